Background: an optimization exercise with open tools, aiming at small area and a short achievable clock period. Do not read the settings as production practice.
RTL that was checked went through simulation tests only; none was proved equivalent to the original.
Order is by start time. A run may have started before the one above it ended, and the first run may already hold edits.
Some runs may be left out. An edit can pass the tests and still lose a function that they never use.
Only the layout flow was run in runs 2 to 8; the RTL was not checked for function there.
Power figures rest on the tool's default switching activity, not on a simulated workload.

**flow/design.v**
```verilog
module comparator#(parameter WIDTH = 8)
(
	input [WIDTH-1:0]A, 
	input	[WIDTH-1:0]B,
	output reg [WIDTH-1:0]L,
	output reg [WIDTH-1:0] H
);
always@(*)
	begin
		if(A < B)
			begin 
				L <= A; 
				H <= B;
			end
		else 
			begin 
				L <= B; 
				H <= A; 
			end
	end
endmodule  
module cableUnit#(parameter WIDTH = 8)
(
	input [WIDTH-1:0]in,
	output [WIDTH-1:0]out
);
assign out = in ;
endmodule
module m_interface#(parameter WIDTH = 1,parameter n = 4)
(
	input [2*n*WIDTH-1:0]in,
	output [n*WIDTH-1:0]outOdd,
	output [n*WIDTH-1:0]outEven
);
wire [(n/2)*WIDTH-1:0] tempAodd; 
wire [(n/2)*WIDTH-1:0] tempAeven; 
wire [(n/2)*WIDTH-1:0] tempBodd; 
wire [(n/2)*WIDTH-1:0] tempBeven; 
assign outOdd = {tempBodd,tempAodd}; 
assign outEven = {tempBeven,tempAeven}; 
genvar i;
generate
	for(i = 0; i < n-1; i = i + 2) 
		begin :oddValues
			if(i == 0) 
				begin 
					cableUnit#(.WIDTH(WIDTH)) unita(in[WIDTH-1:0],tempAodd[WIDTH-1:0]);
					cableUnit#(.WIDTH(WIDTH)) unitb(in[(n+1)*WIDTH-1:n*WIDTH],tempBodd[WIDTH-1:0]);	
				end 
			else 
				begin 
					cableUnit#(.WIDTH(WIDTH)) unita1(in[(i+1)*WIDTH-1:i*WIDTH],tempAodd[((i/2)+1)*WIDTH-1:(i/2)*WIDTH]); 
					cableUnit#(.WIDTH(WIDTH)) unitb2(in[(i+1+n)*WIDTH-1:(i+n)*WIDTH],tempBodd[((i/2)+1)*WIDTH-1:(i/2)*WIDTH]); 
				end
		end
endgenerate
genvar j;
generate
	for(j = 1; j < n; j = j + 2) 
		begin :evenValues
			cableUnit#(.WIDTH(WIDTH)) unita1(in[(j+1)*WIDTH-1:j*WIDTH],tempAeven[(((j-1)/2)+1)*WIDTH-1:((j-1)/2)*WIDTH]); 
			cableUnit#(.WIDTH(WIDTH)) unitb2(in[(j+1+n)*WIDTH-1:(j+n)*WIDTH],tempBeven[(((j-1)/2)+1)*WIDTH-1:((j-1)/2)*WIDTH]); 		
		end
endgenerate
endmodule
module m_2to4#(parameter WIDTH = 4)
(
	input [4*WIDTH-1:0]inba,
	output [4*WIDTH-1:0]c,
	output [WIDTH-1:0]a1_t,
	output [WIDTH-1:0]b1_t,
	output [WIDTH-1:0]a2_t,
	output [WIDTH-1:0]b2_t
);
localparam n = 2; 
wire [n*WIDTH-1:0] tempbaOdd;
wire [n*WIDTH-1:0] tempbaEven;
wire [n*WIDTH-1:0] tempCodd; 
wire [n*WIDTH-1:0] tempCeven;
assign c[WIDTH-1:0] = tempCodd[WIDTH-1:0]; 
assign c[(2*n)*WIDTH-1:(2*n-1)*WIDTH] = tempCeven[n*WIDTH-1:(n-1)*WIDTH]; 
assign a1_t = tempbaOdd[WIDTH-1:0];
assign b1_t = tempbaOdd[2*WIDTH-1:WIDTH];
assign a2_t = tempbaEven[WIDTH-1:0];
assign b2_t = tempbaEven[2*WIDTH-1:WIDTH];
m_interface#(.WIDTH(WIDTH),.n(n)) inInterface
(
	.in(inba),
	.outOdd(tempbaOdd),
	.outEven(tempbaEven)
);
generate 
	genvar i; 
		for(i = 0; i < n; i = i + 1)
			begin:oddEvenMerge 
				if(i == 0)
					begin 
					comparator#(.WIDTH(WIDTH)) comparator_0
					(
						.A(tempbaOdd[WIDTH-1:0]),
						.B(tempbaOdd[2*WIDTH-1:WIDTH]),
						.L(tempCodd[WIDTH-1:0]),
						.H(tempCodd[n*WIDTH-1:(n-1)*WIDTH])
					);				
					end
				else
					begin 
						comparator#(.WIDTH(WIDTH)) comparator_1
					(
						.A(tempbaEven[WIDTH-1:0]),
						.B(tempbaEven[2*WIDTH-1:WIDTH]),
						.L(tempCeven[WIDTH-1:0]),
						.H(tempCeven[n*WIDTH-1:(n-1)*WIDTH])
					);							
					end
			end
	endgenerate
generate 
	genvar j; 
		for(j = 0; j < n-1; j = j + 1)
			begin:finalComparators 
				comparator#(.WIDTH(WIDTH)) comparator_2
					(
						.A(tempCodd[n*WIDTH-1:(n-1)*WIDTH]),
						.B(tempCeven[WIDTH-1:0]),
						.L(c[2*WIDTH-1:WIDTH]),
						.H(c[3*WIDTH-1:2*WIDTH])
					);						
			end
	endgenerate	
endmodule
module m_4to8#(parameter WIDTH = 3)
(
	input [(2*4*WIDTH)-1:0]inba,
	output [(2*4*WIDTH)-1:0]c
);
localparam n = 4; 
wire [2*(n/2)*WIDTH-1:0] tempbaOdd; 
wire [2*(n/2)*WIDTH-1:0] tempbaEven; 
wire [n*WIDTH-1:0] tempCodd; 
wire [n*WIDTH-1:0] tempCeven;
assign c[WIDTH-1:0] = tempCodd[WIDTH-1:0];  
assign c[(2*n*WIDTH)-1:(2*n-1)*WIDTH] = tempCeven[n*WIDTH-1:(n-1)*WIDTH]; 
m_interface#(.WIDTH(WIDTH),.n(n)) inInterface
(
	.in(inba),
	.outOdd(tempbaOdd),
	.outEven(tempbaEven)
);
generate 
	genvar i; 
		for(i = 0; i < 2; i = i + 1)
			begin:oddEvenMerge 
				if(i == 0)
					begin 
					m_2to4#(.WIDTH(WIDTH)) m_2to4_0
					(
						.inba(tempbaOdd),
						.c(tempCodd)
					);				
					end
				else
					begin 
						m_2to4#(.WIDTH(WIDTH)) m_2to4_1
					(
						.inba(tempbaEven),
						.c(tempCeven)
					);						
					end
			end
	endgenerate
generate 
	genvar j; 
		for(j = 1; j < n; j = j + 1)
			begin:finalComparators 
				comparator#(.WIDTH(WIDTH)) comparator_0
					(
						.A(tempCodd[(j+1)*WIDTH-1:j*WIDTH]),
						.B(tempCeven[(j*WIDTH)-1:(j-1)*WIDTH]),
						.L(c[(2*j*WIDTH)-1:(2*j-1)*WIDTH]),
						.H(c[((2*j+1)*WIDTH)-1:(2*j)*WIDTH])
					);						
			end
	endgenerate
wire [1*WIDTH-1:0*WIDTH]c1 = c[1*WIDTH-1:0*WIDTH];
wire [1*WIDTH-1:0*WIDTH]c2 = c[2*WIDTH-1:1*WIDTH];
wire [1*WIDTH-1:0*WIDTH]c3 = c[3*WIDTH-1:2*WIDTH];
wire [1*WIDTH-1:0*WIDTH]c4 = c[4*WIDTH-1:3*WIDTH];
wire [1*WIDTH-1:0*WIDTH]c5 = c[5*WIDTH-1:4*WIDTH];
wire [1*WIDTH-1:0*WIDTH]c6 = c[6*WIDTH-1:5*WIDTH];
wire [1*WIDTH-1:0*WIDTH]c7 = c[7*WIDTH-1:6*WIDTH];
wire [1*WIDTH-1:0*WIDTH]c8 = c[8*WIDTH-1:7*WIDTH];	
endmodule
module regLoad#(parameter WIDTH = 3,parameter n = 2)
(
	input clk,
	input rst,
	input [1:0]load,
	input [2*n*WIDTH-1:0]inba,
	output[2*n*WIDTH-1:0]y
);
reg [n*WIDTH-1:0]tempa,tempb; 
assign y = {tempb,tempa};
always@(posedge clk,negedge rst)
	begin 
		if(!rst)
			begin 
				tempa <= 0; 
				tempb <= 0; 
			end
		else if(load[0])
			begin 
				tempa <= inba[n*WIDTH-1:0];
			end
		else if(load[1])
			begin 
				tempb <= inba[2*n*WIDTH-1:n*WIDTH];
			end
		else 
			begin
				tempa <= tempa; 
				tempb <= tempb; 
			end
	end
endmodule
module m_4to8_r#(parameter WIDTH = 3)
(
	input clk,
	input rst,
	input [1:0]load,
	input [(2*4*WIDTH)-1:0]inba,
	output [(2*4*WIDTH)-1:0]c
);
localparam n = 4; 
wire [(2*n*WIDTH)-1:0]tempba;
wire [2*(n/2)*WIDTH-1:0] tempbaOdd; 
wire [2*(n/2)*WIDTH-1:0] tempbaEven; 
wire [n*WIDTH-1:0] tempCodd; 
wire [n*WIDTH-1:0] tempCeven;
assign c[WIDTH-1:0] = tempCodd[WIDTH-1:0];  
assign c[(2*n*WIDTH)-1:(2*n-1)*WIDTH] = tempCeven[n*WIDTH-1:(n-1)*WIDTH]; 
regLoad#(.WIDTH(WIDTH),.n(n)) register
(
	.clk(clk),
	.rst(rst),
	.load(load),
	.inba(inba),
	.y(tempba)
);
m_interface#(.WIDTH(WIDTH),.n(n)) inInterface
(
	.in(tempba),
	.outOdd(tempbaOdd),
	.outEven(tempbaEven)
);
generate 
	genvar i; 
		for(i = 0; i < 2; i = i + 1)
			begin:oddEvenMerge 
				if(i == 0)
					begin 
					m_2to4#(.WIDTH(WIDTH)) m_2to4_0
					(
						.inba(tempbaOdd),
						.c(tempCodd)
					);				
					end
				else
					begin 
						m_2to4#(.WIDTH(WIDTH)) m_2to4_1
					(
						.inba(tempbaEven),
						.c(tempCeven)
					);						
					end
			end
	endgenerate
generate 
	genvar j; 
		for(j = 1; j < n; j = j + 1)
			begin:finalComparators 
				comparator#(.WIDTH(WIDTH)) comparator_0
					(
						.A(tempCodd[(j+1)*WIDTH-1:j*WIDTH]),
						.B(tempCeven[(j*WIDTH)-1:(j-1)*WIDTH]),
						.L(c[(2*j*WIDTH)-1:(2*j-1)*WIDTH]),
						.H(c[((2*j+1)*WIDTH)-1:(2*j)*WIDTH])
					);						
			end
	endgenerate
wire [1*WIDTH-1:0*WIDTH]c1 = c[1*WIDTH-1:0*WIDTH];
wire [1*WIDTH-1:0*WIDTH]c2 = c[2*WIDTH-1:1*WIDTH];
wire [1*WIDTH-1:0*WIDTH]c3 = c[3*WIDTH-1:2*WIDTH];
wire [1*WIDTH-1:0*WIDTH]c4 = c[4*WIDTH-1:3*WIDTH];
wire [1*WIDTH-1:0*WIDTH]c5 = c[5*WIDTH-1:4*WIDTH];
wire [1*WIDTH-1:0*WIDTH]c6 = c[6*WIDTH-1:5*WIDTH];
wire [1*WIDTH-1:0*WIDTH]c7 = c[7*WIDTH-1:6*WIDTH];
wire [1*WIDTH-1:0*WIDTH]c8 = c[8*WIDTH-1:7*WIDTH];	
endmodule
module m_8to16_r#(parameter WIDTH = 3,parameter n = 8)
(
	input clk,
	input rst,
	input [1:0]load,
	input [(2*n*WIDTH)-1:0]inba,
	output [(2*n*WIDTH)-1:0]c
);
wire [(2*n*WIDTH)-1:0]tempba;
wire [2*(n/2)*WIDTH-1:0] tempbaOdd; 
wire [2*(n/2)*WIDTH-1:0] tempbaEven; 
wire [n*WIDTH-1:0] tempCodd; 
wire [n*WIDTH-1:0] tempCeven;
assign c[WIDTH-1:0] = tempCodd[WIDTH-1:0];  
assign c[(2*n*WIDTH)-1:(2*n-1)*WIDTH] = tempCeven[n*WIDTH-1:(n-1)*WIDTH]; 
regLoad#(.WIDTH(WIDTH),.n(n)) register
(
	.clk(clk),
	.rst(rst),
	.load(load),
	.inba(inba),
	.y(tempba)
);
m_interface#(.WIDTH(WIDTH),.n(n)) inInterface
(
	.in(tempba),
	.outOdd(tempbaOdd),
	.outEven(tempbaEven)
);
generate 
	genvar i; 
		for(i = 0; i < 2; i = i + 1)
			begin:oddEvenMerge 
				if(i == 0)
					begin 
					m_4to8#(.WIDTH(WIDTH)) m_2to4_0
					(
						.inba(tempbaOdd),
						.c(tempCodd)
					);				
					end
				else
					begin 
						m_4to8#(.WIDTH(WIDTH)) m_2to4_1
					(
						.inba(tempbaEven),
						.c(tempCeven)
					);						
					end
			end
	endgenerate
generate 
	genvar j; 
		for(j = 1; j < n; j = j + 1)
			begin:finalComparators 
				comparator#(.WIDTH(WIDTH)) comparator_0
					(
						.A(tempCodd[(j+1)*WIDTH-1:j*WIDTH]),
						.B(tempCeven[(j*WIDTH)-1:(j-1)*WIDTH]),
						.L(c[(2*j*WIDTH)-1:(2*j-1)*WIDTH]),
						.H(c[((2*j+1)*WIDTH)-1:(2*j)*WIDTH])
					);						
			end
	endgenerate
wire [1*WIDTH-1:0*WIDTH]c1 = c[1*WIDTH-1:0*WIDTH];
wire [1*WIDTH-1:0*WIDTH]c2 = c[2*WIDTH-1:1*WIDTH];
wire [1*WIDTH-1:0*WIDTH]c3 = c[3*WIDTH-1:2*WIDTH];
wire [1*WIDTH-1:0*WIDTH]c4 = c[4*WIDTH-1:3*WIDTH];
wire [1*WIDTH-1:0*WIDTH]c5 = c[5*WIDTH-1:4*WIDTH];
wire [1*WIDTH-1:0*WIDTH]c6 = c[6*WIDTH-1:5*WIDTH];
wire [1*WIDTH-1:0*WIDTH]c7 = c[7*WIDTH-1:6*WIDTH];
wire [1*WIDTH-1:0*WIDTH]c8 = c[8*WIDTH-1:7*WIDTH];	
wire [1*WIDTH-1:0*WIDTH]c9 = c[9*WIDTH-1:8*WIDTH];
wire [1*WIDTH-1:0*WIDTH]c10 = c[10*WIDTH-1:9*WIDTH];
wire [1*WIDTH-1:0*WIDTH]c11 = c[11*WIDTH-1:10*WIDTH];
wire [1*WIDTH-1:0*WIDTH]c12 = c[12*WIDTH-1:11*WIDTH];
wire [1*WIDTH-1:0*WIDTH]c13 = c[13*WIDTH-1:12*WIDTH];
wire [1*WIDTH-1:0*WIDTH]c14 = c[14*WIDTH-1:13*WIDTH];
wire [1*WIDTH-1:0*WIDTH]c15 = c[15*WIDTH-1:14*WIDTH];
wire [1*WIDTH-1:0*WIDTH]c16 = c[16*WIDTH-1:15*WIDTH];
wire [1*WIDTH-1:0*WIDTH]a1 = tempbaOdd[1*WIDTH-1:0*WIDTH];
wire [1*WIDTH-1:0*WIDTH]a3 = tempbaOdd[2*WIDTH-1:1*WIDTH];
wire [1*WIDTH-1:0*WIDTH]a5 = tempbaOdd[3*WIDTH-1:2*WIDTH];
wire [1*WIDTH-1:0*WIDTH]a7 = tempbaOdd[4*WIDTH-1:3*WIDTH];
wire [1*WIDTH-1:0*WIDTH]a2 = tempbaEven[1*WIDTH-1:0*WIDTH];
wire [1*WIDTH-1:0*WIDTH]a4 = tempbaEven[2*WIDTH-1:1*WIDTH];
wire [1*WIDTH-1:0*WIDTH]a6 = tempbaEven[3*WIDTH-1:2*WIDTH];
wire [1*WIDTH-1:0*WIDTH]a8 = tempbaEven[4*WIDTH-1:3*WIDTH];
wire [1*WIDTH-1:0*WIDTH]b1 = inba[9*WIDTH-1:8*WIDTH];
wire [1*WIDTH-1:0*WIDTH]b2 = inba[10*WIDTH-1:9*WIDTH];
wire [1*WIDTH-1:0*WIDTH]b3 = inba[11*WIDTH-1:10*WIDTH];
wire [1*WIDTH-1:0*WIDTH]b4 = inba[12*WIDTH-1:11*WIDTH];
endmodule
module sortingNetwork4#
(
parameter WIDTH = 16)
(
	input [WIDTH-1:0]d1, 
	input [WIDTH-1:0]d2,
	input [WIDTH-1:0]d3,
	input [WIDTH-1:0]d4,
	output [4*WIDTH-1:0]d
);
wire [WIDTH-1:0]y1,y2,y3,y4; 
wire [WIDTH-1:0] tempMinComp0;
wire [WIDTH-1:0] tempMinComp1;
wire [WIDTH-1:0] tempMinComp2;
wire [WIDTH-1:0] tempMinComp3;
wire [WIDTH-1:0] tempMaxComp0;
wire [WIDTH-1:0] tempMaxComp1;
wire [WIDTH-1:0] tempMaxComp2;
wire [WIDTH-1:0] tempMaxComp3;
assign d = {y4,y3,y2,y1};
comparator#(.WIDTH(WIDTH)) comparator0
(
	.A(d1),
	.B(d2),
	.L(tempMinComp0),
	.H(tempMaxComp0)
);
comparator#(.WIDTH(WIDTH)) comparator1
(
	.A(d3),
	.B(d4),
	.L(tempMinComp1),
	.H(tempMaxComp1)
);
comparator#(.WIDTH(WIDTH)) comparator2
(
	.A(tempMinComp0),
	.B(tempMaxComp1),
	.L(tempMinComp2),
	.H(tempMaxComp2)
);
comparator#(.WIDTH(WIDTH)) comparator3
(
	.A(tempMaxComp0),
	.B(tempMinComp1),
	.L(tempMinComp3),
	.H(tempMaxComp3)
);
comparator#(.WIDTH(WIDTH)) comparator4
(
	.A(tempMinComp2),
	.B(tempMinComp3),
	.L(y1),
	.H(y2)
);
comparator#(.WIDTH(WIDTH)) comparator5
(
	.A(tempMaxComp3),
	.B(tempMaxComp2),
	.L(y3),
	.H(y4)
);
endmodule
module ctrlUnit_sorter
(
	input clk,
	input rst,
	input [1:0]M,
	input start,
	output reg done,
	output reg [1:0]loadQPSK,
	output reg [1:0]loadQAM16,
	output reg loadOutQPSK,
	output loadOutQAM16
);
parameter M_QPSK = 2'b00;
parameter M_QAM16 = 2'b01;
reg [1:0]countGroups;
reg fullQAM16;
assign loadOutQAM16 = fullQAM16;
always@(*)
	begin
		loadQPSK = 2'b00;
		loadOutQPSK = 1'b0;
		if(start)
			begin
				if(M[0])
					loadQPSK = countGroups[0] ? 2'b10:2'b01;
				else
					loadOutQPSK = 1'b1;
			end
	end
always@(posedge clk, negedge rst)
	begin
		if(!rst)
			begin
				countGroups <= 0;
				loadQAM16 <= 0;
				fullQAM16 <= 0;
				done <= 0;
			end
		else
			begin
				if(start && M[0])
					countGroups <= countGroups + 1;
				if(start && M[0] && countGroups[0])
					loadQAM16 <= countGroups[1] ? 2'b10:2'b01;
				else
					loadQAM16 <= 2'b00;
				fullQAM16 <= loadQAM16[1];
				done <= fullQAM16 | loadOutQPSK;
			end
	end
endmodule
module sorter#
(
	parameter WIDTH = 16
)
(
	input clk,
	input rst,
	input [WIDTH-1:0] d1,
	input [WIDTH-1:0] d2,
	input [WIDTH-1:0] d3,
	input [WIDTH-1:0] d4,
	input start,
	input [1:0]M,
	output done,
	output reg [4*WIDTH-1:0]y
);
wire [4*WIDTH-1:0]tempyQPSK;
wire [8*WIDTH-1:0]tempinba8to16;
wire [16*WIDTH-1:0]tempc_QAM16;
wire [1:0]loadQPSK;
wire [1:0]loadQAM16;
wire loadOutQPSK;
wire loadOutQAM16;
sortingNetwork4#(.WIDTH(WIDTH)) sortingNetwork
(
	.d1(d1),
	.d2(d2),
	.d3(d3),
	.d4(d4),
	.d(tempyQPSK)
);
m_4to8_r#(.WIDTH(WIDTH)) _4to8
(
	 .clk(clk),
	 .rst(rst),
	 .load(loadQPSK),
	 .inba({tempyQPSK,tempyQPSK}),
	 .c(tempinba8to16)
);
m_8to16_r#(.WIDTH(WIDTH)) _8to16
(
	 .clk(clk),
	 .rst(rst),
	 .load(loadQAM16),
	 .inba({tempinba8to16,tempinba8to16}),
	 .c(tempc_QAM16)
);
always@(posedge clk, negedge rst)
	begin
		if(!rst)
			y <= 0;
		else if(loadOutQAM16)
			y <= tempc_QAM16[4*WIDTH-1:0];
		else if(loadOutQPSK)
			y <= tempyQPSK;
	end
ctrlUnit_sorter controlUnit
(
	.clk(clk),
	.rst(rst),
	.start(start),
	.M(M),
	.done(done),
	.loadQPSK(loadQPSK),
	.loadQAM16(loadQAM16),
	.loadOutQPSK(loadOutQPSK),
	.loadOutQAM16(loadOutQAM16)
);
endmodule
```
**flow/constraint.sdc**
```tcl
create_clock -name core_clock -period 10.0 [get_ports {clk}]
set_input_delay 2.0000 -clock core_clock [delete_from_list [all_inputs] [get_ports {clk}]]
set_output_delay 2.0000 -clock core_clock [all_outputs]
set_load 0.01 [all_outputs]
```
**flow/config.mk**
```make
export PLATFORM = sky130hd
export DESIGN_NAME = sorter
export DESIGN_NICKNAME = sorter
export VERILOG_FILES = /design/flow/design.v
export SDC_FILE = /design/flow/constraint.sdc
export NUM_CORES = 4
export LEC_CHECK = 0
export CAP_MARGIN = 20
export CORE_MARGIN = 2
export CORE_UTILIZATION = 40
export SLEW_MARGIN = 20
```
**flow/run.sh**
```bash
#!/bin/bash
# synth_recipe.tcl (not shown) runs the flow's synth.tcl, then flattens the netlist and writes it again
# the make line also repeats each setting of config.mk as NAME=value (left out here)
make -C /OpenROAD-flow-scripts/flow DESIGN_CONFIG=/design/flow/config.mk WORK_HOME=/design/flow/orfs CLKGATE_MAP_FILE= SYNTH_SCRIPT=/design/flow/synth_recipe.tcl finish
```
==> results of run 1 <==
## area by class of cell
class,count,area [µm²],area share (%)
multi-input cells,2849,20600,55.0
flip-flops and latches,390,9760,26.0
repair buffers,330,2890,7.69
inverters,373,1400,3.73
well taps,1060,1330,3.53
clock buffers,63,1250,3.34
clock inverters,15,255,0.680
## sequential cells by signal (all words and copies together) (netlist names)
name / flops
_4to8.register.tempa: 64
_8to16.register.tempb: 96
controlUnit.loadQAM16: 2
_4to8.register.tempb: 64
controlUnit.fullQAM16: 1
controlUnit.countGroups: 2
y: 64
_8to16.register.tempa: 96
controlUnit.done: 1
## kinds of logic (layout without fill, tap and decap cells)
logic type,after synthesis,in the layout,synth area share [%]
buffers and inverters,559,781,6.65
and+or+nand+nor,894,894,12.2
muxes,422,422,13.5
adders and majority gates,402,402,15.6
DFF,390,390,30.2
AOI/OAI and AO/OA,1128,1130,21.7
xor gates and xnor gates,1,1,0.0271
## layout by cell type (no fill, tap or decap), types with 48 or more instances in the layout
master and count:
o21ai_0 359, dfrtp_1 388, inv_1 372, buf_4 192, a21o_1 99, mux2i_1 305
mux2_2 106, nand2_1 366, nand4_1 70, ha_1 402, a21oi_1 306, nor2_1 275
a22oi_1 48, o211ai_1 51, clkdlybuf4s50_1 131
## timing repair
| action | 4_1_cts | 5_1_grt |
|---|---|---|
| setup endpoints to repair | 0 | 48 |
| buffers inserted | 0 | 4 |
| gates resized for setup | 0 | 12 |
## worst max-delay path by stage
| stage | depth (start not counted) | slack, ns | end |
|---|---|---|---|
| after floorplan | 43 | 1.34 | y[33]$_DFFE_PN0P_ |
| after global placement | 41 | 0.37 | y[39]$_DFFE_PN0P_ |
| after detailed placement | 41 | 0.18 | y[41]$_DFFE_PN0P_ |
| after CTS | 41 | 0.11 | y[16]$_DFFE_PN0P_ |
| after global routing | 40 | 0.05 | y[50]$_DFFE_PN0P_ |
| final | 41 | 0.75 | y[39]$_DFFE_PN0P_ |
## worst reg2reg max path: cells and delay by family, from the launching register on
| family | cells | cell delay, ns |
|---|---|---|
| buf+inv | 6 | 1.00 |
| mux | 2 | 0.89 |
| compound gates | 23 | 4.61 |
| flops | 1 | 0.42 |
| simple gates | 6 | 0.99 |
| fa+ha+maj | 4 | 1.20 |
## per-layer routing
| metal | GRT usage [%] | vias up | wire, µm |
|---|---|---|---|
| met5 | 0 | - | 0 |
| met4 | 11.5 | 0 | 5770 |
| met3 | 2.62 | 203 | 6010 |
| met2 | 45.5 | 857 | 53100 |
| met1 | 37.2 | 13900 | 51000 |
| li1 | - | 14000 | - |
## through the flow
stage / std cells / instance area [µm²] / hold WS (ns)
final: 5080 / 37500 / 0.464
after global placement: 4996 / 35900 / 0.462
after CTS: 5074 / 37400 / 0.470
after global routing: 5080 / 37500 / 0.494
after detailed placement: 4996 / 35900 / 0.460
after floorplan: 3796 / 32300 / 0.367
==> impl_metrics.csv, run 1 <==
group,metric,value,unit
floorplan,core-area,80200,µm²
synthesis,ys_async_sr_fraction,100,%
cts,cts_hold_buf,0,
critical_path,path_class,"reg2reg",
synthesis,synthFlopType,"dfrtp_1",
global_routing,grt_pass1_wl,172,mm
sta,setup_tns,0,ns
critical_path,worstPathRequired,10.48,ns
synthesis,synth_top_area_share,30.2,%
global_routing,grtUsageTotal,27.7,%
synthesis,synth-edff-count,0,
global_routing,grt_max_degree,153,
synthesis,synthCells,3796,
finish,drive_gt1_share,11.2,%
sta,timing.fmax,0.108,GHz
finish,fill_cells,7905,
detailed_routing,wl,116,mm
sta,max_slew_margin,22.8,%
synthesis,synth_nets,4267,
synthesis,syn_area_per_cell,8.50,µm²
cts,htreeDepth,2,
finish,fin_util,46.8,%
critical_path,critPathLaunchType,"flop",
detailed_routing,drt-pass1-iter-count,6,
placed_design,io_buffers,132,
critical_path,reg2reg_to,"y[39]$_DFFE_PN0P_",
detailed_routing,vias,29000,
critical_path,r2r_slack,0.75,ns
cts,clk_path_buf_depth,3,
detailed_routing,wl_per_cell,22.8,µm
detailed_routing,ant_nets,0,
sta,hold_viol_final,0,
flow_run,drv_cap,0,
floorplan,chipHeight,288,µm
synthesis,ys_seq_area_share,30.2,%
placed_design,place_hpwl,92.6,mm
critical_path,reg2reg_depth,41,
sta,worstMarginPinSlew,1.13,ns
synthesis,netlist_area,32300,µm²
critical_path,rr_startpoint,"_8to16.register.tempa[10]$_DFFE_PN0P_",
placed_design,place_ws,0.182,ns
hold_path,holdPathEnd,"controlUnit.loadQAM16[0]$_DFF_PN0_",
global_routing,grt_pass1_vias,27400,
detailed_routing,avgViaCountPerCell,5.71,
placed_design,gp_congestion,1.01,
critical_path,slowest_stage,"mux2i_1",
sta,rsz0062_at_grt,"false",
cts,clkTransAtPathRegs,0.07,ns
finish,area_delta_synth_final,16.3,%
synthesis,yosysMostFrequentCell,"ha_1",
critical_path,cp_top_family,"compound AO/OA/AOI/OAI gates",
floorplan,rows,104,
sta,setup_violations,0,
cts,numClockSinks,390,
global_routing,antenna_found_initial,3,
hold_path,worstHoldStart,"controlUnit.countGroups[1]$_DFFE_PN0P_",
outcome,outcome,"complete, no violations",
floorplan,initial_core_util,40.3,%
cts,numCtsBuffers,45,
cts,insertion_delay,0.63,ns
critical_path,critical-path-max-stage-delay,0.53,ns
hold_path,whs_path_depth,1,
sta,layout_min_cycle_time,9.25,ns
synthesis,synth.distinct_cells,83,
critical_path,crit_buf_inv,6,
finish,num_antenna_cells,0,
synthesis,synth-seq-cells,390,
synthesis,ys_warn_count,5,
critical_path,cp_max_fo,56,
critical_path,critical_path.startpoint,"_8to16.register.tempa[10]$_DFFE_PN0P_",
sta,layout_worst_path_cycle_share,92.5,%
floorplan,io_pins,134,
critical_path,critPathCaptureType,"flop",
detailed_routing,drc_errors,0,
detailed_routing,drt_iter0_markers,2352,
floorplan,die_area,83000,µm²
synthesis,post_synth_most_frequent_cells,"ha_1, dfrtp_1, inv_1",
sta,layout_setup_ws,0.748,ns
synthesis,synth_area_leaders,"dfrtp_1, ha_1, mux2i_1, o21ai_0, a21oi_1",
cts,tritoncts,"done",
finish,fin_nets,4460,
sta,drv_slew,0,
hold_path,hold_class,"reg2reg",
critical_path,cp_data_arrival_time,9.73,ns
floorplan,die_x,288,µm
sta,skew,0.0660,ns
cts,root_buffer,"clkbuf_16",
global_routing,overflow,0,
synthesis,synth_top_cell_by_area,"dfrtp_1",
Power of run 1 is not shown: default switching activity piles up to over one toggle a cycle in this logic, so the estimate is an artifact.
==> run 2, diff against run 1 <==
==> flow/design.v (replaced) <==
module sorter#
(
	parameter WIDTH = 16
)
(
	input clk,
	input rst,
	input [WIDTH-1:0] d1,
	input [WIDTH-1:0] d2,
	input [WIDTH-1:0] d3,
	input [WIDTH-1:0] d4,
	input start,
	input [1:0]M,
	output reg done,
	output [4*WIDTH-1:0]y
);
reg [1:0] cnt;       
reg v_r;             
reg first_r;         
reg last_r;          
wire first = ~M[0] | (cnt == 2'd0);
wire last  = ~M[0] | (cnt == 2'd3);
always@(posedge clk, negedge rst)
	begin
		if(!rst)
			begin
				cnt <= 0;
				v_r <= 0;
				first_r <= 0;
				last_r <= 0;
				done <= 0;
			end
		else
			begin
				if(start && M[0])
					cnt <= cnt + 1'b1;
				v_r <= start;
				first_r <= start & first;
				last_r <= start & last;
				done <= last_r;
			end
	end
reg [WIDTH-1:0] g [0:3];
always@(posedge clk)
	begin
		g[0] <= d1;
		g[1] <= d2;
		g[2] <= d3;
		g[3] <= d4;
	end
reg [WIDTH-1:0] s [0:3];
assign y = {s[3], s[2], s[1], s[0]};
reg c [0:3][0:3];
reg b [0:3][0:3];
reg [2:0] ns;         
reg [2:0] ng;         
reg [WIDTH-1:0] nxt [0:3];
integer i, j, k, p;
always@(*)
	begin
		for(j = 0; j < 4; j = j + 1)
			for(k = 0; k < 4; k = k + 1)
				c[j][k] = ~v_r | (~first_r & (s[k] <= g[j]));
		for(i = 0; i < 4; i = i + 1)
			for(j = 0; j < 4; j = j + 1)
				b[i][j] = (i < j) ? (g[i] <= g[j]) : 1'b0;
		for(p = 0; p < 4; p = p + 1)
			nxt[p] = 0;
		for(j = 0; j < 4; j = j + 1)
			begin
				ns = c[j][0] + c[j][1] + c[j][2] + c[j][3];
				ng = 0;
				for(i = 0; i < 4; i = i + 1)
					if(i < j)
						ng = ng + b[i][j];
					else if(i > j)
						ng = ng + !b[j][i];
				for(p = 0; p < 4; p = p + 1)
					if(ns + ng == p)
						nxt[p] = nxt[p] | g[j];
			end
		for(k = 0; k < 4; k = k + 1)
			begin
				ng = !c[0][k] + !c[1][k] + !c[2][k] + !c[3][k];
				for(p = k; p < 4; p = p + 1)
					if(ng == p - k)
						nxt[p] = nxt[p] | s[k];
			end
	end
always@(posedge clk)
	begin
		s[0] <= nxt[0];
		s[1] <= nxt[1];
		s[2] <= nxt[2];
		s[3] <= nxt[3];
	end
endmodule
==> run 2 against run 1 <==
Net effect:
- hold slack worse by 0.097 ns
- via count down 53%
- clock-buffer cell count down 45
- cell area down 57%
==> impl_metrics.csv, run 2 <==
group,metric,value,unit
cts,tritoncts,"done",
global_routing,overflow,0,
cts,root_buffer,"clkbuf_16",
critical_path,crit_buf_inv,3,
hold_path,holdPathEnd,"done$_DFF_PN0_",
cts,cts_resized,0,
global_routing,grt_max_degree,36,
floorplan,initial_core_util,40.5,%
finish,drive_gt1_share,4.78,%
critical_path,cp_top_family,"adder cells",
cts,clkTransAtPathRegs,0.06,ns
synthesis,synth_top_cell_by_area,"ha_1",
synthesis,yosysMostFrequentCell,"ha_1",
cts,numCtsBuffers,17,
detailed_routing,drt_iter0_markers,1621,
sta,rsz0062_at_grt,"false",
critical_path,path_class,"reg2reg",
critical_path,reg2reg_to,"s[0][2]$_DFF_P_",
synthesis,synth_area_leaders,"ha_1, dfxtp_1, a22oi_1, a21oi_1, nand3_1",
synthesis,synthCells,1509,
synthesis,synthFlopType,"dfxtp_1",
power_and_ir_drop,power_density,288,nW/µm²
floorplan,chipHeight,188,µm
sta,setup_violations,0,
floorplan,rows,67,
power_and_ir_drop,leakagePower,7.36,nW
synthesis,netlist_area,13600,µm²
finish,finalNonFillerCells,2102,
placed_design,gp_congestion,0.972,
critical_path,cp_max_fo,16,
finish,fin_util,48.1,%
synthesis,synth-seq-cells,134,
sta,hold_viol_final,0,
detailed_routing,avgViaCountPerCell,6.52,
global_routing,grtUsageTotal,30.0,%
sta,max_slew_margin,29.5,%
detailed_routing,wl,53.6,mm
detailed_routing,wl_per_cell,25.5,µm
placed_design,placed_cells,2072,
finish,final_common_cell,"ha_1",
detailed_routing,drt-pass1-iter-count,9,
sta,skew,0.0193,ns
finish,layout_common_cells,"ha_1, a22oi_1, clkdlybuf4s50_1, a21oi_1, dfxtp_1",
critical_path,r2r_slack,3.72,ns
finish,fin_nets,2094,
global_routing,antenna_found_initial,0,
critical_path,cp_cell_sequence,"inv_1 > ha_1 > a21o_1 > a21oi_1 > a21oi_1 > a2111oi_0 > a31oi_1 > fa_1 > inv_1 > fa_1 > inv_1 > fa_1 > fa_1 > and3_1 > a22oi_1 > nand2_1",
synthesis,synth-edff-count,0,
cts,post_cts_buffers,0,
critical_path,worstPathRequired,10.39,ns
critical_path,critical-path-max-stage-delay,0.90,ns
finish,area_delta_synth_final,18.5,%
floorplan,io_pins,134,
critical_path,cpMostUsedCell,"fa_1",
cts,clk_path_buf_depth,2,
synthesis,syn_area_per_cell,8.99,µm²
finish,largestRegisters,"g: 64 flops, s: 64 flops, cnt: 2 flops",
synthesis,ys_seq_area_share,20.0,%
detailed_routing,drc_errors,0,
synthesis,synth_top_area_share,33.4,%
cts,htreeDepth,4,
sta,drv_slew,0,
outcome,outcome,"complete, no violations",
sta,setup_tns,0,ns
critical_path,reg2reg_depth,16,
floorplan,core-area,33400,µm²
sta,worstMarginPinSlew,1.03,ns
finish,fill_cells,3198,
synthesis,synth.distinct_cells,58,
synthesis,post_synth_most_frequent_cells,"ha_1, a22oi_1, a21oi_1",
synthesis,ys_async_sr_fraction,4.48,%
critical_path,slowest_stage,"a2111oi_0",
placed_design,place_area,15500,µm²
flow_run,drv_cap,0,
detailed_routing,vias,13700,
global_routing,grt_pass1_vias,13300,
hold_path,hold_class,"reg2reg",
critical_path,critPathCaptureType,"flop",
global_routing,grt_pass1_wl,79.7,mm
hold_path,whs_path_depth,0,
critical_path,critPathLaunchType,"flop",
sta,timing.fmax,0.159,GHz
detailed_routing,ant_nets,0,
finish,finalInstanceArea,16100,µm²
critical_path,cp_data_arrival_time,6.67,ns
floorplan,die_area,35400,µm²
cts,numClockSinks,134,
critical_path,crit_cells,16,
power_and_ir_drop,vdd_drop_max,0.208,mV
cts,cts_hold_buf,0,
floorplan,die_x,188,µm
synthesis,ys_warn_count,6,
hold_path,worstHoldStart,"last_r$_DFF_PN0_",
finish,num_antenna_cells,0,
placed_design,place_hpwl,42.8,mm
placed_design,io_buffers,132,
synthesis,synth_nets,1960,
critical_path,rr_startpoint,"g[0][10]$_DFF_P_",
sta,layout_worst_path_cycle_share,62.8,%
cts,insertion_delay,0.46,ns
sta,layout_min_cycle_time,6.28,ns
run 2: cell types whose count changed in the layout (fill, tap and decap cells not counted), moves of 88 or more:
cell	delta
inv_1	-272
o21ai_0	-338
buf_4	-169
nand3_1	+88
nor2_1	-241
mux2_2	-105
nand2_1	-282
dfxtp_1	+128
mux2i_1	-305
a21oi_1	-177
dfrtp_1	-382
run 2: where the power goes:
part           internal, mW  switching (mW)
clock                 0.389           0.255
combinational          1.25            1.63
sequential            0.698           0.408
run 2: how the worst max path moves through the flow:
stage                startpoint  slack, ns          endpoint
4_1_cts        g[0][10]$_DFF_P_       3.91   s[0][2]$_DFF_P_
3_3_place_gp   g[1][10]$_DFF_P_       3.92  s[3][13]$_DFF_P_
2_1_floorplan  g[0][10]$_DFF_P_       5.31   s[0][2]$_DFF_P_
6_report       g[0][10]$_DFF_P_       3.72   s[0][2]$_DFF_P_
3_5_place_dp   g[0][10]$_DFF_P_       3.93   s[0][2]$_DFF_P_
5_1_grt        g[0][10]$_DFF_P_       3.64   s[0][3]$_DFF_P_
run 2: metrics by stage:
stage | setup WS (ns) | total power, mW | hold slack (ns)
after global routing | 3.64 | 4.97 | 0.374
after detailed placement | 3.93 | 3.91 | 0.345
after global placement | 3.92 | 3.80 | 0.341
final | 3.72 | 4.63 | 0.367
after CTS | 3.91 | 4.56 | 0.372
after floorplan | 5.31 | 2.76 | 0.331
run 2: worst reg2reg max path: stages, from the launching register on:
cell and delay, ns:
dfxtp_1 0.64, inv_1 0.22, ha_1 0.37, a21o_1 0.19
a21oi_1 0.14, a21oi_1 0.09, a2111oi_0 0.90, a31oi_1 0.34
fa_1 0.56, inv_1 0.06, fa_1 0.54, inv_1 0.06
fa_1 0.47, fa_1 0.62, and3_1 0.73, a22oi_1 0.20
nand2_1 0.11
run 2: final cells by class:
class	instances	area [µm²]	share of cell area, %
timing repair buffer	155	1490	9.29
inverter	100	375	2.33
multi-input combinational	1235	10300	64.4
sequential	134	2710	16.9
clock inverter	12	156	0.973
clock buffer	18	429	2.67
tap	448	561	3.49
run 2: kinds of logic after synthesis:
kind of cell,count (synthesis),synth area share [%]
AO/OA/AOI/OAI,474,24.7
multiplexers,1,0.0830
flip-flops,134,20.0
AND/OR/NAND/NOR,377,14.8
XOR/XNOR,1,0.0646
buffers and inverters,140,3.98
adder cells (fa/ha/maj),382,36.4
run 2: routing by layer:
layer / global-route usage (%) / part of all wire (%) / wire, µm
met4: 15.1 / 4.8 / 2570
met1: 39.9 / 43 / 22800
met3: 6.34 / 9.3 / 4980
met5: 0 / 0 / 0
met2: 45.6 / 43 / 23200
==> run 3, diff against run 2 <==
--- a/flow/design.v
+++ b/flow/design.v
@@ -51,40 +51,77 @@
 reg [WIDTH-1:0] s [0:3];
 assign y = {s[3], s[2], s[1], s[0]};
 reg c [0:3][0:3];
-reg b [0:3][0:3];
-reg [2:0] ns;         
-reg [2:0] ng;         
+reg bf [0:3][0:3];
+reg ps [0:3][0:4];    
+reg qg [0:3][0:3];    
+reg zs [0:3][0:3];    
+reg [1:0] n1;
+reg [2:0] n2;
+reg sel;
 reg [WIDTH-1:0] nxt [0:3];
-integer i, j, k, p;
+integer i, j, k, m, p;
+function le;
+	input [WIDTH-1:0] a;
+	input [WIDTH-1:0] b;
+	reg [WIDTH-1:0] gg, pp;
+	integer w, x;
+	begin
+		gg = b & ~a;
+		pp = b | ~a;
+		for(w = WIDTH; w > 1; w = w / 2)
+			for(x = 0; x < w / 2; x = x + 1)
+				begin
+					gg[x] = gg[2*x+1] | (pp[2*x+1] & gg[2*x]);
+					pp[x] = pp[2*x+1] & pp[2*x];
+				end
+		le = gg[0] | pp[0];
+	end
+endfunction
 always@(*)
 	begin
 		for(j = 0; j < 4; j = j + 1)
 			for(k = 0; k < 4; k = k + 1)
-				c[j][k] = ~v_r | (~first_r & (s[k] <= g[j]));
+				c[j][k] = ~v_r | (~first_r & le(s[k], g[j]));
 		for(i = 0; i < 4; i = i + 1)
 			for(j = 0; j < 4; j = j + 1)
-				b[i][j] = (i < j) ? (g[i] <= g[j]) : 1'b0;
-		for(p = 0; p < 4; p = p + 1)
-			nxt[p] = 0;
+				if(i < j)
+					bf[i][j] = le(g[i], g[j]);
+				else if(i > j)
+					bf[i][j] = ~le(g[j], g[i]);
+				else
+					bf[i][j] = 1'b0;
 		for(j = 0; j < 4; j = j + 1)
 			begin
-				ns = c[j][0] + c[j][1] + c[j][2] + c[j][3];
-				ng = 0;
+				ps[j][0] = ~c[j][0];
+				for(m = 1; m < 4; m = m + 1)
+					ps[j][m] = c[j][m-1] & ~c[j][m];
+				ps[j][4] = c[j][3];
+				n1 = 0;
+				n2 = 0;
 				for(i = 0; i < 4; i = i + 1)
-					if(i < j)
-						ng = ng + b[i][j];
-					else if(i > j)
-						ng = ng + !b[j][i];
-				for(p = 0; p < 4; p = p + 1)
-					if(ns + ng == p)
-						nxt[p] = nxt[p] | g[j];
+					if(i != j)
+						n2 = n2 + bf[i][j];
+				for(m = 0; m < 4; m = m + 1)
+					qg[j][m] = (n2 == m);
 			end
 		for(k = 0; k < 4; k = k + 1)
 			begin
-				ng = !c[0][k] + !c[1][k] + !c[2][k] + !c[3][k];
-				for(p = k; p < 4; p = p + 1)
-					if(ng == p - k)
-						nxt[p] = nxt[p] | s[k];
+				n2 = !c[0][k] + !c[1][k] + !c[2][k] + !c[3][k];
+				for(m = 0; m < 4; m = m + 1)
+					zs[k][m] = (n2 == m);
+			end
+		for(p = 0; p < 4; p = p + 1)
+			begin
+				nxt[p] = 0;
+				for(j = 0; j < 4; j = j + 1)
+					begin
+						sel = 1'b0;
+						for(m = 0; m <= p; m = m + 1)
+							sel = sel | (ps[j][m] & qg[j][p-m]);
+						nxt[p] = nxt[p] | ({WIDTH{sel}} & g[j]);
+					end
+				for(k = 0; k <= p; k = k + 1)
+					nxt[p] = nxt[p] | ({WIDTH{zs[k][p-k]}} & s[k]);
 			end
 	end
 always@(posedge clk)
--- a/flow/config.mk
+++ b/flow/config.mk
@@ -7,5 +7,5 @@
 export LEC_CHECK = 0
 export CAP_MARGIN = 20
 export CORE_MARGIN = 2
-export CORE_UTILIZATION = 40
+export CORE_UTILIZATION = 30
 export SLEW_MARGIN = 20
==> run 3 against run 2 <==
Net effect:
- still clean
- via count up 7.7%
- die area up 20%
- hold slack worse by 0.012 ns
- routed wire length up 28%
- non-clock buffer count up 4
- clock-buffer cell count up 2
- critical path type unchanged
==> impl_metrics.csv, run 3 <==
group,metric,value,unit
power_and_ir_drop,p_clk_share,14.7,%
outcome,outcome,"complete, no violations",
sta,skew,0.0188,ns
global_routing,antenna_found_initial,3,
placed_design,gp_congestion,1.02,
sta,max_slew_margin,20.4,%
cts,numCtsBuffers,17,
global_routing,overflow,0,
sta,setup_tns,0,ns
power_and_ir_drop,vdd_drop_max,0.156,mV
placed_design,io_buffers,132,
detailed_routing,drt-pass1-iter-count,8,
detailed_routing,vias,14700,
synthesis,synth-seq-cells,134,
synthesis,syn_area_per_cell,7.48,µm²
power_and_ir_drop,p_sw,2.48,mW
synthesis,post_synth_most_frequent_cells,"nand2_1, dfxtp_1, clkbuf_1",
sta,setup_violations,0,
cts,clk_path_buf_depth,2,
finish,layout_common_cells,"nand2_1, clkdlybuf4s50_1, dfxtp_1, inv_1, o21ai_0",
detailed_routing,wl,68.4,mm
detailed_routing,ant_nets,0,
critical_path,critPathLaunchType,"flop",
synthesis,yosysMostFrequentCell,"nand2_1",
synthesis,synth_top_area_share,20.9,%
synthesis,synth_area_leaders,"dfxtp_1, nand2_1, maj3_1, a22oi_1, a222oi_1",
flow_run,drv_cap,0,
detailed_routing,avgViaCountPerCell,6.73,
floorplan,die_area,42500,µm²
sta,whs,0.355,ns
power_and_ir_drop,p_int,2.30,mW
synthesis,synth-edff-count,0,
power_and_ir_drop,leakagePower,5.33,nW
placed_design,place_hpwl,47.4,mm
sta,layout_worst_path_cycle_share,63.9,%
power_and_ir_drop,comb_power_share,60.9,%
cts,root_buffer,"clkbuf_16",
critical_path,cp_max_fo,12,
cts,tritoncts,"done",
synthesis,synth_nets,1726,
cts,post_cts_buffers,0,
cts,cts_hold_buf,0,
sta,rsz0062_at_grt,"false",
hold_path,hold_class,"reg2reg",
floorplan,die_x,206,µm
floorplan,chipHeight,206,µm
sta,worstMarginPinSlew,1.19,ns
power_and_ir_drop,power_density,330,nW/µm²
finish,area_delta_synth_final,18.0,%
critical_path,cp_data_arrival_time,6.79,ns
synthesis,synthCells,1639,
detailed_routing,wl_per_cell,31.2,µm
global_routing,grtUsageTotal,31.7,%
synthesis,netlist_area,12300,µm²
sta,layout_min_cycle_time,6.39,ns
critical_path,path_class,"reg2reg",
cts,htreeDepth,4,
finish,drive_gt1_share,8.75,%
finish,fin_nets,1733,
floorplan,core-area,40600,µm²
global_routing,grt_pass1_vias,14000,
finish,fill_cells,4319,
synthesis,synthFlopType,"dfxtp_1",
cts,insertion_delay,0.48,ns
detailed_routing,drc_errors,0,
critical_path,critPathCaptureType,"flop",
finish,final_common_cell,"nand2_1",
global_routing,grt_max_degree,59,
synthesis,ys_seq_area_share,22.1,%
synthesis,ys_async_sr_fraction,4.48,%
detailed_routing,drt_iter0_markers,2125,
cts,numClockSinks,134,
cts,clkTransAtPathRegs,0.07,ns
finish,largestRegisters,"g: 64 flops, s: 64 flops, cnt: 2 flops",
power_and_ir_drop,p_seq_share,24.4,%
sta,hold_viol_final,0,
cts,cts_resized,0,
sta,drv_slew,0,
synthesis,synth.distinct_cells,92,
floorplan,io_pins,134,
synthesis,ys_warn_count,9,
synthesis,synth_top_cell_by_area,"dfxtp_1",
floorplan,rows,74,
floorplan,initial_core_util,30.2,%
global_routing,grt_pass1_wl,96.9,mm
power_and_ir_drop,switching_share,51.9,%
sta,timing.fmax,0.156,GHz
critical_path,worstPathRequired,10.39,ns
## run 3: changes by cell type in the layout (fill, tap and decap cells not counted), sizes merged, moves of 20 or more
cell	before	now
a21oi	129	83
nand2	84	173
a221o	3	38
nand2b	2	40
o221ai	1	21
nand3	110	68
ha	362	10
nand4	71	23
nor2b	16	39
o22ai	0	37
o21ai	24	93
a22oi	135	71
maj3	0	80
nor2	34	79
## run 3: final cells by class
cell class / count / area, µm² / area share [%]
tap: 532 / 666 / 4.60
antenna: 1 / 2.50 / 0.0173
inverter: 116 / 435 / 3.01
clock inverter: 11 / 173 / 1.19
sequential: 134 / 2710 / 18.7
clock buffer: 20 / 457 / 3.15
multi-input combinational: 1218 / 8460 / 58.4
timing repair buffer: 159 / 1570 / 10.8
## run 3: cells by family (layout without fill, tap and decap cells)
family,after synthesis,after routing,share of synthesized area [%]
buffers and inverters,287,306,10.1
other,0,1,0
adders and majority gates,98,98,9.03
DFF,134,134,22.1
AOI/OAI and AO/OA,610,610,38.2
muxes,2,2,0.173
and+or+nand+nor,507,507,20.4
xor gates and xnor gates,1,1,0.0714
## run 3: critical path, cell delays in order, from the launching register on
cell and delay [ns]:
dfxtp_1 0.72, inv_2 0.26, a222oi_1 0.43, nand2_1 0.30, a2111oi_1 1.01, o22ai_1 0.39, maj3_2 0.40, maj3_2 0.35
o21ai_0 0.25, fa_1 0.45, inv_1 0.07, ha_1 0.14, ha_1 0.26, nor3_4 0.63, buf_8 0.25, a22oi_1 0.08
nand2_1 0.09, a221oi_1 0.05, o211ai_1 0.14
## run 3: path summary, 6_finish.rpt
| kind | from | to | slack, ns | cells after the start |
|---|---|---|---|---|
| min in group asynchronous | rst | last_r$_DFF_PN0_ | 1.77 | 1 |
| hold / removal | last_r$_DFF_PN0_ | done$_DFF_PN0_ | 0.36 | 0 |
| max in group asynchronous | rst | v_r$_DFF_PN0_ | 8.00 | 1 |
| setup reg to reg | g[2][9]$_DFF_P_ | s[3][4]$_DFF_P_ | 3.61 | 18 |
| setup / recovery | g[2][9]$_DFF_P_ | s[3][4]$_DFF_P_ | 3.61 | 18 |
| hold reg to reg | last_r$_DFF_PN0_ | done$_DFF_PN0_ | 0.36 | 0 |
## run 3: metal layers
layer  vias up  share of wire [%]  GRT usage, %
met5         -                  0             0
met4         0                6.2          18.9
met3       242                 11          8.10
met2      1088                 44          48.4
met1      7163                 39          40.0
li1       6254                  -             -
## run 3: power groups by stage
stage	logic, mW	registers, mW	clock network (mW)
global route	3.05	1.18	0.733
global placement	2.69	1.15	0
finish	2.91	1.17	0.704
detailed placement	2.75	1.15	0
floorplan	1.81	0.850	0
CTS	2.76	1.14	0.712
## run 3: through the flow
step	std cells	util (%)	power, mW	setup slack [ns]	instance area [µm²]
final	2191	35.7	4.78	3.61	14500
after CTS	2186	35.5	4.61	3.61	14400
after global placement	2153	33.9	3.84	3.68	13700
after floorplan	1639	-	2.66	5.57	12300
after global routing	2190	35.7	4.96	3.41	14500
after detailed placement	2155	34.0	3.89	3.65	13800
==> run 4, diff against run 3 <==
--- a/flow/config.mk
+++ b/flow/config.mk
@@ -8,4 +8,5 @@
 export CAP_MARGIN = 20
 export CORE_MARGIN = 2
 export CORE_UTILIZATION = 30
+export SETUP_SLACK_MARGIN = 5
 export SLEW_MARGIN = 20
==> run 4 against run 3 <==
Net effect:
- register-to-register slack better by 1.4 ns
- setup slack better by 1.4 ns
- synthesized cell count unchanged
- global-route usage up 0.15 points
- power up 3.7%
- sequential power about the same
- cell area up 5.2%
- fmax up 28%
- critical path depth up 1
- clock skew up 0.0012 ns
- sequential share of layout area down 0.30 points
- critical path type unchanged
==> impl_metrics.csv, run 4 <==
group,metric,value,unit
synthesis,synthSimpleGateAreaFrac,20.4,%
cts,clk_path_buf_depth,2,
outcome,outcome,"complete, no violations",
finish,area_delta_synth_final,24.2,%
global_routing,grt_max_degree,59,
floorplan,die_x,206,µm
sta,worstMarginPinSlew,0.906,ns
placed_design,io_buffers,132,
cts,htreeDepth,4,
cts,insertion_delay,0.48,ns
synthesis,syn_area_per_cell,7.48,µm²
power_and_ir_drop,power_density,326,nW/µm²
detailed_routing,ant_nets,0,
critical_path,critPathCaptureType,"flop",
sta,skew,0.0200,ns
finish,fill_cells,4283,
synthesis,synth.distinct_cells,92,
synthesis,synth_nets,1726,
cts,root_buffer,"clkbuf_16",
finish,fin_nets,1762,
sta,rsz0062_at_grt,"true",
synthesis,ys_warn_count,9,
cts,clkTransAtPathRegs,0.06,ns
detailed_routing,avgViaCountPerCell,6.68,
synthesis,synthFlopType,"dfxtp_1",
cts,cts_hold_buf,0,
detailed_routing,drc_errors,0,
sta,max_slew_margin,39.6,%
detailed_routing,drt-pass1-iter-count,8,
detailed_routing,wl_per_cell,30.9,µm
synthesis,synthCells,1639,
floorplan,initial_core_util,30.2,%
synthesis,synth-xor-area-share,0.0714,%
finish,largestRegisters,"g: 64 flops, s: 64 flops, cnt: 2 flops",
global_routing,grt_pass1_vias,14100,
synthesis,synth_top_area_share,20.9,%
sta,setup_tns,0,ns
critical_path,worstPathRequired,10.34,ns
synthesis,yosysMostFrequentCell,"nand2_1",
floorplan,io_pins,134,
floorplan,chipHeight,206,µm
critical_path,path_class,"reg2reg",
floorplan,core-area,40600,µm²
critical_path,slowest_stage,"fa_2",
floorplan,rows,74,
synthesis,synth_compound_area_share,38.2,%
synthesis,synth_top_cell_by_area,"dfxtp_1",
synthesis,post_synth_most_frequent_cells,"nand2_1, dfxtp_1, clkbuf_1",
finish,layout_common_cells,"nand2_1, clkdlybuf4s50_1, inv_1, o21ai_0, a21oi_1",
finish,final_common_cell,"nand2_1",
detailed_routing,wl,68.7,mm
sta,layout_worst_path_cycle_share,50.0,%
cts,numCtsBuffers,17,
critical_path,cp_max_fo,16,
flow_run,drv_cap,0,
placed_design,place_hpwl,47.4,mm
cts,tritoncts,"done",
power_and_ir_drop,switching_share,51.1,%
critical_path,cp_data_arrival_time,5.34,ns
power_and_ir_drop,comb_power_share,62.1,%
sta,setup_violations,0,
sta,timing.fmax,0.200,GHz
critical_path,critPathLaunchType,"flop",
critical_path,critical-path-max-stage-delay,0.57,ns
synthesis,ys_seq_area_share,22.1,%
synthesis,synthAdderAreaFrac,9.03,%
placed_design,place_ws,3.65,ns
power_and_ir_drop,vdd_drop_max,0.226,mV
synthesis,synth_area_leaders,"dfxtp_1, nand2_1, maj3_1, a22oi_1, a222oi_1",
power_and_ir_drop,leakagePower,5.55,nW
power_and_ir_drop,p_clk_share,14.2,%
synthesis,netlist_area,12300,µm²
global_routing,overflow,0,
power_and_ir_drop,p_seq_share,23.7,%
sta,layout_setup_ws,5.00,ns
sta,drv_slew,0,
global_routing,antenna_found_initial,3,
synthesis,synth-seq-cells,134,
sta,layout_min_cycle_time,5.00,ns
critical_path,crit_buf_inv,3,
detailed_routing,vias,14800,
power_and_ir_drop,p_sw,2.53,mW
power_and_ir_drop,p_int,2.43,mW
detailed_routing,drt_iter0_markers,2177,
critical_path,cp_top_family,"compound AO/OA/AOI/OAI gates",
hold_path,hold_class,"reg2reg",
global_routing,grt_pass1_wl,97.5,mm
placed_design,gp_congestion,1.02,
global_routing,grtUsageTotal,31.8,%
sta,hold_viol_final,0,
critical_path,cp_cell_sequence,"nor2_2 > a21oi_1 > o41ai_2 > o21ai_0 > a221o_1 > a222oi_1 > buf_4 > o21ai_0 > a22oi_1 > o221ai_1 > o211ai_1 > fa_2 > inv_1 > a2111oi_0 > a32oi_1 > o211ai_2 > buf_12 > a221oi_1 > o211ai_1",
synthesis,synth-edff-count,0,
cts,numClockSinks,134,
sta,whs,0.355,ns
synthesis,synth_top_family_by_area,"compound AO/OA/AOI/OAI gates",
synthesis,synthMuxAreaShare,0.173,%
synthesis,ys_async_sr_fraction,4.48,%
finish,drive_gt1_share,16.1,%
floorplan,die_area,42500,µm²
==> run 4: changes by cell type in the layout (fill, tap and decap cells not counted), sizes merged <==
cell | before | now
buf | 27 | 56
clkinvlp | 2 | 9
inv | 111 | 105
clkinv | 10 | 9
==> run 4: final timing paths <==
check	start	end	slack, ns	depth (start not counted)
worst max-delay path	g[3][0]$_DFF_P_	s[3][2]$_DFF_P_	5.00	19
worst min-delay path	last_r$_DFF_PN0_	done$_DFF_PN0_	0.35	0
worst max register to register	g[3][0]$_DFF_P_	s[3][2]$_DFF_P_	5.00	19
worst min register to register	last_r$_DFF_PN0_	done$_DFF_PN0_	0.35	0
max in group asynchronous	rst	v_r$_DFF_PN0_	8.01	1
min in group asynchronous	rst	last_r$_DFF_PN0_	1.76	1
==> run 4: stage by stage <==
step | instance area, µm² | utilization, % | cells | power [mW]
final | 15200 | 37.6 | 2220 | 4.96
after global routing | 15200 | 37.6 | 2219 | 5.14
after CTS | 14900 | 36.8 | 2208 | 4.78
after detailed placement | 13800 | 34.0 | 2155 | 3.89
after global placement | 13700 | 33.9 | 2153 | 3.84
after floorplan | 12300 | - | 1639 | 2.66
==> run 4: layout make-up <==
cell class,instances,area [µm²],share of cell area (%)
Clock inverter,11,173,1.13
Sequential cell,134,2810,18.4
Inverter,116,470,3.09
Clock buffer,20,457,3.00
Timing Repair Buffer,188,1950,12.8
Tap cell,532,666,4.37
Antenna cell,1,2.50,0.0164
Multi-Input combinational cell,1218,8710,57.2
==> run 4: timing repair <==
action / 4_1_cts / 5_1_grt
buffers inserted: 22 / 11
cloned: 0 / 0
pin swaps: 14 / 9
gates resized for setup: 66 / 73
endpoints found under the setup margin: 64 / 64
==> run 4: layer usage <==
| metal | share of wire (%) | vias to the layer above | GRT usage [%] |
|---|---|---|---|
| met4 | 7.0 | 2 | 19.3 |
| met2 | 43 | 1069 | 48.8 |
| met1 | 39 | 7174 | 40.1 |
| met5 | 0.023 | - | 0 |
| li1 | - | 6320 | - |
| met3 | 11 | 269 | 7.95 |
==> run 4: cell families after synthesis <==
logic type                 after synthesis
DFF                                    134
xor gates and xnor gates                 1
and+or+nand+nor                        507
AOI/OAI and AO/OA                      610
muxes                                    2
adders and majority gates               98
buffers and inverters                  287
==> run 4: power groups by stage <==
stage | registers, mW | logic [mW] | clock network [mW]
after floorplan | 0.850 | 1.81 | 0
after global placement | 1.15 | 2.69 | 0
after detailed placement | 1.15 | 2.75 | 0
after CTS | 1.14 | 2.93 | 0.712
after global routing | 1.18 | 3.23 | 0.733
final | 1.17 | 3.08 | 0.703
==> run 5, diff against run 4 <==
==> flow/design.v (replaced) <==
module sorter#
(
	parameter WIDTH = 16
)
(
	input clk,
	input rst,
	input [WIDTH-1:0] d1,
	input [WIDTH-1:0] d2,
	input [WIDTH-1:0] d3,
	input [WIDTH-1:0] d4,
	input start,
	input [1:0]M,
	output reg done,
	output [4*WIDTH-1:0]y
);
function le;
	input [WIDTH-1:0] a;
	input [WIDTH-1:0] b;
	reg [WIDTH-1:0] gg, pp;
	integer w, x;
	begin
		gg = b & ~a;
		pp = b | ~a;
		for(w = WIDTH; w > 1; w = w / 2)
			for(x = 0; x < w / 2; x = x + 1)
				begin
					gg[x] = gg[2*x+1] | (pp[2*x+1] & gg[2*x]);
					pp[x] = pp[2*x+1] & pp[2*x];
				end
		le = gg[0] | pp[0];
	end
endfunction
reg [1:0] cnt;       
reg v_r;             
reg first_r;         
reg last_r;          
wire first = ~M[0] | (cnt == 2'd0);
wire last  = ~M[0] | (cnt == 2'd3);
always@(posedge clk, negedge rst)
	begin
		if(!rst)
			begin
				cnt <= 0;
				v_r <= 0;
				first_r <= 0;
				last_r <= 0;
				done <= 0;
			end
		else
			begin
				if(start && M[0])
					cnt <= cnt + 1'b1;
				v_r <= start;
				first_r <= start & first;
				last_r <= start & last;
				done <= last_r;
			end
	end
wire [WIDTH-1:0] d [0:3];
assign d[0] = d1;
assign d[1] = d2;
assign d[2] = d3;
assign d[3] = d4;
reg bf [0:3][0:3];    
reg [1:0] r [0:3];    
reg [WIDTH-1:0] hn [0:3];
integer i, j, k, p;
always@(*)
	begin
		for(i = 0; i < 4; i = i + 1)
			for(j = 0; j < 4; j = j + 1)
				if(i < j)
					bf[i][j] = le(d[i], d[j]);
				else if(i > j)
					bf[i][j] = ~le(d[j], d[i]);
				else
					bf[i][j] = 1'b0;
		for(j = 0; j < 4; j = j + 1)
			begin
				r[j] = 0;
				for(i = 0; i < 4; i = i + 1)
					if(i != j)
						r[j] = r[j] + bf[i][j];
			end
		for(p = 0; p < 4; p = p + 1)
			begin
				hn[p] = 0;
				for(j = 0; j < 4; j = j + 1)
					hn[p] = hn[p] | ({WIDTH{r[j] == p}} & d[j]);
			end
	end
reg [WIDTH-1:0] h [0:3];
always@(posedge clk)
	begin
		h[0] <= hn[0];
		h[1] <= hn[1];
		h[2] <= hn[2];
		h[3] <= hn[3];
	end
reg [WIDTH-1:0] s [0:3];
assign y = {s[3], s[2], s[1], s[0]};
reg c [0:3][0:3];
reg sel;
reg [WIDTH-1:0] nxt [0:3];
always@(*)
	begin
		for(k = 0; k < 4; k = k + 1)
			for(j = 0; j < 4; j = j + 1)
				c[k][j] = (k + j <= 3) ? (~v_r | (~first_r & le(s[k], h[j]))) : 1'b0;
		for(p = 0; p < 4; p = p + 1)
			begin
				nxt[p] = 0;
				for(k = 0; k <= p; k = k + 1)
					begin
						sel = c[k][p-k];
						if(p - k >= 1)
							sel = sel & ~c[k][p-k-1];
						nxt[p] = nxt[p] | ({WIDTH{sel}} & s[k]);
					end
				for(j = 0; j <= p; j = j + 1)
					begin
						sel = ~c[p-j][j];
						if(p - j >= 1)
							sel = sel & c[p-j-1][j];
						nxt[p] = nxt[p] | ({WIDTH{sel}} & h[j]);
					end
			end
	end
always@(posedge clk)
	begin
		s[0] <= nxt[0];
		s[1] <= nxt[1];
		s[2] <= nxt[2];
		s[3] <= nxt[3];
	end
endmodule
==> run 5 against run 4 <==
Net effect:
- cell area down 8.0%
- synthesized cell count down 12%
- hold slack better by 0.0013 ns
- setup slack worse by 0.17 ns
- clock skew down 0.0035 ns
- global-route usage down 7.4 points
- critical path type is now in2reg
- register-to-register slack better by 0.68 ns
- fmax down 3.3%
- sequential power up 26%
- largest power group unchanged
- clock power down 11%
==> impl_metrics.csv, run 5 <==
group,metric,value,unit
hold_path,whs_path_depth,0,
floorplan,die_area,39100,µm²
finish,final_common_cell,"nand2_1",
cts,cts_hold_buf,0,
floorplan,io_pins,134,
synthesis,synthCells,1439,
synthesis,synth_nets,1514,
flow_run,drv_cap,0,
critical_path,reg2reg_depth,9,
outcome,outcome,"complete, no violations",
placed_design,place_hpwl,36.6,mm
cts,root_buffer,"clkbuf_16",
detailed_routing,avgViaCountPerCell,6.48,
placed_design,placed_cells,1926,
synthesis,syn_area_per_cell,7.82,µm²
finish,layout_common_cells,"nand2_1, inv_1, dfxtp_1, clkdlybuf4s50_1, a22oi_2",
detailed_routing,wl_met1,21.4,mm
detailed_routing,drc_errors,0,
floorplan,chipHeight,198,µm
placed_design,place_ws,3.14,ns
cts,tritoncts,"done",
finish,area_delta_synth_final,24.6,%
critical_path,rr_startpoint,"h[1][13]$_DFF_P_",
floorplan,rows,70,
synthesis,synth_top_cell_by_area,"dfxtp_1",
synthesis,ys_async_sr_fraction,4.48,%
critical_path,cp_max_fo,8,
power_and_ir_drop,power_density,372,nW/µm²
global_routing,antenna_found_initial,0,
cts,numCtsBuffers,17,
placed_design,gp_congestion,0.973,
synthesis,synth-seq-cells,134,
sta,rsz0062_at_grt,"true",
synthesis,synth_top_area_share,19.9,%
sta,skew,0.0164,ns
synthesis,synthFlopType,"dfxtp_1",
hold_path,worstHoldStart,"last_r$_DFF_PN0_",
detailed_routing,vias,12800,
synthesis,netlist_area,11200,µm²
cts,insertion_delay,0.43,ns
power_and_ir_drop,vdd_drop_max,0.149,mV
sta,worstMarginPinSlew,1.11,ns
synthesis,post_synth_most_frequent_cells,"nand2_1, a22oi_1, inv_1",
detailed_routing,wl_met2,21.6,mm
detailed_routing,top_layer,"met4",
finish,finalNonFillerCells,1979,
critical_path,critPathCaptureType,"flop",
global_routing,grtUsageTotal,24.5,%
cts,clkTransAtPathRegs,0.07,ns
critical_path,path_class,"in2reg",
finish,fin_nets,1572,
synthesis,synth_area_leaders,"dfxtp_1, a22oi_1, a221o_1, nand2_1, maj3_1",
critical_path,cp_data_arrival_time,5.49,ns
global_routing,grt_pass1_vias,12300,
floorplan,initial_core_util,30.6,%
global_routing,overflow,0,
synthesis,ys_warn_count,8,
placed_design,io_buffers,132,
synthesis,synth-edff-count,16,
finish,multi_input_area,7790,µm²
sta,layout_worst_path_cycle_share,51.7,%
hold_path,hold_class,"reg2reg",
finish,seq_area,2870,µm²
global_routing,grt_pass1_wl,73.8,mm
cts,numClockSinks,134,
detailed_routing,drt_iter0_markers,1687,
synthesis,yosysMostFrequentCell,"nand2_1",
floorplan,die_x,198,µm
critical_path,critPathLaunchType,"input pin",
sta,drv_slew,0,
critical_path,worstPathRequired,10.32,ns
critical_path,reg2reg_to,"s[3][3]$_DFF_P_",
sta,hold_viol_final,0,
detailed_routing,wl,49.5,mm
detailed_routing,drt-pass1-iter-count,6,
critical_path,r2r_slack,5.68,ns
cts,htreeDepth,4,
finish,fill_cells,3705,
finish,drive_gt1_share,16.4,%
detailed_routing,ant_nets,0,
sta,setup_violations,0,
cts,clk_path_buf_depth,2,
global_routing,grt_max_degree,39,
power_and_ir_drop,leakagePower,5.24,nW
sta,layout_setup_ws,4.83,ns
floorplan,core-area,36800,µm²
synthesis,synth.distinct_cells,90,
synthesis,ys_seq_area_share,25.5,%
sta,setup_tns,0,ns
sta,layout_min_cycle_time,5.17,ns
hold_path,holdPathEnd,"done$_DFF_PN0_",
power_and_ir_drop,power,5.21,mW
sta,max_slew_margin,23.9,%
sta,timing.fmax,0.193,GHz
detailed_routing,wl_per_cell,25.0,µm
detailed_routing,route.met3.wl,4.48,mm
-- run 5: changes by cell type after synthesis, moves of 22 or more --
cell      delta
a221o_1     +25
buf_2       -22
nand2_1     -37
a22oi_1     +64
o21ai_0     -35
a21oi_1     -27
nor2_1      -30
nand3_1     -38
a222oi_1    -27
inv_1       +40
-- run 5: worst max-delay path, cell delays in order --
cell and delay (ns):
buf_8 0.09, nor2b_4 0.11, maj3_2 0.29, maj3_2 0.29
maj3_2 0.30, maj3_2 0.30, maj3_2 0.30, maj3_2 0.31
nand2_2 0.11, a311oi_4 0.11, fa_2 0.54, buf_6 0.15
buf_4 0.13, and2_4 0.19, a22oi_1 0.20, nand2_1 0.07
-- run 5: repair_timing --
| action | 4_1_cts | 5_1_grt |
|---|---|---|
| pin swaps | 19 | 45 |
| resized for setup | 118 | 80 |
| setup endpoints to repair | 64 | 64 |
| gates cloned | 3 | 4 |
| setup buffers | 11 | 1 |
| hold endpoints to repair | 0 | 0 |
-- run 5: cell type report --
class                   instances  area share (%)
diodes                          1          0.0178
repair buffers                169            12.0
multi-input cells            1038            55.6
well taps                     468            4.18
flip-flops and latches        134            20.5
clock buffers                  17            3.03
inverters                     137            3.67
clock inverters                15            1.06
-- run 5: per-stage QoR --
stage	cell area, µm²	utilization [%]	hold slack (ns)
floorplan	11600	-	0.331
detailed placement	12900	35.0	0.339
global placement	12900	35.0	0.339
global route	14000	38.1	0.360
finish	14000	38.1	0.356
CTS	13800	37.4	0.361
-- run 5: worst max-delay path by stage --
stage,start,end,slack (ns),cells after the start
after CTS,d3[0],h[0][10]$_DFF_P_,4.91,15
after global routing,d3[1],h[0][2]$_DFF_P_,4.76,15
after global placement,d2[10],h[2][8]$_DFF_P_,3.18,14
final,d3[0],h[0][2]$_DFF_P_,4.83,16
after floorplan,d3[1],h[2][12]$_DFF_P_,4.68,15
after detailed placement,d2[10],h[1][1]$_DFF_P_,3.14,13
-- run 5: report_power, final --
part           internal, mW  switching [mW]
clock                 0.332           0.295
combinational          1.31            1.80
sequential            0.835           0.645
-- run 5: kinds of logic (layout without fill, tap and decap cells) --
logic type	after synthesis	count (layout)	share of synthesized area (%)
xor gates and xnor gates	1	1	0.0779
other	0	1	0
muxes	2	2	0.200
DFF	134	134	25.5
and+or+nand+nor	383	386	16.8
buffers and inverters	270	338	10.1
adders and majority gates	70	70	6.79
AOI/OAI and AO/OA	579	579	40.5
-- run 5: per-layer routing --
layer / global-route usage [%] / up-vias
li1: - / 5681
met1: 33.7 / 6182
met2: 37.7 / 819
met3: 4.37 / 143
met4: 9.77 / 0
met5: 0 / -
==> run 6, diff against run 5 <==
==> flow/flow/run.sh (new file) <==
#!/bin/bash
# Standard ORFS layout, with two changes: port buffers use the small
# buf_1 cell (repair resizes them where timing needs it), and timing repair
# aims for extra setup slack.
set -euo pipefail
MARGIN=$(cat flow/margin.txt)
bash standard.sh \
	"BUFFER_PORTS_ARGS=-buffer_cell sky130_fd_sc_hd__buf_1" \
	"SETUP_SLACK_MARGIN=$MARGIN" \
	finish > standard.log 2>&1
==> flow/flow/margin.txt (new file) <==
6
==> flow/standard.sh (new file) <==
#!/bin/bash
# synth_recipe.tcl (not shown) runs the flow's synth.tcl, then flattens the netlist and writes it again
# the make line also repeats each setting of config.mk as NAME=value (left out here)
make -C /OpenROAD-flow-scripts/flow DESIGN_CONFIG=/design/flow/config.mk WORK_HOME=/design/flow/orfs CLKGATE_MAP_FILE= SYNTH_SCRIPT=/design/flow/synth_recipe.tcl "${@:-finish}"
--- a/flow/config.mk
+++ b/flow/config.mk
@@ -8,5 +8,4 @@
 export CAP_MARGIN = 20
 export CORE_MARGIN = 2
 export CORE_UTILIZATION = 30
-export SETUP_SLACK_MARGIN = 5
 export SLEW_MARGIN = 20
removed: flow/run.sh
==> run 6 against run 5 <==
Net effect:
- highest routed layer is now met5
- combinational power shrank 5%
- clock power rose by 2%
- clock-buffer cell count unchanged
- cell area fell by 4.5%
- global-route usage increased by 0.35 points
- sequential share of layout area increased by 0.96 points
- cell count increased by 0.15%
- synthesized cell count unchanged
- still clean on timing, DRC and antenna
- power down 2.3%
==> impl_metrics.csv, run 6 <==
group,metric,value,unit
outcome,outcome,"complete, no violations",
hold_path,hold_class,"reg2reg",
synthesis,synth.distinct_cells,90,
power_and_ir_drop,power,5.09,mW
critical_path,r2r_slack,6.11,ns
global_routing,grt_pass1_vias,12300,
critical_path,critical_path.startpoint,"d3[0]",
hold_path,whs_path_depth,0,
critical_path,cpMostUsedCell,"maj3_2",
sta,layout_min_cycle_time,5.18,ns
detailed_routing,drt-pass1-iter-count,6,
finish,area_delta_synth_final,19.1,%
synthesis,synthCells,1439,
critical_path,worstPathRequired,10.36,ns
sta,skew,0.00898,ns
cts,clkTransAtPathRegs,0.07,ns
detailed_routing,wl_per_cell,25.2,µm
synthesis,synth-seq-cells,134,
floorplan,io_pins,134,
cts,insertion_delay,0.42,ns
detailed_routing,vias,12900,
critical_path,reg2reg_depth,8,
synthesis,synth_nets,1514,
floorplan,die_x,198,µm
sta,timing.fmax,0.193,GHz
sta,max_slew_margin,32.8,%
synthesis,ys_warn_count,8,
global_routing,overflow,0,
synthesis,netlist_area,11200,µm²
placed_design,io_buffers,132,
finish,final_common_cell,"nand2_1",
critical_path,path_class,"in2reg",
floorplan,core-area,36800,µm²
global_routing,grt_pass1_wl,74.9,mm
hold_path,holdPathEnd,"done$_DFF_PN0_",
placed_design,place_ws,3.56,ns
synthesis,ys_async_sr_fraction,4.48,%
finish,num_antenna_cells,0,
finish,drive_gt1_share,16.1,%
synthesis,syn_area_per_cell,7.82,µm²
critical_path,cp_max_fo,5,
sta,setup_tns,0,ns
sta,hold_viol_final,0,
sta,worstMarginPinSlew,1.00,ns
detailed_routing,drc_errors,0,
cts,numClockSinks,134,
hold_path,worstHoldStart,"last_r$_DFF_PN0_",
critical_path,rr_startpoint,"h[0][9]$_DFF_P_",
sta,setup_violations,0,
detailed_routing,drt_iter0_markers,1754,
detailed_routing,wl,50.0,mm
cts,tritoncts,"done",
synthesis,synth_area_leaders,"dfxtp_1, a22oi_1, a221o_1, nand2_1, maj3_1",
synthesis,synthFlopType,"dfxtp_1",
synthesis,synth_top_area_share,19.9,%
critical_path,critPathCaptureType,"flop",
finish,fin_nets,1576,
power_and_ir_drop,power_density,380,nW/µm²
synthesis,post_synth_most_frequent_cells,"nand2_1, a22oi_1, inv_1",
finish,finalInstanceArea,13400,µm²
placed_design,gp_congestion,0.968,
placed_design,place_hpwl,36.6,mm
critical_path,reg2reg_to,"s[2][12]$_DFF_P_",
synthesis,synth-edff-count,16,
cts,numCtsBuffers,17,
sta,layout_worst_path_cycle_share,51.8,%
critical_path,cp_data_arrival_time,5.54,ns
critical_path,critical-path-max-stage-delay,0.50,ns
detailed_routing,avgViaCountPerCell,6.49,
global_routing,antenna_found_initial,1,
detailed_routing,ant_nets,0,
global_routing,grt_max_degree,39,
synthesis,ys_seq_area_share,25.5,%
sta,layout_setup_ws,4.82,ns
sta,rsz0062_at_grt,"true",
synthesis,yosysMostFrequentCell,"nand2_1",
sta,drv_slew,0,
global_routing,grtUsageTotal,24.8,%
power_and_ir_drop,vdd_drop_max,0.156,mV
cts,root_buffer,"clkbuf_16",
cts,clk_path_buf_depth,2,
finish,layout_common_cells,"nand2_1, inv_1, buf_1, dfxtp_1, a22oi_1",
power_and_ir_drop,leakagePower,4.91,nW
floorplan,chipHeight,198,µm
synthesis,synth_top_cell_by_area,"dfxtp_1",
floorplan,die_area,39100,µm²
critical_path,slowest_stage,"fa_2",
flow_run,drv_cap,0,
critical_path,cp_cell_sequence,"buf_8 > nor2b_4 > maj3_2 > maj3_2 > maj3_2 > maj3_2 > maj3_2 > maj3_2 > nand2_4 > a311o_1 > fa_2 > buf_6 > nor2b_4 > buf_12 > buf_8 > a22oi_2 > nand2_1",
floorplan,rows,70,
cts,htreeDepth,4,
floorplan,initial_core_util,30.6,%
placed_design,place_area,12000,µm²
critical_path,critPathLaunchType,"input pin",
run 6: how the worst max path moves through the flow:
stage,endpoint,slack [ns],cells past startpoint
after CTS,h[1][3]$_DFF_P_,4.85,17
after floorplan,h[2][12]$_DFF_P_,4.68,15
after global routing,h[1][14]$_DFF_P_,4.76,17
final,h[1][14]$_DFF_P_,4.82,17
after global placement,h[3][14]$_DFF_P_,3.51,13
after detailed placement,h[1][3]$_DFF_P_,3.56,13
run 6: critical path, delay by kind of cell:
family	cells	cell delay [ns]
AO/OA/AOI/OAI	2	0.25
adder cells (fa/ha/maj)	7	2.27
AND/OR/NAND/NOR	4	0.51
buffers and inverters	4	0.51
run 6: cells by family (layout without fill, tap and decap cells):
| kind of cell | count (synthesis) | in the layout | synth area share, % |
|---|---|---|---|
| fa+ha+maj | 70 | 70 | 6.79 |
| mux | 2 | 2 | 0.200 |
| flops | 134 | 134 | 25.5 |
| xor+xnor | 1 | 1 | 0.0779 |
| buf+inv | 270 | 342 | 10.1 |
| compound gates | 579 | 579 | 40.5 |
| simple gates | 383 | 386 | 16.8 |
run 6: per-stage QoR:
stage               utilization (%)  hold slack [ns]  std cells
floorplan                         -            0.331       1439
global placement               32.7            0.339       1923
detailed placement             32.7            0.343       1923
CTS                            35.8            0.355       1977
global route                   36.4            0.358       1982
finish                         36.4            0.355       1982
run 6: timing repair:
item / 4_1_cts / 5_1_grt
gates cloned: 6 / 1
buffers inserted: 16 / 4
pin swaps: 47 / 37
setup endpoints to repair: 64 / 81
hold buffers: 0 / 0
gates resized for setup: 80 / 50
run 6: final cells by class:
class	instances	area, µm²
clock inverter	15	160
multi-input combinational	1038	7810
fill	3835	23400
inverter	137	514
clock buffer	17	425
tap	468	586
timing repair buffer	173	1020
sequential	134	2870
run 6: report_power, final:
part / total, mW / switching (mW) / internal, mW
clock network: 0.638 / 0.284 / 0.354
registers: 1.48 / 0.646 / 0.835
logic: 2.97 / 1.81 / 1.17
total: 5.09 / 2.74 / 2.35
run 6: metal layers:
layer / track usage, % / wire length, µm / up-vias / share of wire (%)
met5: 0 / 18 / - / 0.036
met4: 8.94 / 1590 / 2 / 3.2
met3: 4.18 / 4770 / 132 / 9.6
met2: 39.0 / 22100 / 835 / 44
met1: 34.1 / 21500 / 6218 / 43
li1: - / - / 5685 / -
==> run 7, diff against run 6 <==
--- a/flow/design.v
+++ b/flow/design.v
@@ -1,3 +1,24 @@
+module comparator#(parameter WIDTH = 16)
+(
+	input [WIDTH-1:0] a,
+	input [WIDTH-1:0] b,
+	output o
+);
+reg [WIDTH-1:0] gg, pp;
+integer w, x;
+always@(*)
+	begin
+		gg = b & ~a;
+		pp = b | ~a;
+		for(w = WIDTH; w > 1; w = w / 2)
+			for(x = 0; x < w / 2; x = x + 1)
+				begin
+					gg[x] = gg[2*x+1] | (pp[2*x+1] & gg[2*x]);
+					pp[x] = pp[2*x+1] & pp[2*x];
+				end
+	end
+assign o = gg[0] | pp[0];
+endmodule
 module sorter#
 (
 	parameter WIDTH = 16
@@ -14,23 +35,6 @@
 	output reg done,
 	output [4*WIDTH-1:0]y
 );
-function le;
-	input [WIDTH-1:0] a;
-	input [WIDTH-1:0] b;
-	reg [WIDTH-1:0] gg, pp;
-	integer w, x;
-	begin
-		gg = b & ~a;
-		pp = b | ~a;
-		for(w = WIDTH; w > 1; w = w / 2)
-			for(x = 0; x < w / 2; x = x + 1)
-				begin
-					gg[x] = gg[2*x+1] | (pp[2*x+1] & gg[2*x]);
-					pp[x] = pp[2*x+1] & pp[2*x];
-				end
-		le = gg[0] | pp[0];
-	end
-endfunction
 reg [1:0] cnt;       
 reg v_r;             
 reg first_r;         
@@ -62,8 +66,18 @@
 assign d[1] = d2;
 assign d[2] = d3;
 assign d[3] = d4;
+wire le_d [0:3][0:3];
+genvar gi, gj;
+generate
+	for(gi = 0; gi < 4; gi = gi + 1)
+		for(gj = gi + 1; gj < 4; gj = gj + 1)
+			begin: cmp_d
+				comparator#(.WIDTH(WIDTH)) u(.a(d[gi]), .b(d[gj]), .o(le_d[gi][gj]));
+			end
+endgenerate
 reg bf [0:3][0:3];    
-reg [1:0] r [0:3];    
+reg oh [0:3][0:3];    
+reg x0, x1, x2;
 reg [WIDTH-1:0] hn [0:3];
 integer i, j, k, p;
 always@(*)
@@ -71,23 +85,26 @@
 		for(i = 0; i < 4; i = i + 1)
 			for(j = 0; j < 4; j = j + 1)
 				if(i < j)
-					bf[i][j] = le(d[i], d[j]);
+					bf[i][j] = le_d[i][j];
 				else if(i > j)
-					bf[i][j] = ~le(d[j], d[i]);
+					bf[i][j] = ~le_d[j][i];
 				else
 					bf[i][j] = 1'b0;
 		for(j = 0; j < 4; j = j + 1)
 			begin
-				r[j] = 0;
-				for(i = 0; i < 4; i = i + 1)
-					if(i != j)
-						r[j] = r[j] + bf[i][j];
+				x0 = bf[(j+1)%4][j];
+				x1 = bf[(j+2)%4][j];
+				x2 = bf[(j+3)%4][j];
+				oh[j][0] = ~x0 & ~x1 & ~x2;
+				oh[j][1] = (x0 & ~x1 & ~x2) | (~x0 & x1 & ~x2) | (~x0 & ~x1 & x2);
+				oh[j][2] = (~x0 & x1 & x2) | (x0 & ~x1 & x2) | (x0 & x1 & ~x2);
+				oh[j][3] = x0 & x1 & x2;
 			end
 		for(p = 0; p < 4; p = p + 1)
 			begin
 				hn[p] = 0;
 				for(j = 0; j < 4; j = j + 1)
-					hn[p] = hn[p] | ({WIDTH{r[j] == p}} & d[j]);
+					hn[p] = hn[p] | ({WIDTH{oh[j][p]}} & d[j]);
 			end
 	end
 reg [WIDTH-1:0] h [0:3];
@@ -101,13 +118,21 @@
 reg [WIDTH-1:0] s [0:3];
 assign y = {s[3], s[2], s[1], s[0]};
 reg c [0:3][0:3];
+wire le_sh [0:3][0:3];
+generate
+	for(gi = 0; gi < 4; gi = gi + 1)
+		for(gj = 0; gi + gj < 4; gj = gj + 1)
+			begin: cmp_sh
+				comparator#(.WIDTH(WIDTH)) u(.a(s[gi]), .b(h[gj]), .o(le_sh[gi][gj]));
+			end
+endgenerate
 reg sel;
 reg [WIDTH-1:0] nxt [0:3];
 always@(*)
 	begin
 		for(k = 0; k < 4; k = k + 1)
 			for(j = 0; j < 4; j = j + 1)
-				c[k][j] = (k + j <= 3) ? (~v_r | (~first_r & le(s[k], h[j]))) : 1'b0;
+				c[k][j] = (k + j <= 3) ? (~v_r | (~first_r & le_sh[k][j])) : 1'b0;
 		for(p = 0; p < 4; p = p + 1)
 			begin
 				nxt[p] = 0;
--- a/flow/config.mk
+++ b/flow/config.mk
@@ -9,3 +9,5 @@
 export CORE_MARGIN = 2
 export CORE_UTILIZATION = 30
 export SLEW_MARGIN = 20
+export SYNTH_HIERARCHICAL = 1
+export SYNTH_MINIMUM_KEEP_SIZE = 0
==> run 7 against run 6 <==
Net effect:
- sequential cell count did not move
- sequential power fell by 19%
- critical path depth fell by 5
- critical path type unchanged
==> impl_metrics.csv, run 7 <==
group,metric,value,unit
cts,cts_hold_buf,0,
finish,num_antenna_cells,0,
critical_path,cp_data_arrival_time,4.32,ns
power_and_ir_drop,vdd_drop_max,0.104,mV
synthesis,synth-xor-area-share,0.519,%
cts,numCtsBuffers,17,
synthesis,synth-edff-count,16,
placed_design,place_hpwl,30.8,mm
synthesis,synthFlopType,"dfxtp_1",
sta,timing.fmax,0.248,GHz
critical_path,crit_buf_inv,3,
synthesis,synth_top_family_by_area,"compound AO/OA/AOI/OAI gates",
critical_path,rr_startpoint,"h[0][6]$_DFF_P_",
finish,area_delta_synth_final,16.6,%
critical_path,critPathCaptureType,"flop",
cts,htreeDepth,4,
power_and_ir_drop,p_seq_share,35.6,%
synthesis,netlist_area,11300,µm²
outcome,outcome,"complete, no violations",
synthesis,ys_seq_area_share,25.3,%
detailed_routing,wl_per_cell,19.7,µm
synthesis,synth_top_cell_by_area,"dfxtp_1",
hold_path,whs_path_depth,0,
critical_path,slowest_stage,"maj3_2",
power_and_ir_drop,p_int,1.79,mW
sta,layout_worst_path_cycle_share,40.3,%
critical_path,critical-path-max-stage-delay,0.30,ns
synthesis,ys_warn_count,22,
critical_path,cp_max_fo,16,
floorplan,chipHeight,198,µm
sta,rsz0062_at_grt,"true",
floorplan,die_area,39400,µm²
critical_path,critPathLaunchType,"input pin",
flow_run,drv_cap,0,
detailed_routing,drc_errors,0,
detailed_routing,drt_iter0_markers,1597,
global_routing,grt_max_degree,33,
cts,tritoncts,"done",
detailed_routing,ant_nets,0,
synthesis,yosysMostFrequentCell,"inv_1",
synthesis,synth.distinct_cells,52,
finish,fin_nets,1588,
finish,finalNonFillerCells,2041,
critical_path,worstPathRequired,10.30,ns
hold_path,worstHoldStart,"last_r$_DFF_PN0_",
detailed_routing,avgViaCountPerCell,5.76,
sta,drv_slew,0,
power_and_ir_drop,switching_share,46.8,%
global_routing,overflow,0,
placed_design,gp_congestion,0.887,
synthesis,ys_async_sr_fraction,4.48,%
sta,layout_min_cycle_time,4.03,ns
global_routing,grtUsageTotal,20.0,%
critical_path,reg2reg_depth,9,
synthesis,synth_area_leaders,"dfxtp_1, a222oi_1, inv_1, nand2b_1, a22oi_1",
critical_path,cp_cell_sequence,"buf_2 > nand2b_4 > maj3_2 > nand3_1 > a31oi_2 > o211ai_1 > buf_4 > xor2_4 > mux2i_4 > buf_12 > a22o_1 > a221o_1",
power_and_ir_drop,comb_power_share,46.9,%
critical_path,path_class,"in2reg",
placed_design,placed_cells,1979,
hold_path,hold_class,"reg2reg",
synthesis,syn_area_per_cell,8.15,µm²
floorplan,die_x,198,µm
synthesis,synthSimpleGateAreaFrac,25.2,%
sta,setup_tns,0,ns
placed_design,io_buffers,132,
floorplan,initial_core_util,30.3,%
global_routing,grt_pass1_vias,11200,
cts,clk_path_buf_depth,2,
finish,layout_common_cells,"inv_1, nand2b_1, dfxtp_1, a222oi_1, a22oi_1",
floorplan,core-area,37400,µm²
cts,clkTransAtPathRegs,0.06,ns
finish,final_common_cell,"inv_1",
sta,max_slew_margin,23.5,%
detailed_routing,vias,11800,
synthesis,synthCells,1391,
sta,worstMarginPinSlew,1.14,ns
global_routing,antenna_found_initial,0,
floorplan,io_pins,134,
hold_path,holdPathEnd,"done$_DFF_PN0_",
sta,skew,0.0122,ns
cts,root_buffer,"clkbuf_16",
synthesis,synth_top_area_share,19.8,%
finish,drive_gt1_share,14.5,%
sta,setup_violations,0,
synthesis,synthAdderAreaFrac,7.64,%
cts,numClockSinks,134,
detailed_routing,drt-pass1-iter-count,7,
synthesis,synth_nets,1462,
synthesis,synth-seq-cells,134,
synthesis,synth_compound_area_share,31.6,%
global_routing,grt_pass1_wl,62.7,mm
sta,hold_viol_final,0,
detailed_routing,wl,40.2,mm
critical_path,reg2reg_to,"s[2][2]$_DFF_P_",
power_and_ir_drop,leakagePower,5.35,nW
floorplan,rows,71,
power_and_ir_drop,p_clk_share,17.5,%
critical_path,cp_top_family,"compound AO/OA/AOI/OAI gates",
cts,insertion_delay,0.42,ns
power_and_ir_drop,p_sw,1.58,mW
synthesis,post_synth_most_frequent_cells,"inv_1, nand2b_1, dfxtp_1",
critical_path,r2r_slack,6.82,ns
power_and_ir_drop,power_density,255,nW/µm²
synthesis,synthMuxAreaShare,0.221,%
==> run 7: routing by layer <==
metal	part of all wire, %	routed length (µm)	track usage (%)	vias to the layer above
met5	0	0	0	-
met4	2.0	811	5.29	0
met3	7.3	2930	1.92	52
met2	46	18300	31.8	533
met1	45	18100	28.7	5662
li1	-	-	-	5505
==> run 7: worst reg2reg max path, cell delays in order (launching register included) <==
cell and delay [ns]:
dfxtp_1 0.80, nand2b_1 0.23, nand3_1 0.09, a21oi_1 0.12, a31oi_1 0.15, o211ai_1 0.34, inv_1 0.16, nor3_2 0.87
a222oi_1 0.23, nand2_1 0.14
==> run 7: final cells by class <==
type | count | area [µm²]
fillers | 3996 | 24200
multi-input cells | 998 | 7550
flip-flops and latches | 134 | 2870
repair buffers | 165 | 848
inverters | 201 | 754
well taps | 511 | 639
clock buffers | 17 | 425
clock inverters | 15 | 131
==> run 7: what timing repair did <==
| item | in CTS | in global routing |
|---|---|---|
| setup endpoints to repair | 64 | 64 |
| buffers inserted | 27 | 3 |
| cloned | 0 | 0 |
| pin swaps | 13 | 5 |
| endpoints found under the hold margin | 0 | 0 |
| resized for setup | 53 | 38 |
==> run 7: kinds of logic after synthesis <==
logic type      Yosys count
compound gates          445
buf+inv                 259
xor+xnor                  5
mux                       2
fa+ha+maj                82
flops                   134
simple gates            464
==> run 7: stage by stage <==
| step | instance area (µm²) | total power [mW] | hold slack, ns | util (%) | setup slack (ns) |
|---|---|---|---|---|---|
| 5_1_grt | 13200 | 3.59 | 0.371 | 35.4 | 5.91 |
| 4_1_cts | 13100 | 3.34 | 0.365 | 35.1 | 5.95 |
| 6_report | 13200 | 3.37 | 0.362 | 35.4 | 5.97 |
| 3_5_place_dp | 12200 | 2.71 | 0.341 | 32.6 | 4.60 |
| 3_3_place_gp | 12200 | 2.66 | 0.343 | 32.5 | 4.68 |
| 2_1_floorplan | 11300 | 2.17 | 0.331 | - | 6.11 |
==> run 7: power by group through the flow <==
stage / sequential, mW / combinational [mW] / clock, mW
floorplan: 1.07 / 1.10 / 0
global placement: 1.18 / 1.48 / 0
detailed placement: 1.19 / 1.52 / 0
CTS: 1.18 / 1.56 / 0.595
global route: 1.24 / 1.73 / 0.624
finish: 1.20 / 1.58 / 0.590
==> run 7: how the worst max path moves through the flow <==
stage	start	to	slack, ns	cells after the start
after floorplan	d3[0]	h[2][10]$_DFF_P_	6.11	11
after global placement	d4[6]	h[0][4]$_DFF_P_	4.68	9
after detailed placement	d4[6]	h[1][6]$_DFF_P_	4.60	10
after CTS	d1[7]	h[1][8]$_DFF_P_	5.95	11
after global routing	d4[2]	h[2][8]$_DFF_P_	5.91	11
final	d2[6]	h[2][13]$_DFF_P_	5.97	12
==> run 8, diff against run 7 <==
--- a/flow/design.v
+++ b/flow/design.v
@@ -1,24 +1,3 @@
-module comparator#(parameter WIDTH = 16)
-(
-	input [WIDTH-1:0] a,
-	input [WIDTH-1:0] b,
-	output o
-);
-reg [WIDTH-1:0] gg, pp;
-integer w, x;
-always@(*)
-	begin
-		gg = b & ~a;
-		pp = b | ~a;
-		for(w = WIDTH; w > 1; w = w / 2)
-			for(x = 0; x < w / 2; x = x + 1)
-				begin
-					gg[x] = gg[2*x+1] | (pp[2*x+1] & gg[2*x]);
-					pp[x] = pp[2*x+1] & pp[2*x];
-				end
-	end
-assign o = gg[0] | pp[0];
-endmodule
 module sorter#
 (
 	parameter WIDTH = 16
@@ -35,6 +14,23 @@
 	output reg done,
 	output [4*WIDTH-1:0]y
 );
+function le;
+	input [WIDTH-1:0] a;
+	input [WIDTH-1:0] b;
+	reg [WIDTH-1:0] gg, pp;
+	integer w, x;
+	begin
+		gg = b & ~a;
+		pp = b | ~a;
+		for(w = WIDTH; w > 1; w = w / 2)
+			for(x = 0; x < w / 2; x = x + 1)
+				begin
+					gg[x] = gg[2*x+1] | (pp[2*x+1] & gg[2*x]);
+					pp[x] = pp[2*x+1] & pp[2*x];
+				end
+		le = gg[0] | pp[0];
+	end
+endfunction
 reg [1:0] cnt;       
 reg v_r;             
 reg first_r;         
@@ -66,15 +62,6 @@
 assign d[1] = d2;
 assign d[2] = d3;
 assign d[3] = d4;
-wire le_d [0:3][0:3];
-genvar gi, gj;
-generate
-	for(gi = 0; gi < 4; gi = gi + 1)
-		for(gj = gi + 1; gj < 4; gj = gj + 1)
-			begin: cmp_d
-				comparator#(.WIDTH(WIDTH)) u(.a(d[gi]), .b(d[gj]), .o(le_d[gi][gj]));
-			end
-endgenerate
 reg bf [0:3][0:3];    
 reg oh [0:3][0:3];    
 reg x0, x1, x2;
@@ -85,9 +72,9 @@
 		for(i = 0; i < 4; i = i + 1)
 			for(j = 0; j < 4; j = j + 1)
 				if(i < j)
-					bf[i][j] = le_d[i][j];
+					bf[i][j] = le(d[i], d[j]);
 				else if(i > j)
-					bf[i][j] = ~le_d[j][i];
+					bf[i][j] = ~le(d[j], d[i]);
 				else
 					bf[i][j] = 1'b0;
 		for(j = 0; j < 4; j = j + 1)
@@ -118,21 +105,13 @@
 reg [WIDTH-1:0] s [0:3];
 assign y = {s[3], s[2], s[1], s[0]};
 reg c [0:3][0:3];
-wire le_sh [0:3][0:3];
-generate
-	for(gi = 0; gi < 4; gi = gi + 1)
-		for(gj = 0; gi + gj < 4; gj = gj + 1)
-			begin: cmp_sh
-				comparator#(.WIDTH(WIDTH)) u(.a(s[gi]), .b(h[gj]), .o(le_sh[gi][gj]));
-			end
-endgenerate
 reg sel;
 reg [WIDTH-1:0] nxt [0:3];
 always@(*)
 	begin
 		for(k = 0; k < 4; k = k + 1)
 			for(j = 0; j < 4; j = j + 1)
-				c[k][j] = (k + j <= 3) ? (~v_r | (~first_r & le_sh[k][j])) : 1'b0;
+				c[k][j] = (k + j <= 3) ? (~v_r | (~first_r & le(s[k], h[j]))) : 1'b0;
 		for(p = 0; p < 4; p = p + 1)
 			begin
 				nxt[p] = 0;
--- a/flow/config.mk
+++ b/flow/config.mk
@@ -9,5 +9,3 @@
 export CORE_MARGIN = 2
 export CORE_UTILIZATION = 30
 export SLEW_MARGIN = 20
-export SYNTH_HIERARCHICAL = 1
-export SYNTH_MINIMUM_KEEP_SIZE = 0
==> run 8 against run 7 <==
Net effect:
- synthesized cell count shrank 4.8%
- combinational power is 22% higher
- core utilization rose by 1.9 points
- clock-buffer cell count unchanged
- setup slack worse by 0.052 ns
- cell area is 2.2% lower
- cell count decreased by 8.3%
- first-iteration DRC count grew 57%
- still clean on timing, DRC and antenna
==> impl_metrics.csv, run 8 <==
group,metric,value,unit
global_routing,grt_pass1_vias,11500,
synthesis,ys_seq_area_share,27.0,%
outcome,outcome,"complete, no violations",
sta,setup_tns,0,ns
power_and_ir_drop,p_clk_share,17.6,%
floorplan,initial_core_util,30.6,%
detailed_routing,avgViaCountPerCell,6.59,
sta,drv_slew,0,
critical_path,reg2reg_depth,9,
cts,numClockSinks,134,
synthesis,netlist_area,10600,µm²
floorplan,rows,68,
cts,insertion_delay,0.42,ns
finish,area_delta_synth_final,21.8,%
global_routing,grt_max_degree,18,
power_and_ir_drop,switching_share,48.7,%
global_routing,grtUsageTotal,25.3,%
synthesis,synth_area_leaders,"dfxtp_1, a222oi_1, maj3_1, inv_1, edfxtp_1",
critical_path,path_class,"in2reg",
synthesis,ys_async_sr_fraction,4.48,%
power_and_ir_drop,p_seq_share,31.6,%
cts,root_buffer,"clkbuf_16",
sta,timing.fmax,0.245,GHz
finish,fill_cells,3619,
detailed_routing,drt_iter0_markers,2504,
power_and_ir_drop,comb_power_share,50.7,%
floorplan,die_x,192,µm
synthesis,synth_top_cell_by_area,"dfxtp_1",
synthesis,synth-seq-cells,134,
cts,htreeDepth,4,
power_and_ir_drop,leakagePower,4.99,nW
finish,finalInstanceArea,12900,µm²
synthesis,synth_nets,1395,
floorplan,core-area,34700,µm²
flow_run,drv_cap,0,
global_routing,grt_pass1_wl,71.0,mm
floorplan,die_area,36900,µm²
sta,skew,0.0186,ns
placed_design,gp_congestion,0.947,
synthesis,synthCells,1324,
sta,rsz0062_at_grt,"true",
cts,tritoncts,"done",
synthesis,post_synth_most_frequent_cells,"inv_1, dfxtp_1, nand2_1",
sta,hold_viol_final,0,
cts,clk_path_buf_depth,2,
global_routing,antenna_found_initial,0,
detailed_routing,wl,48.5,mm
placed_design,place_hpwl,34.5,mm
power_and_ir_drop,power,3.79,mW
detailed_routing,wl_met2,20.9,mm
cts,numCtsBuffers,17,
cts,clkTransAtPathRegs,0.06,ns
floorplan,chipHeight,192,µm
critical_path,cp_data_arrival_time,4.37,ns
synthesis,synth-edff-count,16,
placed_design,io_buffers,132,
floorplan,io_pins,134,
sta,setup_violations,0,
detailed_routing,ant_nets,0,
sta,worstMarginPinSlew,1.24,ns
critical_path,critPathCaptureType,"flop",
detailed_routing,top_layer,"met4",
sta,max_slew_margin,17.3,%
hold_path,hold_class,"reg2reg",
critical_path,slowest_stage,"xnor2_4",
synthesis,synthFlopType,"dfxtp_1",
finish,final_common_cell,"inv_1",
hold_path,whs_path_depth,0,
finish,layout_common_cells,"inv_1, dfxtp_1, nand2_1, a222oi_1, buf_1",
detailed_routing,wl_per_cell,25.9,µm
critical_path,critical-path-max-stage-delay,0.30,ns
detailed_routing,drc_errors,0,
synthesis,synth_top_area_share,21.1,%
critical_path,cp_cell_sequence,"buf_1 > inv_2 > a22oi_1 > nand3_2 > o211ai_1 > a21oi_4 > buf_12 > buf_12 > xnor2_4 > a21oi_4 > a22o_1 > a221o_1",
power_and_ir_drop,p_int,1.94,mW
power_and_ir_drop,power_density,293,nW/µm²
detailed_routing,wl_met1,19.5,mm
detailed_routing,drt-pass1-iter-count,10,
synthesis,ys_warn_count,8,
critical_path,cp_max_fo,8,
synthesis,synth.distinct_cells,86,
sta,layout_min_cycle_time,4.08,ns
placed_design,place_area,11400,µm²
power_and_ir_drop,vdd_drop_max,0.180,mV
finish,num_antenna_cells,0,
global_routing,overflow,0,
critical_path,worstPathRequired,10.30,ns
detailed_routing,vias,12300,
synthesis,syn_area_per_cell,8.02,µm²
critical_path,critPathLaunchType,"input pin",
finish,drive_gt1_share,18.5,%
finish,fin_nets,1476,
power_and_ir_drop,p_sw,1.84,mW
detailed_routing,route.met3.wl,5.89,mm
sta,layout_worst_path_cycle_share,40.8,%
synthesis,yosysMostFrequentCell,"inv_1",
-- run 8: final timing paths --
kind	start	end	slack, ns
min in group asynchronous	rst	done$_DFF_PN0_	1.45
hold reg to reg	last_r$_DFF_PN0_	done$_DFF_PN0_	0.35
setup / recovery	d4[8]	h[2][4]$_DFF_P_	5.92
max in group asynchronous	rst	cnt[1]$_DFFE_PN0P_	8.32
setup reg to reg	s[1][14]$_DFF_P_	s[2][4]$_DFF_P_	6.08
hold / removal	last_r$_DFF_PN0_	done$_DFF_PN0_	0.35
-- run 8: layer usage --
layer / track usage [%] / vias up
met5: 0 / -
met4: 10.9 / 0
met3: 5.06 / 165
met2: 37.9 / 982
met1: 34.9 / 5856
li1: - / 5330
-- run 8: area by class of cell --
class / instances / area, µm² / area share (%)
Clock inverter: 14 / 188 / 1.45
Tap cell: 455 / 569 / 4.40
Sequential cell: 134 / 2870 / 22.2
Multi-Input combinational cell: 921 / 7090 / 54.8
Clock buffer: 17 / 425 / 3.29
Inverter: 150 / 576 / 4.45
Timing Repair Buffer: 181 / 1210 / 9.37
-- run 8: repair_timing --
action,4_1_cts,5_1_grt
setup buffers,27,10
gates cloned,2,3
pin swaps,27,33
hold buffers,0,0
gates resized for setup,106,70
endpoints found under the setup margin,64,74
-- run 8: critical path, delay by kind of cell --
| kind | cells | cell delay, ns |
|---|---|---|
| compound gates | 6 | 1.31 |
| xor+xnor | 1 | 0.30 |
| buf+inv | 4 | 0.67 |
| simple gates | 1 | 0.09 |
-- run 8: metrics by stage --
stage                     hold slack, ns  std cells  util, %  setup WS [ns]
after floorplan                    0.331       1324        -           5.79
after global placement             0.337       1799     32.7           4.69
after detailed placement           0.337       1799     32.7           4.77
after CTS                          0.351       1859     36.3           5.93
after global routing               0.365       1872     37.3           5.83
final                              0.349       1872     37.3           5.92
-- run 8: logic make-up (layout without fill, tap and decap cells) --
logic type | after synthesis | after routing | synth area share (%)
compound gates | 521 | 522 | 39.5
simple gates | 321 | 322 | 15.2
buf+inv | 271 | 362 | 10.6
flops | 134 | 134 | 27.0
fa+ha+maj | 66 | 66 | 6.37
mux | 6 | 6 | 0.789
xor+xnor | 5 | 5 | 0.483
-- run 8: power by group through the flow --
| stage | Clock [mW] | Combinational, mW | Sequential [mW] |
|---|---|---|---|
| floorplan | 0 | 1.26 | 1.00 |
| global placement | 0 | 1.73 | 1.18 |
| detailed placement | 0 | 1.74 | 1.18 |
| CTS | 0.674 | 1.83 | 1.17 |
| global route | 0.696 | 2.04 | 1.22 |
| finish | 0.668 | 1.92 | 1.20 |
==> run 9, diff against run 8 <==
--- a/flow/design.v
+++ b/flow/design.v
@@ -1,3 +1,24 @@
+module comparator#(parameter WIDTH = 16)
+(
+	input [WIDTH-1:0] a,
+	input [WIDTH-1:0] b,
+	output o
+);
+reg [WIDTH-1:0] gg, pp;
+integer w, x;
+always@(*)
+	begin
+		gg = b & ~a;
+		pp = b | ~a;
+		for(w = WIDTH; w > 1; w = w / 2)
+			for(x = 0; x < w / 2; x = x + 1)
+				begin
+					gg[x] = gg[2*x+1] | (pp[2*x+1] & gg[2*x]);
+					pp[x] = pp[2*x+1] & pp[2*x];
+				end
+	end
+assign o = gg[0] | pp[0];
+endmodule
 module sorter#
 (
 	parameter WIDTH = 16
@@ -14,23 +35,6 @@
 	output reg done,
 	output [4*WIDTH-1:0]y
 );
-function le;
-	input [WIDTH-1:0] a;
-	input [WIDTH-1:0] b;
-	reg [WIDTH-1:0] gg, pp;
-	integer w, x;
-	begin
-		gg = b & ~a;
-		pp = b | ~a;
-		for(w = WIDTH; w > 1; w = w / 2)
-			for(x = 0; x < w / 2; x = x + 1)
-				begin
-					gg[x] = gg[2*x+1] | (pp[2*x+1] & gg[2*x]);
-					pp[x] = pp[2*x+1] & pp[2*x];
-				end
-		le = gg[0] | pp[0];
-	end
-endfunction
 reg [1:0] cnt;       
 reg v_r;             
 reg first_r;         
@@ -62,19 +66,27 @@
 assign d[1] = d2;
 assign d[2] = d3;
 assign d[3] = d4;
+wire le_d [0:3][0:3];
+genvar gi, gj;
+generate
+	for(gi = 0; gi < 4; gi = gi + 1)
+		for(gj = gi + 1; gj < 4; gj = gj + 1)
+			begin: cmp_d
+				comparator#(.WIDTH(WIDTH)) u(.a(d[gi]), .b(d[gj]), .o(le_d[gi][gj]));
+			end
+endgenerate
 reg bf [0:3][0:3];    
 reg oh [0:3][0:3];    
 reg x0, x1, x2;
-reg [WIDTH-1:0] hn [0:3];
 integer i, j, k, p;
 always@(*)
 	begin
 		for(i = 0; i < 4; i = i + 1)
 			for(j = 0; j < 4; j = j + 1)
 				if(i < j)
-					bf[i][j] = le(d[i], d[j]);
+					bf[i][j] = le_d[i][j];
 				else if(i > j)
-					bf[i][j] = ~le(d[j], d[i]);
+					bf[i][j] = ~le_d[j][i];
 				else
 					bf[i][j] = 1'b0;
 		for(j = 0; j < 4; j = j + 1)
@@ -87,31 +99,46 @@
 				oh[j][2] = (~x0 & x1 & x2) | (x0 & ~x1 & x2) | (x0 & x1 & ~x2);
 				oh[j][3] = x0 & x1 & x2;
 			end
-		for(p = 0; p < 4; p = p + 1)
+	end
+reg [WIDTH-1:0] g [0:3];
+reg oh_r [0:3][0:3];
+always@(posedge clk)
+	begin
+		for(j = 0; j < 4; j = j + 1)
 			begin
-				hn[p] = 0;
-				for(j = 0; j < 4; j = j + 1)
-					hn[p] = hn[p] | ({WIDTH{oh[j][p]}} & d[j]);
+				g[j] <= d[j];
+				for(p = 0; p < 4; p = p + 1)
+					oh_r[j][p] <= oh[j][p];
 			end
 	end
 reg [WIDTH-1:0] h [0:3];
-always@(posedge clk)
+always@(*)
 	begin
-		h[0] <= hn[0];
-		h[1] <= hn[1];
-		h[2] <= hn[2];
-		h[3] <= hn[3];
+		for(p = 0; p < 4; p = p + 1)
+			begin
+				h[p] = 0;
+				for(j = 0; j < 4; j = j + 1)
+					h[p] = h[p] | ({WIDTH{oh_r[j][p]}} & g[j]);
+			end
 	end
 reg [WIDTH-1:0] s [0:3];
 assign y = {s[3], s[2], s[1], s[0]};
 reg c [0:3][0:3];
+wire le_sh [0:3][0:3];
+generate
+	for(gi = 0; gi < 4; gi = gi + 1)
+		for(gj = 0; gi + gj < 4; gj = gj + 1)
+			begin: cmp_sh
+				comparator#(.WIDTH(WIDTH)) u(.a(s[gi]), .b(h[gj]), .o(le_sh[gi][gj]));
+			end
+endgenerate
 reg sel;
 reg [WIDTH-1:0] nxt [0:3];
 always@(*)
 	begin
 		for(k = 0; k < 4; k = k + 1)
 			for(j = 0; j < 4; j = j + 1)
-				c[k][j] = (k + j <= 3) ? (~v_r | (~first_r & le(s[k], h[j]))) : 1'b0;
+				c[k][j] = (k + j <= 3) ? (~v_r | (~first_r & le_sh[k][j])) : 1'b0;
 		for(p = 0; p < 4; p = p + 1)
 			begin
 				nxt[p] = 0;
==> flow/flow/margin.txt (replaced) <==
6.5
--- a/flow/config.mk
+++ b/flow/config.mk
@@ -9,3 +9,5 @@
 export CORE_MARGIN = 2
 export CORE_UTILIZATION = 30
 export SLEW_MARGIN = 20
+export SYNTH_HIERARCHICAL = 1
+export SYNTH_MINIMUM_KEEP_SIZE = 0
==> run 9 against run 8 <==
Net effect:
- clock power up 2%
- sequential cell count up 16
- clock-buffer cell count up 1
- first-iteration DRC count down 36%
- hold slack worse by 0.0040 ns
- register-to-register slack better by 0.52 ns
- cell area about the same
- power down 8.4%
- synthesized area up 5.3%
- combinational power down 15%
- largest power group unchanged
- highest routed layer unchanged
==> impl_metrics.csv, run 9 <==
group,metric,value,unit
cts,numCtsBuffers,17,
synthesis,synth-edff-count,16,
power_and_ir_drop,p_int,1.87,mW
detailed_routing,drt-pass1-iter-count,9,
critical_path,cp_top_family,"compound AO/OA/AOI/OAI gates",
placed_design,place_area,12000,µm²
sta,rsz0062_at_grt,"true",
hold_path,worstHoldStart,"last_r$_DFF_PN0_",
synthesis,synth_nets,1444,
power_and_ir_drop,comb_power_share,47.4,%
synthesis,syn_area_per_cell,8.15,µm²
finish,finalNonFillerCells,1981,
finish,final_common_cell,"a22oi_1",
global_routing,grt_pass1_wl,64.3,mm
detailed_routing,ant_nets,0,
cts,clkTransAtPathRegs,0.07,ns
synthesis,synth_area_leaders,"dfxtp_1, a22oi_1, inv_1, nand2b_1, a222oi_1",
cts,cts_hold_buf,0,
synthesis,post_synth_most_frequent_cells,"a22oi_1, inv_1, dfxtp_1",
global_routing,overflow,0,
floorplan,rows,70,
floorplan,initial_core_util,30.5,%
placed_design,place_hpwl,30.9,mm
finish,layout_common_cells,"a22oi_1, inv_1, buf_1, dfxtp_1, nand2b_1",
synthesis,synth.distinct_cells,47,
detailed_routing,wl,41.5,mm
finish,fin_nets,1571,
floorplan,chipHeight,197,µm
critical_path,critPathCaptureType,"flop",
cts,tritoncts,"done",
critical_path,critical-path-max-stage-delay,0.52,ns
critical_path,cp_max_fo,7,
sta,layout_min_cycle_time,3.42,ns
sta,skew,0.0115,ns
sta,timing.fmax,0.293,GHz
finish,drive_gt1_share,11.2,%
synthesis,synthFlopType,"dfxtp_1",
global_routing,grt_pass1_vias,11100,
sta,hold_viol_final,0,
detailed_routing,wl_per_cell,20.9,µm
finish,fin_util,35.2,%
synthesis,synth_top_area_share,22.9,%
cts,htreeDepth,4,
synthesis,yosysMostFrequentCell,"a22oi_1",
cts,insertion_delay,0.43,ns
finish,finalInstanceArea,12900,µm²
floorplan,die_area,38800,µm²
sta,setup_violations,0,
synthesis,ys_async_sr_fraction,4.00,%
critical_path,slowest_stage,"o211ai_1",
critical_path,cpMostUsedCell,"nand3_1",
global_routing,grtUsageTotal,21.1,%
finish,num_antenna_cells,0,
global_routing,antenna_found_initial,0,
critical_path,crit_buf_inv,1,
floorplan,core-area,36700,µm²
power_and_ir_drop,vdd_drop_max,0.100,mV
cts,numClockSinks,150,
flow_run,drv_cap,0,
power_and_ir_drop,leakagePower,5.31,nW
outcome,outcome,"complete, no violations",
power_and_ir_drop,p_sw,1.60,mW
sta,setup_tns,0,ns
finish,area_delta_synth_final,15.6,%
power_and_ir_drop,p_clk_share,19.6,%
synthesis,synth_top_cell_by_area,"dfxtp_1",
placed_design,placed_cells,1922,
sta,drv_slew,0,
placed_design,gp_congestion,0.910,
sta,max_slew_margin,47.6,%
critical_path,cp_data_arrival_time,3.73,ns
synthesis,netlist_area,11200,µm²
hold_path,hold_class,"reg2reg",
floorplan,io_pins,134,
critical_path,critPathLaunchType,"input pin",
cts,clk_path_buf_depth,2,
sta,layout_worst_path_cycle_share,34.2,%
placed_design,io_buffers,132,
power_and_ir_drop,p_seq_share,33.1,%
critical_path,critical_path.startpoint,"d3[6]",
critical_path,cp_cell_sequence,"clkbuf_2 > nand2b_4 > maj3_2 > nand3_1 > a31oi_1 > o211ai_1 > nand2b_1 > nand3_1 > o21ai_0",
floorplan,die_x,197,µm
cts,root_buffer,"clkbuf_16",
synthesis,synthCells,1373,
critical_path,worstPathRequired,10.31,ns
detailed_routing,drt_iter0_markers,1605,
sta,worstMarginPinSlew,0.785,ns
critical_path,path_class,"in2reg",
detailed_routing,avgViaCountPerCell,5.92,
power_and_ir_drop,switching_share,46.1,%
power_and_ir_drop,power_density,268,nW/µm²
detailed_routing,drc_errors,0,
detailed_routing,vias,11700,
sta,whs,0.344,ns
synthesis,ys_warn_count,24,
synthesis,ys_seq_area_share,28.5,%
critical_path,rr_startpoint,"oh_r[5]$_DFF_P_",
synthesis,synth-seq-cells,150,
global_routing,grt_max_degree,17,
## run 9: power by group through the flow
stage / sequential [mW] / clock (mW) / combinational [mW]
final: 1.15 / 0.679 / 1.64
after global placement: 1.14 / 0 / 1.52
after global routing: 1.17 / 0.713 / 1.80
after floorplan: 1.02 / 0 / 1.13
after CTS: 1.13 / 0.686 / 1.60
after detailed placement: 1.14 / 0 / 1.55
## run 9: worst register-to-register path, cell delays in order (launching register included)
cell       delay, ns
dfxtp_2         0.46
a22oi_1         0.22
nand2_1         0.44
nand2b_1        0.36
o2111ai_1       0.12
nand3_1         0.10
a31oi_1         0.31
o211ai_1        0.33
nor3b_4         0.28
buf_12          0.19
a222oi_1        0.36
nand3_1         0.12
## run 9: what timing repair did
item,in CTS,in global routing
gates resized for setup,17,13
pin swaps,6,6
buffers inserted,21,6
endpoints found under the setup margin,60,56
## run 9: final cells by class
| cell class | instances | area [µm²] |
|---|---|---|
| fillers | 3777 | 23800 |
| multi-input cells | 962 | 6930 |
| flip-flops and latches | 150 | 3210 |
| repair buffers | 165 | 831 |
| inverters | 204 | 766 |
| well taps | 468 | 586 |
| clock buffers | 18 | 450 |
| clock inverters | 14 | 160 |
## run 9: layer usage
metal | vias up | wire length [µm] | track usage (%)
li1 | 5353 | - | -
met1 | 5642 | 18300 | 30.5
met2 | 682 | 18200 | 32.3
met3 | 51 | 4240 | 3.43
met4 | 0 | 734 | 5.90
met5 | - | 0 | 0
## run 9: final timing paths
path	slack (ns)	end	cells past startpoint
hold / removal	0.34	done$_DFF_PN0_	0
setup / recovery	6.58	oh_r[10]$_DFF_P_	9
setup reg to reg	6.60	s[2][13]$_DFF_P_	11
hold reg to reg	0.34	done$_DFF_PN0_	0
max in group asynchronous	8.34	last_r$_DFF_PN0_	1
min in group asynchronous	1.42	done$_DFF_PN0_	1
## run 9: cells by family after synthesis
logic type / synth area share [%]
buf+inv: 9.72
fa+ha+maj: 7.74
flops: 28.5
compound gates: 30.0
mux: 0.101
xor+xnor: 0.313
simple gates: 23.6
## run 9: through the flow
| stage | total power, mW | setup WS, ns |
|---|---|---|
| finish | 3.47 | 6.58 |
| global route | 3.69 | 6.47 |
| CTS | 3.42 | 6.53 |
| detailed placement | 2.69 | 5.87 |
| global placement | 2.66 | 5.89 |
| floorplan | 2.15 | 6.63 |
==> run 10, diff against run 9 <==
--- a/flow/design.v
+++ b/flow/design.v
@@ -1,6 +1,6 @@
 module comparator#(parameter WIDTH = 16)
 (
-	input [WIDTH-1:0] a,
+	input [WIDTH-1:0] na,
 	input [WIDTH-1:0] b,
 	output o
 );
@@ -8,8 +8,29 @@
 integer w, x;
 always@(*)
 	begin
-		gg = b & ~a;
-		pp = b | ~a;
+		gg = b & na;
+		pp = b | na;
+		for(w = WIDTH; w > 1; w = w / 2)
+			for(x = 0; x < w / 2; x = x + 1)
+				begin
+					gg[x] = gg[2*x+1] | (pp[2*x+1] & gg[2*x]);
+					pp[x] = pp[2*x+1] & pp[2*x];
+				end
+	end
+assign o = gg[0] | pp[0];
+endmodule
+module comparator_nb#(parameter WIDTH = 16)
+(
+	input [WIDTH-1:0] a,
+	input [WIDTH-1:0] nb,
+	output o
+);
+reg [WIDTH-1:0] gg, pp;
+integer w, x;
+always@(*)
+	begin
+		gg = ~(nb | a);
+		pp = ~(nb & a);
 		for(w = WIDTH; w > 1; w = w / 2)
 			for(x = 0; x < w / 2; x = x + 1)
 				begin
@@ -72,7 +93,7 @@
 	for(gi = 0; gi < 4; gi = gi + 1)
 		for(gj = gi + 1; gj < 4; gj = gj + 1)
 			begin: cmp_d
-				comparator#(.WIDTH(WIDTH)) u(.a(d[gi]), .b(d[gj]), .o(le_d[gi][gj]));
+				comparator#(.WIDTH(WIDTH)) u(.na(~d[gi]), .b(d[gj]), .o(le_d[gi][gj]));
 			end
 endgenerate
 reg bf [0:3][0:3];    
@@ -129,7 +150,7 @@
 	for(gi = 0; gi < 4; gi = gi + 1)
 		for(gj = 0; gi + gj < 4; gj = gj + 1)
 			begin: cmp_sh
-				comparator#(.WIDTH(WIDTH)) u(.a(s[gi]), .b(h[gj]), .o(le_sh[gi][gj]));
+				comparator_nb#(.WIDTH(WIDTH)) u(.a(s[gi]), .nb(~h[gj]), .o(le_sh[gi][gj]));
 			end
 endgenerate
 reg sel;
--- a/flow/config.mk
+++ b/flow/config.mk
@@ -6,6 +6,7 @@
 export NUM_CORES = 4
 export LEC_CHECK = 0
 export CAP_MARGIN = 20
+export CELL_PAD_IN_SITES_DETAIL_PLACEMENT = 1
 export CORE_MARGIN = 2
 export CORE_UTILIZATION = 30
 export SLEW_MARGIN = 20
==> run 10 against run 9 <==
Net effect:
- still clean
- cell area shrank 3.3%
- critical path depth is the same
- non-clock buffer count rose by 29
- synthesized area down 9.3%
- first-iteration DRC count decreased by 3.2%
- fmax fell by 2.4%
- clock skew increased by 0.0026 ns
- power rose by 2.6%
- clock power shrank 8.0%
- combinational power is 4% higher
- sequential share of layout area is 1.1 points higher
- sequential power grew 7%
- critical endpoint is now oh_r[7]$_DFF_P_
- largest cell class unchanged
==> impl_metrics.csv, run 10 <==
group,metric,value,unit
outcome,outcome,"complete, no violations",
synthesis,synth-xor-area-share,0.345,%
placed_design,gp_congestion,0.913,
synthesis,synthSimpleGateAreaFrac,10.4,%
detailed_routing,drc_errors,0,
detailed_routing,drt-pass1-iter-count,13,
critical_path,path_class,"in2reg",
global_routing,overflow,0,
synthesis,synth_area_leaders,"dfxtp_1, a22o_1, a22oi_1, o21ai_0, a222oi_1",
sta,worstMarginPinSlew,0.856,ns
synthesis,ys_warn_count,25,
detailed_routing,vias,12100,
placed_design,place_area,11200,µm²
cts,numClockSinks,150,
power_and_ir_drop,vdd_drop_max,0.113,mV
cts,root_buffer,"clkbuf_16",
synthesis,synth.distinct_cells,54,
placed_design,place_hpwl,31.7,mm
critical_path,slowest_stage,"or3_4",
global_routing,grtUsageMet1,32.4,%
synthesis,synth-seq-cells,150,
finish,fin_nets,1429,
detailed_routing,drt_iter0_markers,1554,
finish,final_common_cell,"dfxtp_1",
detailed_routing,ant_nets,0,
sta,skew,0.0142,ns
synthesis,yosysMostFrequentCell,"dfxtp_1",
finish,area_delta_synth_final,23.3,%
sta,layout_min_cycle_time,3.50,ns
sta,rsz0062_at_grt,"true",
cts,htreeDepth,4,
synthesis,ys_async_sr_fraction,4.00,%
hold_path,worstHoldStart,"last_r$_DFF_PN0_",
floorplan,io_pins,134,
synthesis,synthMuxAreaShare,0.111,%
detailed_routing,wl,44.4,mm
floorplan,die_x,188,µm
floorplan,rows,67,
synthesis,syn_area_per_cell,8.41,µm²
critical_path,cp_data_arrival_time,3.81,ns
cts,clkTransAtPathRegs,0.07,ns
cts,cts_hold_buf,0,
global_routing,grt_pass1_vias,11800,
detailed_routing,wl_per_cell,24.4,µm
power_and_ir_drop,leakagePower,4.78,nW
critical_path,critPathLaunchType,"input pin",
flow_run,drv_cap,0,
critical_path,critPathCaptureType,"flop",
global_routing,grt_pass1_wl,67.1,mm
power_and_ir_drop,power_density,285,nW/µm²
sta,max_slew_margin,43.0,%
synthesis,synthCells,1207,
floorplan,initial_core_util,30.3,%
critical_path,cp_top_family,"simple AND/OR/NAND/NOR gates",
global_routing,met3_usage,3.63,%
synthesis,synthAdderAreaFrac,0.912,%
floorplan,die_area,35300,µm²
synthesis,synth_top_area_share,25.3,%
cts,insertion_delay,0.44,ns
cts,tritoncts,"done",
sta,setup_tns,0,ns
critical_path,rr_startpoint,"oh_r[14]$_DFF_P_",
global_routing,grtUsageTotal,23.7,%
synthesis,synth-edff-count,16,
critical_path,critical-path-max-stage-delay,0.45,ns
global_routing,top_usage_layer,"met2",
finish,finalInstanceArea,12500,µm²
cts,numCtsBuffers,17,
synthesis,synth_top_family_by_area,"compound AO/OA/AOI/OAI gates",
synthesis,synthFlopType,"dfxtp_1",
sta,layout_worst_path_cycle_share,35.0,%
floorplan,core-area,33400,µm²
detailed_routing,avgViaCountPerCell,6.65,
finish,drive_gt1_share,17.6,%
global_routing,grtUsageMet2,38.3,%
synthesis,synth_nets,1278,
critical_path,critical_path.startpoint,"d2[5]",
placed_design,io_buffers,132,
sta,drv_slew,0,
synthesis,post_synth_most_frequent_cells,"dfxtp_1, o21ai_0, inv_1",
critical_path,cp_max_fo,5,
critical_path,cp_cell_sequence,"buf_2 > inv_8 > or2_1 > maj3_2 > a21oi_2 > nor4_2 > or3_4 > buf_4 > nor3b_1",
global_routing,grt_max_degree,17,
cts,clk_path_buf_depth,2,
critical_path,crit_buf_inv,3,
critical_path,worstPathRequired,10.31,ns
sta,hold_viol_final,0,
synthesis,ys_seq_area_share,31.5,%
finish,num_antenna_cells,0,
synthesis,synth_compound_area_share,50.5,%
synthesis,netlist_area,10100,µm²
sta,setup_violations,0,
finish,layout_common_cells,"dfxtp_1, o21ai_0, buf_1, a22oi_1, o22ai_1",
global_routing,antenna_found_initial,0,
floorplan,chipHeight,188,µm
synthesis,synth_top_cell_by_area,"dfxtp_1",
sta,timing.fmax,0.286,GHz
hold_path,hold_class,"reg2reg",
-- run 10: power by group --
| part | internal [mW] | switching (mW) | leakage (nW) |
|---|---|---|---|
| Combinational | 0.726 | 0.980 | 3.18 |
| Clock | 0.329 | 0.296 | 0.276 |
| Sequential | 0.780 | 0.447 | 1.32 |
| Total | 1.83 | 1.72 | 4.78 |
-- run 10: logic make-up after synthesis --
kind of cell / after synthesis
mux: 1
flops: 150
buf+inv: 150
simple gates: 209
fa+ha+maj: 8
compound gates: 685
xor+xnor: 4
-- run 10: layout make-up --
type                       count  area (µm²)
multi-input combinational    908        6750
clock buffer                  17         425
fill                        3971       20900
sequential                   150        3240
inverter                      87         348
tap                          448         561
clock inverter                15         131
timing repair buffer         194        1050
-- run 10: worst paths after layout --
path,endpoint,slack (ns),depth (start not counted)
min reg2reg,done$_DFF_PN0_,0.35,0
max in group asynchronous,cnt[1]$_DFFE_PN0P_,8.35,1
min,done$_DFF_PN0_,0.35,0
min in group asynchronous,done$_DFF_PN0_,1.43,1
max reg2reg,s[3][15]$_DFF_P_,6.55,12
max,oh_r[7]$_DFF_P_,6.50,9
-- run 10: worst register-to-register path, stage by stage (launching register included) --
cell and delay [ns]:
dfxtp_2 0.47, a22o_1 0.27, a221oi_4 0.25, buf_4 0.20
o21ai_0 0.08, a211o_1 0.33, a32oi_1 0.29, nand3_1 0.14
nor4bb_2 0.20, buf_4 0.22, a22oi_1 0.23, o21ai_0 0.13
or4_1 0.51
-- run 10: layer usage --
metal	wire (µm)	up-vias
li1	-	5336
met3	3890	87
met5	0	-
met2	20500	697
met1	19000	5971
met4	1090	0
-- run 10: metrics by stage --
step | utilization (%) | setup WS (ns) | cells | hold slack [ns] | power, mW
2_1_floorplan | - | 6.44 | 1207 | 0.331 | 2.11
3_3_place_gp | 33.3 | 5.89 | 1748 | 0.339 | 2.65
3_5_place_dp | 33.4 | 5.86 | 1750 | 0.338 | 2.72
4_1_cts | 35.8 | 6.42 | 1789 | 0.353 | 3.41
5_1_grt | 37.4 | 6.41 | 1819 | 0.381 | 3.75
6_report | 37.4 | 6.50 | 1819 | 0.355 | 3.56
-- run 10: repair_timing --
item | CTS | global route
hold endpoints to repair | 0 | 0
endpoints found under the setup margin | 76 | 78
pin swaps | 1 | 20
buffers inserted | 7 | 29
gates resized for setup | 48 | 79
cloned | 0 | 1
==> run 11, diff against run 10 <==
--- a/flow/config.mk
+++ b/flow/config.mk
@@ -6,7 +6,6 @@
 export NUM_CORES = 4
 export LEC_CHECK = 0
 export CAP_MARGIN = 20
-export CELL_PAD_IN_SITES_DETAIL_PLACEMENT = 1
 export CORE_MARGIN = 2
 export CORE_UTILIZATION = 30
 export SLEW_MARGIN = 20
==> run 11 against run 10 <==
Net effect:
- clock-buffer cell count up 4
- sequential cell count unchanged
- power is 1.3% lower
- cell area decreased by 1.3%
- highest routed layer unchanged
- clock skew is 0.0014 ns lower
- largest power group unchanged
==> impl_metrics.csv, run 11 <==
group,metric,value,unit
cts,cts_hold_buf,0,
finish,final_common_cell,"dfxtp_1",
global_routing,grt_pass1_wl,61.9,mm
cts,numCtsBuffers,17,
floorplan,io_pins,134,
global_routing,overflow,0,
detailed_routing,avgViaCountPerCell,6.53,
global_routing,top_usage_layer,"met2",
sta,drv_slew,0,
synthesis,post_synth_most_frequent_cells,"dfxtp_1, o21ai_0, inv_1",
critical_path,critPathCaptureType,"flop",
synthesis,netlist_area,10100,µm²
synthesis,syn_area_per_cell,8.41,µm²
placed_design,place_area,11200,µm²
sta,skew,0.0128,ns
cts,insertion_delay,0.43,ns
sta,hold_viol_final,0,
critical_path,cp_max_fo,7,
sta,max_slew_margin,30.1,%
global_routing,met3_usage,2.84,%
cts,clk_path_buf_depth,2,
synthesis,ys_warn_count,25,
synthesis,synthCells,1207,
synthesis,synth-xor-area-share,0.345,%
critical_path,worstPathRequired,10.32,ns
critical_path,critPathLaunchType,"input pin",
flow_run,drv_cap,0,
critical_path,cp_data_arrival_time,3.78,ns
detailed_routing,drc_errors,0,
hold_path,hold_class,"reg2reg",
global_routing,antenna_found_initial,0,
floorplan,chipHeight,188,µm
sta,setup_tns,0,ns
critical_path,path_class,"in2reg",
cts,tritoncts,"done",
hold_path,holdPathEnd,"done$_DFF_PN0_",
sta,layout_min_cycle_time,3.47,ns
placed_design,io_buffers,132,
detailed_routing,wl,40.3,mm
critical_path,reg2reg_depth,9,
synthesis,synth_compound_area_share,50.5,%
floorplan,initial_core_util,30.3,%
sta,worstMarginPinSlew,1.04,ns
synthesis,ys_seq_area_share,31.5,%
hold_path,whs_path_depth,0,
synthesis,synthMuxAreaShare,0.111,%
cts,numClockSinks,150,
finish,fin_nets,1409,
detailed_routing,drt-pass1-iter-count,10,
finish,area_delta_synth_final,21.7,%
floorplan,rows,67,
global_routing,grt_pass1_vias,10700,
synthesis,synthFlopType,"dfxtp_1",
critical_path,r2r_slack,6.58,ns
sta,setup_violations,0,
synthesis,synth_top_cell_by_area,"dfxtp_1",
power_and_ir_drop,leakagePower,4.68,nW
power_and_ir_drop,vdd_drop_max,0.133,mV
floorplan,core-area,33400,µm²
sta,timing.fmax,0.289,GHz
finish,drive_gt1_share,15.1,%
placed_design,gp_congestion,0.913,
synthesis,yosysMostFrequentCell,"dfxtp_1",
synthesis,synth.distinct_cells,54,
detailed_routing,wl_per_cell,22.4,µm
critical_path,reg2reg_to,"s[3][3]$_DFF_P_",
cts,clkTransAtPathRegs,0.06,ns
synthesis,ys_async_sr_fraction,4.00,%
placed_design,place_hpwl,29.4,mm
sta,layout_worst_path_cycle_share,34.7,%
finish,layout_common_cells,"dfxtp_1, buf_1, o21ai_0, inv_1",
synthesis,synth-edff-count,16,
detailed_routing,drt_iter0_markers,1731,
global_routing,grtUsageMet1,32.2,%
detailed_routing,vias,11700,
cts,htreeDepth,4,
finish,finalInstanceArea,12400,µm²
power_and_ir_drop,power_density,284,nW/µm²
global_routing,grtUsageMet2,33.4,%
synthesis,synth_area_leaders,"dfxtp_1, a22o_1, a22oi_1, o21ai_0, a222oi_1",
synthesis,synthAdderAreaFrac,0.912,%
synthesis,synth-seq-cells,150,
sta,rsz0062_at_grt,"true",
outcome,outcome,"complete, no violations",
synthesis,synthSimpleGateAreaFrac,10.4,%
floorplan,die_area,35300,µm²
global_routing,grt_max_degree,17,
finish,num_antenna_cells,0,
cts,root_buffer,"clkbuf_16",
critical_path,rr_startpoint,"oh_r[11]$_DFF_P_",
synthesis,synth_nets,1278,
hold_path,worstHoldStart,"last_r$_DFF_PN0_",
synthesis,synth_top_area_share,25.3,%
synthesis,synth_top_family_by_area,"compound AO/OA/AOI/OAI gates",
global_routing,grtUsageTotal,21.9,%
floorplan,die_x,188,µm
detailed_routing,ant_nets,0,
==> run 11: critical path, cell delays in order <==
cell and delay, ns:
buf_2 0.15, inv_1 0.06, or2_1 0.24, maj3_2 0.31, a21oi_2 0.12, nor4_2 0.06
or3_4 0.44, xor2_2 0.20, o21a_1 0.19
==> run 11: worst max-delay path by stage <==
stage,from,endpoint,slack (ns),cells past startpoint
3_3_place_gp,d4[14],oh_r[5]$_DFF_P_,5.89,9
6_report,d3[5],oh_r[13]$_DFF_P_,6.53,9
3_5_place_dp,d4[14],oh_r[5]$_DFF_P_,5.89,9
2_1_floorplan,d1[14],oh_r[2]$_DFF_P_,6.44,9
4_1_cts,d2[5],oh_r[6]$_DFF_P_,6.50,9
5_1_grt,oh_r[14]$_DFF_P_,s[3][15]$_DFF_P_,6.41,12
==> run 11: power breakdown <==
group          internal [mW]  leakage [nW]  switching (mW)
clock network          0.389         0.289           0.269
logic                  0.711          3.08           0.920
registers              0.780          1.32           0.442
total                   1.88          4.68            1.63
==> run 11: kinds of logic after synthesis <==
kind of cell / Yosys count
flip-flops: 150
buffers and inverters: 150
multiplexers: 1
AND/OR/NAND/NOR: 209
AO/OA/AOI/OAI: 685
adder cells (fa/ha/maj): 8
XOR/XNOR: 4
==> run 11: routing by layer <==
| metal | routed length, µm | vias up | part of all wire, % |
|---|---|---|---|
| li1 | - | 5291 | - |
| met1 | 17500 | 5642 | 43 |
| met2 | 17700 | 742 | 44 |
| met3 | 4230 | 68 | 11 |
| met4 | 873 | 0 | 2.2 |
| met5 | 0 | - | 0 |
==> run 11: per-stage QoR <==
| step | std cells | worst slack, ns | utilization (%) | hold WS [ns] | total power, mW |
|---|---|---|---|---|---|
| floorplan | 1207 | 6.44 | - | 0.331 | 2.11 |
| global route | 1799 | 6.41 | 36.9 | 0.378 | 3.70 |
| CTS | 1783 | 6.50 | 35.8 | 0.353 | 3.39 |
| finish | 1799 | 6.53 | 36.9 | 0.355 | 3.51 |
| detailed placement | 1750 | 5.89 | 33.4 | 0.340 | 2.69 |
| global placement | 1748 | 5.89 | 33.3 | 0.339 | 2.65 |
==> run 11: what timing repair did <==
item,CTS,global route
pin swaps,0,10
buffers inserted,1,16
endpoints found under the setup margin,58,57
gates resized for setup,38,67
==> run 11: cell type report <==
| type | instances | area (µm²) |
|---|---|---|
| fill | 3407 | 21100 |
| multi-input combinational | 907 | 6710 |
| sequential | 150 | 3240 |
| timing repair buffer | 175 | 908 |
| tap | 448 | 561 |
| clock buffer | 21 | 472 |
| inverter | 87 | 344 |
| clock inverter | 11 | 121 |
==> run 12, diff against run 11 <==
==> flow/flow/margin.txt (replaced) <==
6.6
--- a/flow/config.mk
+++ b/flow/config.mk
@@ -8,6 +8,7 @@
 export CAP_MARGIN = 20
 export CORE_MARGIN = 2
 export CORE_UTILIZATION = 30
+export CTS_BUF_LIST = sky130_fd_sc_hd__clkbuf_8
 export SLEW_MARGIN = 20
 export SYNTH_HIERARCHICAL = 1
 export SYNTH_MINIMUM_KEEP_SIZE = 0
==> run 12 against run 11 <==
Net effect:
- largest cell class unchanged
- clock skew rose by 0.0025 ns
- non-clock buffer count increased by 31
- routed wire length increased by 0.41%
- first-iteration DRC count is 0.64% lower
- cell count is 1.8% higher
==> impl_metrics.csv, run 12 <==
group,metric,value,unit
global_routing,grtUsageTotal,21.6,%
finish,final_common_cell,"dfxtp_1",
critical_path,worstPathRequired,10.36,ns
finish,layout_common_cells,"dfxtp_1, o21ai_0, buf_1, a22oi_1, inv_1",
critical_path,reg2reg_to,"s[3][15]$_DFF_P_",
critical_path,crit_buf_inv,1,
power_and_ir_drop,power_density,273,nW/µm²
synthesis,synthAdderAreaFrac,0.912,%
power_and_ir_drop,p_clk_share,15.2,%
cts,clkTransAtPathRegs,0.09,ns
power_and_ir_drop,leakagePower,4.81,nW
sta,layout_setup_ws,6.60,ns
sta,setup_violations,0,
synthesis,synth-seq-cells,150,
synthesis,yosysMostFrequentCell,"dfxtp_1",
detailed_routing,drt-pass1-iter-count,8,
outcome,outcome,"complete, no violations",
synthesis,synth-xor-area-share,0.345,%
synthesis,synth-edff-count,16,
power_and_ir_drop,p_int,1.78,mW
power_and_ir_drop,p_seq_share,33.9,%
finish,fin_nets,1442,
cts,cts_hold_buf,0,
power_and_ir_drop,p_sw,1.65,mW
critical_path,slowest_stage,"or3_4",
finish,seq_area,3250,µm²
hold_path,hold_class,"reg2reg",
finish,finalNonFillerCells,1832,
sta,layout_worst_path_cycle_share,34.0,%
finish,multi_input_area,6820,µm²
critical_path,cp_cell_sequence,"buf_1 > or2_1 > maj3_2 > a21oi_2 > nor4_4 > or3_4 > xor2_2 > o21a_1",
synthesis,netlist_area,10100,µm²
placed_design,place_area,11200,µm²
synthesis,synth_nets,1278,
sta,drv_slew,0,
sta,hold_viol_final,0,
synthesis,synth_compound_area_share,50.5,%
sta,timing.fmax,0.294,GHz
global_routing,grt_max_degree,17,
finish,drive_gt1_share,19.2,%
sta,layout_min_cycle_time,3.40,ns
synthesis,syn_area_per_cell,8.41,µm²
sta,rsz0062_at_grt,"true",
cts,htreeDepth,4,
cts,numClockSinks,150,
sta,max_slew_margin,46.0,%
cts,numCtsBuffers,17,
synthesis,synthMuxAreaShare,0.111,%
critical_path,cp_top_family,"simple AND/OR/NAND/NOR gates",
critical_path,reg2reg_depth,12,
synthesis,synthCells,1207,
synthesis,post_synth_most_frequent_cells,"dfxtp_1, o21ai_0, inv_1",
critical_path,path_class,"in2reg",
detailed_routing,drc_errors,0,
critical_path,cp_max_fo,7,
critical_path,rr_startpoint,"oh_r[10]$_DFF_P_",
hold_path,holdPathEnd,"done$_DFF_PN0_",
cts,tritoncts,"done",
synthesis,ys_async_sr_fraction,4.00,%
detailed_routing,ant_nets,0,
hold_path,whs_path_depth,0,
cts,insertion_delay,0.47,ns
synthesis,synth_area_leaders,"dfxtp_1, a22o_1, a22oi_1, o21ai_0, a222oi_1",
synthesis,synthFlopType,"dfxtp_1",
cts,clk_path_buf_depth,2,
critical_path,r2r_slack,6.69,ns
power_and_ir_drop,vdd_drop_max,0.127,mV
finish,finalInstanceArea,12500,µm²
finish,num_antenna_cells,0,
global_routing,antenna_found_initial,0,
global_routing,overflow,0,
detailed_routing,avgViaCountPerCell,6.47,
placed_design,placed_cells,1746,
sta,worstMarginPinSlew,0.811,ns
global_routing,grt_pass1_wl,60.6,mm
power_and_ir_drop,switching_share,48.0,%
synthesis,synth_top_area_share,25.3,%
floorplan,initial_core_util,30.3,%
critical_path,critPathCaptureType,"flop",
detailed_routing,wl_per_cell,22.1,µm
critical_path,cp_data_arrival_time,3.76,ns
placed_design,io_buffers,132,
floorplan,chipHeight,188,µm
sta,setup_tns,0,ns
detailed_routing,vias,11800,
finish,area_delta_synth_final,23.6,%
hold_path,worstHoldStart,"last_r$_DFF_PN0_",
power_and_ir_drop,comb_power_share,51.0,%
synthesis,ys_seq_area_share,31.5,%
placed_design,place_hpwl,29.1,mm
synthesis,synthSimpleGateAreaFrac,10.4,%
cts,root_buffer,"clkbuf_8",
finish,fin_util,37.5,%
floorplan,rows,67,
placed_design,gp_congestion,0.927,
flow_run,drv_cap,0,
floorplan,io_pins,134,
synthesis,synth_top_cell_by_area,"dfxtp_1",
placed_design,place_ws,5.90,ns
detailed_routing,wl,40.4,mm
floorplan,core-area,33400,µm²
floorplan,die_x,188,µm
critical_path,critical-path-max-stage-delay,0.44,ns
detailed_routing,drt_iter0_markers,1720,
synthesis,synth.distinct_cells,54,
synthesis,ys_warn_count,25,
floorplan,die_area,35300,µm²
finish,fill_cells,3435,
global_routing,grt_pass1_vias,10400,
synthesis,synth_top_family_by_area,"compound AO/OA/AOI/OAI gates",
sta,skew,0.0153,ns
critical_path,critPathLaunchType,"input pin",
[run 12: cell counts after synthesis]
No cell type changed its count.
[run 12: worst max-delay path by stage]
stage	start	end	slack, ns	depth (start not counted)
after global routing	oh_r[10]$_DFF_P_	s[3][15]$_DFF_P_	6.54	12
after CTS	oh_r[2]$_DFF_P_	s[3][7]$_DFF_P_	6.57	9
after global placement	d1[14]	oh_r[2]$_DFF_P_	5.94	9
after detailed placement	d4[14]	oh_r[5]$_DFF_P_	5.90	9
final	d4[5]	oh_r[13]$_DFF_P_	6.60	8
after floorplan	d1[14]	oh_r[2]$_DFF_P_	6.44	9
[run 12: area by class of cell]
class / count / area share, %
clock buffer: 17 / 1.87
clock inverter: 15 / 1.54
inverter: 87 / 2.79
multi-input combinational: 909 / 54.4
sequential: 150 / 25.9
tap: 448 / 4.47
timing repair buffer: 206 / 9.10
[run 12: worst register-to-register path, cell delays in order (launching register included)]
cell and delay [ns]:
dfxtp_4 0.44, a22o_1 0.29, a221oi_4 0.24, buf_6 0.18
o21ai_0 0.08, a211o_1 0.32, a32oi_1 0.25, nand3_1 0.17
nor4bb_2 0.21, buf_4 0.22, a22oi_1 0.19, o21ai_0 0.10
or4_1 0.50
[run 12: stage by stage]
step	power [mW]	hold slack [ns]
global route	3.62	0.374
global placement	2.64	0.339
CTS	3.25	0.365
detailed placement	2.67	0.339
finish	3.43	0.364
floorplan	2.11	0.331
[run 12: power by group through the flow]
stage	Clock [mW]	Sequential, mW	Combinational [mW]
3_3_place_gp	0	1.18	1.46
4_1_cts	0.527	1.17	1.56
2_1_floorplan	0	1.06	1.06
5_1_grt	0.553	1.18	1.89
6_report	0.520	1.16	1.75
3_5_place_dp	0	1.19	1.49
[run 12: cells by family (layout without fill, tap and decap cells)]
logic type,count (synthesis),after routing
AO/OA/AOI/OAI,685,685
AND/OR/NAND/NOR,209,211
flip-flops,150,150
buffers and inverters,150,325
adder cells (fa/ha/maj),8,8
XOR/XNOR,4,4
multiplexers,1,1
[run 12: layer usage]
layer / GRT usage [%] / wire, µm / vias to the layer above
met2: 32.2 / 17500 / 797
met1: 32.2 / 17800 / 5631
met5: 0 / 0 / -
li1: - / - / 5368
met3: 3.54 / 4470 / 50
met4: 5.57 / 713 / 0
[run 12: what timing repair did]
| item | 4_1_cts | 5_1_grt |
|---|---|---|
| setup endpoints to repair | 82 | 82 |
| cloned | 0 | 2 |
| pin swaps | 0 | 13 |
| buffers inserted | 9 | 42 |
| resized for setup | 50 | 86 |
==> run 13, diff against run 12 <==
==> flow/run.sh (new file) <==
#!/bin/bash
# synth_recipe.tcl (not shown) runs the flow's synth.tcl, then flattens the netlist and writes it again
# the make line also repeats each setting of config.mk as NAME=value (left out here)
make -C /OpenROAD-flow-scripts/flow DESIGN_CONFIG=/design/flow/config.mk WORK_HOME=/design/flow/orfs CLKGATE_MAP_FILE= SYNTH_SCRIPT=/design/flow/synth_recipe.tcl finish
--- a/flow/config.mk
+++ b/flow/config.mk
@@ -9,6 +9,7 @@
 export CORE_MARGIN = 2
 export CORE_UTILIZATION = 30
 export CTS_BUF_LIST = sky130_fd_sc_hd__clkbuf_8
+export SETUP_SLACK_MARGIN = 5
 export SLEW_MARGIN = 20
 export SYNTH_HIERARCHICAL = 1
 export SYNTH_MINIMUM_KEEP_SIZE = 0
removed: flow/flow/run.sh
removed: flow/flow/margin.txt
removed: flow/standard.sh
==> run 13 against run 12 <==
Net effect:
- global-route usage increased by 0.16 points
- via count decreased by 2.9%
- sequential cell count unchanged
- still clean
- largest power group unchanged
- sequential power increased by 4%
- non-clock buffer count decreased by 46
- register-to-register slack got worse by 0.84 ns
- core utilization decreased by 0.45 points
- cell area decreased by 1.2%
- routed wire length decreased by 2.6%
- critical path depth increased by 2
- sequential share of layout area decreased by 0.11 points
==> impl_metrics.csv, run 13 <==
group,metric,value,unit
synthesis,synth.distinct_cells,54,
sta,skew,0.0258,ns
global_routing,antenna_found_initial,0,
synthesis,synth_nets,1278,
floorplan,die_x,188,µm
synthesis,ys_seq_area_share,31.5,%
cts,htreeDepth,4,
outcome,outcome,"complete, no violations",
finish,area_delta_synth_final,22.2,%
global_routing,overflow,0,
cts,cts_hold_buf,0,
cts,tritoncts,"done",
synthesis,synth-edff-count,16,
sta,layout_min_cycle_time,4.15,ns
synthesis,synth_area_leaders,"dfxtp_1, a22o_1, a22oi_1, o21ai_0, a222oi_1",
sta,rsz0062_at_grt,"false",
critical_path,worstPathRequired,10.35,ns
critical_path,path_class,"reg2reg",
power_and_ir_drop,p_clk_share,15.3,%
sta,layout_worst_path_cycle_share,41.5,%
synthesis,netlist_area,10100,µm²
finish,final_common_cell,"clkdlybuf4s50_1",
power_and_ir_drop,p_sw,1.55,mW
placed_design,gp_congestion,0.900,
global_routing,grtUsageTotal,21.8,%
global_routing,grt_pass1_vias,10700,
synthesis,post_synth_most_frequent_cells,"dfxtp_1, o21ai_0, inv_1",
detailed_routing,vias,11500,
critical_path,cp_top_family,"compound AO/OA/AOI/OAI gates",
critical_path,cpMostUsedCell,"a22o_1",
synthesis,synth_top_area_share,25.3,%
finish,fin_nets,1394,
floorplan,die_area,35300,µm²
sta,worstMarginPinSlew,1.16,ns
placed_design,place_hpwl,29.4,mm
finish,fill_cells,3378,
power_and_ir_drop,p_seq_share,35.6,%
cts,numCtsBuffers,17,
synthesis,ys_warn_count,25,
critical_path,critPathLaunchType,"flop",
power_and_ir_drop,leakagePower,4.72,nW
sta,max_slew_margin,22.9,%
sta,hold_viol_final,0,
synthesis,synth_top_cell_by_area,"dfxtp_1",
sta,timing.fmax,0.241,GHz
floorplan,core-area,33400,µm²
floorplan,rows,67,
critical_path,critPathCaptureType,"flop",
power_and_ir_drop,power_density,274,nW/µm²
sta,whs,0.357,ns
synthesis,synth-seq-cells,150,
power_and_ir_drop,vdd_drop_max,0.143,mV
power_and_ir_drop,p_int,1.84,mW
global_routing,grt_pass1_wl,61.7,mm
cts,insertion_delay,0.47,ns
floorplan,initial_core_util,30.3,%
detailed_routing,drt_iter0_markers,1616,
power_and_ir_drop,switching_share,45.7,%
synthesis,ys_async_sr_fraction,4.00,%
critical_path,cp_data_arrival_time,4.50,ns
finish,num_antenna_cells,0,
synthesis,syn_area_per_cell,8.41,µm²
cts,clk_path_buf_depth,2,
detailed_routing,wl_per_cell,22.1,µm
floorplan,io_pins,134,
hold_path,hold_class,"reg2reg",
cts,numClockSinks,150,
critical_path,cp_max_fo,16,
cts,post_cts_buffers,0,
global_routing,grt_max_degree,17,
synthesis,synthCells,1207,
sta,drv_slew,0,
critical_path,cp_cell_sequence,"a22o_1 > a221oi_1 > a222oi_1 > a22o_1 > o21ai_0 > nand3_1 > inv_1 > or3_1 > o221ai_1 > or4_1",
critical_path,critical-path-max-stage-delay,0.89,ns
floorplan,chipHeight,188,µm
flow_run,drv_cap,0,
critical_path,crit_buf_inv,1,
detailed_routing,drc_errors,0,
synthesis,yosysMostFrequentCell,"dfxtp_1",
power_and_ir_drop,comb_power_share,49.1,%
cts,cts_resized,0,
detailed_routing,ant_nets,0,
detailed_routing,wl,39.4,mm
detailed_routing,drt-pass1-iter-count,10,
cts,root_buffer,"clkbuf_8",
sta,setup_violations,0,
sta,setup_tns,0,ns
detailed_routing,avgViaCountPerCell,6.45,
finish,layout_common_cells,"clkdlybuf4s50_1, dfxtp_1, o21ai_0, inv_1",
finish,drive_gt1_share,7.71,%
critical_path,slowest_stage,"a221oi_1",
placed_design,io_buffers,132,
synthesis,synthFlopType,"dfxtp_1",
cts,clkTransAtPathRegs,0.10,ns
-- run 13: power groups by stage --
stage	clock network [mW]	registers (mW)	logic (mW)
3_5_place_dp	0	1.20	1.64
6_report	0.519	1.21	1.67
3_3_place_gp	0	1.19	1.61
5_1_grt	0.550	1.24	1.81
4_1_cts	0.526	1.19	1.64
2_1_floorplan	0	1.06	1.05
-- run 13: final timing paths --
check	slack, ns	cells past startpoint	startpoint	endpoint
max	5.85	10	oh_r[10]$_DFF_P_	s[3][10]$_DFF_P_
min	0.36	0	last_r$_DFF_PN0_	done$_DFF_PN0_
max reg2reg	5.85	10	oh_r[10]$_DFF_P_	s[3][10]$_DFF_P_
min reg2reg	0.36	0	last_r$_DFF_PN0_	done$_DFF_PN0_
max in group asynchronous	8.01	1	rst	v_r$_DFF_PN0_
min in group asynchronous	1.77	1	rst	done$_DFF_PN0_
-- run 13: logic make-up (layout without fill, tap and decap cells) --
kind of cell,Yosys count,after routing,share of synthesized area [%]
buf+inv,150,279,6.26
compound gates,685,685,50.5
xor+xnor,4,4,0.345
fa+ha+maj,8,8,0.912
flops,150,150,31.5
simple gates,209,209,10.4
mux,1,1,0.111
-- run 13: layout make-up --
class / count / area (µm²) / area share, %
repair buffers: 160 / 1540 / 12.4
clock inverters: 15 / 198 / 1.59
inverters: 87 / 327 / 2.63
well taps: 448 / 561 / 4.52
clock buffers: 17 / 234 / 1.89
multi-input cells: 907 / 6340 / 51.2
flip-flops and latches: 150 / 3190 / 25.8
-- run 13: routing by layer --
metal	vias up	track usage, %	share of wire, %
li1	5260	-	-
met1	5515	31.5	45
met3	65	3.43	9.0
met5	-	0.549	0
met4	0	6.48	2.1
met2	665	33.2	44
-- run 13: worst reg2reg max path, stage by stage (launching register included) --
cell      delay [ns]
dfxtp_1         0.54
a22o_1          0.33
a221oi_1        0.89
a222oi_1        0.25
a22o_1          0.27
o21ai_0         0.14
nand3_1         0.15
inv_1           0.16
or3_1           0.53
o221ai_1        0.22
or4_1           0.57
-- run 13: stage by stage --
stage | instances | power (mW) | setup WS [ns] | utilization [%] | cell area [µm²]
floorplan | 1207 | 2.10 | 6.22 | - | 10100
global placement | 1749 | 2.80 | 5.53 | 35.7 | 11900
global route | 1784 | 3.60 | 5.61 | 37.1 | 12400
detailed placement | 1751 | 2.84 | 5.57 | 35.7 | 12000
finish | 1784 | 3.39 | 5.85 | 37.1 | 12400
CTS | 1783 | 3.35 | 5.97 | 37.0 | 12400

==> static timing again, ports no longer ideal <==
In the flow no input, the clock included, has a driving cell. The finished layouts below were timed again as built, in two steps.
Step 1: set_driving_cell puts a clkbuf_16 on clk and a buf_2 on each other input, an assumption about the parent block.
Step 2 also shifts input and output timing later by t, the mid clock arrival at the registers, as if the neighbouring blocks saw the same clock.
Three values: no drivers, after step 1, after step 2; two values: the first two.
run | t (ns) | setup WS [ns] | hold WS [ns] | latest minus earliest clock arrival (ns) | cell pins on the clock port's net
run 1 | 0.664 | 0.748 / 0.748 / 0.514 | 0.464 / 0.464 / 0.464 | 0.070 / 0.070 | 1
run 2 | 0.501 | 3.718 / 3.718 / 3.718 | 0.367 / 0.367 / 0.367 | 0.020 / 0.020 | 1
run 3 | 0.520 | 3.606 / 3.606 / 3.606 | 0.355 / 0.355 / 0.355 | 0.019 / 0.019 | 1
run 4 | 0.522 | 5.003 / 5.003 / 5.003 | 0.355 / 0.355 / 0.355 | 0.020 / 0.020 | 1
run 5 | 0.474 | 4.832 / 4.832 / 4.359 | 0.356 / 0.356 / 0.356 | 0.016 / 0.017 | 1
run 6 | 0.469 | 4.818 / 4.820 / 4.351 | 0.355 / 0.355 / 0.355 | 0.009 / 0.009 | 1
run 7 | 0.462 | 5.972 / 5.977 / 5.516 | 0.362 / 0.362 / 0.362 | 0.012 / 0.013 | 1
run 8 | 0.459 | 5.921 / 5.936 / 5.477 | 0.349 / 0.349 / 0.349 | 0.018 / 0.019 | 1
run 9 | 0.477 | 6.585 / 6.568 / 6.129 | 0.344 / 0.344 / 0.344 | 0.011 / 0.012 | 1
run 10 | 0.477 | 6.501 / 6.524 / 6.053 | 0.355 / 0.355 / 0.355 | 0.014 / 0.014 | 1
run 11 | 0.476 | 6.534 / 6.525 / 6.088 | 0.355 / 0.355 / 0.355 | 0.013 / 0.012 | 1
run 12 | 0.504 | 6.600 / 6.585 / 6.122 | 0.364 / 0.364 / 0.364 | 0.015 / 0.015 | 1
run 13 | 0.505 | 5.850 / 5.850 / 5.514 | 0.357 / 0.357 / 0.357 | 0.026 / 0.026 | 1
After both steps setup and hold are still met in every run listed. The setup slack of run 12, which loses most, moves by -0.015 ns with the drivers and by -0.478 ns with both steps.
